This is an optimization exercise on Yosys and OpenROAD, whose aim is small area and a short achievable clock period, not a production implementation. RTL that was checked went through simulation tests only; none was proved equivalent to the original. Runs are listed by start time; runs that overlapped did not see each other's results, and the first one shown may already differ from the original design. The series may have gaps, and a smaller design here may also do less where the tests do not look. Function not checked in runs 1 to 3 and 7: the RTL went through the layout flow alone. No activity file was given, so power comes from the tool's default toggle rates.

<file path="flow/design.v">
module mul16lo(input [15:0] a, input [15:0] b, output [15:0] p);
  wire pp0_0 = a[0] & b[0];
  wire pp0_1 = a[1] & b[0];
  wire pp0_2 = a[2] & b[0];
  wire pp0_3 = a[3] & b[0];
  wire pp0_4 = a[4] & b[0];
  wire pp0_5 = a[5] & b[0];
  wire pp0_6 = a[6] & b[0];
  wire pp0_7 = a[7] & b[0];
  wire pp0_8 = a[8] & b[0];
  wire pp0_9 = a[9] & b[0];
  wire pp0_10 = a[10] & b[0];
  wire pp0_11 = a[11] & b[0];
  wire pp0_12 = a[12] & b[0];
  wire pp0_13 = a[13] & b[0];
  wire pp0_14 = a[14] & b[0];
  wire pp0_15 = a[15] & b[0];
  wire pp1_0 = a[0] & b[1];
  wire pp1_1 = a[1] & b[1];
  wire pp1_2 = a[2] & b[1];
  wire pp1_3 = a[3] & b[1];
  wire pp1_4 = a[4] & b[1];
  wire pp1_5 = a[5] & b[1];
  wire pp1_6 = a[6] & b[1];
  wire pp1_7 = a[7] & b[1];
  wire pp1_8 = a[8] & b[1];
  wire pp1_9 = a[9] & b[1];
  wire pp1_10 = a[10] & b[1];
  wire pp1_11 = a[11] & b[1];
  wire pp1_12 = a[12] & b[1];
  wire pp1_13 = a[13] & b[1];
  wire pp1_14 = a[14] & b[1];
  wire pp2_0 = a[0] & b[2];
  wire pp2_1 = a[1] & b[2];
  wire pp2_2 = a[2] & b[2];
  wire pp2_3 = a[3] & b[2];
  wire pp2_4 = a[4] & b[2];
  wire pp2_5 = a[5] & b[2];
  wire pp2_6 = a[6] & b[2];
  wire pp2_7 = a[7] & b[2];
  wire pp2_8 = a[8] & b[2];
  wire pp2_9 = a[9] & b[2];
  wire pp2_10 = a[10] & b[2];
  wire pp2_11 = a[11] & b[2];
  wire pp2_12 = a[12] & b[2];
  wire pp2_13 = a[13] & b[2];
  wire pp3_0 = a[0] & b[3];
  wire pp3_1 = a[1] & b[3];
  wire pp3_2 = a[2] & b[3];
  wire pp3_3 = a[3] & b[3];
  wire pp3_4 = a[4] & b[3];
  wire pp3_5 = a[5] & b[3];
  wire pp3_6 = a[6] & b[3];
  wire pp3_7 = a[7] & b[3];
  wire pp3_8 = a[8] & b[3];
  wire pp3_9 = a[9] & b[3];
  wire pp3_10 = a[10] & b[3];
  wire pp3_11 = a[11] & b[3];
  wire pp3_12 = a[12] & b[3];
  wire pp4_0 = a[0] & b[4];
  wire pp4_1 = a[1] & b[4];
  wire pp4_2 = a[2] & b[4];
  wire pp4_3 = a[3] & b[4];
  wire pp4_4 = a[4] & b[4];
  wire pp4_5 = a[5] & b[4];
  wire pp4_6 = a[6] & b[4];
  wire pp4_7 = a[7] & b[4];
  wire pp4_8 = a[8] & b[4];
  wire pp4_9 = a[9] & b[4];
  wire pp4_10 = a[10] & b[4];
  wire pp4_11 = a[11] & b[4];
  wire pp5_0 = a[0] & b[5];
  wire pp5_1 = a[1] & b[5];
  wire pp5_2 = a[2] & b[5];
  wire pp5_3 = a[3] & b[5];
  wire pp5_4 = a[4] & b[5];
  wire pp5_5 = a[5] & b[5];
  wire pp5_6 = a[6] & b[5];
  wire pp5_7 = a[7] & b[5];
  wire pp5_8 = a[8] & b[5];
  wire pp5_9 = a[9] & b[5];
  wire pp5_10 = a[10] & b[5];
  wire pp6_0 = a[0] & b[6];
  wire pp6_1 = a[1] & b[6];
  wire pp6_2 = a[2] & b[6];
  wire pp6_3 = a[3] & b[6];
  wire pp6_4 = a[4] & b[6];
  wire pp6_5 = a[5] & b[6];
  wire pp6_6 = a[6] & b[6];
  wire pp6_7 = a[7] & b[6];
  wire pp6_8 = a[8] & b[6];
  wire pp6_9 = a[9] & b[6];
  wire pp7_0 = a[0] & b[7];
  wire pp7_1 = a[1] & b[7];
  wire pp7_2 = a[2] & b[7];
  wire pp7_3 = a[3] & b[7];
  wire pp7_4 = a[4] & b[7];
  wire pp7_5 = a[5] & b[7];
  wire pp7_6 = a[6] & b[7];
  wire pp7_7 = a[7] & b[7];
  wire pp7_8 = a[8] & b[7];
  wire pp8_0 = a[0] & b[8];
  wire pp8_1 = a[1] & b[8];
  wire pp8_2 = a[2] & b[8];
  wire pp8_3 = a[3] & b[8];
  wire pp8_4 = a[4] & b[8];
  wire pp8_5 = a[5] & b[8];
  wire pp8_6 = a[6] & b[8];
  wire pp8_7 = a[7] & b[8];
  wire pp9_0 = a[0] & b[9];
  wire pp9_1 = a[1] & b[9];
  wire pp9_2 = a[2] & b[9];
  wire pp9_3 = a[3] & b[9];
  wire pp9_4 = a[4] & b[9];
  wire pp9_5 = a[5] & b[9];
  wire pp9_6 = a[6] & b[9];
  wire pp10_0 = a[0] & b[10];
  wire pp10_1 = a[1] & b[10];
  wire pp10_2 = a[2] & b[10];
  wire pp10_3 = a[3] & b[10];
  wire pp10_4 = a[4] & b[10];
  wire pp10_5 = a[5] & b[10];
  wire pp11_0 = a[0] & b[11];
  wire pp11_1 = a[1] & b[11];
  wire pp11_2 = a[2] & b[11];
  wire pp11_3 = a[3] & b[11];
  wire pp11_4 = a[4] & b[11];
  wire pp12_0 = a[0] & b[12];
  wire pp12_1 = a[1] & b[12];
  wire pp12_2 = a[2] & b[12];
  wire pp12_3 = a[3] & b[12];
  wire pp13_0 = a[0] & b[13];
  wire pp13_1 = a[1] & b[13];
  wire pp13_2 = a[2] & b[13];
  wire pp14_0 = a[0] & b[14];
  wire pp14_1 = a[1] & b[14];
  wire pp15_0 = a[0] & b[15];
  wire s0, c0;
  assign s0 = pp0_13 ^ pp1_12;
  assign c0 = pp0_13 & pp1_12;
  wire s1, c1;
  assign s1 = pp0_14 ^ pp1_13 ^ pp2_12;
  assign c1 = (pp0_14 & pp1_13) | (pp0_14 & pp2_12) | (pp1_13 & pp2_12);
  wire s2, c2;
  assign s2 = pp3_11 ^ pp4_10;
  assign c2 = pp3_11 & pp4_10;
  wire s3, c3;
  assign s3 = pp0_15 ^ pp1_14 ^ pp2_13;
  assign c3 = (pp0_15 & pp1_14) | (pp0_15 & pp2_13) | (pp1_14 & pp2_13);
  wire s4, c4;
  assign s4 = pp3_12 ^ pp4_11 ^ pp5_10;
  assign c4 = (pp3_12 & pp4_11) | (pp3_12 & pp5_10) | (pp4_11 & pp5_10);
  wire s5, c5;
  assign s5 = pp6_9 ^ pp7_8;
  assign c5 = pp6_9 & pp7_8;
  wire s6, c6;
  assign s6 = pp0_9 ^ pp1_8;
  assign c6 = pp0_9 & pp1_8;
  wire s7, c7;
  assign s7 = pp0_10 ^ pp1_9 ^ pp2_8;
  assign c7 = (pp0_10 & pp1_9) | (pp0_10 & pp2_8) | (pp1_9 & pp2_8);
  wire s8, c8;
  assign s8 = pp3_7 ^ pp4_6;
  assign c8 = pp3_7 & pp4_6;
  wire s9, c9;
  assign s9 = pp0_11 ^ pp1_10 ^ pp2_9;
  assign c9 = (pp0_11 & pp1_10) | (pp0_11 & pp2_9) | (pp1_10 & pp2_9);
  wire s10, c10;
  assign s10 = pp3_8 ^ pp4_7 ^ pp5_6;
  assign c10 = (pp3_8 & pp4_7) | (pp3_8 & pp5_6) | (pp4_7 & pp5_6);
  wire s11, c11;
  assign s11 = pp6_5 ^ pp7_4;
  assign c11 = pp6_5 & pp7_4;
  wire s12, c12;
  assign s12 = pp0_12 ^ pp1_11 ^ pp2_10;
  assign c12 = (pp0_12 & pp1_11) | (pp0_12 & pp2_10) | (pp1_11 & pp2_10);
  wire s13, c13;
  assign s13 = pp3_9 ^ pp4_8 ^ pp5_7;
  assign c13 = (pp3_9 & pp4_8) | (pp3_9 & pp5_7) | (pp4_8 & pp5_7);
  wire s14, c14;
  assign s14 = pp6_6 ^ pp7_5 ^ pp8_4;
  assign c14 = (pp6_6 & pp7_5) | (pp6_6 & pp8_4) | (pp7_5 & pp8_4);
  wire s15, c15;
  assign s15 = pp9_3 ^ pp10_2;
  assign c15 = pp9_3 & pp10_2;
  wire s16, c16;
  assign s16 = s0 ^ pp2_11 ^ pp3_10;
  assign c16 = (s0 & pp2_11) | (s0 & pp3_10) | (pp2_11 & pp3_10);
  wire s17, c17;
  assign s17 = pp4_9 ^ pp5_8 ^ pp6_7;
  assign c17 = (pp4_9 & pp5_8) | (pp4_9 & pp6_7) | (pp5_8 & pp6_7);
  wire s18, c18;
  assign s18 = pp7_6 ^ pp8_5 ^ pp9_4;
  assign c18 = (pp7_6 & pp8_5) | (pp7_6 & pp9_4) | (pp8_5 & pp9_4);
  wire s19, c19;
  assign s19 = pp10_3 ^ pp11_2 ^ pp12_1;
  assign c19 = (pp10_3 & pp11_2) | (pp10_3 & pp12_1) | (pp11_2 & pp12_1);
  wire s20, c20;
  assign s20 = c0 ^ s1 ^ s2;
  assign c20 = (c0 & s1) | (c0 & s2) | (s1 & s2);
  wire s21, c21;
  assign s21 = pp5_9 ^ pp6_8 ^ pp7_7;
  assign c21 = (pp5_9 & pp6_8) | (pp5_9 & pp7_7) | (pp6_8 & pp7_7);
  wire s22, c22;
  assign s22 = pp8_6 ^ pp9_5 ^ pp10_4;
  assign c22 = (pp8_6 & pp9_5) | (pp8_6 & pp10_4) | (pp9_5 & pp10_4);
  wire s23, c23;
  assign s23 = pp11_3 ^ pp12_2 ^ pp13_1;
  assign c23 = (pp11_3 & pp12_2) | (pp11_3 & pp13_1) | (pp12_2 & pp13_1);
  wire s24, c24;
  assign s24 = c1 ^ c2 ^ s3;
  assign c24 = (c1 & c2) | (c1 & s3) | (c2 & s3);
  wire s25, c25;
  assign s25 = s4 ^ s5 ^ pp8_7;
  assign c25 = (s4 & s5) | (s4 & pp8_7) | (s5 & pp8_7);
  wire s26, c26;
  assign s26 = pp9_6 ^ pp10_5 ^ pp11_4;
  assign c26 = (pp9_6 & pp10_5) | (pp9_6 & pp11_4) | (pp10_5 & pp11_4);
  wire s27, c27;
  assign s27 = pp12_3 ^ pp13_2 ^ pp14_1;
  assign c27 = (pp12_3 & pp13_2) | (pp12_3 & pp14_1) | (pp13_2 & pp14_1);
  wire s28, c28;
  assign s28 = pp0_6 ^ pp1_5;
  assign c28 = pp0_6 & pp1_5;
  wire s29, c29;
  assign s29 = pp0_7 ^ pp1_6 ^ pp2_5;
  assign c29 = (pp0_7 & pp1_6) | (pp0_7 & pp2_5) | (pp1_6 & pp2_5);
  wire s30, c30;
  assign s30 = pp3_4 ^ pp4_3;
  assign c30 = pp3_4 & pp4_3;
  wire s31, c31;
  assign s31 = pp0_8 ^ pp1_7 ^ pp2_6;
  assign c31 = (pp0_8 & pp1_7) | (pp0_8 & pp2_6) | (pp1_7 & pp2_6);
  wire s32, c32;
  assign s32 = pp3_5 ^ pp4_4 ^ pp5_3;
  assign c32 = (pp3_5 & pp4_4) | (pp3_5 & pp5_3) | (pp4_4 & pp5_3);
  wire s33, c33;
  assign s33 = pp6_2 ^ pp7_1;
  assign c33 = pp6_2 & pp7_1;
  wire s34, c34;
  assign s34 = s6 ^ pp2_7 ^ pp3_6;
  assign c34 = (s6 & pp2_7) | (s6 & pp3_6) | (pp2_7 & pp3_6);
  wire s35, c35;
  assign s35 = pp4_5 ^ pp5_4 ^ pp6_3;
  assign c35 = (pp4_5 & pp5_4) | (pp4_5 & pp6_3) | (pp5_4 & pp6_3);
  wire s36, c36;
  assign s36 = pp7_2 ^ pp8_1 ^ pp9_0;
  assign c36 = (pp7_2 & pp8_1) | (pp7_2 & pp9_0) | (pp8_1 & pp9_0);
  wire s37, c37;
  assign s37 = c6 ^ s7 ^ s8;
  assign c37 = (c6 & s7) | (c6 & s8) | (s7 & s8);
  wire s38, c38;
  assign s38 = pp5_5 ^ pp6_4 ^ pp7_3;
  assign c38 = (pp5_5 & pp6_4) | (pp5_5 & pp7_3) | (pp6_4 & pp7_3);
  wire s39, c39;
  assign s39 = pp8_2 ^ pp9_1 ^ pp10_0;
  assign c39 = (pp8_2 & pp9_1) | (pp8_2 & pp10_0) | (pp9_1 & pp10_0);
  wire s40, c40;
  assign s40 = c7 ^ c8 ^ s9;
  assign c40 = (c7 & c8) | (c7 & s9) | (c8 & s9);
  wire s41, c41;
  assign s41 = s10 ^ s11 ^ pp8_3;
  assign c41 = (s10 & s11) | (s10 & pp8_3) | (s11 & pp8_3);
  wire s42, c42;
  assign s42 = pp9_2 ^ pp10_1 ^ pp11_0;
  assign c42 = (pp9_2 & pp10_1) | (pp9_2 & pp11_0) | (pp10_1 & pp11_0);
  wire s43, c43;
  assign s43 = c9 ^ c10 ^ c11;
  assign c43 = (c9 & c10) | (c9 & c11) | (c10 & c11);
  wire s44, c44;
  assign s44 = s12 ^ s13 ^ s14;
  assign c44 = (s12 & s13) | (s12 & s14) | (s13 & s14);
  wire s45, c45;
  assign s45 = s15 ^ pp11_1 ^ pp12_0;
  assign c45 = (s15 & pp11_1) | (s15 & pp12_0) | (pp11_1 & pp12_0);
  wire s46, c46;
  assign s46 = c12 ^ c13 ^ c14;
  assign c46 = (c12 & c13) | (c12 & c14) | (c13 & c14);
  wire s47, c47;
  assign s47 = c15 ^ s16 ^ s17;
  assign c47 = (c15 & s16) | (c15 & s17) | (s16 & s17);
  wire s48, c48;
  assign s48 = s18 ^ s19 ^ pp13_0;
  assign c48 = (s18 & s19) | (s18 & pp13_0) | (s19 & pp13_0);
  wire s49, c49;
  assign s49 = c16 ^ c17 ^ c18;
  assign c49 = (c16 & c17) | (c16 & c18) | (c17 & c18);
  wire s50, c50;
  assign s50 = c19 ^ s20 ^ s21;
  assign c50 = (c19 & s20) | (c19 & s21) | (s20 & s21);
  wire s51, c51;
  assign s51 = s22 ^ s23 ^ pp14_0;
  assign c51 = (s22 & s23) | (s22 & pp14_0) | (s23 & pp14_0);
  wire s52, c52;
  assign s52 = c20 ^ c21 ^ c22;
  assign c52 = (c20 & c21) | (c20 & c22) | (c21 & c22);
  wire s53, c53;
  assign s53 = c23 ^ s24 ^ s25;
  assign c53 = (c23 & s24) | (c23 & s25) | (s24 & s25);
  wire s54, c54;
  assign s54 = s26 ^ s27 ^ pp15_0;
  assign c54 = (s26 & s27) | (s26 & pp15_0) | (s27 & pp15_0);
  wire s55, c55;
  assign s55 = pp0_4 ^ pp1_3;
  assign c55 = pp0_4 & pp1_3;
  wire s56, c56;
  assign s56 = pp0_5 ^ pp1_4 ^ pp2_3;
  assign c56 = (pp0_5 & pp1_4) | (pp0_5 & pp2_3) | (pp1_4 & pp2_3);
  wire s57, c57;
  assign s57 = pp3_2 ^ pp4_1;
  assign c57 = pp3_2 & pp4_1;
  wire s58, c58;
  assign s58 = s28 ^ pp2_4 ^ pp3_3;
  assign c58 = (s28 & pp2_4) | (s28 & pp3_3) | (pp2_4 & pp3_3);
  wire s59, c59;
  assign s59 = pp4_2 ^ pp5_1 ^ pp6_0;
  assign c59 = (pp4_2 & pp5_1) | (pp4_2 & pp6_0) | (pp5_1 & pp6_0);
  wire s60, c60;
  assign s60 = c28 ^ s29 ^ s30;
  assign c60 = (c28 & s29) | (c28 & s30) | (s29 & s30);
  wire s61, c61;
  assign s61 = pp5_2 ^ pp6_1 ^ pp7_0;
  assign c61 = (pp5_2 & pp6_1) | (pp5_2 & pp7_0) | (pp6_1 & pp7_0);
  wire s62, c62;
  assign s62 = c29 ^ c30 ^ s31;
  assign c62 = (c29 & c30) | (c29 & s31) | (c30 & s31);
  wire s63, c63;
  assign s63 = s32 ^ s33 ^ pp8_0;
  assign c63 = (s32 & s33) | (s32 & pp8_0) | (s33 & pp8_0);
  wire s64, c64;
  assign s64 = c31 ^ c32 ^ c33;
  assign c64 = (c31 & c32) | (c31 & c33) | (c32 & c33);
  wire s65, c65;
  assign s65 = s34 ^ s35 ^ s36;
  assign c65 = (s34 & s35) | (s34 & s36) | (s35 & s36);
  wire s66, c66;
  assign s66 = c34 ^ c35 ^ c36;
  assign c66 = (c34 & c35) | (c34 & c36) | (c35 & c36);
  wire s67, c67;
  assign s67 = s37 ^ s38 ^ s39;
  assign c67 = (s37 & s38) | (s37 & s39) | (s38 & s39);
  wire s68, c68;
  assign s68 = c37 ^ c38 ^ c39;
  assign c68 = (c37 & c38) | (c37 & c39) | (c38 & c39);
  wire s69, c69;
  assign s69 = s40 ^ s41 ^ s42;
  assign c69 = (s40 & s41) | (s40 & s42) | (s41 & s42);
  wire s70, c70;
  assign s70 = c40 ^ c41 ^ c42;
  assign c70 = (c40 & c41) | (c40 & c42) | (c41 & c42);
  wire s71, c71;
  assign s71 = s43 ^ s44 ^ s45;
  assign c71 = (s43 & s44) | (s43 & s45) | (s44 & s45);
  wire s72, c72;
  assign s72 = c43 ^ c44 ^ c45;
  assign c72 = (c43 & c44) | (c43 & c45) | (c44 & c45);
  wire s73, c73;
  assign s73 = s46 ^ s47 ^ s48;
  assign c73 = (s46 & s47) | (s46 & s48) | (s47 & s48);
  wire s74, c74;
  assign s74 = c46 ^ c47 ^ c48;
  assign c74 = (c46 & c47) | (c46 & c48) | (c47 & c48);
  wire s75, c75;
  assign s75 = s49 ^ s50 ^ s51;
  assign c75 = (s49 & s50) | (s49 & s51) | (s50 & s51);
  wire s76, c76;
  assign s76 = c49 ^ c50 ^ c51;
  assign c76 = (c49 & c50) | (c49 & c51) | (c50 & c51);
  wire s77, c77;
  assign s77 = s52 ^ s53 ^ s54;
  assign c77 = (s52 & s53) | (s52 & s54) | (s53 & s54);
  wire s78, c78;
  assign s78 = pp0_3 ^ pp1_2;
  assign c78 = pp0_3 & pp1_2;
  wire s79, c79;
  assign s79 = s55 ^ pp2_2 ^ pp3_1;
  assign c79 = (s55 & pp2_2) | (s55 & pp3_1) | (pp2_2 & pp3_1);
  wire s80, c80;
  assign s80 = c55 ^ s56 ^ s57;
  assign c80 = (c55 & s56) | (c55 & s57) | (s56 & s57);
  wire s81, c81;
  assign s81 = c56 ^ c57 ^ s58;
  assign c81 = (c56 & c57) | (c56 & s58) | (c57 & s58);
  wire s82, c82;
  assign s82 = c58 ^ c59 ^ s60;
  assign c82 = (c58 & c59) | (c58 & s60) | (c59 & s60);
  wire s83, c83;
  assign s83 = c60 ^ c61 ^ s62;
  assign c83 = (c60 & c61) | (c60 & s62) | (c61 & s62);
  wire s84, c84;
  assign s84 = c62 ^ c63 ^ s64;
  assign c84 = (c62 & c63) | (c62 & s64) | (c63 & s64);
  wire s85, c85;
  assign s85 = c64 ^ c65 ^ s66;
  assign c85 = (c64 & c65) | (c64 & s66) | (c65 & s66);
  wire s86, c86;
  assign s86 = c66 ^ c67 ^ s68;
  assign c86 = (c66 & c67) | (c66 & s68) | (c67 & s68);
  wire s87, c87;
  assign s87 = c68 ^ c69 ^ s70;
  assign c87 = (c68 & c69) | (c68 & s70) | (c69 & s70);
  wire s88, c88;
  assign s88 = c70 ^ c71 ^ s72;
  assign c88 = (c70 & c71) | (c70 & s72) | (c71 & s72);
  wire s89, c89;
  assign s89 = c72 ^ c73 ^ s74;
  assign c89 = (c72 & c73) | (c72 & s74) | (c73 & s74);
  wire s90, c90;
  assign s90 = c74 ^ c75 ^ s76;
  assign c90 = (c74 & c75) | (c74 & s76) | (c75 & s76);
  wire s91, c91;
  assign s91 = pp0_2 ^ pp1_1;
  assign c91 = pp0_2 & pp1_1;
  wire s92, c92;
  assign s92 = s78 ^ pp2_1 ^ pp3_0;
  assign c92 = (s78 & pp2_1) | (s78 & pp3_0) | (pp2_1 & pp3_0);
  wire s93, c93;
  assign s93 = c78 ^ s79 ^ pp4_0;
  assign c93 = (c78 & s79) | (c78 & pp4_0) | (s79 & pp4_0);
  wire s94, c94;
  assign s94 = c79 ^ s80 ^ pp5_0;
  assign c94 = (c79 & s80) | (c79 & pp5_0) | (s80 & pp5_0);
  wire s95, c95;
  assign s95 = c80 ^ s81 ^ s59;
  assign c95 = (c80 & s81) | (c80 & s59) | (s81 & s59);
  wire s96, c96;
  assign s96 = c81 ^ s82 ^ s61;
  assign c96 = (c81 & s82) | (c81 & s61) | (s82 & s61);
  wire s97, c97;
  assign s97 = c82 ^ s83 ^ s63;
  assign c97 = (c82 & s83) | (c82 & s63) | (s83 & s63);
  wire s98, c98;
  assign s98 = c83 ^ s84 ^ s65;
  assign c98 = (c83 & s84) | (c83 & s65) | (s84 & s65);
  wire s99, c99;
  assign s99 = c84 ^ s85 ^ s67;
  assign c99 = (c84 & s85) | (c84 & s67) | (s85 & s67);
  wire s100, c100;
  assign s100 = c85 ^ s86 ^ s69;
  assign c100 = (c85 & s86) | (c85 & s69) | (s86 & s69);
  wire s101, c101;
  assign s101 = c86 ^ s87 ^ s71;
  assign c101 = (c86 & s87) | (c86 & s71) | (s87 & s71);
  wire s102, c102;
  assign s102 = c87 ^ s88 ^ s73;
  assign c102 = (c87 & s88) | (c87 & s73) | (s88 & s73);
  wire s103, c103;
  assign s103 = c88 ^ s89 ^ s75;
  assign c103 = (c88 & s89) | (c88 & s75) | (s89 & s75);
  wire s104, c104;
  assign s104 = c89 ^ s90 ^ s77;
  assign c104 = (c89 & s90) | (c89 & s77) | (s90 & s77);
  wire [15:0] x = {c103, c102, c101, c100, c99, c98, c97, c96, c95, c94, c93, c92, c91, s91, pp0_1, pp0_0};
  wire [15:0] y = {s104, s103, s102, s101, s100, s99, s98, s97, s96, s95, s94, s93, s92, pp2_0, pp1_0, 1'b0};
  assign p = x + y;
endmodule
`timescale 1ns / 1ps
module Main(
	input clk,
	input reset,
	input start_button,
	input axis_valid,
	input [15:0]axis_value,
	input [15:0]mem_rdata,
	output mem_en,
	output mem_we,
	output [14:0]mem_addr,
	output [15:0]mem_wdata,
	output [15:0]led_value
	);
	reg [1:0] st;
	reg [15:0] ir;
	reg [15:0] opA, opB;
	reg [14:0] pc;
	reg fc, fg, fe;             
	reg [255:0] rf;             
	reg [15:0] led;
	wire s00 = (st == 2'b00);
	wire s01 = (st == 2'b01);
	wire s10 = (st == 2'b10);
	wire s11 = (st == 2'b11);
	always @(posedge clk) begin
		if (reset) st <= 2'b00;
		else st <= st + 2'b01;
	end
	always @(posedge clk) begin
		if (reset) ir <= 16'h0000;
		else if (s01) ir <= mem_rdata;
	end
	wire [3:0] opc = ir[15:12];
	wire [3:0] fn  = ir[7:4];
	wire [3:0] rd  = ir[11:8];
	wire [3:0] rs  = ir[3:0];
	wire is_r   = (opc == 4'b0000);
	wire is_i   = (opc == 4'b0101) | (opc == 4'b0110) | (opc == 4'b1001) | (opc == 4'b1011) |
	              (opc == 4'b0001) | (opc == 4'b0010) | (opc == 4'b0011) | (opc == 4'b1110);
	wire is_ls  = (opc == 4'b0100);
	wire is_st  = is_ls & (fn == 4'b0100);
	wire is_jmp = is_ls & (fn == 4'b1100);
	wire is_ld  = is_ls & ~is_st & ~is_jmp;
	wire is_br  = (opc == 4'b1100);
	wire [3:0] op = is_r ? fn : (is_i ? opc : 4'b0000);
	wire op_add  = (op == 4'b0101) | (op == 4'b0110);
	wire op_addc = (op == 4'b0111) | (op == 4'b0001);
	wire op_sub  = (op == 4'b1001);
	wire op_cmp  = (op == 4'b1011);
	wire op_cmpu = (op == 4'b1000);
	wire op_and  = (op == 4'b1111);
	wire op_or   = (op == 4'b0010);
	wire op_xor  = (op == 4'b0011);
	wire op_not  = (op == 4'b1010);
	wire op_lsh  = (op == 4'b0100);
	wire op_mul  = (op == 4'b1110);
	wire op_zero = (op == 4'b1101);
	wire op_wr = op_add | op_addc | op_sub | op_and | op_or | op_xor | op_not | op_lsh | op_mul | op_zero;
	wire [7:0] ext = (opc == 4'b0110) ? 8'h00 : {8{ir[7]}};
	wire [15:0] imm = {ext, ir[7:0]};
	wire [15:0] A = opA;
	wire [15:0] B = is_i ? imm : opB;
	wire inv = op_sub | op_cmp | op_cmpu;
	wire cin = inv | (op_addc & fc);
	wire [15:0] Bx = B ^ {16{inv}};
	wire [15:0] sum;
	wire [16:0] cy;
	assign cy[0] = cin;
	genvar g;
	generate for (g = 0; g < 16; g = g + 1) begin : add
		assign sum[g] = A[g] ^ Bx[g] ^ cy[g];
		assign cy[g+1] = (A[g] & Bx[g]) | (A[g] & cy[g]) | (Bx[g] & cy[g]);
	end endgenerate
	wire cout = cy[16];
	wire eq = (A == B);
	wire ge_s = (~A[15] & B[15]) | (~A[15] & cy[15]) | (B[15] & cy[15]);
	wire [15:0] prod;
	mul16lo mul (.a(A), .b(B), .p(prod));
	wire [15:0] shl = (opB[15:4] != 12'd0) ? 16'h0000 : (A << opB[3:0]);
	wire [15:0] result =
		({16{op_add | op_addc | op_sub}} & sum) |
		({16{op_and}} & (A & B)) |
		({16{op_or}}  & (A | B)) |
		({16{op_xor}} & (A ^ B)) |
		({16{op_not}} & ~A) |
		({16{op_lsh}} & shl) |
		({16{op_mul}} & prod);
	wire nfc = (op_add | op_addc) ? cout : (op_sub ? ~cout : fc);
	wire nfg = op_cmp ? (ge_s & ~eq) : (op_cmpu ? (cout & ~eq) : fg);
	wire nfe = (op_cmp | op_cmpu) ? eq : fe;
	always @(posedge clk) begin
		if (reset) begin
			fc <= 1'b0; fg <= 1'b0; fe <= 1'b0;
		end else begin
			fc <= nfc; fg <= nfg; fe <= nfe;
		end
	end
	wire we = (s10 & ((op_wr & ~is_ls) | is_ld)) | (s11 & is_ld);
	wire [15:0] wd = s11 ? mem_rdata : (is_ld ? ir : result);
	wire [3:0] ra = mem_rdata[11:8];
	wire [3:0] rb = mem_rdata[3:0];
	reg [15:0] pa, pb;
	integer k;
	always @* begin
		pa = 16'h0000;
		pb = 16'h0000;
		for (k = 0; k < 16; k = k + 1) begin
			pa = pa | ({16{ra == k}} & rf[16*k +: 16]);
			pb = pb | ({16{rb == k}} & rf[16*k +: 16]);
		end
	end
	generate for (g = 0; g < 16; g = g + 1) begin : regs
		wire wsel = we & (rd == g);
		if (g == 0) begin : r0
			wire hold = ~wsel & ~reset & ~axis_valid;
			always @(posedge clk)
				rf[15:0] <= ({16{axis_valid}} & axis_value) |
				            ({16{wsel & ~axis_valid}} & wd) |
				            ({16{hold}} & rf[15:0]);
		end else begin : rn
			wire hold = ~wsel & ~reset;
			always @(posedge clk)
				rf[16*g +: 16] <= ({16{wsel}} & wd) | ({16{hold}} & rf[16*g +: 16]);
		end
	end endgenerate
	always @(posedge clk) led <= rf[255:240];
	wire axA = axis_valid & (s01 ? (ra == 4'd0) : (rd == 4'd0));
	wire axB = axis_valid & (s01 ? (rb == 4'd0) : (rs == 4'd0));
	always @(posedge clk) begin
		if (axA) opA <= axis_value;
		else if (s01) opA <= pa;
		else if (we) opA <= wd;
		if (axB) opB <= axis_value;
		else if (s01) opB <= pb;
		else if (we & (rs == rd)) opB <= wd;
	end
	reg cond;
	always @* begin
		case (rd)
			4'b0000: cond = 1'b1;
			4'b0001: cond = fc;
			4'b0010: cond = fg;
			4'b0011: cond = fe;
			4'b0100: cond = start_button;
			default: cond = 1'b0;
		endcase
	end
	wire pc_zero = (pc == 15'd0);
	wire [14:0] pc_inc = pc + 15'd1;
	wire [14:0] pc_off = pc + {{7{ir[7]}}, ir[7:0]};
	wire [14:0] step = (is_jmp & cond) ? opB[14:0] :
	                   (pc_zero | ~(is_br & cond)) ? pc_inc : pc_off;
	always @(posedge clk) begin
		if (s11) pc <= step;
		else if (reset) pc <= 15'd0;
	end
	assign mem_en = ~s10 | (is_ls & ~is_jmp);
	assign mem_we = s10 & is_st;
	assign mem_addr = st[1] ? opB[14:0] : pc;
	assign mem_wdata = opA;
	assign led_value = led;
endmodule
</file>
<file path="flow/run.sh">
#!/bin/bash
# synth_recipe.tcl (not shown) runs the flow's synth.tcl, then flattens the netlist and writes it again
# the make line also repeats each setting of config.mk as NAME=value (left out here)
make -C /OpenROAD-flow-scripts/flow DESIGN_CONFIG=/design/flow/config.mk WORK_HOME=/design/flow/orfs CLKGATE_MAP_FILE= SYNTH_SCRIPT=/design/flow/synth_recipe.tcl finish
</file>
<file path="flow/config.mk">
export PLATFORM = sky130hd
export DESIGN_NAME = Main
export DESIGN_NICKNAME = Main
export VERILOG_FILES = /design/flow/design.v
export SDC_FILE = /design/flow/constraint.sdc
export NUM_CORES = 4
export LEC_CHECK = 0
export CAP_MARGIN = 20
export CORE_MARGIN = 2
export CORE_UTILIZATION = 40
export SLEW_MARGIN = 20
</file>
<file path="flow/constraint.sdc">
create_clock -name core_clock -period 11.0 [get_ports {clk}]
set_input_delay 2.2000 -clock core_clock [delete_from_list [all_inputs] [get_ports {clk}]]
set_output_delay 2.2000 -clock core_clock [all_outputs]
set_load 0.01 [all_outputs]
</file>
==> flow_metrics.env, run 1 <==
export IMPL_status="timing/DRC/antenna clean"
export IMPL_critical_path_max_stage_delay_ns=0.52
export IMPL_synthArstFlopShare_pct=0
export IMPL_start_util_pct=40.4
export IMPL_clock_sinks=340
export IMPL_fmax_mhz=98.4
export IMPL_hold_buffers=0
export IMPL_clk_latency_ns=0.59
export IMPL_synthMuxAreaShare_pct=3.64
export IMPL_period_share_pct=92.4
export IMPL_powerDensity_nw_per_um2=282
export IMPL_yosys_warnings=1
export IMPL_cts_resized=0
export IMPL_tns_ns=0
export IMPL_cp_top_family="adder cells"
export IMPL_synth_simple_area_share_pct=23.6
export IMPL_root_buffer="clkbuf_16"
export IMPL_synth_top_family_by_area="simple AND/OR/NAND/NOR gates"
export IMPL_io_buffer_count=84
export IMPL_clk_pin_slew_ns=0.06
export IMPL_hold_viol=0
export IMPL_synth_top_area_cell="dfxtp_1"
export IMPL_synth_adder_area_share_pct=12.2
export IMPL_rsz0062_at_grt="false"
export IMPL_first_iter_violations=3629
export IMPL_irDropWorstVdd_mv=0.974
export IMPL_synthCells=2853
export IMPL_setup_viol=0
export IMPL_cts_tree="built"
export IMPL_track_usage_pct=34.0
export IMPL_netlist_area_um2=23700
export IMPL_synth_edf_count=47
export IMPL_synth_ff_type="dfxtp_1"
export IMPL_final_layout_size_suffix_gt1_share_pct=8.54
export IMPL_ys_seq_area_share_pct=30.7
export IMPL_leakage_nw=10.6
export IMPL_synth_xor_area_share_pct=2.77
export IMPL_startpoint_type="register"
export IMPL_cts_setup_buffers=0
export IMPL_cp_end_kind="register"
export IMPL_area_growth_syn_to_layout_pct=13.4
export IMPL_routed_via_count=23700
export IMPL_avgViaCountPerCell=6.46
export IMPL_grt_pass1_wl_mm=153
export IMPL_cp_max_fo=34
export IMPL_required_ns=11.32
export IMPL_fp_row_count=89
export IMPL_synth_top_cell_area_share_pct=24.7
export IMPL_cp_slowest_cell="dfxtp_1"
export IMPL_rrSetupSlack_ns=0.84
export IMPL_crit_type="register to register"
export IMPL_wirelength_mm=105
export IMPL_drt_antenna_violating_nets=0
export IMPL_synth_cell_type_count=86
export IMPL_antenna_found_initial=4
export IMPL_slew_viol_final=0
export IMPL_synth_compound_area_share_pct=20.5
export IMPL_hold_ws_ns=0.391
export IMPL_period_needed_ns=10.16
export IMPL_syn_avg_cell_area_um2=8.32
export IMPL_holdCritPathClass="register to register"
export IMPL_maxSlewHeadroom_pct=29.3
export IMPL_nNetsFinal=3072
export IMPL_clock_path_buffers=3
export IMPL_ys_ff_latch=340
export IMPL_core_area_um2=58800
export IMPL_synth_area_top_cells="dfxtp_1, fa_1, nand3b_1"
export IMPL_path_buf_inv=2
export IMPL_pin_count=85
export IMPL_worstPathArrival_ns=10.48
export IMPL_worst_path_most_repeated_cell="fa_1"
export IMPL_synth_nets=3062
export IMPL_wl_per_cell_um=28.6
export IMPL_htreeDepth=2
export IMPL_fillers=5672
export IMPL_tightestPinTransition_ns=1.04
export IMPL_final_setup_skew_ns=0.0644
export IMPL_gr_total_overflow=0
export IMPL_dp_hpwl_mm=70.4
export IMPL_fp_dieW_um=248
export IMPL_drcViolationCount=0
export IMPL_grt_max_degree=144
export IMPL_numCtsBuffers=40
export IMPL_finalPower_mw=7.60
export IMPL_dieArea_um2=61300
export IMPL_gp_congestion=1.02
export IMPL_maxCapViolCount=0
export IMPL_diodes=0
export IMPL_drtPass1Iterations=8
export IMPL_die_h_um=248
export IMPL_grt_pass1_vias=22800
==> state kept, by name (all words and copies together) (netlist names) <==
register,flops
rf,256
opA,16
fc,1
opB,16
fg,1
led,16
ir,16
pc,15
fe,1
st,2
==> cell usage after synthesis, types with 7 or more instances <==
cell,n
xnor2_1,35
inv_1,166
mux2i_1,51
and2_1,16
fa_1,96
nor2b_1,11
xor2_1,22
o221ai_1,13
nand4_1,70
a21o_1,9
o22ai_1,27
nor4_1,13
a22oi_1,163
nand3_1,25
nor3_1,30
o211ai_1,7
nor2_1,244
edfxtp_1,47
mux2_2,18
clkbuf_1,177
a21oi_1,109
nand2_1,347
ha_1,77
a222oi_1,24
nand2b_1,47
a311oi_1,7
a221oi_1,28
a21boi_0,9
a22o_1,41
a211oi_1,15
nand3b_1,244
buf_4,9
and3_1,8
o21ai_0,202
buf_2,22
o21ai_2,11
dfxtp_1,293
==> power by group <==
group	leakage (nW)	switching, mW	internal, mW
sequential	2.84	0.113	1.32
clock	0.675	0.573	0.822
combinational	7.07	2.99	1.78
==> worst reg2reg max path: cells and delay by family, from the launching register on <==
kind	cells	cell delay, ns
adders and majority gates	16	6.44
DFF	1	0.52
buffers and inverters	2	0.50
AOI/OAI and AO/OA	6	1.42
and+or+nand+nor	4	0.98
==> worst paths after layout <==
check	startpoint	to	cells after the start
max	ir[13]	opA[15]	28
max reg2reg	ir[13]	opA[15]	28
min reg2reg	rf[242]	led[2]	0
min	rf[242]	led[2]	0
==> metal layers <==
metal / global-route usage, % / part of all wire, % / vias to the layer above
met5: 0.238 / 0.021 / -
met4: 19.8 / 6.8 / 4
met3: 8.74 / 11 / 448
met2: 51.4 / 43 / 1595
met1: 43.7 / 39 / 11400
li1: - / - / 10200
==> through the flow <==
stage / utilization [%] / instance area (µm²) / setup slack, ns / cells
4_1_cts: 45.7 / 26900 / 0.740 / 3665
3_5_place_dp: 43.4 / 25500 / 0.738 / 3593
2_1_floorplan: - / 23700 / 1.43 / 2853
3_3_place_gp: 43.4 / 25500 / 0.997 / 3593
5_1_grt: 45.8 / 26900 / 0.420 / 3666
6_report: 45.8 / 26900 / 0.841 / 3666
==> cells in the final DEF, fill, tap and decap left out, types with 22 or more instances in the layout <==
master and count:
a21oi_1 109, mux2i_1 50, nor2_1 242, xor2_1 22, o21ai_0 202, a221oi_1 28, edfxtp_1 47, nand4_1 70
fa_1 96, nand3_1 22, clkbuf_16 42, nand3b_1 244, inv_1 166, nand2_1 346, clkdlybuf4s50_1 83, a22oi_1 163
nand2b_1 47, xnor2_1 35, dfxtp_1 293, ha_1 76, o22ai_1 26, a22o_1 41, buf_4 99, a222oi_1 24
==> final cells by class <==
class / count / area, µm² / share of cell area, %
well taps: 773 / 967 / 3.59
clock buffers: 62 / 1230 / 4.56
inverters: 175 / 657 / 2.44
multi-input cells: 2121 / 15000 / 55.8
repair buffers: 185 / 1610 / 5.98
clock inverters: 10 / 148 / 0.549
flip-flops and latches: 340 / 7280 / 27.0
==> cells by family (layout without fill, tap and decap cells) <==
group                      after synthesis  in the layout
and+or+nand+nor                       1087           1087
AOI/OAI and AO/OA                      721            721
xor gates and xnor gates                64             64
buffers and inverters                  392            432
adders and majority gates              173            173
DFF                                    340            340
muxes                                   76             76
==> run 2: changes to the inputs <==
--- a/flow/config.mk
+++ b/flow/config.mk
@@ -5,6 +5,7 @@
 export SDC_FILE = /design/flow/constraint.sdc
 export NUM_CORES = 4
 export LEC_CHECK = 0
+export ABC_AREA = 1
 export CAP_MARGIN = 20
 export CORE_MARGIN = 2
 export CORE_UTILIZATION = 40
==> run 2 against run 1 <==
  * Worst hold slack worse by 0.040 ns
  * Final cell count rose by 3.5%
  * Largest cell class unchanged
  * Global-route usage increased by 1.6 points
  * Clock power fell by 9%
  * Register-to-register slack got worse by 0.06 ns
  * First-iteration DRC count down 7.9%
  * Critical path type unchanged
  * Highest routed layer is now met4
  * Sequential power about the same
  * Sequential share of layout area is 1.9 points higher
  * Critical path depth grew 4
  * Count of clock-buffer cells in the layout decreased by 11
==> flow_metrics.env, run 2 <==
export IMPL_status="timing/DRC/antenna clean"
export IMPL_grt_pass1_wl_mm=149
export IMPL_drcViolationCount=0
export IMPL_holdCritPathClass="register to register"
export IMPL_yosys_warnings=1
export IMPL_area_growth_syn_to_layout_pct=13.0
export IMPL_clock_path_buffers=3
export IMPL_grt_pass1_vias=22100
export IMPL_startpoint_type="register"
export IMPL_gp_congestion=1.00
export IMPL_setup_viol=0
export IMPL_grt_max_degree=47
export IMPL_dieArea_um2=57500
export IMPL_synth_cell_type_count=58
export IMPL_critical_path_max_stage_delay_ns=0.47
export IMPL_period_share_pct=92.9
export IMPL_irDropWorstVdd_mv=0.579
export IMPL_cts_setup_buffers=0
export IMPL_synth_area_top_cells="dfxtp_1, o22ai_1, fa_1"
export IMPL_final_layout_size_suffix_gt1_share_pct=6.47
export IMPL_fmax_mhz=97.8
export IMPL_routed_via_count=23800
export IMPL_dp_hpwl_mm=75.5
export IMPL_cp_top_family="adder cells"
export IMPL_clk_latency_ns=0.56
export IMPL_r2r_start="ir[15]"
export IMPL_cp_end_kind="register"
export IMPL_leakage_nw=9.92
export IMPL_syn_avg_cell_area_um2=7.48
export IMPL_rrSetupSlack_ns=0.78
export IMPL_cts_tree="built"
export IMPL_crit_type="register to register"
export IMPL_synthArstFlopShare_pct=0
export IMPL_gr_total_overflow=0
export IMPL_hold_ws_ns=0.351
export IMPL_drtPass1Iterations=9
export IMPL_start_util_pct=40.4
export IMPL_ys_ff_latch=340
export IMPL_rr_endpoint="opB[14]"
export IMPL_slew_viol_final=0
export IMPL_htreeDepth=2
export IMPL_powerDensity_nw_per_um2=276
export IMPL_core_area_um2=55000
export IMPL_synthCells=2973
export IMPL_hold_viol=0
export IMPL_synth_top_cell_area_share_pct=26.4
export IMPL_pin_count=85
export IMPL_rsz0062_at_grt="false"
export IMPL_synth_edf_count=47
export IMPL_synth_common_cells="inv_1, nand2_1, o22ai_1"
export IMPL_maxCapViolCount=0
export IMPL_period_needed_ns=10.22
export IMPL_clk_pin_slew_ns=0.07
export IMPL_synth_most_common_cell="inv_1"
export IMPL_mostFrequentLayoutCells="inv_1, nand2_1, o22ai_1, dfxtp_1, nor2_1"
export IMPL_avgViaCountPerCell=6.26
export IMPL_synth_nets=3182
export IMPL_nNetsFinal=3228
export IMPL_worstPathArrival_ns=10.63
export IMPL_drt_antenna_violating_nets=0
export IMPL_cp_depth=32
export IMPL_critPathLaunch="ir[15]"
export IMPL_design_area_um2=25100
export IMPL_maxSlewHeadroom_pct=22.5
export IMPL_first_iter_violations=3343
export IMPL_wl_per_cell_um=27.5
export IMPL_ys_seq_area_share_pct=32.7
export IMPL_clock_sinks=340
export IMPL_netlist_area_um2=22200
export IMPL_final_setup_skew_ns=0.0191
export IMPL_layout_commonest_cell="inv_1"
export IMPL_top_register="rf"
export IMPL_die_h_um=240
export IMPL_hold_buffers=0
export IMPL_track_usage_pct=35.6
export IMPL_cts_resized=0
export IMPL_numCtsBuffers=36
export IMPL_synth_ff_type="dfxtp_1"
export IMPL_synth_top_area_cell="dfxtp_1"
export IMPL_critPathCapture="opB[14]"
export IMPL_fp_dieW_um=240
export IMPL_cp_max_fo=20
export IMPL_antenna_found_initial=3
export IMPL_io_buffer_count=84
export IMPL_required_ns=11.41
export IMPL_path_buf_inv=5
export IMPL_ff2ff_path_depth=32
export IMPL_worst_path_most_repeated_cell="fa_1"
export IMPL_fp_row_count=86
export IMPL_tightestPinTransition_ns=1.13
export IMPL_tns_ns=0
export IMPL_largest_reg_flops=256
export IMPL_root_buffer="clkbuf_16"
export IMPL_cp_slowest_cell="nand2_2"
export IMPL_wirelength_mm=105
export IMPL_place_area_um2=23900
## run 2: cell type report
cell class	instances	area, µm²
diodes	2	5.00
repair buffers	143	1290
clock inverters	14	129
flip-flops and latches	340	7280
well taps	748	936
clock buffers	51	1080
multi-input cells	1942	12300
inverters	556	2090
fillers	5529	29900
## run 2: worst min path at each step
stage,start,endpoint,cells past startpoint
2_1_floorplan,rf[240],led[0],0
3_3_place_gp,rf[244],led[4],0
3_5_place_dp,rf[245],led[5],0
4_1_cts,rf[246],led[6],0
5_1_grt,rf[247],led[7],0
6_report,rf[244],led[4],0
## run 2: metal layers
layer | vias up | GRT usage (%) | routed length (µm)
met5 | - | 0 | 0
met1 | 11300 | 48.2 | 41100
met4 | 0 | 18.0 | 6300
li1 | 10200 | - | -
met3 | 401 | 12.0 | 15700
met2 | 1869 | 50.0 | 41500
## run 2: cell families after synthesis
family / after synthesis / share of synthesized area (%)
buffers and inverters: 691 / 12.0
and+or+nand+nor: 899 / 16.8
AOI/OAI and AO/OA: 830 / 23.9
adders and majority gates: 173 / 13.0
DFF: 340 / 32.7
xor gates and xnor gates: 40 / 1.58
## run 2: worst reg2reg max path: cells and delay by family (launching register included)
family | cells | cell delay (ns)
DFF | 1 | 0.35
adders and majority gates | 15 | 6.47
AOI/OAI and AO/OA | 4 | 0.68
xor gates and xnor gates | 1 | 0.16
buffers and inverters | 5 | 0.61
and+or+nand+nor | 7 | 1.81
## run 2: metrics by stage
step	util [%]	instances	total power, mW	worst slack, ns
2_1_floorplan	-	2973	4.30	2.29
3_3_place_gp	43.5	3728	5.50	1.05
3_5_place_dp	43.5	3728	5.61	0.886
4_1_cts	45.7	3793	6.88	0.832
5_1_grt	45.7	3796	7.46	0.182
6_report	45.7	3796	6.93	0.776
## run 2: power breakdown
part	leakage [nW]	switching [mW]	internal [mW]	total, mW
sequential	2.85	0.127	1.33	1.46
clock	0.604	0.563	0.715	1.28
combinational	6.47	2.78	1.40	4.19
total	9.92	3.47	3.45	6.93
==> run 3: changes to the inputs <==
--- a/flow/design.v
+++ b/flow/design.v
@@ -475,7 +475,6 @@
 	reg fc, fg, fe;             
 	reg [255:0] rf;             
 	reg [15:0] led;
-	wire s00 = (st == 2'b00);
 	wire s01 = (st == 2'b01);
 	wire s10 = (st == 2'b10);
 	wire s11 = (st == 2'b11);
@@ -487,13 +486,16 @@
 		if (reset) ir <= 16'h0000;
 		else if (s01) ir <= mem_rdata;
 	end
+	function f_is_i(input [3:0] o);
+		f_is_i = (o == 4'b0101) | (o == 4'b0110) | (o == 4'b1001) | (o == 4'b1011) |
+		         (o == 4'b0001) | (o == 4'b0010) | (o == 4'b0011) | (o == 4'b1110);
+	endfunction
 	wire [3:0] opc = ir[15:12];
 	wire [3:0] fn  = ir[7:4];
 	wire [3:0] rd  = ir[11:8];
 	wire [3:0] rs  = ir[3:0];
 	wire is_r   = (opc == 4'b0000);
-	wire is_i   = (opc == 4'b0101) | (opc == 4'b0110) | (opc == 4'b1001) | (opc == 4'b1011) |
-	              (opc == 4'b0001) | (opc == 4'b0010) | (opc == 4'b0011) | (opc == 4'b1110);
+	wire is_i   = f_is_i(opc);
 	wire is_ls  = (opc == 4'b0100);
 	wire is_st  = is_ls & (fn == 4'b0100);
 	wire is_jmp = is_ls & (fn == 4'b1100);
@@ -513,35 +515,29 @@
 	wire op_mul  = (op == 4'b1110);
 	wire op_zero = (op == 4'b1101);
 	wire op_wr = op_add | op_addc | op_sub | op_and | op_or | op_xor | op_not | op_lsh | op_mul | op_zero;
-	wire [7:0] ext = (opc == 4'b0110) ? 8'h00 : {8{ir[7]}};
-	wire [15:0] imm = {ext, ir[7:0]};
+	function [15:0] f_imm(input [15:0] w);
+		f_imm = {(w[15:12] == 4'b0110) ? 8'h00 : {8{w[7]}}, w[7:0]};
+	endfunction
 	wire [15:0] A = opA;
-	wire [15:0] B = is_i ? imm : opB;
-	wire inv = op_sub | op_cmp | op_cmpu;
-	wire cin = inv | (op_addc & fc);
-	wire [15:0] Bx = B ^ {16{inv}};
-	wire [15:0] sum;
-	wire [16:0] cy;
-	assign cy[0] = cin;
-	genvar g;
-	generate for (g = 0; g < 16; g = g + 1) begin : add
-		assign sum[g] = A[g] ^ Bx[g] ^ cy[g];
-		assign cy[g+1] = (A[g] & Bx[g]) | (A[g] & cy[g]) | (Bx[g] & cy[g]);
-	end endgenerate
-	wire cout = cy[16];
-	wire eq = (A == B);
-	wire ge_s = (~A[15] & B[15]) | (~A[15] & cy[15]) | (B[15] & cy[15]);
+	wire [15:0] B = opB;
+	wire inv = op_sub | op_cmp | op_cmpu | op_not;
+	wire cin = (op_sub | op_cmp | op_cmpu) | (op_addc & fc);
+	wire [15:0] Bx = (op_not ? 16'h0000 : B) ^ {16{inv}};
+	wire [15:0] px = A ^ Bx;                 
+	wire [16:0] s17 = {1'b0, A} + {1'b0, Bx} + {16'h0000, cin};
+	wire [15:0] sum = s17[15:0];
+	wire cout = s17[16];
+	wire c15 = sum[15] ^ A[15] ^ Bx[15];     
+	wire eq = &px;                           
+	wire ge_s = (~A[15] & B[15]) | (~A[15] & c15) | (B[15] & c15);
 	wire [15:0] prod;
 	mul16lo mul (.a(A), .b(B), .p(prod));
-	wire [15:0] shl = (opB[15:4] != 12'd0) ? 16'h0000 : (A << opB[3:0]);
 	wire [15:0] result =
 		({16{op_add | op_addc | op_sub}} & sum) |
 		({16{op_and}} & (A & B)) |
 		({16{op_or}}  & (A | B)) |
-		({16{op_xor}} & (A ^ B)) |
-		({16{op_not}} & ~A) |
-		({16{op_lsh}} & shl) |
-		({16{op_mul}} & prod);
+		({16{op_xor | op_not}} & px) |
+		({16{op_lsh | op_mul}} & prod);
 	wire nfc = (op_add | op_addc) ? cout : (op_sub ? ~cout : fc);
 	wire nfg = op_cmp ? (ge_s & ~eq) : (op_cmpu ? (cout & ~eq) : fg);
 	wire nfe = (op_cmp | op_cmpu) ? eq : fe;
@@ -552,44 +548,41 @@
 			fc <= nfc; fg <= nfg; fe <= nfe;
 		end
 	end
-	wire we = (s10 & ((op_wr & ~is_ls) | is_ld)) | (s11 & is_ld);
+	wire we = (s10 & (op_wr | is_ld)) | (s11 & is_ld);
 	wire [15:0] wd = s11 ? mem_rdata : (is_ld ? ir : result);
+	wire [15:0] wdr = wd & {16{~reset}};
 	wire [3:0] ra = mem_rdata[11:8];
-	wire [3:0] rb = mem_rdata[3:0];
-	reg [15:0] pa, pb;
-	integer k;
-	always @* begin
-		pa = 16'h0000;
-		pb = 16'h0000;
-		for (k = 0; k < 16; k = k + 1) begin
-			pa = pa | ({16{ra == k}} & rf[16*k +: 16]);
-			pb = pb | ({16{rb == k}} & rf[16*k +: 16]);
-		end
-	end
+	wire [3:0] rb = s01 ? mem_rdata[3:0] : rs;
+	wire [15:0] pa = rf[16*ra +: 16];
+	wire [15:0] pb = rf[16*rb +: 16];
+	genvar g;
 	generate for (g = 0; g < 16; g = g + 1) begin : regs
 		wire wsel = we & (rd == g);
 		if (g == 0) begin : r0
-			wire hold = ~wsel & ~reset & ~axis_valid;
 			always @(posedge clk)
-				rf[15:0] <= ({16{axis_valid}} & axis_value) |
-				            ({16{wsel & ~axis_valid}} & wd) |
-				            ({16{hold}} & rf[15:0]);
+				if (axis_valid | wsel | reset) rf[15:0] <= axis_valid ? axis_value : wdr;
 		end else begin : rn
-			wire hold = ~wsel & ~reset;
 			always @(posedge clk)
-				rf[16*g +: 16] <= ({16{wsel}} & wd) | ({16{hold}} & rf[16*g +: 16]);
+				if (wsel | reset) rf[16*g +: 16] <= wdr;
 		end
 	end endgenerate
 	always @(posedge clk) led <= rf[255:240];
 	wire axA = axis_valid & (s01 ? (ra == 4'd0) : (rd == 4'd0));
 	wire axB = axis_valid & (s01 ? (rb == 4'd0) : (rs == 4'd0));
+	wire [15:0] nb = axB ? axis_value : pb;
+	wire n_r   = (mem_rdata[15:12] == 4'b0000);
+	wire n_lsh = n_r & (mem_rdata[7:4] == 4'b0100);
+	wire n_i   = f_is_i(mem_rdata[15:12]);
+	wire [15:0] n_sh = (nb[15:4] != 12'd0) ? 16'h0000 : (16'h0001 << nb[3:0]);
 	always @(posedge clk) begin
 		if (axA) opA <= axis_value;
 		else if (s01) opA <= pa;
 		else if (we) opA <= wd;
-		if (axB) opB <= axis_value;
-		else if (s01) opB <= pb;
-		else if (we & (rs == rd)) opB <= wd;
+		if (s01) opB <= n_i ? f_imm(mem_rdata) : (n_lsh ? n_sh : nb);
+		else if (~is_i) begin
+			if (axB) opB <= axis_value;
+			else if (we & (rs == rd)) opB <= wd;
+		end
 	end
 	reg cond;
 	always @* begin
@@ -603,17 +596,15 @@
 		endcase
 	end
 	wire pc_zero = (pc == 15'd0);
-	wire [14:0] pc_inc = pc + 15'd1;
-	wire [14:0] pc_off = pc + {{7{ir[7]}}, ir[7:0]};
-	wire [14:0] step = (is_jmp & cond) ? opB[14:0] :
-	                   (pc_zero | ~(is_br & cond)) ? pc_inc : pc_off;
+	wire take = is_br & cond & ~pc_zero;
+	wire [14:0] pc_next = pc + (take ? {{7{ir[7]}}, ir[7:0]} : 15'd1);
 	always @(posedge clk) begin
-		if (s11) pc <= step;
-		else if (reset) pc <= 15'd0;
+		if (reset) pc <= 15'd0;
+		else if (s11) pc <= (is_jmp & cond) ? pb[14:0] : pc_next;
 	end
 	assign mem_en = ~s10 | (is_ls & ~is_jmp);
 	assign mem_we = s10 & is_st;
-	assign mem_addr = st[1] ? opB[14:0] : pc;
+	assign mem_addr = st[1] ? pb[14:0] : pc;
 	assign mem_wdata = opA;
 	assign led_value = led;
 endmodule
--- a/flow/config.mk
+++ b/flow/config.mk
@@ -5,8 +5,8 @@
 export SDC_FILE = /design/flow/constraint.sdc
 export NUM_CORES = 4
 export LEC_CHECK = 0
-export ABC_AREA = 1
 export CAP_MARGIN = 20
 export CORE_MARGIN = 2
-export CORE_UTILIZATION = 40
+export CORE_UTILIZATION = 60
+export CTS_BUF_LIST = sky130_fd_sc_hd__clkbuf_4 sky130_fd_sc_hd__clkbuf_8
 export SLEW_MARGIN = 20
==> run 3 against run 2 <==
  * Via count down 24%
  * Combinational power rose by 46%
  * Worst hold slack improved by 0.061 ns
==> flow_metrics.env, run 3 <==
export IMPL_synth_area_top_cells="edfxtp_1, mux4_2, fa_1"
export IMPL_fp_row_count=72
export IMPL_avgViaCountPerCell=6.67
export IMPL_dieArea_um2=40700
export IMPL_clk_latency_ns=0.68
export IMPL_first_iter_violations=2057
export IMPL_powerDensity_nw_per_um2=367
export IMPL_drt_antenna_violating_nets=0
export IMPL_drtPass1Iterations=6
export IMPL_diodes=0
export IMPL_final_setup_skew_ns=0.0367
export IMPL_synthArstFlopShare_pct=0
export IMPL_cp_max_fo=41
export IMPL_track_usage_pct=36.6
export IMPL_grt_pass1_vias=18200
export IMPL_period_share_pct=76.6
export IMPL_leakage_nw=10.1
export IMPL_tns_ns=0
export IMPL_routed_via_count=18200
export IMPL_worstPathArrival_ns=6.23
export IMPL_ys_ff_latch=340
export IMPL_dp_cells=2620
export IMPL_setup_viol=0
export IMPL_nNetsFinal=2337
export IMPL_cts_setup_buffers=0
export IMPL_dp_hpwl_mm=50.0
export IMPL_clk_pin_slew_ns=0.06
export IMPL_die_h_um=202
export IMPL_largest_reg_flops=256
export IMPL_synth_top_cell_area_share_pct=36.9
export IMPL_holdCritPathClass="register to register"
export IMPL_io_buffer_count=84
export IMPL_final_layout_size_suffix_gt1_share_pct=15.2
export IMPL_syn_avg_cell_area_um2=11.2
export IMPL_synth_most_common_cell="edfxtp_1"
export IMPL_fillers=2905
export IMPL_wl_per_cell_um=26.9
export IMPL_mostFrequentLayoutCells="edfxtp_1, nand2_1, nor2_1, inv_1, mux4_2"
export IMPL_critical_path_max_stage_delay_ns=0.69
export IMPL_maxCapViolCount=0
export IMPL_worst_slack_ns=2.57
export IMPL_status="timing/DRC/antenna clean"
export IMPL_required_ns=8.80
export IMPL_fmax_mhz=119
export IMPL_dp_slack_ns=2.62
export IMPL_gp_congestion=0.959
export IMPL_synthCells=2093
export IMPL_startpoint_type="input port"
export IMPL_worst_path_most_repeated_cell="clkdlybuf4s50_1"
export IMPL_area_growth_syn_to_layout_pct=10.8
export IMPL_period_needed_ns=8.43
export IMPL_grt_pass1_wl_mm=111
export IMPL_layout_commonest_cell="edfxtp_1"
export IMPL_cts_tree="built"
export IMPL_synth_ff_type="edfxtp_1"
export IMPL_netlist_area_um2=23500
export IMPL_htreeDepth=2
export IMPL_yosys_warnings=1
export IMPL_fp_dieW_um=202
export IMPL_gr_total_overflow=0
export IMPL_slew_viol_final=0
export IMPL_cts_resized=0
export IMPL_cp_slowest_cell="mux2_4"
export IMPL_cp_end_kind="output port"
export IMPL_synth_nets=2271
export IMPL_hold_viol=0
export IMPL_final_cells=2721
export IMPL_wirelength_mm=73.3
export IMPL_start_util_pct=60.7
export IMPL_synth_edf_count=288
export IMPL_numCtsBuffers=55
export IMPL_antenna_found_initial=2
export IMPL_top_register="rf"
export IMPL_synth_top_area_cell="edfxtp_1"
export IMPL_clock_sinks=340
export IMPL_core_area_um2=38600
export IMPL_rsz0062_at_grt="false"
export IMPL_irDropWorstVdd_mv=0.823
export IMPL_grt_max_degree=69
export IMPL_tightestPinTransition_ns=1.17
export IMPL_drcViolationCount=0
export IMPL_fin_util_pct=67.3
export IMPL_root_buffer="clkbuf_8"
export IMPL_maxSlewHeadroom_pct=21.9
export IMPL_synth_cell_type_count=86
export IMPL_hold_buffers=0
export IMPL_clock_path_buffers=3
export IMPL_crit_type="input port to output port"
export IMPL_ys_seq_area_share_pct=41.3
export IMPL_pin_count=85
export IMPL_synth_common_cells="edfxtp_1, nand2_1, nor2_1"
export IMPL_crit_chain="clkdlybuf4s50_1 -> mux2_4 -> buf_4 -> mux4_1 -> a22oi_1 -> nand3_1 -> mux2_2 -> clkdlybuf4s50_1"
-- run 3: cell count changes after synthesis, moves of 89 or more --
cell	change
nor2_1	-92
o21ai_0	-89
mux4_2	+119
o22ai_1	-310
edfxtp_1	+241
dfxtp_1	-241
and2_1	+112
nand2_1	-229
inv_1	-370
-- run 3: path summary, 6_finish.rpt --
path,startpoint,to,slack (ns),cells after the start
setup reg to reg,opA[6],rf[57],4.56,19
hold / removal,rf[242],led[2],0.41,0
hold reg to reg,rf[242],led[2],0.41,0
setup / recovery,mem_rdata[0],mem_addr[7],2.57,8
-- run 3: layer usage --
metal  track usage [%]  wire length (µm)  vias to the layer above
met1              48.6             28200                     8931
met2              57.9             33900                     1064
li1                  -                 -                     7894
met4              18.9              4230                        2
met5                 0                18                        -
met3              7.09              7010                      267
-- run 3: critical path, delay by kind of cell --
| kind | cells | cell delay, ns |
|---|---|---|
| AO/OA/AOI/OAI | 1 | 0.20 |
| multiplexers | 3 | 1.76 |
| AND/OR/NAND/NOR | 1 | 0.44 |
| buffers and inverters | 3 | 1.59 |
-- run 3: power breakdown --
group / internal, mW / total [mW] / switching (mW)
Clock: 0.656 / 1.19 / 0.536
Combinational: 2.64 / 6.11 / 3.47
Sequential: 1.93 / 2.24 / 0.309
Total: 5.22 / 9.54 / 4.32
-- run 3: through the flow --
step | cell area (µm²) | total power, mW | hold WS (ns)
2_1_floorplan | 23500 | 6.65 | 0.357
3_3_place_gp | 24800 | 8.22 | 0.398
3_5_place_dp | 24800 | 8.31 | 0.403
4_1_cts | 26000 | 9.51 | 0.417
5_1_grt | 26000 | 10.3 | 0.437
6_report | 26000 | 9.54 | 0.412
-- run 3: final cells by class --
type	instances	area, µm²	share of cell area (%)
multi-input combinational	1482	12700	48.9
timing repair buffer	139	1240	4.77
sequential	340	9690	37.3
inverter	141	529	2.04
clock inverter	19	200	0.770
clock buffer	82	991	3.81
tap	518	648	2.49
-- run 3: kinds of logic after synthesis --
group,Yosys count,synth area share (%)
fa+ha+maj,142,10.2
xor+xnor,57,2.24
compound gates,422,12.2
flops,340,41.3
simple gates,665,13.7
buf+inv,271,4.77
mux,196,15.6
==> run 4: changes to the inputs <==
--- a/flow/design.v
+++ b/flow/design.v
@@ -471,6 +471,7 @@
 	reg [1:0] st;
 	reg [15:0] ir;
 	reg [15:0] opA, opB;
+	reg [14:0] ad;
 	reg [14:0] pc;
 	reg fc, fg, fe;             
 	reg [255:0] rf;             
@@ -532,12 +533,20 @@
 	wire ge_s = (~A[15] & B[15]) | (~A[15] & c15) | (B[15] & c15);
 	wire [15:0] prod;
 	mul16lo mul (.a(A), .b(B), .p(prod));
+	wire nr = ~reset;
+	wire sel_sum  = nr & s10 & (op_add | op_addc | op_sub);
+	wire sel_and  = nr & s10 & op_and;
+	wire sel_or   = nr & s10 & op_or;
+	wire sel_x    = nr & s10 & (op_xor | op_not);
+	wire sel_prod = nr & s10 & (op_lsh | op_mul);
+	wire sel_ir   = nr & s10 & is_ld;
+	wire sel_mem  = nr & s11;
 	wire [15:0] result =
-		({16{op_add | op_addc | op_sub}} & sum) |
-		({16{op_and}} & (A & B)) |
-		({16{op_or}}  & (A | B)) |
-		({16{op_xor | op_not}} & px) |
-		({16{op_lsh | op_mul}} & prod);
+		({16{sel_sum}} & sum) |
+		({16{sel_and}} & (A & B)) |
+		({16{sel_or}}  & (A | B)) |
+		({16{sel_x}}   & px) |
+		({16{sel_prod}} & prod);
 	wire nfc = (op_add | op_addc) ? cout : (op_sub ? ~cout : fc);
 	wire nfg = op_cmp ? (ge_s & ~eq) : (op_cmpu ? (cout & ~eq) : fg);
 	wire nfe = (op_cmp | op_cmpu) ? eq : fe;
@@ -549,10 +558,9 @@
 		end
 	end
 	wire we = (s10 & (op_wr | is_ld)) | (s11 & is_ld);
-	wire [15:0] wd = s11 ? mem_rdata : (is_ld ? ir : result);
-	wire [15:0] wdr = wd & {16{~reset}};
+	wire [15:0] wd = result | ({16{sel_ir}} & ir) | ({16{sel_mem}} & mem_rdata);
 	wire [3:0] ra = mem_rdata[11:8];
-	wire [3:0] rb = s01 ? mem_rdata[3:0] : rs;
+	wire [3:0] rb = mem_rdata[3:0];
 	wire [15:0] pa = rf[16*ra +: 16];
 	wire [15:0] pb = rf[16*rb +: 16];
 	genvar g;
@@ -560,10 +568,10 @@
 		wire wsel = we & (rd == g);
 		if (g == 0) begin : r0
 			always @(posedge clk)
-				if (axis_valid | wsel | reset) rf[15:0] <= axis_valid ? axis_value : wdr;
+				if (axis_valid | wsel | reset) rf[15:0] <= axis_valid ? axis_value : wd;
 		end else begin : rn
 			always @(posedge clk)
-				if (wsel | reset) rf[16*g +: 16] <= wdr;
+				if (wsel | reset) rf[16*g +: 16] <= wd;
 		end
 	end endgenerate
 	always @(posedge clk) led <= rf[255:240];
@@ -578,6 +586,9 @@
 		if (axA) opA <= axis_value;
 		else if (s01) opA <= pa;
 		else if (we) opA <= wd;
+		if (s01) ad <= nb[14:0];
+		else if (axB) ad <= axis_value[14:0];
+		else if (we & (rs == rd)) ad <= wd[14:0];
 		if (s01) opB <= n_i ? f_imm(mem_rdata) : (n_lsh ? n_sh : nb);
 		else if (~is_i) begin
 			if (axB) opB <= axis_value;
@@ -600,11 +611,11 @@
 	wire [14:0] pc_next = pc + (take ? {{7{ir[7]}}, ir[7:0]} : 15'd1);
 	always @(posedge clk) begin
 		if (reset) pc <= 15'd0;
-		else if (s11) pc <= (is_jmp & cond) ? pb[14:0] : pc_next;
+		else if (s11) pc <= (is_jmp & cond) ? ad : pc_next;
 	end
 	assign mem_en = ~s10 | (is_ls & ~is_jmp);
 	assign mem_we = s10 & is_st;
-	assign mem_addr = st[1] ? pb[14:0] : pc;
+	assign mem_addr = st[1] ? ad : pc;
 	assign mem_wdata = opA;
 	assign led_value = led;
 endmodule
==> flow/flow/run.sh (new file) <==
#!/bin/bash
# The standard layout (standard.sh), with plain buf_2 cells instead of
# delay buffers as the port buffers. Full tool output goes to standard.log.
export BUFFER_PORTS_ARGS="-buffer_cell sky130_fd_sc_hd__buf_2"
bash standard.sh finish > standard.log 2>&1
status=$?
tail -n 5 standard.log
exit $status
==> flow/standard.sh (new file) <==
#!/bin/bash
# synth_recipe.tcl (not shown) runs the flow's synth.tcl, then flattens the netlist and writes it again
# the make line also repeats each setting of config.mk as NAME=value (left out here)
make -C /OpenROAD-flow-scripts/flow DESIGN_CONFIG=/design/flow/config.mk WORK_HOME=/design/flow/orfs CLKGATE_MAP_FILE= SYNTH_SCRIPT=/design/flow/synth_recipe.tcl "${@:-finish}"
--- a/flow/config.mk
+++ b/flow/config.mk
@@ -9,4 +9,5 @@
 export CORE_MARGIN = 2
 export CORE_UTILIZATION = 60
 export CTS_BUF_LIST = sky130_fd_sc_hd__clkbuf_4 sky130_fd_sc_hd__clkbuf_8
+export SETUP_SLACK_MARGIN = 5
 export SLEW_MARGIN = 20
removed: flow/run.sh
==> run 4 against run 3 <==
  * Still clean on timing, DRC and antenna
  * Register-to-register slack improved by 0.67 ns
  * Critical path depth rose by 11
  * Final cell count fell by 3.7%
  * Count of clock-buffer cells in the layout fell by 7
  * Clock power barely moved
  * Clock skew fell by 0.013 ns
  * First-iteration DRC count rose by 14%
  * Non-clock buffer count rose by 18
  * Critical path type is now register to register
  * Largest cell class unchanged
==> flow_metrics.env, run 4 <==
export IMPL_period_needed_ns=5.77
export IMPL_hold_viol=0
export IMPL_synth_area_top_cells="edfxtp_1, mux4_2, fa_1"
export IMPL_die_h_um=202
export IMPL_worstPathArrival_ns=6.17
export IMPL_synth_edf_count=303
export IMPL_first_iter_violations=2349
export IMPL_dp_cells=2473
export IMPL_synthArstFlopShare_pct=0
export IMPL_critical_path_max_stage_delay_ns=0.53
export IMPL_top_layer_used="met5"
export IMPL_largest_reg_flops=256
export IMPL_place_area_um2=24400
export IMPL_cts_tree="built"
export IMPL_status="timing/DRC/antenna clean"
export IMPL_layout_commonest_cell="edfxtp_1"
export IMPL_cp_max_fo=18
export IMPL_dieArea_um2=40700
export IMPL_grt_max_degree=56
export IMPL_clock_sinks=355
export IMPL_holdCritPathClass="register to register"
export IMPL_track_usage_pct=36.0
export IMPL_synth_common_cells="edfxtp_1, nor2_1, mux4_2"
export IMPL_syn_avg_cell_area_um2=12.0
export IMPL_ys_ff_latch=355
export IMPL_final_setup_skew_ns=0.0235
export IMPL_ys_seq_area_share_pct=43.2
export IMPL_gp_congestion=0.963
export IMPL_nNetsFinal=2230
export IMPL_routed_via_count=17700
export IMPL_slew_viol_final=0
export IMPL_synth_cell_type_count=82
export IMPL_antenna_found_initial=2
export IMPL_io_buffer_count=84
export IMPL_hold_buffers=0
export IMPL_startpoint_type="register"
export IMPL_netlist_area_um2=23500
export IMPL_tns_ns=0
export IMPL_cp_slowest_cell="fa_1"
export IMPL_core_area_um2=38600
export IMPL_rsz0062_at_grt="true"
export IMPL_powerDensity_nw_per_um2=262
export IMPL_maxSlewHeadroom_pct=23.0
export IMPL_clock_path_buffers=3
export IMPL_synth_nets=2134
export IMPL_fillers=2897
export IMPL_drt_antenna_violating_nets=0
export IMPL_clk_latency_ns=0.67
export IMPL_pin_count=85
export IMPL_cp_end_kind="register"
export IMPL_grt_pass1_vias=17400
export IMPL_dr_wl_met2_mm=34.0
export IMPL_fp_dieW_um=202
export IMPL_fmax_mhz=173
export IMPL_avgViaCountPerCell=6.75
export IMPL_tightestPinTransition_ns=1.15
export IMPL_clk_pin_slew_ns=0.07
export IMPL_yosys_warnings=1
export IMPL_crit_type="register to register"
export IMPL_drtPass1Iterations=6
export IMPL_final_cells=2621
export IMPL_leakage_nw=10.1
export IMPL_drt_met1_wl_mm=27.2
export IMPL_crit_chain="buf_4 -> and2_1 -> fa_1 -> inv_1 -> fa_1 -> inv_1 -> fa_1 -> inv_1 -> fa_1 -> inv_1 -> ha_1 -> or3_1 -> o2111ai_1 -> a21oi_1 -> nor2_1 -> xnor2_1 -> a211o_4 -> mux2_2 -> a21o_1"
export IMPL_wl_per_cell_um=27.6
export IMPL_synthCells=1956
export IMPL_synth_most_common_cell="edfxtp_1"
export IMPL_area_growth_syn_to_layout_pct=10.8
export IMPL_required_ns=11.40
export IMPL_period_share_pct=52.5
export IMPL_numCtsBuffers=58
export IMPL_dp_hpwl_mm=48.6
export IMPL_final_layout_size_suffix_gt1_share_pct=23.7
export IMPL_drcViolationCount=0
export IMPL_synth_top_area_cell="edfxtp_1"
export IMPL_top_register="rf"
export IMPL_root_buffer="clkbuf_8"
export IMPL_synth_ff_type="edfxtp_1"
export IMPL_maxCapViolCount=0
export IMPL_synth_top_cell_area_share_pct=38.8
export IMPL_htreeDepth=2
export IMPL_start_util_pct=60.7
export IMPL_wirelength_mm=72.3
export IMPL_grt_pass1_wl_mm=109
export IMPL_mostFrequentLayoutCells="edfxtp_1, nor2_1, mux4_2, nand2_1, inv_1"
export IMPL_fp_row_count=72
export IMPL_design_area_um2=26000
export IMPL_gr_total_overflow=0
export IMPL_wl_met3_mm=7.52
export IMPL_setup_viol=0
export IMPL_irDropWorstVdd_mv=0.449
[run 4: cell count changes after synthesis, sizes merged, moves of 10 or more]
cell | before | now
nand3 | 35 | 17
o31ai | 28 | 6
edfxtp | 288 | 303
a21o | 27 | 17
a221oi | 5 | 18
a22o | 1 | 13
a21oi | 98 | 82
nand2 | 215 | 146
mux2i | 48 | 27
clkbuf | 101 | 85
mux4 | 130 | 147
o21bai | 10 | 24
mux2 | 18 | 37
[run 4: kinds of logic (layout without fill, tap and decap cells)]
| kind of cell | Yosys count | in the layout | synth area share, % |
|---|---|---|---|
| AND/OR/NAND/NOR | 547 | 547 | 11.4 |
| AO/OA/AOI/OAI | 385 | 385 | 11.6 |
| flip-flops | 355 | 355 | 43.2 |
| buffers and inverters | 261 | 407 | 4.49 |
| multiplexers | 211 | 211 | 17.0 |
| adder cells (fa/ha/maj) | 142 | 142 | 10.2 |
| XOR/XNOR | 55 | 55 | 2.11 |
| other | 0 | 1 | 0 |
[run 4: where the power goes]
| group | internal (mW) | switching (mW) | leakage (nW) |
|---|---|---|---|
| Clock | 0.656 | 0.561 | 0.646 |
| Combinational | 1.55 | 2.10 | 5.93 |
| Sequential | 1.74 | 0.196 | 3.54 |
[run 4: timing repair]
| action | in CTS | in global routing |
|---|---|---|
| setup buffers | 23 | 14 |
| pin swaps | 1 | 4 |
| gates resized for setup | 6 | 10 |
| endpoints found under the setup margin | 56 | 58 |
[run 4: worst paths after layout]
path	from	to	slack, ns	cells past startpoint
worst max register to register	opB[1]	ad[13]	5.23	19
worst max-delay path	opB[1]	ad[13]	5.23	19
worst min-delay path	rf[240]	led[0]	0.40	0
worst min register to register	rf[240]	led[0]	0.40	0
[run 4: cell type report]
| class | instances | area (µm²) | share of cell area (%) |
|---|---|---|---|
| Antenna cell | 1 | 2.50 | 0.00962 |
| Clock buffer | 75 | 932 | 3.58 |
| Clock inverter | 35 | 282 | 1.08 |
| Inverter | 140 | 526 | 2.02 |
| Multi-Input combinational cell | 1340 | 12500 | 48.0 |
| Sequential cell | 355 | 10100 | 39.0 |
| Tap cell | 518 | 648 | 2.49 |
| Timing Repair Buffer | 157 | 990 | 3.80 |
[run 4: per-stage QoR]
step	utilization (%)	setup slack [ns]	hold WS [ns]	power, mW
global route	67.3	4.97	0.411	7.25
CTS	66.9	5.03	0.401	6.74
finish	67.3	5.23	0.401	6.81
floorplan	-	5.36	0.360	4.44
global placement	63.2	4.40	0.381	5.41
detailed placement	63.2	4.34	0.385	5.44
[run 4: worst max-delay path, delay by kind of cell (launching register included)]
kind	cells	cell delay, ns
buffers and inverters	5	0.41
AO/OA/AOI/OAI	4	1.12
flip-flops	1	0.50
XOR/XNOR	1	0.17
multiplexers	1	0.32
AND/OR/NAND/NOR	3	0.75
adder cells (fa/ha/maj)	5	2.23
[run 4: routing by layer]
metal,track usage [%],vias up
met4,16.1,2
met2,56.8,1150
met5,0,-
met3,7.30,241
met1,48.8,8744
li1,-,7549
==> run 5: changes to the inputs <==
--- a/flow/config.mk
+++ b/flow/config.mk
@@ -9,5 +9,7 @@
 export CORE_MARGIN = 2
 export CORE_UTILIZATION = 60
 export CTS_BUF_LIST = sky130_fd_sc_hd__clkbuf_4 sky130_fd_sc_hd__clkbuf_8
+export CTS_CLUSTER_DIAMETER = 60
+export CTS_CLUSTER_SIZE = 16
 export SETUP_SLACK_MARGIN = 5
 export SLEW_MARGIN = 20
==> run 5 against run 4 <==
  * Non-clock buffer count fell by 2
  * Power fell by 5.1%
  * Still clean
  * Final cell count fell by 1.9%
  * First-iteration DRC count fell by 6.9%
  * Clock skew rose by 0.036 ns
  * Register-to-register slack got worse by 0.06 ns
  * Worst setup slack got worse by 0.057 ns
  * Critical path type unchanged
  * Wire length fell by 0.38%
  * Sequential cell count did not move
  * Global-route usage fell by 0.17 points
  * Via count fell by 0.92%
==> flow_metrics.env, run 5 <==
export IMPL_status="timing/DRC/antenna clean"
export IMPL_clock_path_buffers=3
export IMPL_wl_per_cell_um=28.0
export IMPL_root_buffer="clkbuf_8"
export IMPL_gr_total_overflow=0
export IMPL_antenna_found_initial=2
export IMPL_p_comb_share_pct=56.1
export IMPL_io_buffer_count=84
export IMPL_top_register="rf"
export IMPL_avgViaCountPerCell=6.82
export IMPL_internal_power_mw=3.68
export IMPL_period_share_pct=53.0
export IMPL_cp_end_kind="register"
export IMPL_fillers=2941
export IMPL_fmax_mhz=172
export IMPL_dieArea_um2=40700
export IMPL_ys_ff_latch=355
export IMPL_maxCapViolCount=0
export IMPL_numCtsBuffers=35
export IMPL_grt_max_degree=56
export IMPL_grt_pass1_wl_mm=108
export IMPL_tns_ns=0
export IMPL_drcViolationCount=0
export IMPL_netlist_area_um2=23500
export IMPL_hold_buffers=0
export IMPL_final_layout_size_suffix_gt1_share_pct=22.3
export IMPL_synth_edf_count=303
export IMPL_tightestPinTransition_ns=1.16
export IMPL_dp_cells=2473
export IMPL_synth_top_area_cell="edfxtp_1"
export IMPL_clkPwrFrac_pct=14.0
export IMPL_irDropWorstVdd_mv=0.394
export IMPL_met2_usage_pct=57.1
export IMPL_synth_common_cells="edfxtp_1, nor2_1, mux4_2"
export IMPL_wirelength_mm=72.0
export IMPL_fp_dieW_um=202
export IMPL_synth_top_cell_area_share_pct=38.8
export IMPL_period_needed_ns=5.83
export IMPL_syn_avg_cell_area_um2=12.0
export IMPL_synth_ff_type="edfxtp_1"
export IMPL_layout_commonest_cell="edfxtp_1"
export IMPL_yosys_warnings=1
export IMPL_worst_slack_ns=5.17
export IMPL_synth_nets=2134
export IMPL_synth_cell_type_count=82
export IMPL_worstPathArrival_ns=6.19
export IMPL_nNetsFinal=2205
export IMPL_synth_area_top_cells="edfxtp_1, mux4_2, fa_1"
export IMPL_seqPwrFrac_pct=29.9
export IMPL_clk_pin_slew_ns=0.10
export IMPL_routed_via_count=17500
export IMPL_final_cells=2571
export IMPL_pin_count=85
export IMPL_dp_hpwl_mm=48.6
export IMPL_busiest_layer="met2"
export IMPL_track_usage_pct=35.8
export IMPL_met1_usage_pct=47.9
export IMPL_grt_util_met3_pct=6.90
export IMPL_area_growth_syn_to_layout_pct=8.77
export IMPL_mostFrequentLayoutCells="edfxtp_1, nor2_1, mux4_2, nand2_1, inv_1"
export IMPL_core_area_um2=38600
export IMPL_clk_latency_ns=0.64
export IMPL_synthArstFlopShare_pct=0
export IMPL_cts_tree="built"
export IMPL_gp_congestion=0.963
export IMPL_swShare_pct=43.0
export IMPL_rsz0062_at_grt="true"
export IMPL_fp_row_count=72
export IMPL_start_util_pct=60.7
export IMPL_required_ns=11.36
export IMPL_cp_max_fo=17
export IMPL_crit_type="register to register"
export IMPL_synth_most_common_cell="edfxtp_1"
export IMPL_ys_seq_area_share_pct=43.2
export IMPL_startpoint_type="register"
export IMPL_final_setup_skew_ns=0.0599
export IMPL_maxSlewHeadroom_pct=23.0
export IMPL_dp_slack_ns=4.34
export IMPL_clock_sinks=355
export IMPL_drtPass1Iterations=6
export IMPL_first_iter_violations=2187
export IMPL_drt_antenna_violating_nets=0
export IMPL_hold_viol=0
export IMPL_largest_reg_flops=256
export IMPL_synthCells=1956
export IMPL_die_h_um=202
export IMPL_htreeDepth=2
export IMPL_powerDensity_nw_per_um2=253
export IMPL_p_switching_mw=2.78
export IMPL_holdCritPathClass="register to register"
export IMPL_slew_viol_final=0
export IMPL_leakage_nw=9.84
export IMPL_grt_pass1_vias=17200
export IMPL_setup_viol=0
## run 5: cell count changes in the layout (fill, tap and decap cells not counted), moves of 2 or more
cell,delta
clkbuf_8,-24
clkinv_2,-12
clkinv_8,+2
bufinv_16,-2
clkbuf_4,-6
buf_4,-2
clkinv_1,-11
## run 5: area by class of cell
class / count / area (µm²) / area share, %
inverters: 140 / 526 / 2.06
repair buffers: 155 / 975 / 3.82
multi-input cells: 1340 / 12500 / 48.9
clock buffers: 45 / 557 / 2.18
flip-flops and latches: 355 / 10100 / 39.7
well taps: 518 / 648 / 2.54
diodes: 2 / 5.00 / 0.0196
clock inverters: 16 / 189 / 0.740
## run 5: cell families (layout without fill, tap and decap cells)
| logic type | Yosys count | in the layout | share of synthesized area [%] |
|---|---|---|---|
| buf+inv | 261 | 356 | 4.49 |
| flops | 355 | 355 | 43.2 |
| mux | 211 | 211 | 17.0 |
| fa+ha+maj | 142 | 142 | 10.2 |
| simple gates | 547 | 547 | 11.4 |
| compound gates | 385 | 385 | 11.6 |
| xor+xnor | 55 | 55 | 2.11 |
| other cells | 0 | 2 | 0 |
## run 5: layer usage
layer | vias to the layer above | part of all wire, %
met1 | 8766 | 38
met2 | 1057 | 48
met5 | - | 0.019
met3 | 231 | 9.9
met4 | 2 | 4.7
li1 | 7468 | -
## run 5: timing repair
item / 4_1_cts / 5_1_grt
setup endpoints to repair: 33 / 59
pin swaps: 1 / 3
resized for setup: 4 / 11
setup buffers: 26 / 9
## run 5: power by group through the flow
stage | Combinational [mW] | Sequential [mW] | Clock, mW
3_5_place_dp | 3.45 | 1.99 | 0
5_1_grt | 4.00 | 1.94 | 0.961
2_1_floorplan | 2.58 | 1.86 | 0
4_1_cts | 3.58 | 1.92 | 0.916
3_3_place_gp | 3.42 | 1.98 | 0
6_report | 3.62 | 1.93 | 0.908
## run 5: worst max-delay path, cell delays in order, from the launching register on
cell,delay (ns)
edfxtp_1,0.54
and2_1,0.23
ha_1,0.28
inv_1,0.05
fa_1,0.48
inv_1,0.05
fa_1,0.50
inv_1,0.05
fa_1,0.41
fa_1,0.49
fa_1,0.44
xor2_1,0.17
xnor2_1,0.22
xnor2_1,0.16
xnor2_1,0.16
xnor3_1,0.43
a21boi_0,0.14
o21ai_2,0.12
buf_4,0.16
nand2_4,0.13
a211o_1,0.33
## run 5: metrics by stage
| stage | instance area (µm²) | util [%] | hold slack (ns) | power [mW] |
|---|---|---|---|---|
| after floorplan | 23500 | - | 0.360 | 4.44 |
| after global placement | 24400 | 63.2 | 0.381 | 5.41 |
| after detailed placement | 24400 | 63.2 | 0.385 | 5.44 |
| after CTS | 25400 | 65.7 | 0.399 | 6.42 |
| after global routing | 25500 | 66.1 | 0.410 | 6.90 |
| final | 25500 | 66.1 | 0.394 | 6.46 |
## run 5: path summary, 6_finish.rpt
path | cells past startpoint | from | slack (ns) | to
setup reg to reg | 20 | opA[12] | 5.17 | opB[15]
hold / removal | 0 | rf[240] | 0.39 | led[0]
setup / recovery | 20 | opA[12] | 5.17 | opB[15]
hold reg to reg | 0 | rf[240] | 0.39 | led[0]
==> run 6: changes to the inputs <==
==> flow/flow/run.sh (replaced) <==
#!/bin/bash
# The standard layout (standard.sh), with plain buf_2 cells instead of
# delay buffers as the port buffers, and timing repair aimed at 7 ns of
# setup slack. Full tool output goes to standard.log.
export BUFFER_PORTS_ARGS="-buffer_cell sky130_fd_sc_hd__buf_2"
export SETUP_SLACK_MARGIN=7
bash standard.sh finish > standard.log 2>&1
status=$?
tail -n 5 standard.log
exit $status
--- a/flow/config.mk
+++ b/flow/config.mk
@@ -11,5 +11,4 @@
 export CTS_BUF_LIST = sky130_fd_sc_hd__clkbuf_4 sky130_fd_sc_hd__clkbuf_8
 export CTS_CLUSTER_DIAMETER = 60
 export CTS_CLUSTER_SIZE = 16
-export SETUP_SLACK_MARGIN = 5
 export SLEW_MARGIN = 20
==> run 6 against run 5 <==
  * Still clean
  * Die area did not move
  * Final cell count rose by 7.8%
  * Sequential cell count did not move
  * Largest cell class unchanged
  * Largest power group unchanged
==> flow_metrics.env, run 6 <==
export IMPL_first_iter_violations=2498
export IMPL_nNetsFinal=2405
export IMPL_ys_seq_area_share_pct=43.2
export IMPL_clk_pin_slew_ns=0.10
export IMPL_p_comb_share_pct=68.8
export IMPL_root_buffer="clkbuf_8"
export IMPL_leakage_nw=11.5
export IMPL_p_switching_mw=3.86
export IMPL_top_register="rf"
export IMPL_mostFrequentLayoutCells="edfxtp_1, buf_4, mux4_2, nor2_1, nand2_1"
export IMPL_cp_slowest_cell="fa_1"
export IMPL_startpoint_type="register"
export IMPL_tns_ns=0
export IMPL_rr_endpoint="rf[95]"
export IMPL_synth_simple_area_share_pct=11.4
export IMPL_tightestPinTransition_ns=1.03
export IMPL_synth_area_top_cells="edfxtp_1, mux4_2, fa_1"
export IMPL_dieArea_um2=40700
export IMPL_fillers=2417
export IMPL_crit_chain="and2_4 -> ha_4 -> inv_2 -> fa_1 -> inv_2 -> fa_2 -> inv_2 -> fa_2 -> fa_1 -> fa_2 -> xor2_2 -> xnor2_2 -> xnor2_1 -> xnor2_1 -> xnor3_1 -> and3b_2 -> o21ai_4 -> nand2_4 -> buf_4 -> buf_8"
export IMPL_synthArstFlopShare_pct=0
export IMPL_synth_nets=2134
export IMPL_gr_total_overflow=0
export IMPL_status="timing/DRC/antenna clean"
export IMPL_rrSetupSlack_ns=5.62
export IMPL_slew_viol_final=0
export IMPL_hold_viol=0
export IMPL_grt_pass1_wl_mm=118
export IMPL_antenna_found_initial=2
export IMPL_yosys_warnings=1
export IMPL_largest_reg_flops=256
export IMPL_drt_antenna_violating_nets=0
export IMPL_clk_latency_ns=0.64
export IMPL_synth_cell_type_count=82
export IMPL_final_setup_skew_ns=0.0417
export IMPL_drtPass1Iterations=6
export IMPL_synth_ff_type="edfxtp_1"
export IMPL_cts_tree="built"
export IMPL_synthCells=1956
export IMPL_avgViaCountPerCell=6.87
export IMPL_rsz0062_at_grt="true"
export IMPL_pin_count=85
export IMPL_cp_depth=20
export IMPL_htreeDepth=2
export IMPL_holdCritPathClass="register to register"
export IMPL_grt_max_degree=61
export IMPL_start_util_pct=60.7
export IMPL_clock_path_buffers=3
export IMPL_routed_via_count=19100
export IMPL_io_buffer_count=84
export IMPL_synth_top_area_cell="edfxtp_1"
export IMPL_fmax_mhz=186
export IMPL_grt_pass1_vias=18500
export IMPL_required_ns=11.39
export IMPL_die_h_um=202
export IMPL_crit_type="register to register"
export IMPL_ys_ff_latch=355
export IMPL_worstPathArrival_ns=5.77
export IMPL_critPathLaunch="opB[0]"
export IMPL_synth_edf_count=303
export IMPL_drcViolationCount=0
export IMPL_cp_max_fo=15
export IMPL_seqPwrFrac_pct=21.2
export IMPL_netlist_area_um2=23500
export IMPL_setup_viol=0
export IMPL_maxSlewHeadroom_pct=31.2
export IMPL_synth_adder_area_share_pct=10.2
export IMPL_core_area_um2=38600
export IMPL_swShare_pct=42.9
export IMPL_numCtsBuffers=34
export IMPL_final_layout_size_suffix_gt1_share_pct=39.2
export IMPL_layout_commonest_cell="edfxtp_1"
export IMPL_syn_avg_cell_area_um2=12.0
export IMPL_track_usage_pct=39.4
export IMPL_hold_ws_ns=0.420
export IMPL_fp_row_count=72
export IMPL_path_buf_inv=5
export IMPL_clkPwrFrac_pct=10.0
export IMPL_synth_top_family_by_area="multiplexers"
export IMPL_period_needed_ns=5.38
export IMPL_clock_sinks=355
export IMPL_gp_congestion=0.943
export IMPL_irDropWorstVdd_mv=0.583
export IMPL_fp_dieW_um=202
export IMPL_cp_top_family="adder cells"
export IMPL_finalPower_mw=8.99
export IMPL_critPathCapture="rf[95]"
export IMPL_area_growth_syn_to_layout_pct=26.5
export IMPL_synth_xor_area_share_pct=2.11
export IMPL_critical_path_max_stage_delay_ns=0.52
export IMPL_synth_compound_area_share_pct=11.6
export IMPL_period_share_pct=48.9
export IMPL_wl_per_cell_um=29.4
export IMPL_ff2ff_path_depth=20
export IMPL_synthMuxAreaShare_pct=17.0
export IMPL_synth_top_cell_area_share_pct=38.8
export IMPL_powerDensity_nw_per_um2=303
export IMPL_synth_most_common_cell="edfxtp_1"
export IMPL_internal_power_mw=5.14
export IMPL_wirelength_mm=81.6
export IMPL_synth_common_cells="edfxtp_1, nor2_1, mux4_2"
export IMPL_dp_hpwl_mm=49.1
export IMPL_cp_end_kind="register"
export IMPL_r2r_start="opB[0]"
export IMPL_maxCapViolCount=0
==> run 6: metrics by stage <==
stage	cell area (µm²)	utilization, %	cells	setup WS [ns]
global placement	24900	64.4	2468	4.91
floorplan	24300	-	1956	5.78
CTS	28300	73.1	2697	5.60
finish	29700	76.8	2772	5.62
detailed placement	24900	64.4	2468	4.78
global route	29700	76.8	2771	5.45
==> run 6: worst min-delay path by stage <==
stage | from | endpoint | slack (ns) | cells after the start
detailed placement | rf[246] | led[6] | 0.39 | 0
floorplan | rf[240] | led[0] | 0.36 | 0
CTS | rf[245] | led[5] | 0.42 | 0
global route | rf[245] | led[5] | 0.43 | 0
global placement | rf[244] | led[4] | 0.38 | 0
finish | rf[245] | led[5] | 0.42 | 0
==> run 6: power by group through the flow <==
stage	clock [mW]	combinational, mW	sequential, mW
2_1_floorplan	0	2.88	1.86
3_3_place_gp	0	3.75	1.98
3_5_place_dp	0	3.85	1.99
4_1_cts	0.902	5.35	1.89
5_1_grt	0.951	6.53	1.92
6_report	0.900	6.19	1.91
==> run 6: layout make-up <==
class,instances,area [µm²],share of cell area (%)
Multi-Input combinational cell,1340,14200,47.7
Sequential cell,355,10200,34.2
Timing Repair Buffer,356,3430,11.5
Tap cell,518,648,2.18
Clock buffer,47,578,1.95
Inverter,140,549,1.85
Clock inverter,14,155,0.523
Antenna cell,2,5.00,0.0169
==> run 6: cells by family after synthesis <==
| logic type | count (synthesis) |
|---|---|
| AOI/OAI and AO/OA | 385 |
| buffers and inverters | 261 |
| DFF | 355 |
| and+or+nand+nor | 547 |
| muxes | 211 |
| adders and majority gates | 142 |
| xor gates and xnor gates | 55 |
==> run 6: per-layer routing <==
layer | vias to the layer above | routed length [µm] | track usage (%)
met5 | - | 13 | 0
met1 | 9534 | 29800 | 52.7
met4 | 2 | 4860 | 20.4
li1 | 7905 | - | -
met2 | 1300 | 38600 | 62.8
met3 | 310 | 8320 | 6.55
==> run 6: repair_timing <==
item / in CTS / in global routing
pin swaps: 103 / 109
gates cloned: 13 / 6
buffers inserted: 155 / 67
setup endpoints to repair: 346 / 300
resized for setup: 219 / 166
hold buffers: 0 / 0
==> run 7: changes to the inputs <==
==> flow/design.v (replaced) <==
module mul16lo(input [15:0] a, input [15:0] b, output [15:0] p);
  wire pp0_0 = a[0] & b[0];
  wire pp0_1 = a[1] & b[0];
  wire pp0_2 = a[2] & b[0];
  wire pp0_3 = a[3] & b[0];
  wire pp0_4 = a[4] & b[0];
  wire pp0_5 = a[5] & b[0];
  wire pp0_6 = a[6] & b[0];
  wire pp0_7 = a[7] & b[0];
  wire pp0_8 = a[8] & b[0];
  wire pp0_9 = a[9] & b[0];
  wire pp0_10 = a[10] & b[0];
  wire pp0_11 = a[11] & b[0];
  wire pp0_12 = a[12] & b[0];
  wire pp0_13 = a[13] & b[0];
  wire pp0_14 = a[14] & b[0];
  wire pp0_15 = a[15] & b[0];
  wire pp1_0 = a[0] & b[1];
  wire pp1_1 = a[1] & b[1];
  wire pp1_2 = a[2] & b[1];
  wire pp1_3 = a[3] & b[1];
  wire pp1_4 = a[4] & b[1];
  wire pp1_5 = a[5] & b[1];
  wire pp1_6 = a[6] & b[1];
  wire pp1_7 = a[7] & b[1];
  wire pp1_8 = a[8] & b[1];
  wire pp1_9 = a[9] & b[1];
  wire pp1_10 = a[10] & b[1];
  wire pp1_11 = a[11] & b[1];
  wire pp1_12 = a[12] & b[1];
  wire pp1_13 = a[13] & b[1];
  wire pp1_14 = a[14] & b[1];
  wire pp2_0 = a[0] & b[2];
  wire pp2_1 = a[1] & b[2];
  wire pp2_2 = a[2] & b[2];
  wire pp2_3 = a[3] & b[2];
  wire pp2_4 = a[4] & b[2];
  wire pp2_5 = a[5] & b[2];
  wire pp2_6 = a[6] & b[2];
  wire pp2_7 = a[7] & b[2];
  wire pp2_8 = a[8] & b[2];
  wire pp2_9 = a[9] & b[2];
  wire pp2_10 = a[10] & b[2];
  wire pp2_11 = a[11] & b[2];
  wire pp2_12 = a[12] & b[2];
  wire pp2_13 = a[13] & b[2];
  wire pp3_0 = a[0] & b[3];
  wire pp3_1 = a[1] & b[3];
  wire pp3_2 = a[2] & b[3];
  wire pp3_3 = a[3] & b[3];
  wire pp3_4 = a[4] & b[3];
  wire pp3_5 = a[5] & b[3];
  wire pp3_6 = a[6] & b[3];
  wire pp3_7 = a[7] & b[3];
  wire pp3_8 = a[8] & b[3];
  wire pp3_9 = a[9] & b[3];
  wire pp3_10 = a[10] & b[3];
  wire pp3_11 = a[11] & b[3];
  wire pp3_12 = a[12] & b[3];
  wire pp4_0 = a[0] & b[4];
  wire pp4_1 = a[1] & b[4];
  wire pp4_2 = a[2] & b[4];
  wire pp4_3 = a[3] & b[4];
  wire pp4_4 = a[4] & b[4];
  wire pp4_5 = a[5] & b[4];
  wire pp4_6 = a[6] & b[4];
  wire pp4_7 = a[7] & b[4];
  wire pp4_8 = a[8] & b[4];
  wire pp4_9 = a[9] & b[4];
  wire pp4_10 = a[10] & b[4];
  wire pp4_11 = a[11] & b[4];
  wire pp5_0 = a[0] & b[5];
  wire pp5_1 = a[1] & b[5];
  wire pp5_2 = a[2] & b[5];
  wire pp5_3 = a[3] & b[5];
  wire pp5_4 = a[4] & b[5];
  wire pp5_5 = a[5] & b[5];
  wire pp5_6 = a[6] & b[5];
  wire pp5_7 = a[7] & b[5];
  wire pp5_8 = a[8] & b[5];
  wire pp5_9 = a[9] & b[5];
  wire pp5_10 = a[10] & b[5];
  wire pp6_0 = a[0] & b[6];
  wire pp6_1 = a[1] & b[6];
  wire pp6_2 = a[2] & b[6];
  wire pp6_3 = a[3] & b[6];
  wire pp6_4 = a[4] & b[6];
  wire pp6_5 = a[5] & b[6];
  wire pp6_6 = a[6] & b[6];
  wire pp6_7 = a[7] & b[6];
  wire pp6_8 = a[8] & b[6];
  wire pp6_9 = a[9] & b[6];
  wire pp7_0 = a[0] & b[7];
  wire pp7_1 = a[1] & b[7];
  wire pp7_2 = a[2] & b[7];
  wire pp7_3 = a[3] & b[7];
  wire pp7_4 = a[4] & b[7];
  wire pp7_5 = a[5] & b[7];
  wire pp7_6 = a[6] & b[7];
  wire pp7_7 = a[7] & b[7];
  wire pp7_8 = a[8] & b[7];
  wire pp8_0 = a[0] & b[8];
  wire pp8_1 = a[1] & b[8];
  wire pp8_2 = a[2] & b[8];
  wire pp8_3 = a[3] & b[8];
  wire pp8_4 = a[4] & b[8];
  wire pp8_5 = a[5] & b[8];
  wire pp8_6 = a[6] & b[8];
  wire pp8_7 = a[7] & b[8];
  wire pp9_0 = a[0] & b[9];
  wire pp9_1 = a[1] & b[9];
  wire pp9_2 = a[2] & b[9];
  wire pp9_3 = a[3] & b[9];
  wire pp9_4 = a[4] & b[9];
  wire pp9_5 = a[5] & b[9];
  wire pp9_6 = a[6] & b[9];
  wire pp10_0 = a[0] & b[10];
  wire pp10_1 = a[1] & b[10];
  wire pp10_2 = a[2] & b[10];
  wire pp10_3 = a[3] & b[10];
  wire pp10_4 = a[4] & b[10];
  wire pp10_5 = a[5] & b[10];
  wire pp11_0 = a[0] & b[11];
  wire pp11_1 = a[1] & b[11];
  wire pp11_2 = a[2] & b[11];
  wire pp11_3 = a[3] & b[11];
  wire pp11_4 = a[4] & b[11];
  wire pp12_0 = a[0] & b[12];
  wire pp12_1 = a[1] & b[12];
  wire pp12_2 = a[2] & b[12];
  wire pp12_3 = a[3] & b[12];
  wire pp13_0 = a[0] & b[13];
  wire pp13_1 = a[1] & b[13];
  wire pp13_2 = a[2] & b[13];
  wire pp14_0 = a[0] & b[14];
  wire pp14_1 = a[1] & b[14];
  wire pp15_0 = a[0] & b[15];
  wire s0, c0;
  assign s0 = pp0_2 ^ pp1_1;
  assign c0 = pp0_2 & pp1_1;
  wire s1, c1;
  assign s1 = pp0_3 ^ pp1_2 ^ pp2_1;
  assign c1 = (pp0_3 & pp1_2) | (pp0_3 & pp2_1) | (pp1_2 & pp2_1);
  wire s2, c2;
  assign s2 = pp3_0 ^ c0;
  assign c2 = pp3_0 & c0;
  wire s3, c3;
  assign s3 = pp0_4 ^ pp1_3 ^ pp2_2;
  assign c3 = (pp0_4 & pp1_3) | (pp0_4 & pp2_2) | (pp1_3 & pp2_2);
  wire s4, c4;
  assign s4 = pp3_1 ^ pp4_0 ^ c2;
  assign c4 = (pp3_1 & pp4_0) | (pp3_1 & c2) | (pp4_0 & c2);
  wire s5, c5;
  assign s5 = c1 ^ s3;
  assign c5 = c1 & s3;
  wire s6, c6;
  assign s6 = pp0_5 ^ pp1_4 ^ pp2_3;
  assign c6 = (pp0_5 & pp1_4) | (pp0_5 & pp2_3) | (pp1_4 & pp2_3);
  wire s7, c7;
  assign s7 = pp3_2 ^ pp4_1 ^ pp5_0;
  assign c7 = (pp3_2 & pp4_1) | (pp3_2 & pp5_0) | (pp4_1 & pp5_0);
  wire s8, c8;
  assign s8 = c3 ^ s6 ^ s7;
  assign c8 = (c3 & s6) | (c3 & s7) | (s6 & s7);
  wire s9, c9;
  assign s9 = c5 ^ c4;
  assign c9 = c5 & c4;
  wire s10, c10;
  assign s10 = pp0_6 ^ pp1_5 ^ pp2_4;
  assign c10 = (pp0_6 & pp1_5) | (pp0_6 & pp2_4) | (pp1_5 & pp2_4);
  wire s11, c11;
  assign s11 = pp3_3 ^ pp4_2 ^ pp5_1;
  assign c11 = (pp3_3 & pp4_2) | (pp3_3 & pp5_1) | (pp4_2 & pp5_1);
  wire s12, c12;
  assign s12 = pp6_0 ^ c6 ^ c7;
  assign c12 = (pp6_0 & c6) | (pp6_0 & c7) | (c6 & c7);
  wire s13, c13;
  assign s13 = s10 ^ s11 ^ c8;
  assign c13 = (s10 & s11) | (s10 & c8) | (s11 & c8);
  wire s14, c14;
  assign s14 = s12 ^ c9;
  assign c14 = s12 & c9;
  wire s15, c15;
  assign s15 = pp0_7 ^ pp1_6 ^ pp2_5;
  assign c15 = (pp0_7 & pp1_6) | (pp0_7 & pp2_5) | (pp1_6 & pp2_5);
  wire s16, c16;
  assign s16 = pp3_4 ^ pp4_3 ^ pp5_2;
  assign c16 = (pp3_4 & pp4_3) | (pp3_4 & pp5_2) | (pp4_3 & pp5_2);
  wire s17, c17;
  assign s17 = pp6_1 ^ pp7_0 ^ c10;
  assign c17 = (pp6_1 & pp7_0) | (pp6_1 & c10) | (pp7_0 & c10);
  wire s18, c18;
  assign s18 = c11 ^ s15 ^ s16;
  assign c18 = (c11 & s15) | (c11 & s16) | (s15 & s16);
  wire s19, c19;
  assign s19 = c12 ^ s17 ^ s18;
  assign c19 = (c12 & s17) | (c12 & s18) | (s17 & s18);
  wire s20, c20;
  assign s20 = c14 ^ c13;
  assign c20 = c14 & c13;
  wire s21, c21;
  assign s21 = pp0_8 ^ pp1_7 ^ pp2_6;
  assign c21 = (pp0_8 & pp1_7) | (pp0_8 & pp2_6) | (pp1_7 & pp2_6);
  wire s22, c22;
  assign s22 = pp3_5 ^ pp4_4 ^ pp5_3;
  assign c22 = (pp3_5 & pp4_4) | (pp3_5 & pp5_3) | (pp4_4 & pp5_3);
  wire s23, c23;
  assign s23 = pp6_2 ^ pp7_1 ^ pp8_0;
  assign c23 = (pp6_2 & pp7_1) | (pp6_2 & pp8_0) | (pp7_1 & pp8_0);
  wire s24, c24;
  assign s24 = c15 ^ c16 ^ s21;
  assign c24 = (c15 & c16) | (c15 & s21) | (c16 & s21);
  wire s25, c25;
  assign s25 = s22 ^ s23 ^ c17;
  assign c25 = (s22 & s23) | (s22 & c17) | (s23 & c17);
  wire s26, c26;
  assign s26 = c18 ^ s24 ^ s25;
  assign c26 = (c18 & s24) | (c18 & s25) | (s24 & s25);
  wire s27, c27;
  assign s27 = c19 ^ c20;
  assign c27 = c19 & c20;
  wire s28, c28;
  assign s28 = pp0_9 ^ pp1_8 ^ pp2_7;
  assign c28 = (pp0_9 & pp1_8) | (pp0_9 & pp2_7) | (pp1_8 & pp2_7);
  wire s29, c29;
  assign s29 = pp3_6 ^ pp4_5 ^ pp5_4;
  assign c29 = (pp3_6 & pp4_5) | (pp3_6 & pp5_4) | (pp4_5 & pp5_4);
  wire s30, c30;
  assign s30 = pp6_3 ^ pp7_2 ^ pp8_1;
  assign c30 = (pp6_3 & pp7_2) | (pp6_3 & pp8_1) | (pp7_2 & pp8_1);
  wire s31, c31;
  assign s31 = pp9_0 ^ c21 ^ c22;
  assign c31 = (pp9_0 & c21) | (pp9_0 & c22) | (c21 & c22);
  wire s32, c32;
  assign s32 = c23 ^ s28 ^ s29;
  assign c32 = (c23 & s28) | (c23 & s29) | (s28 & s29);
  wire s33, c33;
  assign s33 = s30 ^ c24 ^ s31;
  assign c33 = (s30 & c24) | (s30 & s31) | (c24 & s31);
  wire s34, c34;
  assign s34 = s32 ^ c25 ^ s33;
  assign c34 = (s32 & c25) | (s32 & s33) | (c25 & s33);
  wire s35, c35;
  assign s35 = c27 ^ c26;
  assign c35 = c27 & c26;
  wire s36, c36;
  assign s36 = pp0_10 ^ pp10_0 ^ pp1_9;
  assign c36 = (pp0_10 & pp10_0) | (pp0_10 & pp1_9) | (pp10_0 & pp1_9);
  wire s37, c37;
  assign s37 = pp2_8 ^ pp3_7 ^ pp4_6;
  assign c37 = (pp2_8 & pp3_7) | (pp2_8 & pp4_6) | (pp3_7 & pp4_6);
  wire s38, c38;
  assign s38 = pp5_5 ^ pp6_4 ^ pp7_3;
  assign c38 = (pp5_5 & pp6_4) | (pp5_5 & pp7_3) | (pp6_4 & pp7_3);
  wire s39, c39;
  assign s39 = pp8_2 ^ pp9_1 ^ c28;
  assign c39 = (pp8_2 & pp9_1) | (pp8_2 & c28) | (pp9_1 & c28);
  wire s40, c40;
  assign s40 = c29 ^ c30 ^ s36;
  assign c40 = (c29 & c30) | (c29 & s36) | (c30 & s36);
  wire s41, c41;
  assign s41 = s37 ^ s38 ^ c31;
  assign c41 = (s37 & s38) | (s37 & c31) | (s38 & c31);
  wire s42, c42;
  assign s42 = c32 ^ s39 ^ s40;
  assign c42 = (c32 & s39) | (c32 & s40) | (s39 & s40);
  wire s43, c43;
  assign s43 = c33 ^ s41 ^ s42;
  assign c43 = (c33 & s41) | (c33 & s42) | (s41 & s42);
  wire s44, c44;
  assign s44 = c34 ^ s43;
  assign c44 = c34 & s43;
  wire s45, c45;
  assign s45 = pp0_11 ^ pp10_1 ^ pp11_0;
  assign c45 = (pp0_11 & pp10_1) | (pp0_11 & pp11_0) | (pp10_1 & pp11_0);
  wire s46, c46;
  assign s46 = pp1_10 ^ pp2_9 ^ pp3_8;
  assign c46 = (pp1_10 & pp2_9) | (pp1_10 & pp3_8) | (pp2_9 & pp3_8);
  wire s47, c47;
  assign s47 = pp4_7 ^ pp5_6 ^ pp6_5;
  assign c47 = (pp4_7 & pp5_6) | (pp4_7 & pp6_5) | (pp5_6 & pp6_5);
  wire s48, c48;
  assign s48 = pp7_4 ^ pp8_3 ^ pp9_2;
  assign c48 = (pp7_4 & pp8_3) | (pp7_4 & pp9_2) | (pp8_3 & pp9_2);
  wire s49, c49;
  assign s49 = c36 ^ c37 ^ c38;
  assign c49 = (c36 & c37) | (c36 & c38) | (c37 & c38);
  wire s50, c50;
  assign s50 = s45 ^ s46 ^ s47;
  assign c50 = (s45 & s46) | (s45 & s47) | (s46 & s47);
  wire s51, c51;
  assign s51 = s48 ^ c39 ^ c40;
  assign c51 = (s48 & c39) | (s48 & c40) | (c39 & c40);
  wire s52, c52;
  assign s52 = s49 ^ s50 ^ c41;
  assign c52 = (s49 & s50) | (s49 & c41) | (s50 & c41);
  wire s53, c53;
  assign s53 = c42 ^ s51 ^ s52;
  assign c53 = (c42 & s51) | (c42 & s52) | (s51 & s52);
  wire s54, c54;
  assign s54 = c43 ^ c44;
  assign c54 = c43 & c44;
  wire s55, c55;
  assign s55 = pp0_12 ^ pp10_2 ^ pp11_1;
  assign c55 = (pp0_12 & pp10_2) | (pp0_12 & pp11_1) | (pp10_2 & pp11_1);
  wire s56, c56;
  assign s56 = pp12_0 ^ pp1_11 ^ pp2_10;
  assign c56 = (pp12_0 & pp1_11) | (pp12_0 & pp2_10) | (pp1_11 & pp2_10);
  wire s57, c57;
  assign s57 = pp3_9 ^ pp4_8 ^ pp5_7;
  assign c57 = (pp3_9 & pp4_8) | (pp3_9 & pp5_7) | (pp4_8 & pp5_7);
  wire s58, c58;
  assign s58 = pp6_6 ^ pp7_5 ^ pp8_4;
  assign c58 = (pp6_6 & pp7_5) | (pp6_6 & pp8_4) | (pp7_5 & pp8_4);
  wire s59, c59;
  assign s59 = pp9_3 ^ c45 ^ c46;
  assign c59 = (pp9_3 & c45) | (pp9_3 & c46) | (c45 & c46);
  wire s60, c60;
  assign s60 = c47 ^ c48 ^ s55;
  assign c60 = (c47 & c48) | (c47 & s55) | (c48 & s55);
  wire s61, c61;
  assign s61 = s56 ^ s57 ^ s58;
  assign c61 = (s56 & s57) | (s56 & s58) | (s57 & s58);
  wire s62, c62;
  assign s62 = c49 ^ c50 ^ s59;
  assign c62 = (c49 & c50) | (c49 & s59) | (c50 & s59);
  wire s63, c63;
  assign s63 = s60 ^ s61 ^ c51;
  assign c63 = (s60 & s61) | (s60 & c51) | (s61 & c51);
  wire s64, c64;
  assign s64 = s62 ^ c52 ^ s63;
  assign c64 = (s62 & c52) | (s62 & s63) | (c52 & s63);
  wire s65, c65;
  assign s65 = c53 ^ c54;
  assign c65 = c53 & c54;
  wire s66, c66;
  assign s66 = pp0_13 ^ pp10_3 ^ pp11_2;
  assign c66 = (pp0_13 & pp10_3) | (pp0_13 & pp11_2) | (pp10_3 & pp11_2);
  wire s67, c67;
  assign s67 = pp12_1 ^ pp13_0 ^ pp1_12;
  assign c67 = (pp12_1 & pp13_0) | (pp12_1 & pp1_12) | (pp13_0 & pp1_12);
  wire s68, c68;
  assign s68 = pp2_11 ^ pp3_10 ^ pp4_9;
  assign c68 = (pp2_11 & pp3_10) | (pp2_11 & pp4_9) | (pp3_10 & pp4_9);
  wire s69, c69;
  assign s69 = pp5_8 ^ pp6_7 ^ pp7_6;
  assign c69 = (pp5_8 & pp6_7) | (pp5_8 & pp7_6) | (pp6_7 & pp7_6);
  wire s70, c70;
  assign s70 = pp8_5 ^ pp9_4 ^ c55;
  assign c70 = (pp8_5 & pp9_4) | (pp8_5 & c55) | (pp9_4 & c55);
  wire s71, c71;
  assign s71 = c56 ^ c57 ^ c58;
  assign c71 = (c56 & c57) | (c56 & c58) | (c57 & c58);
  wire s72, c72;
  assign s72 = s66 ^ s67 ^ s68;
  assign c72 = (s66 & s67) | (s66 & s68) | (s67 & s68);
  wire s73, c73;
  assign s73 = s69 ^ c59 ^ c60;
  assign c73 = (s69 & c59) | (s69 & c60) | (c59 & c60);
  wire s74, c74;
  assign s74 = c61 ^ s70 ^ s71;
  assign c74 = (c61 & s70) | (c61 & s71) | (s70 & s71);
  wire s75, c75;
  assign s75 = s72 ^ c62 ^ s73;
  assign c75 = (s72 & c62) | (s72 & s73) | (c62 & s73);
  wire s76, c76;
  assign s76 = s74 ^ c63 ^ s75;
  assign c76 = (s74 & c63) | (s74 & s75) | (c63 & s75);
  wire s77, c77;
  assign s77 = c64 ^ s76;
  assign c77 = c64 & s76;
  wire s78, c78;
  assign s78 = pp0_14 ^ pp10_4 ^ pp11_3;
  assign c78 = (pp0_14 & pp10_4) | (pp0_14 & pp11_3) | (pp10_4 & pp11_3);
  wire s79, c79;
  assign s79 = pp12_2 ^ pp13_1 ^ pp14_0;
  assign c79 = (pp12_2 & pp13_1) | (pp12_2 & pp14_0) | (pp13_1 & pp14_0);
  wire s80, c80;
  assign s80 = pp1_13 ^ pp2_12 ^ pp3_11;
  assign c80 = (pp1_13 & pp2_12) | (pp1_13 & pp3_11) | (pp2_12 & pp3_11);
  wire s81, c81;
  assign s81 = pp4_10 ^ pp5_9 ^ pp6_8;
  assign c81 = (pp4_10 & pp5_9) | (pp4_10 & pp6_8) | (pp5_9 & pp6_8);
  wire s82, c82;
  assign s82 = pp7_7 ^ pp8_6 ^ pp9_5;
  assign c82 = (pp7_7 & pp8_6) | (pp7_7 & pp9_5) | (pp8_6 & pp9_5);
  wire s83, c83;
  assign s83 = c66 ^ c67 ^ c68;
  assign c83 = (c66 & c67) | (c66 & c68) | (c67 & c68);
  wire s84, c84;
  assign s84 = c69 ^ s78 ^ s79;
  assign c84 = (c69 & s78) | (c69 & s79) | (s78 & s79);
  wire s85, c85;
  assign s85 = s80 ^ s81 ^ s82;
  assign c85 = (s80 & s81) | (s80 & s82) | (s81 & s82);
  wire s86, c86;
  assign s86 = c70 ^ c71 ^ c72;
  assign c86 = (c70 & c71) | (c70 & c72) | (c71 & c72);
  wire s87, c87;
  assign s87 = s83 ^ s84 ^ s85;
  assign c87 = (s83 & s84) | (s83 & s85) | (s84 & s85);
  wire s88, c88;
  assign s88 = c73 ^ c74 ^ s86;
  assign c88 = (c73 & c74) | (c73 & s86) | (c74 & s86);
  wire s89, c89;
  assign s89 = s87 ^ c75 ^ s88;
  assign c89 = (s87 & c75) | (s87 & s88) | (c75 & s88);
  wire s90, c90;
  assign s90 = c76 ^ s89;
  assign c90 = c76 & s89;
  wire s91, c91;
  assign s91 = pp0_15 ^ pp10_5 ^ pp11_4;
  wire s92, c92;
  assign s92 = pp12_3 ^ pp13_2 ^ pp14_1;
  wire s93, c93;
  assign s93 = pp15_0 ^ pp1_14 ^ pp2_13;
  wire s94, c94;
  assign s94 = pp3_12 ^ pp4_11 ^ pp5_10;
  wire s95, c95;
  assign s95 = pp6_9 ^ pp7_8 ^ pp8_7;
  wire s96, c96;
  assign s96 = pp9_6 ^ c78 ^ c79;
  wire s97, c97;
  assign s97 = c80 ^ c81 ^ c82;
  wire s98, c98;
  assign s98 = s91 ^ s92 ^ s93;
  wire s99, c99;
  assign s99 = s94 ^ s95 ^ c83;
  wire s100, c100;
  assign s100 = c84 ^ c85 ^ s96;
  wire s101, c101;
  assign s101 = s97 ^ s98 ^ c86;
  wire s102, c102;
  assign s102 = s99 ^ c87 ^ s100;
  wire s103, c103;
  assign s103 = c88 ^ s101 ^ s102;
  wire s104, c104;
  assign s104 = c89 ^ s103;
  wire [15:0] x = {c90, c77, c65, s64, s53, c35, s34, s27, s19, s14, s8, s5, s2, pp2_0, pp0_1, pp0_0};
  wire [15:0] y = {s104, s90, s77, s65, s54, s44, s35, s26, s20, s13, s9, s4, s1, s0, pp1_0, 1'b0};
  assign p = x + y;
endmodule
`timescale 1ns / 1ps
module Main(
	input clk,
	input reset,
	input start_button,
	input axis_valid,
	input [15:0]axis_value,
	input [15:0]mem_rdata,
	output mem_en,
	output mem_we,
	output [14:0]mem_addr,
	output [15:0]mem_wdata,
	output [15:0]led_value
	);
	reg [1:0] st;
	reg [15:0] ir;
	reg [15:0] opA, opB;
	reg [14:0] ad;
	reg [14:0] pc;
	reg fc, fg, fe;             
	reg [255:0] rf;             
	reg [15:0] led;
	wire s01 = (st == 2'b01);
	wire s10 = (st == 2'b10);
	wire s11 = (st == 2'b11);
	always @(posedge clk) begin
		if (reset) st <= 2'b00;
		else st <= st + 2'b01;
	end
	always @(posedge clk) begin
		if (reset) ir <= 16'h0000;
		else if (s01) ir <= mem_rdata;
	end
	function f_is_i(input [3:0] o);
		f_is_i = (o == 4'b0101) | (o == 4'b0110) | (o == 4'b1001) | (o == 4'b1011) |
		         (o == 4'b0001) | (o == 4'b0010) | (o == 4'b0011) | (o == 4'b1110);
	endfunction
	wire [3:0] opc = ir[15:12];
	wire [3:0] fn  = ir[7:4];
	wire [3:0] rd  = ir[11:8];
	wire [3:0] rs  = ir[3:0];
	wire is_r   = (opc == 4'b0000);
	wire is_i   = f_is_i(opc);
	wire is_ls  = (opc == 4'b0100);
	wire is_st  = is_ls & (fn == 4'b0100);
	wire is_jmp = is_ls & (fn == 4'b1100);
	wire is_ld  = is_ls & ~is_st & ~is_jmp;
	wire is_br  = (opc == 4'b1100);
	wire [3:0] op = is_r ? fn : (is_i ? opc : 4'b0000);
	wire op_add  = (op == 4'b0101) | (op == 4'b0110);
	wire op_addc = (op == 4'b0111) | (op == 4'b0001);
	wire op_sub  = (op == 4'b1001);
	wire op_cmp  = (op == 4'b1011);
	wire op_cmpu = (op == 4'b1000);
	wire op_and  = (op == 4'b1111);
	wire op_or   = (op == 4'b0010);
	wire op_xor  = (op == 4'b0011);
	wire op_not  = (op == 4'b1010);
	wire op_lsh  = (op == 4'b0100);
	wire op_mul  = (op == 4'b1110);
	wire op_zero = (op == 4'b1101);
	wire op_wr = op_add | op_addc | op_sub | op_and | op_or | op_xor | op_not | op_lsh | op_mul | op_zero;
	function [15:0] f_imm(input [15:0] w);
		f_imm = {(w[15:12] == 4'b0110) ? 8'h00 : {8{w[7]}}, w[7:0]};
	endfunction
	wire [15:0] A = opA;
	wire [15:0] B = opB;
	wire inv = op_sub | op_cmp | op_cmpu | op_not;
	wire cin = (op_sub | op_cmp | op_cmpu) | (op_addc & fc);
	wire [15:0] Bx = (op_not ? 16'h0000 : B) ^ {16{inv}};
	wire [15:0] px = A ^ Bx;                 
	wire [16:0] s17 = {1'b0, A} + {1'b0, Bx} + {16'h0000, cin};
	wire [15:0] sum = s17[15:0];
	wire cout = s17[16];
	wire c15 = sum[15] ^ A[15] ^ Bx[15];     
	wire eq = &px;                           
	wire ge_s = (~A[15] & B[15]) | (~A[15] & c15) | (B[15] & c15);
	wire [15:0] prod;
	mul16lo mul (.a(A), .b(B), .p(prod));
	wire nr = ~reset;
	wire sel_sum  = nr & s10 & (op_add | op_addc | op_sub);
	wire sel_and  = nr & s10 & op_and;
	wire sel_or   = nr & s10 & op_or;
	wire sel_x    = nr & s10 & (op_xor | op_not);
	wire sel_prod = nr & s10 & (op_lsh | op_mul);
	wire sel_ir   = nr & s10 & is_ld;
	wire sel_mem  = nr & s11;
	wire [15:0] result =
		({16{sel_sum}} & sum) |
		({16{sel_and}} & (A & B)) |
		({16{sel_or}}  & (A | B)) |
		({16{sel_x}}   & px) |
		({16{sel_prod}} & prod);
	wire nfc = (op_add | op_addc) ? cout : (op_sub ? ~cout : fc);
	wire nfg = op_cmp ? (ge_s & ~eq) : (op_cmpu ? (cout & ~eq) : fg);
	wire nfe = (op_cmp | op_cmpu) ? eq : fe;
	always @(posedge clk) begin
		if (reset) begin
			fc <= 1'b0; fg <= 1'b0; fe <= 1'b0;
		end else begin
			fc <= nfc; fg <= nfg; fe <= nfe;
		end
	end
	wire we = (s10 & (op_wr | is_ld)) | (s11 & is_ld);
	wire [15:0] wd = result | ({16{sel_ir}} & ir) | ({16{sel_mem}} & mem_rdata);
	wire [3:0] ra = mem_rdata[11:8];
	wire [3:0] rb = mem_rdata[3:0];
	wire [15:0] pa = rf[16*ra +: 16];
	wire [15:0] pb = rf[16*rb +: 16];
	genvar g;
	generate for (g = 0; g < 16; g = g + 1) begin : regs
		wire wsel = we & (rd == g);
		if (g == 0) begin : r0
			always @(posedge clk)
				if (axis_valid | wsel | reset) rf[15:0] <= axis_valid ? axis_value : wd;
		end else begin : rn
			always @(posedge clk)
				if (wsel | reset) rf[16*g +: 16] <= wd;
		end
	end endgenerate
	always @(posedge clk) led <= rf[255:240];
	wire axA = axis_valid & (s01 ? (ra == 4'd0) : (rd == 4'd0));
	wire axB = axis_valid & (s01 ? (rb == 4'd0) : (rs == 4'd0));
	wire [15:0] nb = axB ? axis_value : pb;
	wire n_r   = (mem_rdata[15:12] == 4'b0000);
	wire n_lsh = n_r & (mem_rdata[7:4] == 4'b0100);
	wire n_i   = f_is_i(mem_rdata[15:12]);
	wire [15:0] n_sh = (nb[15:4] != 12'd0) ? 16'h0000 : (16'h0001 << nb[3:0]);
	always @(posedge clk) begin
		if (axA) opA <= axis_value;
		else if (s01) opA <= pa;
		else if (we) opA <= wd;
		if (s01) ad <= nb[14:0];
		else if (axB) ad <= axis_value[14:0];
		else if (we & (rs == rd)) ad <= wd[14:0];
		if (s01) opB <= n_i ? f_imm(mem_rdata) : (n_lsh ? n_sh : nb);
		else if (~is_i) begin
			if (axB) opB <= axis_value;
			else if (we & (rs == rd)) opB <= wd;
		end
	end
	reg cond;
	always @* begin
		case (rd)
			4'b0000: cond = 1'b1;
			4'b0001: cond = fc;
			4'b0010: cond = fg;
			4'b0011: cond = fe;
			4'b0100: cond = start_button;
			default: cond = 1'b0;
		endcase
	end
	wire pc_zero = (pc == 15'd0);
	wire take = is_br & cond & ~pc_zero;
	wire [14:0] pc_next = pc + (take ? {{7{ir[7]}}, ir[7:0]} : 15'd1);
	always @(posedge clk) begin
		if (reset) pc <= 15'd0;
		else if (s11) pc <= (is_jmp & cond) ? ad : pc_next;
	end
	assign mem_en = ~s10 | (is_ls & ~is_jmp);
	assign mem_we = s10 & is_st;
	assign mem_addr = st[1] ? ad : pc;
	assign mem_wdata = opA;
	assign led_value = led;
endmodule
==> flow/flow/run.sh (replaced) <==
#!/bin/bash
# The standard layout (standard.sh), with plain buf_2 cells instead of
# delay buffers as the port buffers, and timing repair aimed at 6 ns of
# setup slack. Full tool output goes to standard.log.
export BUFFER_PORTS_ARGS="-buffer_cell sky130_fd_sc_hd__buf_2"
export SETUP_SLACK_MARGIN=6
bash standard.sh finish > standard.log 2>&1
status=$?
tail -n 5 standard.log
exit $status
==> run 7 against run 6 <==
  * Still clean
  * Synthesized cell count down 2.0%
  * Clock skew increased by 0.0036 ns
  * Worst setup slack better by 0.0015 ns
  * First-iteration DRC count is 7.5% lower
  * Synthesized area is 0.74% lower
  * Via count decreased by 6.6%
  * Sequential power decreased by 3%
  * Final cell count fell by 5.6%
  * Fmax about the same
  * Clock power rose by 1%
  * Register-to-register slack about the same
  * Critical endpoint is now rf[15]
  * Largest cell class unchanged
  * Highest routed layer is now met4
==> flow_metrics.env, run 7 <==
export IMPL_holdCritPathClass="register to register"
export IMPL_fillers=2763
export IMPL_hold_path_depth=0
export IMPL_dr_wl_met2_mm=34.5
export IMPL_worstPathArrival_ns=5.77
export IMPL_drcViolationCount=0
export IMPL_synth_common_cells="edfxtp_1, nand2_1, mux4_2"
export IMPL_synth_cell_type_count=86
export IMPL_cp_max_fo=5
export IMPL_top_register="rf"
export IMPL_area_growth_syn_to_layout_pct=16.5
export IMPL_synth_xor_area_share_pct=1.94
export IMPL_tns_ns=0
export IMPL_synthMuxAreaShare_pct=18.1
export IMPL_path_buf_inv=2
export IMPL_netlist_area_um2=23300
export IMPL_synth_top_area_cell="edfxtp_1"
export IMPL_irDropWorstVdd_mv=0.708
export IMPL_hold_buffers=0
export IMPL_synth_adder_area_share_pct=10.3
export IMPL_gp_congestion=0.976
export IMPL_top_layer_used="met4"
export IMPL_dp_hpwl_mm=47.9
export IMPL_cp_end_kind="register"
export IMPL_syn_avg_cell_area_um2=12.2
export IMPL_wirelength_mm=74.0
export IMPL_crit_type="register to register"
export IMPL_synth_simple_area_share_pct=11.0
export IMPL_fp_row_count=72
export IMPL_fp_dieW_um=201
export IMPL_startpoint_type="register"
export IMPL_antenna_found_initial=0
export IMPL_rsz0062_at_grt="true"
export IMPL_io_buffer_count=84
export IMPL_critical_path_max_stage_delay_ns=0.57
export IMPL_period_share_pct=48.9
export IMPL_dp_slack_ns=4.65
export IMPL_period_needed_ns=5.38
export IMPL_worst_path_most_repeated_cell="xnor2_1"
export IMPL_drtPass1Iterations=8
export IMPL_crit_chain="inv_1 -> nor2_1 -> fa_1 -> inv_2 -> fa_2 -> fa_2 -> fa_1 -> fa_1 -> xnor2_1 -> xnor2_1 -> xnor2_1 -> xnor2_1 -> xnor3_1 -> xnor2_2 -> o221ai_4 -> mux2_4"
export IMPL_gr_total_overflow=0
export IMPL_synth_compound_area_share_pct=11.0
export IMPL_final_layout_size_suffix_gt1_share_pct=31.6
export IMPL_pin_count=85
export IMPL_diodes=0
export IMPL_cp_depth=16
export IMPL_largest_reg_flops=256
export IMPL_start_util_pct=60.6
export IMPL_die_h_um=201
export IMPL_htreeDepth=2
export IMPL_wl_met3_mm=7.10
export IMPL_hp_start="rf[240]"
export IMPL_final_setup_skew_ns=0.0452
export IMPL_track_usage_pct=36.7
export IMPL_clk_pin_slew_ns=0.10
export IMPL_drt_met1_wl_mm=28.8
export IMPL_leakage_nw=10.5
export IMPL_powerDensity_nw_per_um2=290
export IMPL_core_area_um2=38500
export IMPL_ff2ff_path_depth=16
export IMPL_dieArea_um2=40400
export IMPL_synth_area_top_cells="edfxtp_1, mux4_2, fa_1"
export IMPL_first_iter_violations=2311
export IMPL_worst_slack_ns=5.62
export IMPL_hold_viol=0
export IMPL_nNetsFinal=2252
export IMPL_required_ns=11.38
export IMPL_ys_ff_latch=355
export IMPL_maxSlewHeadroom_pct=40.5
export IMPL_numCtsBuffers=34
export IMPL_synth_top_family_by_area="multiplexers"
export IMPL_synth_ff_type="edfxtp_1"
export IMPL_grt_pass1_vias=17400
export IMPL_cp_slowest_cell="fa_1"
export IMPL_hold_ws_ns=0.417
export IMPL_synthCells=1916
export IMPL_fmax_mhz=186
export IMPL_layout_commonest_cell="edfxtp_1"
export IMPL_mostFrequentLayoutCells="edfxtp_1, nand2_1, mux4_2, nor2_1"
export IMPL_critPathLaunch="opA[8]"
export IMPL_ys_seq_area_share_pct=43.5
export IMPL_cp_top_family="adder cells"
export IMPL_setup_viol=0
export IMPL_wl_per_cell_um=28.3
export IMPL_synthArstFlopShare_pct=0
export IMPL_synth_edf_count=303
export IMPL_drt_antenna_violating_nets=0
export IMPL_clock_path_buffers=3
export IMPL_tightestPinTransition_ns=0.881
export IMPL_grt_max_degree=65
export IMPL_r2r_start="opA[8]"
export IMPL_clk_latency_ns=0.63
export IMPL_slew_viol_final=0
export IMPL_status="timing/DRC/antenna clean"
export IMPL_clock_sinks=355
export IMPL_grt_pass1_wl_mm=110
export IMPL_maxCapViolCount=0
export IMPL_routed_via_count=17800
export IMPL_synth_most_common_cell="edfxtp_1"
export IMPL_root_buffer="clkbuf_8"
export IMPL_cts_tree="built"
export IMPL_fin_util_pct=70.6
export IMPL_yosys_warnings=1
export IMPL_avgViaCountPerCell=6.80
export IMPL_synth_top_cell_area_share_pct=39.0
export IMPL_synth_nets=2094
## run 7: kinds of logic (layout without fill, tap and decap cells)
family,after synthesis,after routing
AOI/OAI and AO/OA,369,369
xor gates and xnor gates,50,50
adders and majority gates,143,143
buffers and inverters,244,426
DFF,355,355
muxes,233,233
and+or+nand+nor,522,522
## run 7: path summary, 6_finish.rpt
path / slack, ns / endpoint
worst min register to register: 0.42 / led[0]
worst min-delay path: 0.42 / led[0]
worst max register to register: 5.62 / rf[15]
worst max-delay path: 5.62 / rf[15]
## run 7: metal layers
metal	up-vias	track usage, %
met5	-	0
met4	0	15.8
met3	204	6.70
met2	1047	57.5
met1	8973	50.8
li1	7565	-
## run 7: cell type report
cell class	count	area, µm²	share of cell area (%)
inverters	126	487	1.79
clock buffers	45	563	2.07
well taps	518	648	2.39
multi-input cells	1317	13100	48.4
clock inverters	15	196	0.723
repair buffers	240	1970	7.27
flip-flops and latches	355	10100	37.4
## run 7: worst reg2reg max path: cells and delay by family, from the launching register on
| kind | cells | cell delay [ns] |
|---|---|---|
| xor+xnor | 6 | 1.56 |
| flops | 1 | 0.56 |
| compound gates | 1 | 0.21 |
| simple gates | 1 | 0.07 |
| buf+inv | 2 | 0.21 |
| fa+ha+maj | 5 | 2.22 |
| mux | 1 | 0.33 |
## run 7: timing repair
action                                  4_1_cts  5_1_grt
endpoints found under the setup margin      178      127
endpoints found under the hold margin         0        0
gates resized for setup                     116      114
buffers inserted                             86       31
pin swaps                                    55       47
cloned                                        2        2
## run 7: power breakdown
part           internal (mW)  switching (mW)
sequential              1.70           0.150
clock                  0.408           0.505
combinational           2.45            2.67
## run 7: per-stage QoR
step           std cells  instance area (µm²)  total power, mW
4_1_cts             2583                26400             7.18
6_report            2616                27200             7.89
3_5_place_dp        2435                24400             5.58
3_3_place_gp        2435                24400             5.50
2_1_floorplan       1916                23600             4.64
5_1_grt             2616                27200             8.30
==> run 8: changes to the inputs <==
==> flow/design.v: back to that of run 4 <==
==> flow/flow/run.sh (replaced) <==
#!/bin/bash
# The standard layout (standard.sh), with plain buf_2 cells instead of
# delay buffers as the port buffers, timing repair aimed at 6 ns of setup
# slack, and clock tree synthesis without dummy loads. Full tool output goes
# to standard.log.
export BUFFER_PORTS_ARGS="-buffer_cell sky130_fd_sc_hd__buf_2"
export SETUP_SLACK_MARGIN=6
export CTS_ARGS="-sink_clustering_enable -repair_clock_nets -sink_clustering_size 16 -sink_clustering_max_diameter 60 -buf_list {sky130_fd_sc_hd__clkbuf_4 sky130_fd_sc_hd__clkbuf_8} -dont_use_dummy_load"
bash standard.sh finish > standard.log 2>&1
status=$?
tail -n 5 standard.log
exit $status
--- a/flow/config.mk
+++ b/flow/config.mk
@@ -7,7 +7,7 @@
 export LEC_CHECK = 0
 export CAP_MARGIN = 20
 export CORE_MARGIN = 2
-export CORE_UTILIZATION = 60
+export CORE_UTILIZATION = 70
 export CTS_BUF_LIST = sky130_fd_sc_hd__clkbuf_4 sky130_fd_sc_hd__clkbuf_8
 export CTS_CLUSTER_DIAMETER = 60
 export CTS_CLUSTER_SIZE = 16
==> run 8 against run 7 <==
  * Synthesized area grew 0.75%
  * Still clean
  * Worst setup slack lost 0.15 ns
  * Sequential power grew 4%
  * Count of clock-buffer cells in the layout fell by 15
  * Utilization rose by 9.6 points
==> flow_metrics.env, run 8 <==
export IMPL_status="timing/DRC/antenna clean"
export IMPL_clock_sinks=355
export IMPL_root_buffer="clkbuf_8"
export IMPL_powerDensity_nw_per_um2=306
export IMPL_period_needed_ns=5.53
export IMPL_maxSlewHeadroom_pct=19.0
export IMPL_hold_buffers=0
export IMPL_synth_nets=2134
export IMPL_top_register="rf"
export IMPL_mostFrequentLayoutCells="edfxtp_1, nor2_1, mux4_2, nand2_1, inv_1"
export IMPL_final_setup_skew_ns=0.153
export IMPL_worstPathArrival_ns=5.86
export IMPL_avgViaCountPerCell=7.36
export IMPL_holdPathEnd="led[0]"
export IMPL_nNetsFinal=2281
export IMPL_hold_viol=0
export IMPL_maxCapViolCount=0
export IMPL_tightestPinTransition_ns=1.22
export IMPL_track_usage_pct=43.0
export IMPL_gr_total_overflow=0
export IMPL_core_area_um2=33300
export IMPL_netlist_area_um2=23500
export IMPL_dieArea_um2=35000
export IMPL_ff2ff_path_depth=20
export IMPL_place_area_um2=24500
export IMPL_die_h_um=187
export IMPL_synth_ff_type="edfxtp_1"
export IMPL_antenna_found_initial=0
export IMPL_leakage_nw=10.3
export IMPL_start_util_pct=70.5
export IMPL_irDropWorstVdd_mv=0.673
export IMPL_synth_area_top_cells="edfxtp_1, mux4_2, fa_1"
export IMPL_synth_common_cells="edfxtp_1, nor2_1, mux4_2"
export IMPL_holdCritPathClass="register to register"
export IMPL_routed_via_count=18800
export IMPL_rrSetupSlack_ns=5.47
export IMPL_fmax_mhz=181
export IMPL_area_growth_syn_to_layout_pct=13.7
export IMPL_drcViolationCount=0
export IMPL_gp_congestion=1.01
export IMPL_drt_antenna_violating_nets=0
export IMPL_crit_type="register to register"
export IMPL_wl_per_cell_um=30.1
export IMPL_cp_end_kind="register"
export IMPL_ys_ff_latch=355
export IMPL_rr_endpoint="ad[13]"
export IMPL_cp_max_fo=4
export IMPL_cts_tree="built"
export IMPL_htreeDepth=1
export IMPL_synth_most_common_cell="edfxtp_1"
export IMPL_ys_seq_area_share_pct=43.2
export IMPL_first_iter_violations=2679
export IMPL_slew_viol_final=0
export IMPL_drtPass1Iterations=8
export IMPL_synth_top_cell_area_share_pct=38.8
export IMPL_dp_hpwl_mm=49.0
export IMPL_startpoint_type="register"
export IMPL_grt_pass1_wl_mm=112
export IMPL_grt_pass1_vias=18500
export IMPL_fp_row_count=67
export IMPL_largest_reg_flops=256
export IMPL_numCtsBuffers=30
export IMPL_synth_top_area_cell="edfxtp_1"
export IMPL_final_layout_size_suffix_gt1_share_pct=29.5
export IMPL_synthCells=1956
export IMPL_fp_dieW_um=187
export IMPL_syn_avg_cell_area_um2=12.0
export IMPL_rsz0062_at_grt="true"
export IMPL_design_area_um2=26700
export IMPL_synthArstFlopShare_pct=0
export IMPL_grt_max_degree=56
export IMPL_pin_count=85
export IMPL_hp_start="rf[240]"
export IMPL_wirelength_mm=76.7
export IMPL_yosys_warnings=1
export IMPL_clock_path_buffers=3
export IMPL_io_buffer_count=84
export IMPL_tns_ns=0
export IMPL_synth_cell_type_count=82
export IMPL_setup_viol=0
export IMPL_diodes=0
export IMPL_clk_pin_slew_ns=0.11
export IMPL_hold_path_depth=0
export IMPL_synth_edf_count=303
export IMPL_r2r_start="opA[6]"
export IMPL_period_share_pct=50.3
export IMPL_layout_commonest_cell="edfxtp_1"
export IMPL_clk_latency_ns=0.70
export IMPL_required_ns=11.33
-- run 8: cell count changes after synthesis, moves of 5 or more --
| cell | before | now |
|---|---|---|
| clkbuf_1 | 80 | 85 |
| a22o_1 | 4 | 13 |
| inv_1 | 125 | 139 |
| nand2_1 | 165 | 146 |
| a21oi_1 | 69 | 82 |
| a221oi_1 | 7 | 14 |
| mux2_2 | 30 | 36 |
| a211o_1 | 10 | 5 |
| mux2i_1 | 55 | 27 |
| and2_1 | 92 | 107 |
| nor2_1 | 132 | 157 |
-- run 8: layout make-up --
| class | count | area, µm² |
|---|---|---|
| fill | 1901 | 6580 |
| clock buffer | 30 | 413 |
| multi-input combinational | 1340 | 13200 |
| sequential | 355 | 10100 |
| timing repair buffer | 236 | 1860 |
| tap | 448 | 561 |
| inverter | 140 | 533 |
-- run 8: where the power goes --
group	leakage (nW)	switching, mW	internal, mW	total, mW
sequential	3.54	0.195	1.74	1.93
combinational	6.55	2.96	2.61	5.58
clock	0.216	0.415	0.242	0.657
total	10.3	3.57	4.59	8.17
-- run 8: how the worst max path moves through the flow --
stage,from,to,slack (ns),depth (start not counted)
CTS,opB[0],opB[15],5.60,20
floorplan,opB[2],opB[14],5.78,20
global route,opA[6],opB[15],5.38,20
global placement,mem_rdata[0],opB[2],4.71,11
finish,opA[6],ad[13],5.47,20
detailed placement,ir[12],opB[14],4.73,16
-- run 8: cell families after synthesis --
logic type / share of synthesized area [%]
compound gates: 11.6
xor+xnor: 2.11
fa+ha+maj: 10.2
buf+inv: 4.49
flops: 43.2
mux: 17.0
simple gates: 11.4
-- run 8: repair_timing --
| action | 4_1_cts | 5_1_grt |
|---|---|---|
| pin swaps | 50 | 49 |
| setup endpoints to repair | 202 | 173 |
| gates resized for setup | 82 | 108 |
| setup buffers | 87 | 14 |
| cloned | 1 | 4 |
-- run 8: critical path, cell delays in order (launching register included) --
cell and delay, ns:
edfxtp_1 0.43, buf_6 0.17, and2_4 0.16, fa_1 0.55, inv_2 0.04, fa_1 0.49
inv_2 0.05, fa_1 0.50, inv_1 0.05, fa_1 0.50, inv_2 0.05, ha_4 0.26
o21a_1 0.17, o21a_2 0.22, o2111ai_4 0.15, a21oi_2 0.25, nor2_2 0.08, xnor2_2 0.17
a211o_4 0.38, mux2_4 0.28, a21o_1 0.23
-- run 8: per-stage QoR --
stage / instances / hold WS [ns] / setup WS [ns] / total power [mW] / util, %
5_1_grt: 2549 / 0.414 / 5.38 / 8.53 / 80.2
4_1_cts: 2531 / 0.397 / 5.60 / 7.26 / 78.2
3_3_place_gp: 2413 / 0.382 / 4.71 / 5.59 / 73.6
6_report: 2549 / 0.401 / 5.47 / 8.17 / 80.2
3_5_place_dp: 2413 / 0.385 / 4.73 / 5.68 / 73.6
2_1_floorplan: 1956 / 0.360 / 5.78 / 4.67 / -
-- run 8: metal layers --
layer	vias up	global-route usage, %	wire (µm)
met2	1625	67.6	35300
met4	0	26.4	5690
li1	7594	-	-
met5	-	0	0
met3	426	9.57	9880
met1	9114	55.3	25800
==> run 9: changes to the inputs <==
==> flow/flow/run.sh (replaced) <==
#!/bin/bash
# The standard layout (standard.sh), with plain buf_2 cells instead of
# delay buffers as the port buffers, and timing repair aimed at 6 ns of
# setup slack. Full tool output goes to standard.log.
export BUFFER_PORTS_ARGS="-buffer_cell sky130_fd_sc_hd__buf_2"
export SETUP_SLACK_MARGIN=6
bash standard.sh finish > standard.log 2>&1
status=$?
tail -n 5 standard.log
exit $status
--- a/flow/config.mk
+++ b/flow/config.mk
@@ -7,7 +7,7 @@
 export LEC_CHECK = 0
 export CAP_MARGIN = 20
 export CORE_MARGIN = 2
-export CORE_UTILIZATION = 70
+export CORE_UTILIZATION = 60
 export CTS_BUF_LIST = sky130_fd_sc_hd__clkbuf_4 sky130_fd_sc_hd__clkbuf_8
 export CTS_CLUSTER_DIAMETER = 60
 export CTS_CLUSTER_SIZE = 16
==> run 9 against run 8 <==
  * Power rose by 2.3%
  * Still clean
  * Highest routed layer unchanged
  * Sequential share of layout area fell by 0.49 points
  * Non-clock buffer count fell by 10
==> flow_metrics.env, run 9 <==
export IMPL_required_ns=11.36
export IMPL_tightestPinTransition_ns=1.11
export IMPL_io_buffer_count=84
export IMPL_avgViaCountPerCell=6.79
export IMPL_hold_buffers=0
export IMPL_gp_congestion=0.976
export IMPL_fp_row_count=72
export IMPL_holdCritPathClass="register to register"
export IMPL_clkPwrFrac_pct=10.2
export IMPL_routed_via_count=17900
export IMPL_drt_antenna_violating_nets=0
export IMPL_clock_path_buffers=3
export IMPL_fp_dieW_um=202
export IMPL_synth_cell_type_count=82
export IMPL_worstPathArrival_ns=5.78
export IMPL_cp_end_kind="register"
export IMPL_synth_top_cell_area_share_pct=38.8
export IMPL_dieArea_um2=40700
export IMPL_final_layout_size_suffix_gt1_share_pct=30.0
export IMPL_rr_endpoint="opB[15]"
export IMPL_mostFrequentLayoutCells="edfxtp_1, nor2_1, mux4_2, nand2_1, inv_1"
export IMPL_maxCapViolCount=0
export IMPL_area_growth_syn_to_layout_pct=15.2
export IMPL_wl_per_cell_um=28.1
export IMPL_fmax_mhz=185
export IMPL_p_comb_share_pct=66.9
export IMPL_cts_tree="built"
export IMPL_antenna_found_initial=2
export IMPL_final_setup_skew_ns=0.0496
export IMPL_netlist_area_um2=23500
export IMPL_pin_count=85
export IMPL_grt_max_degree=59
export IMPL_holdPathEnd="led[2]"
export IMPL_fillers=2784
export IMPL_synth_area_top_cells="edfxtp_1, mux4_2, fa_1"
export IMPL_top_register="rf"
export IMPL_p_switching_mw=3.60
export IMPL_seqCellArea_um2=10100
export IMPL_synth_top_area_cell="edfxtp_1"
export IMPL_rrSetupSlack_ns=5.58
export IMPL_numCtsBuffers=34
export IMPL_synthArstFlopShare_pct=0
export IMPL_tns_ns=0
export IMPL_synth_common_cells="edfxtp_1, nor2_1, mux4_2"
export IMPL_nNetsFinal=2275
export IMPL_layout_commonest_cell="edfxtp_1"
export IMPL_hold_path_depth=0
export IMPL_first_iter_violations=2347
export IMPL_multi_input_area_um2=13200
export IMPL_synth_edf_count=303
export IMPL_r2r_start="opA[9]"
export IMPL_hold_viol=0
export IMPL_setup_viol=0
export IMPL_maxSlewHeadroom_pct=25.3
export IMPL_irDropWorstVdd_mv=0.679
export IMPL_hold_ws_ns=0.404
export IMPL_powerDensity_nw_per_um2=309
export IMPL_drtPass1Iterations=8
export IMPL_slew_viol_final=0
export IMPL_ys_seq_area_share_pct=43.2
export IMPL_drcViolationCount=0
export IMPL_core_area_um2=38600
export IMPL_track_usage_pct=36.6
export IMPL_grt_pass1_wl_mm=111
export IMPL_synth_nets=2134
export IMPL_startpoint_type="register"
export IMPL_wirelength_mm=74.3
export IMPL_synth_most_common_cell="edfxtp_1"
export IMPL_status="timing/DRC/antenna clean"
export IMPL_clock_sinks=355
export IMPL_ff2ff_path_depth=18
export IMPL_crit_type="register to register"
export IMPL_period_share_pct=49.2
export IMPL_gr_total_overflow=0
export IMPL_dp_cells=2472
export IMPL_synth_ff_type="edfxtp_1"
export IMPL_clk_pin_slew_ns=0.09
export IMPL_largest_reg_flops=256
export IMPL_htreeDepth=2
export IMPL_syn_avg_cell_area_um2=12.0
export IMPL_root_buffer="clkbuf_8"
export IMPL_rsz0062_at_grt="true"
export IMPL_leakage_nw=10.4
export IMPL_final_cells=2640
export IMPL_synthCells=1956
export IMPL_swShare_pct=43.1
export IMPL_die_h_um=202
export IMPL_cp_max_fo=6
export IMPL_grt_pass1_vias=17600
export IMPL_dp_hpwl_mm=48.2
export IMPL_ys_ff_latch=355
export IMPL_start_util_pct=60.7
export IMPL_period_needed_ns=5.42
export IMPL_clk_latency_ns=0.63
export IMPL_internal_power_mw=4.76
export IMPL_seqPwrFrac_pct=22.8
export IMPL_yosys_warnings=1
export IMPL_hp_start="rf[242]"
==> run 9: worst max path at each step <==
stage                      start       to  depth (start not counted)
floorplan                 opB[2]  opB[14]                         20
global placement    mem_rdata[0]   opB[2]                         11
detailed placement        ir[12]   ad[14]                         16
CTS                       opB[8]   rf[14]                         18
global route              opB[1]  opB[15]                         20
finish                    opA[9]  opB[15]                         18
==> run 9: critical path, cell delays in order (launching register included) <==
cell and delay [ns]:
edfxtp_1 0.53, buf_4 0.18, inv_1 0.05, nor2_1 0.25, fa_1 0.51, fa_2 0.59, inv_2 0.04, fa_2 0.33
fa_1 0.47, fa_2 0.39, xor2_2 0.19, xnor2_1 0.22, xnor2_1 0.18, xnor2_1 0.17, xnor3_1 0.21, and3b_2 0.24
o21ai_4 0.21, nand2_4 0.10, a211o_1 0.29
==> run 9: kinds of logic (layout without fill, tap and decap cells) <==
family                   after synthesis  in the layout  synth area share, %
AND/OR/NAND/NOR                      547            547                 11.4
AO/OA/AOI/OAI                        385            385                 11.6
multiplexers                         211            211                 17.0
other                                  0              2                    0
buffers and inverters                261            425                 4.49
adder cells (fa/ha/maj)              142            142                 10.2
XOR/XNOR                              55             55                 2.11
flip-flops                           355            355                 43.2
==> run 9: metal layers <==
layer / vias up / routed length, µm / share of wire, % / track usage, %
li1: 7609 / - / - / -
met1: 8926 / 28200 / 38 / 50.3
met2: 1159 / 35000 / 47 / 58.3
met3: 220 / 7570 / 10 / 6.03
met4: 0 / 3480 / 4.7 / 16.0
met5: - / 0 / 0 / 0
==> run 9: per-stage QoR <==
| step | cell area (µm²) | worst slack, ns | utilization (%) | power (mW) |
|---|---|---|---|---|
| after floorplan | 23700 | 5.78 | - | 4.67 |
| after global placement | 24600 | 4.63 | 63.5 | 5.64 |
| after detailed placement | 24600 | 4.56 | 63.5 | 5.72 |
| after CTS | 26400 | 5.64 | 68.4 | 7.56 |
| after global routing | 27000 | 5.45 | 70.0 | 8.81 |
| final | 27100 | 5.58 | 70.0 | 8.36 |
==> run 9: final cells by class <==
| class | count | area share (%) |
|---|---|---|
| antenna | 2 | 0.0185 |
| clock buffer | 47 | 2.11 |
| clock inverter | 12 | 0.500 |
| inverter | 140 | 1.99 |
| multi-input combinational | 1340 | 48.8 |
| sequential | 355 | 37.5 |
| tap | 518 | 2.40 |
| timing repair buffer | 226 | 6.71 |
==> run 9: power groups by stage <==
stage               logic [mW]  clock network, mW  registers (mW)
floorplan                 2.81                  0            1.86
finish                    5.59              0.856            1.91
CTS                       4.78              0.865            1.91
global route              5.97              0.914            1.93
global placement          3.65                  0            1.99
detailed placement        3.72                  0            2.00
==> run 9: repair_timing <==
action / CTS / global route
resized for setup: 105 / 78
pin swaps: 48 / 52
gates cloned: 2 / 2
setup buffers: 76 / 26
endpoints found under the setup margin: 202 / 173
==> run 10: changes to the inputs <==
==> flow/flow/run.sh (replaced) <==
#!/bin/bash
# The standard layout (standard.sh), with plain buf_2 cells instead of
# delay buffers as the port buffers, and timing repair aimed at 5.5 ns of
# setup slack. Full tool output goes to standard.log.
export BUFFER_PORTS_ARGS="-buffer_cell sky130_fd_sc_hd__buf_2"
export SETUP_SLACK_MARGIN=5.5
bash standard.sh finish > standard.log 2>&1
status=$?
tail -n 5 standard.log
exit $status
==> run 10 against run 9 <==
  * Die area stayed put
  * Fmax is 0.56% lower
  * Sequential power hardly changed
  * Register-to-register slack worse by 0.03 ns
  * Utilization is 1.9 points lower
  * Combinational power is 14% lower
  * Cell area is 2.7% lower
  * First-iteration DRC count is 3.7% lower
  * Count of clock-buffer cells in the layout is 1 higher
  * Synthesized area stayed put
  * Largest power group unchanged
==> flow_metrics.env, run 10 <==
export IMPL_seqPwrFrac_pct=25.0
export IMPL_nNetsFinal=2258
export IMPL_routed_via_count=17800
export IMPL_die_h_um=202
export IMPL_synth_most_common_cell="edfxtp_1"
export IMPL_numCtsBuffers=36
export IMPL_slew_viol_final=0
export IMPL_worst_slack_ns=5.55
export IMPL_fmax_mhz=184
export IMPL_avgViaCountPerCell=6.75
export IMPL_syn_avg_cell_area_um2=12.0
export IMPL_layout_commonest_cell="edfxtp_1"
export IMPL_antenna_found_initial=1
export IMPL_powerDensity_nw_per_um2=290
export IMPL_mostFrequentLayoutCells="edfxtp_1, nor2_1, mux4_2, nand2_1, inv_1"
export IMPL_crit_type="register to register"
export IMPL_synth_top_family_by_area="multiplexers"
export IMPL_status="timing/DRC/antenna clean"
export IMPL_ys_ff_latch=355
export IMPL_synth_top_area_cell="edfxtp_1"
export IMPL_clock_sinks=355
export IMPL_ff2ff_path_depth=20
export IMPL_worstPathArrival_ns=5.81
export IMPL_dp_cells=2479
export IMPL_leakage_nw=10.2
export IMPL_first_iter_violations=2259
export IMPL_start_util_pct=60.7
export IMPL_final_cells=2629
export IMPL_synth_nets=2134
export IMPL_drt_antenna_violating_nets=0
export IMPL_io_buffer_count=84
export IMPL_rr_endpoint="rf[14]"
export IMPL_grt_pass1_wl_mm=109
export IMPL_setup_viol=0
export IMPL_ys_seq_area_share_pct=43.2
export IMPL_hold_viol=0
export IMPL_rrSetupSlack_ns=5.55
export IMPL_period_needed_ns=5.45
export IMPL_area_growth_syn_to_layout_pct=12.1
export IMPL_top_register="rf"
export IMPL_hold_buffers=0
export IMPL_holdCritPathClass="register to register"
export IMPL_drtPass1Iterations=23
export IMPL_grt_pass1_vias=17400
export IMPL_fp_dieW_um=202
export IMPL_clock_path_buffers=3
export IMPL_grt_max_degree=69
export IMPL_drt_met1_wl_mm=28.1
export IMPL_synth_xor_area_share_pct=2.11
export IMPL_hold_ws_ns=0.408
export IMPL_gp_congestion=0.985
export IMPL_synth_common_cells="edfxtp_1, nor2_1, mux4_2"
export IMPL_root_buffer="clkbuf_8"
export IMPL_critPathLaunch="opA[6]"
export IMPL_synth_top_cell_area_share_pct=38.8
export IMPL_clk_pin_slew_ns=0.09
export IMPL_wirelength_mm=73.4
export IMPL_r2r_start="opA[6]"
export IMPL_dieArea_um2=40700
export IMPL_final_setup_skew_ns=0.0661
export IMPL_wl_per_cell_um=27.9
export IMPL_dp_slack_ns=4.63
export IMPL_synth_adder_area_share_pct=10.2
export IMPL_swShare_pct=43.2
export IMPL_synth_edf_count=303
export IMPL_irDropWorstVdd_mv=0.613
export IMPL_cts_tree="built"
export IMPL_synth_ff_type="edfxtp_1"
export IMPL_period_share_pct=49.5
export IMPL_internal_power_mw=4.34
export IMPL_synth_simple_area_share_pct=11.4
export IMPL_pin_count=85
export IMPL_clkPwrFrac_pct=12.0
export IMPL_synthCells=1956
export IMPL_critPathCapture="rf[14]"
export IMPL_synthMuxAreaShare_pct=17.0
export IMPL_drcViolationCount=0
export IMPL_maxSlewHeadroom_pct=26.2
export IMPL_dp_hpwl_mm=48.1
export IMPL_largest_reg_flops=256
export IMPL_top_layer_used="met4"
export IMPL_startpoint_type="register"
export IMPL_gr_total_overflow=0
export IMPL_synth_compound_area_share_pct=11.6
export IMPL_tns_ns=0
export IMPL_core_area_um2=38600
export IMPL_required_ns=11.36
export IMPL_rsz0062_at_grt="true"
export IMPL_clk_latency_ns=0.64
export IMPL_synth_area_top_cells="edfxtp_1, mux4_2, fa_1"
export IMPL_p_switching_mw=3.29
export IMPL_synth_cell_type_count=82
export IMPL_dr_wl_met2_mm=34.3
export IMPL_yosys_warnings=1
export IMPL_wl_met3_mm=6.86
export IMPL_cp_end_kind="register"
export IMPL_track_usage_pct=36.4
export IMPL_maxCapViolCount=0
export IMPL_final_layout_size_suffix_gt1_share_pct=26.9
export IMPL_tightestPinTransition_ns=1.11
export IMPL_fp_row_count=72
export IMPL_synthArstFlopShare_pct=0
export IMPL_netlist_area_um2=23500
export IMPL_cp_max_fo=6
export IMPL_p_comb_share_pct=63.0
export IMPL_htreeDepth=2
[run 10: cell counts after synthesis]
No cell type changed its count.
[run 10: per-layer routing]
| layer | vias to the layer above | GRT usage, % |
|---|---|---|
| met2 | 1086 | 57.2 |
| met5 | - | 0 |
| met1 | 8812 | 50.3 |
| met3 | 263 | 5.80 |
| met4 | 0 | 17.6 |
| li1 | 7592 | - |
[run 10: power by group through the flow]
stage	clock network (mW)	logic [mW]	registers, mW
2_1_floorplan	0	2.59	1.86
3_5_place_dp	0	3.43	2.00
4_1_cts	0.918	3.91	1.92
5_1_grt	0.970	5.18	1.92
3_3_place_gp	0	3.42	1.99
6_report	0.912	4.81	1.91
[run 10: worst max-delay path, cell delays in order (launching register included)]
cell	delay [ns]
edfxtp_1	0.55
buf_6	0.21
and2_1	0.17
fa_1	0.55
fa_1	0.17
inv_1	0.05
fa_1	0.53
inv_2	0.05
fa_1	0.53
inv_1	0.05
fa_1	0.49
inv_2	0.05
ha_4	0.22
or2_2	0.32
a21oi_4	0.16
a31oi_4	0.06
xor2_2	0.20
a22oi_1	0.15
nand4_1	0.24
buf_4	0.23
mux2_2	0.25
[run 10: worst min path at each step]
stage | startpoint | to | slack (ns) | cells past startpoint
5_1_grt | rf[243] | led[3] | 0.42 | 0
3_3_place_gp | rf[240] | led[0] | 0.38 | 0
4_1_cts | rf[241] | led[1] | 0.41 | 0
6_report | rf[241] | led[1] | 0.41 | 0
2_1_floorplan | rf[240] | led[0] | 0.36 | 0
3_5_place_dp | rf[245] | led[5] | 0.38 | 0
[run 10: layout make-up]
| type | count | area [µm²] |
|---|---|---|
| fill | 2801 | 12300 |
| antenna | 4 | 10.0 |
| tap | 518 | 648 |
| inverter | 140 | 528 |
| timing repair buffer | 207 | 1420 |
| clock inverter | 17 | 179 |
| sequential | 355 | 10100 |
| multi-input combinational | 1340 | 12800 |
| clock buffer | 48 | 586 |
[run 10: metrics by stage]
step / util, % / total power [mW] / cell area [µm²]
5_1_grt: 68.1 / 8.07 / 26300
3_3_place_gp: 63.2 / 5.42 / 24400
4_1_cts: 66.7 / 6.75 / 25800
2_1_floorplan: - / 4.45 / 23500
6_report: 68.1 / 7.63 / 26300
3_5_place_dp: 63.2 / 5.43 / 24400
[run 10: cells by family after synthesis]
logic type | count (synthesis)
flops | 355
buf+inv | 261
simple gates | 547
xor+xnor | 55
compound gates | 385
mux | 211
fa+ha+maj | 142
[run 10: what timing repair did]
item,4_1_cts,5_1_grt
endpoints found under the setup margin,150,116
resized for setup,31,68
pin swaps,11,51
buffers inserted,54,27
==> run 11: changes to the inputs <==
==> flow/flow/run.sh (replaced) <==
#!/bin/bash
# The standard layout (standard.sh), with plain buf_2 cells instead of
# delay buffers as the port buffers, timing repair aimed at 5.5 ns of setup
# slack, and clock tree synthesis without dummy loads. Full tool output goes
# to standard.log.
export BUFFER_PORTS_ARGS="-buffer_cell sky130_fd_sc_hd__buf_2"
export SETUP_SLACK_MARGIN=5.5
export CTS_ARGS="-sink_clustering_enable -repair_clock_nets -sink_clustering_size 16 -sink_clustering_max_diameter 60 -buf_list {sky130_fd_sc_hd__clkbuf_4 sky130_fd_sc_hd__clkbuf_8} -dont_use_dummy_load"
bash standard.sh finish > standard.log 2>&1
status=$?
tail -n 5 standard.log
exit $status
==> run 11 against run 10 <==
  * Power shrank 0.46%
  * Sequential share of layout area grew 0.21 points
  * Combinational power grew 3%
  * Critical path type is now input port to register
  * Utilization shrank 0.36 points
  * Non-clock buffer count grew 12
  * Critical endpoint is now opB[2]
==> flow_metrics.env, run 11 <==
export IMPL_synthArstFlopShare_pct=0
export IMPL_fillers=2827
export IMPL_area_growth_syn_to_layout_pct=11.5
export IMPL_clk_pin_slew_ns=0.10
export IMPL_grt_max_degree=69
export IMPL_tightestPinTransition_ns=1.11
export IMPL_dieArea_um2=40700
export IMPL_synth_common_cells="edfxtp_1, nor2_1, mux4_2"
export IMPL_hp_start="rf[243]"
export IMPL_clk_latency_ns=0.64
export IMPL_cts_tree="built"
export IMPL_ys_seq_area_share_pct=43.2
export IMPL_design_area_um2=26200
export IMPL_syn_avg_cell_area_um2=12.0
export IMPL_first_iter_violations=2227
export IMPL_synth_top_area_cell="edfxtp_1"
export IMPL_io_buffer_count=84
export IMPL_synth_top_cell_area_share_pct=38.8
export IMPL_place_area_um2=24400
export IMPL_avgViaCountPerCell=6.80
export IMPL_largest_reg_flops=256
export IMPL_rsz0062_at_grt="true"
export IMPL_dp_hpwl_mm=48.1
export IMPL_period_needed_ns=5.46
export IMPL_track_usage_pct=36.4
export IMPL_setup_viol=0
export IMPL_hold_viol=0
export IMPL_yosys_warnings=1
export IMPL_routed_via_count=17800
export IMPL_mostFrequentLayoutCells="edfxtp_1, nor2_1, mux4_2, nand2_1, inv_1"
export IMPL_drcViolationCount=0
export IMPL_cp_end_kind="register"
export IMPL_numCtsBuffers=36
export IMPL_core_area_um2=38600
export IMPL_synth_compound_area_share_pct=11.6
export IMPL_fin_util_pct=67.7
export IMPL_wirelength_mm=73.2
export IMPL_status="timing/DRC/antenna clean"
export IMPL_maxCapViolCount=0
export IMPL_maxSlewHeadroom_pct=26.0
export IMPL_clock_sinks=355
export IMPL_irDropWorstVdd_mv=0.642
export IMPL_r2r_start="opB[1]"
export IMPL_pin_count=85
export IMPL_rrSetupSlack_ns=5.56
export IMPL_netlist_area_um2=23500
export IMPL_synthCells=1956
export IMPL_top_register="rf"
export IMPL_worstPathArrival_ns=5.89
export IMPL_fp_row_count=72
export IMPL_ys_ff_latch=355
export IMPL_ff2ff_path_depth=22
export IMPL_fp_dieW_um=202
export IMPL_drt_antenna_violating_nets=0
export IMPL_grt_pass1_wl_mm=109
export IMPL_synth_adder_area_share_pct=10.2
export IMPL_synth_area_top_cells="edfxtp_1, mux4_2, fa_1"
export IMPL_final_layout_size_suffix_gt1_share_pct=26.7
export IMPL_leakage_nw=10.1
export IMPL_layout_commonest_cell="edfxtp_1"
export IMPL_required_ns=11.43
export IMPL_synth_ff_type="edfxtp_1"
export IMPL_final_setup_skew_ns=0.0987
export IMPL_slew_viol_final=0
export IMPL_htreeDepth=2
export IMPL_hold_path_depth=0
export IMPL_crit_type="input port to register"
export IMPL_synth_cell_type_count=82
export IMPL_synth_most_common_cell="edfxtp_1"
export IMPL_gp_congestion=0.985
export IMPL_powerDensity_nw_per_um2=290
export IMPL_period_share_pct=49.6
export IMPL_antenna_found_initial=2
export IMPL_rr_endpoint="rf[14]"
export IMPL_finalPower_mw=7.60
export IMPL_start_util_pct=60.7
export IMPL_grt_pass1_vias=17300
export IMPL_startpoint_type="input port"
export IMPL_synthMuxAreaShare_pct=17.0
export IMPL_dp_cells=2479
export IMPL_holdCritPathClass="register to register"
export IMPL_clock_path_buffers=3
export IMPL_drtPass1Iterations=7
export IMPL_gr_total_overflow=0
export IMPL_cp_max_fo=68
export IMPL_tns_ns=0
export IMPL_synth_xor_area_share_pct=2.11
export IMPL_wl_per_cell_um=28.0
export IMPL_synth_edf_count=303
export IMPL_synth_simple_area_share_pct=11.4
export IMPL_synth_top_family_by_area="multiplexers"
export IMPL_holdPathEnd="led[3]"
export IMPL_root_buffer="clkbuf_8"
export IMPL_die_h_um=202
export IMPL_final_cells=2611
export IMPL_fmax_mhz=183
export IMPL_synth_nets=2134
export IMPL_nNetsFinal=2270
## run 11: cell counts after synthesis
No cell type changed its count.
## run 11: cell type report
cell class / count / area (µm²) / share of cell area, %
Sequential cell: 355 / 10100 / 38.7
Tap cell: 518 / 648 / 2.48
Inverter: 140 / 528 / 2.02
Timing Repair Buffer: 219 / 1540 / 5.88
Multi-Input combinational cell: 1340 / 12800 / 49.0
Clock buffer: 36 / 495 / 1.89
Antenna cell: 3 / 7.51 / 0.0287
## run 11: cells by family (layout without fill, tap and decap cells)
kind of cell | Yosys count | count (layout)
AND/OR/NAND/NOR | 547 | 547
other | 0 | 3
adder cells (fa/ha/maj) | 142 | 142
buffers and inverters | 261 | 395
multiplexers | 211 | 211
AO/OA/AOI/OAI | 385 | 385
flip-flops | 355 | 355
XOR/XNOR | 55 | 55
## run 11: report_power, final
group          internal (mW)  switching [mW]  total [mW]  leakage (nW)
sequential              1.74           0.163        1.90          3.54
combinational           2.28            2.68        4.96          6.29
clock                  0.292           0.443       0.735         0.259
## run 11: repair_timing
| item | CTS | global route |
|---|---|---|
| endpoints found under the setup margin | 150 | 87 |
| buffers inserted | 57 | 36 |
| pin swaps | 22 | 42 |
| resized for setup | 38 | 70 |
| endpoints found under the hold margin | 0 | 0 |
| hold buffers | 0 | 0 |
## run 11: how the worst max path moves through the flow
stage / end / start / cells past startpoint
CTS: opA[11] / opA[5] / 19
detailed placement: ad[14] / opB[2] / 18
global route: opA[15] / opA[12] / 20
floorplan: opB[15] / opB[0] / 21
global placement: opB[2] / mem_rdata[0] / 11
finish: opB[2] / mem_rdata[2] / 10
## run 11: routing by layer
metal / GRT usage [%] / up-vias / part of all wire (%) / wire, µm
met2: 57.2 / 1090 / 47 / 34200
met3: 5.43 / 255 / 9.6 / 7050
met4: 17.2 / 2 / 5.4 / 3970
li1: - / 7583 / - / -
met1: 50.7 / 8826 / 38 / 28000
met5: 0 / - / 0.016 / 12
## run 11: through the flow
step	setup WS, ns	hold slack (ns)
after global placement	4.71	0.384
final	5.54	0.408
after CTS	5.51	0.410
after global routing	5.39	0.418
after floorplan	5.50	0.360
after detailed placement	4.63	0.385
## run 11: critical path: stages
cell and delay [ns]:
buf_2 0.07, buf_4 0.75, or3_1 0.24, nor2_1 0.06
a21oi_1 0.85, mux2i_1 0.69, o21ai_1 0.29, or2_0 0.30
o221a_1 0.23, o21ai_1 0.13
==> run 12: changes to the inputs <==
--- a/flow/design.v
+++ b/flow/design.v
@@ -582,18 +582,20 @@
 	wire n_lsh = n_r & (mem_rdata[7:4] == 4'b0100);
 	wire n_i   = f_is_i(mem_rdata[15:12]);
 	wire [15:0] n_sh = (nb[15:4] != 12'd0) ? 16'h0000 : (16'h0001 << nb[3:0]);
+	wire tb_ax = ~s01 & ~is_i & axB;
+	wire tb_wd = ~s01 & ~is_i & ~axB & we & (rs == rd);
 	always @(posedge clk) begin
-		if (axA) opA <= axis_value;
-		else if (s01) opA <= pa;
-		else if (we) opA <= wd;
+		opA <= ({16{axA}} & axis_value) |
+		       ({16{~axA & s01}} & pa) |
+		       ({16{~axA & ~s01 & we}} & wd) |
+		       ({16{~axA & ~s01 & ~we}} & opA);
 		if (s01) ad <= nb[14:0];
 		else if (axB) ad <= axis_value[14:0];
 		else if (we & (rs == rd)) ad <= wd[14:0];
-		if (s01) opB <= n_i ? f_imm(mem_rdata) : (n_lsh ? n_sh : nb);
-		else if (~is_i) begin
-			if (axB) opB <= axis_value;
-			else if (we & (rs == rd)) opB <= wd;
-		end
+		opB <= ({16{s01}} & (n_i ? f_imm(mem_rdata) : (n_lsh ? n_sh : nb))) |
+		       ({16{tb_ax}} & axis_value) |
+		       ({16{tb_wd}} & wd) |
+		       ({16{~s01 & ~tb_ax & ~tb_wd}} & opB);
 	end
 	reg cond;
 	always @* begin
==> flow/flow/run.sh (replaced) <==
#!/bin/bash
# The standard layout (standard.sh), with plain buf_2 cells instead of
# delay buffers as the port buffers, and timing repair aimed at 5.5 ns of
# setup slack. Full tool output goes to standard.log.
export BUFFER_PORTS_ARGS="-buffer_cell sky130_fd_sc_hd__buf_2"
export SETUP_SLACK_MARGIN=5.5
bash standard.sh finish > standard.log 2>&1
status=$?
tail -n 5 standard.log
exit $status
==> run 12 against run 11 <==
  * Still clean
  * Count of clock-buffer cells in the layout grew 8
  * Combinational power shrank about 30%
  * Critical path depth grew 7
  * Via count grew 2.5%
  * Clock power grew about 10%
  * Worst setup slack gained 0.11 ns
  * Sequential cell count is the same
  * Register-to-register slack gained 0.09 ns
  * Critical path type is now register to register
==> flow_metrics.env, run 12 <==
export IMPL_slew_viol_final=0
export IMPL_first_iter_violations=2365
export IMPL_io_buffer_count=84
export IMPL_core_area_um2=38900
export IMPL_layout_commonest_cell="edfxtp_1"
export IMPL_numCtsBuffers=31
export IMPL_wirelength_mm=74.2
export IMPL_maxCapViolCount=0
export IMPL_drcViolationCount=0
export IMPL_seqPwrFrac_pct=30.5
export IMPL_grt_pass1_wl_mm=111
export IMPL_required_ns=11.43
export IMPL_top_register="rf"
export IMPL_pin_count=85
export IMPL_start_util_pct=61.1
export IMPL_r2r_start="opA[14]"
export IMPL_yosys_warnings=1
export IMPL_rrSetupSlack_ns=5.65
export IMPL_synth_edf_count=271
export IMPL_mostFrequentLayoutCells="edfxtp_1, nand2_1, inv_1, mux4_2, nor2_1"
export IMPL_synth_most_common_cell="edfxtp_1"
export IMPL_period_needed_ns=5.35
export IMPL_hold_buffers=0
export IMPL_cts_tree="built"
export IMPL_ys_seq_area_share_pct=41.3
export IMPL_clkPwrFrac_pct=13.2
export IMPL_wl_per_cell_um=28.1
export IMPL_diodes=0
export IMPL_setup_viol=0
export IMPL_clk_latency_ns=0.69
export IMPL_grt_pass1_vias=17800
export IMPL_fmax_mhz=187
export IMPL_startpoint_type="register"
export IMPL_grt_max_degree=66
export IMPL_finalPower_mw=6.16
export IMPL_rsz0062_at_grt="true"
export IMPL_gp_congestion=1.02
export IMPL_dieArea_um2=41200
export IMPL_cp_max_fo=18
export IMPL_hold_path_depth=0
export IMPL_worstPathArrival_ns=5.78
export IMPL_fillers=3037
export IMPL_cp_slowest_cell="dfxtp_1"
export IMPL_syn_avg_cell_area_um2=11.5
export IMPL_final_layout_size_suffix_gt1_share_pct=21.6
export IMPL_area_growth_syn_to_layout_pct=7.99
export IMPL_clk_pin_slew_ns=0.09
export IMPL_p_switching_mw=2.67
export IMPL_design_area_um2=25700
export IMPL_synth_cell_type_count=91
export IMPL_netlist_area_um2=23800
export IMPL_critical_path_max_stage_delay_ns=0.71
export IMPL_gr_total_overflow=0
export IMPL_ff2ff_path_depth=17
export IMPL_ys_ff_latch=355
export IMPL_worst_path_most_repeated_cell="fa_1"
export IMPL_synth_ff_type="edfxtp_1"
export IMPL_leakage_nw=9.92
export IMPL_synth_nets=2240
export IMPL_cp_end_kind="register"
export IMPL_fp_dieW_um=203
export IMPL_final_setup_skew_ns=0.0566
export IMPL_irDropWorstVdd_mv=0.353
export IMPL_tightestPinTransition_ns=1.14
export IMPL_htreeDepth=1
export IMPL_avgViaCountPerCell=6.88
export IMPL_p_comb_share_pct=56.4
export IMPL_crit_type="register to register"
export IMPL_die_h_um=203
export IMPL_clock_sinks=355
export IMPL_antenna_found_initial=2
export IMPL_maxSlewHeadroom_pct=24.0
export IMPL_nNetsFinal=2279
export IMPL_drt_antenna_violating_nets=0
export IMPL_place_area_um2=24800
export IMPL_hold_viol=0
export IMPL_synth_common_cells="edfxtp_1, nand2_1, inv_1"
export IMPL_dp_hpwl_mm=51.4
export IMPL_synth_area_top_cells="edfxtp_1, mux4_2, dfxtp_1"
export IMPL_internal_power_mw=3.48
export IMPL_rr_endpoint="rf[15]"
export IMPL_holdCritPathClass="register to register"
export IMPL_holdPathEnd="led[7]"
export IMPL_synth_top_cell_area_share_pct=34.2
export IMPL_fp_row_count=72
export IMPL_synthArstFlopShare_pct=0
export IMPL_status="timing/DRC/antenna clean"
export IMPL_hp_start="rf[247]"
export IMPL_drtPass1Iterations=7
export IMPL_swShare_pct=43.4
export IMPL_synthCells=2061
export IMPL_period_share_pct=48.6
export IMPL_tns_ns=0
export IMPL_clock_path_buffers=3
export IMPL_track_usage_pct=36.2
export IMPL_synth_top_area_cell="edfxtp_1"
export IMPL_crit_chain="nand2_1 -> fa_1 -> inv_1 -> fa_1 -> inv_1 -> fa_1 -> fa_1 -> fa_1 -> xor2_1 -> xnor2_1 -> xnor2_1 -> xnor2_1 -> xnor3_1 -> xnor2_2 -> o211ai_1 -> buf_6 -> mux2_4"
export IMPL_powerDensity_nw_per_um2=240
export IMPL_routed_via_count=18200
export IMPL_root_buffer="clkbuf_8"
export IMPL_largest_reg_flops=256
==> run 12: worst max path at each step <==
stage | startpoint | endpoint
2_1_floorplan | opB[1] | ad[13]
3_3_place_gp | opB[2] | rf[9]
3_5_place_dp | mem_rdata[0] | opB[13]
4_1_cts | opA[9] | ad[13]
5_1_grt | opA[5] | rf[9]
6_report | opA[14] | rf[15]
==> run 12: cells by family after synthesis <==
logic type / Yosys count / synth area share, %
fa+ha+maj: 143 / 10.1
mux: 208 / 16.7
simple gates: 578 / 12.3
buf+inv: 294 / 5.05
xor+xnor: 54 / 2.05
flops: 355 / 41.3
compound gates: 429 / 12.6
==> run 12: layout make-up <==
class	instances	area, µm²	share of cell area, %
Multi-Input combinational cell	1412	13000	50.8
Sequential cell	355	9860	38.4
Timing Repair Buffer	144	887	3.45
Tap cell	518	648	2.52
Inverter	156	589	2.29
Clock buffer	44	531	2.07
Clock inverter	14	128	0.497
==> run 12: stage by stage <==
stage | instances | util, % | setup slack, ns | hold slack (ns)
CTS | 2636 | 65.5 | 5.53 | 0.412
floorplan | 2061 | - | 5.61 | 0.360
finish | 2643 | 66.0 | 5.65 | 0.414
global placement | 2578 | 63.7 | 5.17 | 0.382
global route | 2643 | 66.0 | 5.47 | 0.428
detailed placement | 2578 | 63.8 | 5.07 | 0.383
==> run 12: power by group through the flow <==
stage | Combinational [mW] | Sequential [mW] | Clock (mW)
6_report | 3.47 | 1.88 | 0.810
3_3_place_gp | 3.07 | 1.88 | 0
5_1_grt | 3.78 | 1.89 | 0.862
4_1_cts | 3.13 | 1.87 | 0.814
2_1_floorplan | 2.34 | 1.77 | 0
3_5_place_dp | 3.10 | 1.89 | 0
==> run 12: repair_timing <==
item,4_1_cts,5_1_grt
gates resized for setup,13,32
setup endpoints to repair,48,75
setup buffers,0,7
pin swaps,1,4
==> run 12: worst max-delay path: cells and delay by family, from the launching register on <==
kind | cells | cell delay (ns)
buffers and inverters | 3 | 0.31
AOI/OAI and AO/OA | 1 | 0.15
DFF | 1 | 0.71
xor gates and xnor gates | 6 | 1.12
adders and majority gates | 5 | 2.45
muxes | 1 | 0.26
and+or+nand+nor | 1 | 0.14
==> run 12: per-layer routing <==
layer	vias up	routed length, µm	global-route usage, %
li1	7806	-	-
met1	9077	29100	51.0
met2	1114	34100	57.0
met3	192	7660	6.21
met4	4	3260	13.8
met5	-	33	0
==> run 13: changes to the inputs <==
==> flow/flow/run.sh (replaced) <==
#!/bin/bash
# The standard layout (standard.sh), with plain buf_2 cells instead of
# delay buffers as the port buffers, and timing repair aimed at 6 ns of
# setup slack. Full tool output goes to standard.log.
export BUFFER_PORTS_ARGS="-buffer_cell sky130_fd_sc_hd__buf_2"
export SETUP_SLACK_MARGIN=6
bash standard.sh finish > standard.log 2>&1
status=$?
tail -n 5 standard.log
exit $status
==> run 13 against run 12 <==
  * Synthesized cell count unchanged
  * Worst hold slack worse by 0.0062 ns
  * First-iteration DRC count up 5.1%
  * Critical path type unchanged
  * Critical endpoint unchanged
  * Highest routed layer is now met4
==> flow_metrics.env, run 13 <==
export IMPL_status="timing/DRC/antenna clean"
export IMPL_synth_area_top_cells="edfxtp_1, mux4_2, dfxtp_1"
export IMPL_grt_util_met3_pct=6.81
export IMPL_crit_chain="and2_4 -> ha_4 -> inv_2 -> fa_1 -> inv_2 -> fa_2 -> inv_2 -> fa_2 -> fa_1 -> fa_2 -> xor2_2 -> xnor2_2 -> xnor2_1 -> xnor2_1 -> xnor3_1 -> xnor2_2 -> o211ai_1 -> buf_6 -> mux2_4"
export IMPL_ff2ff_path_depth=19
export IMPL_grt_max_degree=61
export IMPL_design_area_um2=26700
export IMPL_path_buf_inv=4
export IMPL_tightestPinTransition_ns=1.11
export IMPL_rsz0062_at_grt="true"
export IMPL_drcViolationCount=0
export IMPL_mostFrequentLayoutCells="edfxtp_1, nand2_1, mux4_2, inv_1, nor2_1"
export IMPL_setup_viol=0
export IMPL_leakage_nw=10.2
export IMPL_clk_pin_slew_ns=0.10
export IMPL_irDropWorstVdd_mv=0.542
export IMPL_dp_hpwl_mm=51.9
export IMPL_hold_path_depth=0
export IMPL_start_util_pct=61.1
export IMPL_diodes=0
export IMPL_met2_usage_pct=57.5
export IMPL_fp_dieW_um=203
export IMPL_largest_reg_flops=256
export IMPL_crit_type="register to register"
export IMPL_synthArstFlopShare_pct=0
export IMPL_avgViaCountPerCell=6.91
export IMPL_synth_cell_type_count=91
export IMPL_netlist_area_um2=23800
export IMPL_cp_slowest_cell="fa_2"
export IMPL_die_h_um=203
export IMPL_tns_ns=0
export IMPL_core_area_um2=38900
export IMPL_place_area_um2=24900
export IMPL_cts_tree="built"
export IMPL_synth_top_cell_area_share_pct=34.2
export IMPL_wirelength_mm=75.8
export IMPL_final_setup_skew_ns=0.0732
export IMPL_io_buffer_count=84
export IMPL_numCtsBuffers=30
export IMPL_synthCells=2061
export IMPL_synth_most_common_cell="edfxtp_1"
export IMPL_maxSlewHeadroom_pct=25.1
export IMPL_synth_nets=2240
export IMPL_fmax_mhz=194
export IMPL_slew_viol_final=0
export IMPL_ys_ff_latch=355
export IMPL_root_buffer="clkbuf_8"
export IMPL_cp_depth=19
export IMPL_powerDensity_nw_per_um2=271
export IMPL_cp_max_fo=6
export IMPL_synth_edf_count=271
export IMPL_cp_end_kind="register"
export IMPL_startpoint_type="register"
export IMPL_required_ns=11.44
export IMPL_gp_congestion=0.975
export IMPL_pin_count=85
export IMPL_grt_pass1_vias=18200
export IMPL_top_register="rf"
export IMPL_grt_pass1_wl_mm=113
export IMPL_fp_row_count=72
export IMPL_synth_common_cells="edfxtp_1, nand2_1, inv_1"
export IMPL_clock_path_buffers=3
export IMPL_holdCritPathClass="register to register"
export IMPL_cp_top_family="adder cells"
export IMPL_clk_latency_ns=0.69
export IMPL_yosys_warnings=1
export IMPL_antenna_found_initial=0
export IMPL_period_needed_ns=5.14
export IMPL_area_growth_syn_to_layout_pct=12.1
export IMPL_met1_usage_pct=51.7
export IMPL_first_iter_violations=2485
export IMPL_syn_avg_cell_area_um2=11.5
export IMPL_maxCapViolCount=0
export IMPL_routed_via_count=18500
export IMPL_hold_viol=0
export IMPL_clock_sinks=355
export IMPL_synth_ff_type="edfxtp_1"
export IMPL_dieArea_um2=41200
export IMPL_final_layout_size_suffix_gt1_share_pct=27.5
export IMPL_wl_per_cell_um=28.3
export IMPL_busiest_layer="met2"
export IMPL_critical_path_max_stage_delay_ns=0.52
export IMPL_track_usage_pct=36.9
export IMPL_hold_buffers=0
export IMPL_htreeDepth=1
export IMPL_layout_commonest_cell="edfxtp_1"
export IMPL_drt_antenna_violating_nets=0
export IMPL_gr_total_overflow=0
export IMPL_worstPathArrival_ns=5.58
export IMPL_nNetsFinal=2318
export IMPL_ys_seq_area_share_pct=41.3
export IMPL_drtPass1Iterations=8
export IMPL_period_share_pct=46.8
export IMPL_synth_top_area_cell="edfxtp_1"
run 13: where the power goes:
part / switching [mW] / internal (mW)
combinational: 2.43 / 2.10
sequential: 0.227 / 1.66
clock: 0.472 / 0.338
total: 3.13 / 4.10
run 13: kinds of logic (layout without fill, tap and decap cells):
kind of cell,Yosys count,in the layout,share of synthesized area (%)
flip-flops,355,355,41.3
XOR/XNOR,54,54,2.05
buffers and inverters,294,395,5.05
AO/OA/AOI/OAI,429,429,12.6
adder cells (fa/ha/maj),143,143,10.1
multiplexers,208,208,16.7
AND/OR/NAND/NOR,578,578,12.3
run 13: final timing paths:
kind | from | endpoint | slack, ns
max | opB[1] | rf[15] | 5.86
min | rf[241] | led[1] | 0.41
max reg2reg | opB[1] | rf[15] | 5.86
min reg2reg | rf[241] | led[1] | 0.41
run 13: what timing repair did:
action,in CTS,in global routing
buffers inserted,27,19
gates cloned,0,3
resized for setup,80,105
pin swaps,25,41
endpoints found under the setup margin,177,183
run 13: layout make-up:
cell class | count | area (µm²)
multi-input combinational | 1412 | 13600
timing repair buffer | 182 | 1280
inverter | 156 | 606
clock inverter | 13 | 139
sequential | 355 | 9900
timing repair inverter | 2 | 15.0
clock buffer | 42 | 509
fill | 2924 | 12300
tap | 518 | 648
run 13: worst register-to-register path: cells and delay by family (launching register included):
| family | cells | cell delay, ns |
|---|---|---|
| multiplexers | 1 | 0.25 |
| buffers and inverters | 4 | 0.30 |
| AO/OA/AOI/OAI | 1 | 0.14 |
| AND/OR/NAND/NOR | 1 | 0.17 |
| flip-flops | 1 | 0.40 |
| XOR/XNOR | 6 | 1.15 |
| adder cells (fa/ha/maj) | 6 | 2.49 |
run 13: per-stage QoR:
step / util (%) / hold WS (ns) / setup WS, ns / total power [mW] / instances
2_1_floorplan: - / 0.360 / 5.83 / 4.21 / 2061
3_3_place_gp: 63.9 / 0.386 / 5.16 / 5.07 / 2576
3_5_place_dp: 64.0 / 0.384 / 5.08 / 5.10 / 2576
4_1_cts: 67.0 / 0.412 / 5.89 / 6.59 / 2658
5_1_grt: 68.5 / 0.426 / 5.71 / 7.67 / 2680
6_report: 68.5 / 0.408 / 5.86 / 7.23 / 2680
run 13: routing by layer:
metal,vias up,part of all wire (%)
met3,198,11
li1,7862,-
met1,9259,39
met5,-,0
met4,0,4.2
met2,1210,46
==> run 14: changes to the inputs <==
==> flow/flow/run.sh (replaced) <==
#!/bin/bash
# The standard layout (standard.sh), with plain buf_2 cells instead of
# delay buffers as the port buffers, and timing repair aimed at 6.5 ns of
# setup slack. Full tool output goes to standard.log.
export BUFFER_PORTS_ARGS="-buffer_cell sky130_fd_sc_hd__buf_2"
export SETUP_SLACK_MARGIN=6.5
bash standard.sh finish > standard.log 2>&1
status=$?
tail -n 5 standard.log
exit $status
==> run 14 against run 13 <==
  * Still clean
  * Worst setup slack better by 0.10 ns
  * Final cell count up 1.4%
  * Die area unchanged
  * Sequential power hardly changed
  * Sequential cell count did not move
  * Worst hold slack about the same
  * Global-route usage up 1.7 points
  * Cell area rose by 3.6%
  * Sequential share of layout area shrank 1.3 points
  * Clock skew increased by 0.019 ns
  * Critical path type unchanged
  * Largest power group unchanged
==> flow_metrics.env, run 14 <==
export IMPL_place_area_um2=25100
export IMPL_gr_total_overflow=0
export IMPL_worst_path_most_repeated_cell="xnor2_1"
export IMPL_period_needed_ns=5.04
export IMPL_period_share_pct=45.8
export IMPL_startpoint_type="register"
export IMPL_pin_count=85
export IMPL_avgViaCountPerCell=6.99
export IMPL_rsz0062_at_grt="true"
export IMPL_cts_tree="built"
export IMPL_leakage_nw=10.5
export IMPL_design_area_um2=27600
export IMPL_synthArstFlopShare_pct=0
export IMPL_clk_pin_slew_ns=0.10
export IMPL_track_usage_pct=38.6
export IMPL_maxCapViolCount=0
export IMPL_cp_end_kind="register"
export IMPL_htreeDepth=1
export IMPL_synth_most_common_cell="edfxtp_1"
export IMPL_synth_simple_area_share_pct=12.3
export IMPL_synth_top_cell_area_share_pct=34.2
export IMPL_synth_cell_type_count=91
export IMPL_cp_max_fo=4
export IMPL_wl_per_cell_um=29.6
export IMPL_grt_pass1_vias=18400
export IMPL_diodes=0
export IMPL_area_growth_syn_to_layout_pct=16.1
export IMPL_numCtsBuffers=30
export IMPL_setup_viol=0
export IMPL_rrSetupSlack_ns=5.96
export IMPL_r2r_start="opA[13]"
export IMPL_hold_viol=0
export IMPL_routed_via_count=19000
export IMPL_status="timing/DRC/antenna clean"
export IMPL_holdCritPathClass="register to register"
export IMPL_dieArea_um2=41200
export IMPL_synth_top_area_cell="edfxtp_1"
export IMPL_yosys_warnings=1
export IMPL_io_buffer_count=84
export IMPL_clock_path_buffers=3
export IMPL_wirelength_mm=80.4
export IMPL_irDropWorstVdd_mv=0.429
export IMPL_clock_sinks=355
export IMPL_worstPathArrival_ns=5.44
export IMPL_worst_slack_ns=5.96
export IMPL_synth_edf_count=271
export IMPL_hold_path_depth=0
export IMPL_synthCells=2061
export IMPL_drtPass1Iterations=6
export IMPL_nNetsFinal=2357
export IMPL_clk_latency_ns=0.71
export IMPL_tns_ns=0
export IMPL_ys_ff_latch=355
export IMPL_final_setup_skew_ns=0.0919
export IMPL_dp_hpwl_mm=52.6
export IMPL_hp_start="rf[243]"
export IMPL_required_ns=11.40
export IMPL_powerDensity_nw_per_um2=258
export IMPL_crit_chain="and2_4 -> ha_4 -> inv_2 -> fa_1 -> inv_1 -> fa_2 -> inv_2 -> fa_1 -> fa_1 -> fa_2 -> xor2_1 -> xnor2_1 -> xnor2_1 -> xnor2_1 -> xnor3_1 -> xnor2_1 -> o211ai_1 -> buf_4 -> buf_8 -> mux2_4"
export IMPL_maxSlewHeadroom_pct=9.62
export IMPL_die_h_um=203
export IMPL_largest_reg_flops=256
export IMPL_synth_nets=2240
export IMPL_grt_max_degree=66
export IMPL_antenna_found_initial=3
export IMPL_rr_endpoint="rf[15]"
export IMPL_cp_slowest_cell="fa_1"
export IMPL_slew_viol_final=0
export IMPL_ff2ff_path_depth=20
export IMPL_crit_type="register to register"
export IMPL_layout_commonest_cell="edfxtp_1"
export IMPL_cp_top_family="adder cells"
export IMPL_ys_seq_area_share_pct=41.3
export IMPL_synth_area_top_cells="edfxtp_1, mux4_2, dfxtp_1"
export IMPL_start_util_pct=61.1
export IMPL_dp_slack_ns=5.11
export IMPL_synth_xor_area_share_pct=2.05
export IMPL_mostFrequentLayoutCells="edfxtp_1, nand2_1, mux4_2, inv_1, nor2_1"
export IMPL_drt_antenna_violating_nets=0
export IMPL_synth_adder_area_share_pct=10.1
export IMPL_synth_compound_area_share_pct=12.6
export IMPL_core_area_um2=38900
export IMPL_fmax_mhz=198
export IMPL_drcViolationCount=0
export IMPL_critical_path_max_stage_delay_ns=0.52
export IMPL_synthMuxAreaShare_pct=16.7
export IMPL_cp_depth=20
export IMPL_path_buf_inv=5
export IMPL_hold_buffers=0
export IMPL_synth_top_family_by_area="multiplexers"
export IMPL_holdPathEnd="led[3]"
export IMPL_synth_ff_type="edfxtp_1"
export IMPL_first_iter_violations=2467
export IMPL_fp_dieW_um=203
export IMPL_gp_congestion=1.01
export IMPL_final_layout_size_suffix_gt1_share_pct=30.2
export IMPL_fp_row_count=72
export IMPL_root_buffer="clkbuf_8"
export IMPL_top_register="rf"
export IMPL_synth_common_cells="edfxtp_1, nand2_1, inv_1"
export IMPL_syn_avg_cell_area_um2=11.5
export IMPL_netlist_area_um2=23800
export IMPL_tightestPinTransition_ns=1.34
export IMPL_grt_pass1_wl_mm=117
## run 14: cell counts after synthesis
No cell type changed its count.
## run 14: cells by family after synthesis
| family | after synthesis |
|---|---|
| AND/OR/NAND/NOR | 578 |
| AO/OA/AOI/OAI | 429 |
| flip-flops | 355 |
| buffers and inverters | 294 |
| multiplexers | 208 |
| adder cells (fa/ha/maj) | 143 |
| XOR/XNOR | 54 |
## run 14: worst reg2reg max path, stage by stage, from the launching register on
cell,delay (ns)
dfxtp_4,0.39
and2_4,0.17
ha_4,0.25
inv_2,0.03
fa_1,0.47
inv_1,0.05
fa_2,0.33
inv_2,0.06
fa_1,0.44
fa_1,0.52
fa_2,0.35
xor2_1,0.15
xnor2_1,0.17
xnor2_1,0.15
xnor2_1,0.14
xnor3_1,0.24
xnor2_1,0.17
o211ai_1,0.09
buf_4,0.19
buf_8,0.12
mux2_4,0.25
## run 14: how the worst max path moves through the flow
stage / start / endpoint
after detailed placement: mem_rdata[0] / opB[13]
final: opA[13] / rf[15]
after global placement: opB[2] / rf[15]
after CTS: opA[13] / rf[15]
after global routing: opA[13] / rf[15]
after floorplan: opB[0] / rf[15]
## run 14: repair_timing
action / in CTS / in global routing
pin swaps: 55 / 49
hold endpoints to repair: 0 / 0
setup buffers: 63 / 24
resized for setup: 133 / 112
setup endpoints to repair: 294 / 226
gates cloned: 3 / 6
## run 14: cell type report
cell class	instances	area, µm²
multi-input cells	1412	13900
flip-flops and latches	355	9900
fillers	2848	11300
repair buffers	222	1870
clock inverters	10	105
clock buffers	44	524
repair inverters	1	7.51
inverters	156	613
well taps	518	648
## run 14: routing by layer
layer / up-vias / global-route usage [%] / routed length, µm
li1: 7954 / - / -
met1: 9499 / 52.7 / 30000
met2: 1270 / 61.0 / 37100
met3: 264 / 7.06 / 8890
met4: 2 / 17.3 / 4420
met5: - / 0 / 13
## run 14: power by group
part,switching [mW],internal (mW),leakage [nW]
clock network,0.477,0.322,0.333
logic,2.35,2.09,6.69
registers,0.216,1.66,3.50
## run 14: metrics by stage
step                      utilization (%)  instances  hold slack [ns]  power, mW
after floorplan                         -       2061            0.360       4.41
after detailed placement             64.6       2568            0.383       5.27
after global routing                 70.9       2718            0.433       7.57
final                                70.9       2718            0.409       7.11
after global placement               64.6       2567            0.385       5.20
after CTS                            68.9       2688            0.409       6.61
==> run 15: changes to the inputs <==
==> flow/flow/run.sh (replaced) <==
#!/bin/bash
# The standard layout (standard.sh), with plain buf_2 cells instead of
# delay buffers as the port buffers, and timing repair aimed at 6 ns of
# setup slack. Full tool output goes to standard.log.
export BUFFER_PORTS_ARGS="-buffer_cell sky130_fd_sc_hd__buf_2"
export SETUP_SLACK_MARGIN=6
bash standard.sh finish > standard.log 2>&1
status=$?
tail -n 5 standard.log
exit $status
--- a/flow/config.mk
+++ b/flow/config.mk
@@ -7,7 +7,7 @@
 export LEC_CHECK = 0
 export CAP_MARGIN = 20
 export CORE_MARGIN = 2
-export CORE_UTILIZATION = 60
+export CORE_UTILIZATION = 50
 export CTS_BUF_LIST = sky130_fd_sc_hd__clkbuf_4 sky130_fd_sc_hd__clkbuf_8
 export CTS_CLUSTER_DIAMETER = 60
 export CTS_CLUSTER_SIZE = 16
==> run 15 against run 14 <==
  * Cell area fell by 2.7%
  * Register-to-register slack worse by 0.04 ns
  * Synthesized cell count stayed put
  * Still clean on timing, DRC and antenna
  * Count of clock-buffer cells in the layout fell by 1
  * First-iteration DRC count is 11% lower
  * Critical path depth is the same
  * Synthesized area did not move
  * Global-route usage is 6.0 points lower
  * Power is 0.73% lower
  * Combinational power is 4% lower
==> flow_metrics.env, run 15 <==
export IMPL_fmax_mhz=197
export IMPL_tightestPinTransition_ns=1.23
export IMPL_root_buffer="clkbuf_8"
export IMPL_fin_util_pct=57.4
export IMPL_dp_slack_ns=5.00
export IMPL_grt_max_degree=61
export IMPL_tns_ns=0
export IMPL_ys_ff_latch=355
export IMPL_cts_tree="built"
export IMPL_synth_common_cells="edfxtp_1, nand2_1, inv_1"
export IMPL_drtPass1Iterations=6
export IMPL_routed_via_count=18500
export IMPL_cp_end_kind="register"
export IMPL_ff2ff_path_depth=20
export IMPL_critical_path_max_stage_delay_ns=0.52
export IMPL_synth_nets=2240
export IMPL_pin_count=85
export IMPL_irDropWorstVdd_mv=0.383
export IMPL_drcViolationCount=0
export IMPL_design_area_um2=26800
export IMPL_status="timing/DRC/antenna clean"
export IMPL_htreeDepth=2
export IMPL_fp_dieW_um=222
export IMPL_synth_top_cell_area_share_pct=34.2
export IMPL_powerDensity_nw_per_um2=263
export IMPL_top_register="rf"
export IMPL_cp_slowest_cell="fa_2"
export IMPL_crit_type="register to register"
export IMPL_holdCritPathClass="register to register"
export IMPL_leakage_nw=10.2
export IMPL_synthCells=2061
export IMPL_crit_chain="buf_12 -> and2_4 -> ha_4 -> inv_2 -> fa_1 -> inv_1 -> fa_2 -> inv_2 -> fa_2 -> fa_1 -> fa_2 -> xor2_1 -> xnor2_1 -> xnor2_1 -> xnor2_1 -> xnor3_1 -> xnor2_2 -> o211ai_1 -> buf_6 -> mux2_4"
export IMPL_maxCapViolCount=0
export IMPL_maxSlewHeadroom_pct=17.8
export IMPL_start_util_pct=50.9
export IMPL_antenna_found_initial=2
export IMPL_clk_latency_ns=0.63
export IMPL_largest_reg_flops=256
export IMPL_hold_buffers=0
export IMPL_synth_area_top_cells="edfxtp_1, mux4_2, dfxtp_1"
export IMPL_track_usage_pct=32.6
export IMPL_gr_total_overflow=0
export IMPL_worst_slack_ns=5.92
export IMPL_nNetsFinal=2327
export IMPL_synthArstFlopShare_pct=0
export IMPL_synth_edf_count=271
export IMPL_fp_row_count=79
export IMPL_slew_viol_final=0
export IMPL_final_setup_skew_ns=0.0360
export IMPL_grt_pass1_wl_mm=119
export IMPL_synth_ff_type="edfxtp_1"
export IMPL_dp_hpwl_mm=53.9
export IMPL_synth_cell_type_count=91
export IMPL_setup_viol=0
export IMPL_netlist_area_um2=23800
export IMPL_avgViaCountPerCell=6.64
export IMPL_ys_seq_area_share_pct=41.3
export IMPL_hold_viol=0
export IMPL_wl_per_cell_um=28.9
export IMPL_grt_pass1_vias=18100
export IMPL_synth_most_common_cell="edfxtp_1"
export IMPL_io_buffer_count=84
export IMPL_gp_congestion=1.02
export IMPL_rsz0062_at_grt="true"
export IMPL_clk_pin_slew_ns=0.11
export IMPL_final_layout_size_suffix_gt1_share_pct=27.0
export IMPL_synth_top_area_cell="edfxtp_1"
export IMPL_area_growth_syn_to_layout_pct=12.9
export IMPL_period_needed_ns=5.08
export IMPL_place_area_um2=25000
export IMPL_hold_path_depth=0
export IMPL_clock_sinks=355
export IMPL_drt_antenna_violating_nets=0
export IMPL_period_share_pct=46.2
export IMPL_cp_max_fo=4
export IMPL_first_iter_violations=2184
export IMPL_die_h_um=222
export IMPL_dieArea_um2=49300
export IMPL_worstPathArrival_ns=5.47
export IMPL_startpoint_type="register"
export IMPL_layout_commonest_cell="edfxtp_1"
export IMPL_required_ns=11.39
export IMPL_finalPower_mw=7.06
export IMPL_syn_avg_cell_area_um2=11.5
export IMPL_numCtsBuffers=34
export IMPL_yosys_warnings=1
export IMPL_core_area_um2=46800
export IMPL_clock_path_buffers=3
export IMPL_wirelength_mm=80.5
export IMPL_mostFrequentLayoutCells="edfxtp_1, nand2_1, mux4_2, inv_1, nor2_1"
run 15: power by group:
part | switching, mW | internal (mW) | total (mW) | leakage (nW)
Sequential | 0.215 | 1.66 | 1.88 | 3.50
Combinational | 2.31 | 1.97 | 4.28 | 6.36
Clock | 0.511 | 0.394 | 0.905 | 0.386
Total | 3.04 | 4.02 | 7.06 | 10.2
run 15: routing by layer:
metal / vias up / share of wire (%) / GRT usage [%]
met2: 1059 / 46 / 50.9
met3: 190 / 9.6 / 5.61
met4: 2 / 4.2 / 12.9
met1: 9323 / 40 / 45.8
li1: 7899 / - / -
met5: - / 0.016 / 0
run 15: area by class of cell:
type,instances,area (µm²)
well taps,607,759
diodes,2,5.00
clock buffers,43,542
multi-input cells,1412,13400
flip-flops and latches,355,9890
fillers,3909,19900
repair inverters,1,7.51
repair buffers,188,1420
inverters,156,599
clock inverters,19,220
run 15: repair_timing:
action	CTS	global route
buffers inserted	41	10
setup endpoints to repair	177	164
cloned	0	2
pin swaps	32	20
resized for setup	103	66
run 15: worst paths after layout:
check	startpoint	end	slack, ns
worst max-delay path	opB[1]	rf[15]	5.92
worst min-delay path	rf[243]	led[3]	0.39
worst max register to register	opB[1]	rf[15]	5.92
worst min register to register	rf[243]	led[3]	0.39
run 15: through the flow:
step                      std cells  hold slack [ns]
after detailed placement       2666            0.377
final                          2783            0.393
after floorplan                2061            0.360
after CTS                      2769            0.398
after global placement         2666            0.380
after global routing           2781            0.411
run 15: critical path, delay by kind of cell, from the launching register on:
family	cells	cell delay (ns)
flip-flops	1	0.34
XOR/XNOR	6	1.15
buffers and inverters	5	0.44
AO/OA/AOI/OAI	1	0.13
adder cells (fa/ha/maj)	6	2.40
AND/OR/NAND/NOR	1	0.16
multiplexers	1	0.25
run 15: kinds of logic (layout without fill, tap and decap cells):
family,after synthesis,after routing,synth area share [%]
AOI/OAI and AO/OA,429,429,12.6
and+or+nand+nor,578,578,12.3
adders and majority gates,143,143,10.1
muxes,208,208,16.7
DFF,355,355,41.3
other,0,2,0
buffers and inverters,294,407,5.05
xor gates and xnor gates,54,54,2.05

what the ideal ports hide:
The flow's constraints put no driver on any port. The routed layouts listed below were extracted and timed again, unchanged, in two steps. Step 1 (the two cells are an assumption about what drives the block):
set clk [get_ports {clk}]
set_driving_cell -lib_cell sky130_fd_sc_hd__clkbuf_16 $clk
set_driving_cell -lib_cell sky130_fd_sc_hd__buf_2 [delete_from_list [all_inputs] $clk]
Step 2, shift: input delay + t, output delay - t, t = (earliest + latest rising clock arrival at the registers) / 2. This alone moves slack from input paths to output paths. a / b / c = ideal ports / drivers / drivers and shift; a / b = the first two.
run | shift t [ns] | setup slack, ns | latest minus earliest clock arrival (ns) | pins driven straight from the clock port
run 1 | 0.625 | 0.841 / 0.841 / 0.841 | 0.066 / 0.065 | 1
run 2 | 0.601 | 0.776 / 0.776 / 0.776 | 0.019 / 0.019 | 1
run 3 | 0.714 | 2.569 / 2.478 / 2.478 | 0.037 / 0.037 | 1
run 4 | 0.710 | 5.228 / 5.228 / 4.662 | 0.023 / 0.023 | 1
run 5 | 0.669 | 5.171 / 5.171 / 4.592 | 0.060 / 0.060 | 1
run 6 | 0.681 | 5.618 / 5.618 / 5.618 | 0.042 / 0.042 | 1
run 7 | 0.667 | 5.619 / 5.619 / 5.435 | 0.048 / 0.049 | 1
run 8 | 0.674 | 5.467 / 5.467 / 5.014 | 0.163 / 0.163 | 1
run 9 | 0.664 | 5.583 / 5.583 / 5.517 | 0.050 / 0.051 | 1
run 10 | 0.671 | 5.552 / 5.552 / 4.988 | 0.067 / 0.067 | 1
run 11 | 0.649 | 5.540 / 5.560 / 4.934 | 0.098 / 0.099 | 1
run 12 | 0.722 | 5.651 / 5.651 / 5.224 | 0.059 / 0.059 | 1
run 13 | 0.711 | 5.857 / 5.857 / 5.482 | 0.074 / 0.073 | 1
run 14 | 0.720 | 5.958 / 5.958 / 5.815 | 0.092 / 0.092 | 1
run 15 | 0.667 | 5.919 / 5.919 / 5.499 | 0.041 / 0.041 | 1
After both steps setup and hold are still met in every run listed. The setup slack of run 11, which loses most, moves by +0.020 ns with the drivers and by -0.606 ns with both steps.
